What follows belongs to an exercise in optimizing a design on an open flow for small area, a short achievable clock period and few clock cycles per item; a production flow would make more cautious choices.
Where RTL was checked, it was by simulation tests only, not by an equivalence proof against the original.
The runs stand in the order in which they began. Some may have run side by side, so a run need not build on the results above it, and the first need not be the original design.
Not every run is shown, and edits may drop behaviour that the tests do not exercise.
Function not checked in runs 1, 3 to 5 and 15: the RTL went through the layout flow alone.
In runs 13 to 26 the design's own scripts or RTL, not TritonCTS, make the clock network.
The clock port is modelled as an ideal driver, which makes a skipped or thinned clock tree look cheaper than it is; a real chip needs a root buffer or a tree.
Power is estimated from default activity; no workload was simulated.

===== flow/config.mk =====
export PLATFORM = sky130hd
export DESIGN_NAME = mproc
export DESIGN_NICKNAME = mproc
export VERILOG_FILES = /design/flow/design.v
export SDC_FILE = /design/flow/constraint.sdc
export NUM_CORES = 4
export LEC_CHECK = 0
export CAP_MARGIN = 20
export CORE_MARGIN = 2
export CORE_UTILIZATION = 40
export SLEW_MARGIN = 20

===== flow/constraint.sdc =====
create_clock -name core_clock -period 12.0 [get_ports {clk}]
set_input_delay 2.4000 -clock core_clock [delete_from_list [all_inputs] [get_ports {clk}]]
set_output_delay 2.4000 -clock core_clock [all_outputs]
set_load 0.01 [all_outputs]

===== flow/design.v =====
module invert (input wire i, output wire o);
   assign o = !i;
endmodule
module and2 (input wire i0, i1, output wire o);
  assign o = i0 & i1;
endmodule
module or2 (input wire i0, i1, output wire o);
  assign o = i0 | i1;
endmodule
module xor2 (input wire i0, i1, output wire o);
  assign o = i0 ^ i1;
endmodule
module nand2 (input wire i0, i1, output wire o);
   wire t;
   and2 and2_0 (i0, i1, t);
   invert invert_0 (t, o);
endmodule
module nor2 (input wire i0, i1, output wire o);
   wire t;
   or2 or2_0 (i0, i1, t);
   invert invert_0 (t, o);
endmodule
module xnor2 (input wire i0, i1, output wire o);
   wire t;
   xor2 xor2_0 (i0, i1, t);
   invert invert_0 (t, o);
endmodule
module and3 (input wire i0, i1, i2, output wire o);
   wire t;
   and2 and2_0 (i0, i1, t);
   and2 and2_1 (i2, t, o);
endmodule
module or3 (input wire i0, i1, i2, output wire o);
   wire t;
   or2 or2_0 (i0, i1, t);
   or2 or2_1 (i2, t, o);
endmodule
module nor3 (input wire i0, i1, i2, output wire o);
   wire t;
   or2 or2_0 (i0, i1, t);
   nor2 nor2_0 (i2, t, o);
endmodule
module nand3 (input wire i0, i1, i2, output wire o);
   wire t;
   and2 and2_0 (i0, i1, t);
   nand2 nand2_1 (i2, t, o);
endmodule
module xor3 (input wire i0, i1, i2, output wire o);
   wire t;
   xor2 xor2_0 (i0, i1, t);
   xor2 xor2_1 (i2, t, o);
endmodule
module xnor3 (input wire i0, i1, i2, output wire o);
   wire t;
   xor2 xor2_0 (i0, i1, t);
   xnor2 xnor2_0 (i2, t, o);
endmodule
module mux2 (input wire i0, i1, j, output wire o);
  assign o = (j==0)?i0:i1;
endmodule
module mux4 (input wire [0:3] i, input wire j1, j0, output wire o);
  wire  t0, t1;
  mux2 mux2_0 (i[0], i[1], j1, t0);
  mux2 mux2_1 (i[2], i[3], j1, t1);
  mux2 mux2_2 (t0, t1, j0, o);
endmodule
module mux8 (input wire [0:7] i, input wire j2, j1, j0, output wire o);
  wire  t0, t1;
  mux4 mux4_0 (i[0:3], j2, j1, t0);
  mux4 mux4_1 (i[4:7], j2, j1, t1);
  mux2 mux2_0 (t0, t1, j0, o);
endmodule
module demux2 (input wire i, j, output wire o0, o1);
  assign o0 = (j==0)?i:1'b0;
  assign o1 = (j==1)?i:1'b0;
endmodule
module demux4 (input wire i, j1, j0, output wire [0:3] o);
  wire  t0, t1;
  demux2 demux2_0 (i, j1, t0, t1);
  demux2 demux2_1 (t0, j0, o[0], o[1]);
  demux2 demux2_2 (t1, j0, o[2], o[3]);
endmodule
module demux8 (input wire i, j2, j1, j0, output wire [0:7] o);
  wire  t0, t1;
  demux2 demux2_0 (i, j2, t0, t1);
  demux4 demux4_0 (t0, j1, j0, o[0:3]);
  demux4 demux4_1 (t1, j1, j0, o[4:7]);
endmodule
module df (input wire clk, in, output wire out);
  reg df_out;
  always@(posedge clk) df_out <= in;
  assign out = df_out;
endmodule
module dfr (input wire clk, reset, in, output wire out);
  wire reset_, df_in;
  invert invert_0 (reset, reset_);
  and2 and2_0 (in, reset_, df_in);
  df df_0 (clk, df_in, out);
endmodule
module dfrl (input wire clk, reset, load, in, output wire out);
  wire _in;
  mux2 mux2_0(out, in, load, _in);
  dfr dfr_1(clk, reset, _in, out);
endmodule
module dfs (input wire clk, set, in, output wire out);
  wire dfr_in,dfr_out;
  invert invert_0(in, dfr_in);
  invert invert_1(dfr_out, out);
  dfr dfr_2(clk, set, dfr_in, dfr_out);
endmodule
module dfsl (input wire clk, set, load, in, output wire out);
  wire _in;
  mux2 mux2_0(out, in, load, _in);
  dfs dfs_1(clk, set, _in, out);
endmodule
module alu_slice (input wire [1:0] op, input wire i0, i1, cin, output wire o, cout);
   wire t_sumdiff, t_and, t_or, t_andor;
   addsub _i0 (op[0], i0, i1, cin, t_sumdiff, cout);
   and2 _i1 (i0, i1, t_and);
   or2 _i2 (i0, i1, t_or);
   mux2 _i3 (t_and, t_or, op[0], t_andor);
   mux2 _i4 (t_sumdiff, t_andor, op[1], o);
endmodule
module alu (input wire [1:0] op, input wire [15:0] i0, i1,
    output wire [15:0] o, output wire cout);
   wire	[14:0] c;
   alu_slice _i0 (op, i0[0], i1[0], op[0] , o[0], c[0]);
   alu_slice _i1 (op, i0[1], i1[1], c[0], o[1], c[1]);
   alu_slice _i2 (op, i0[2], i1[2], c[1], o[2], c[2]);
   alu_slice _i3 (op, i0[3], i1[3], c[2], o[3], c[3]);
   alu_slice _i4 (op, i0[4], i1[4], c[3], o[4], c[4]);
   alu_slice _i5 (op, i0[5], i1[5], c[4], o[5], c[5]);
   alu_slice _i6 (op, i0[6], i1[6], c[5], o[6], c[6]);
   alu_slice _i7 (op, i0[7], i1[7], c[6], o[7], c[7]);
   alu_slice _i8 (op, i0[8], i1[8], c[7], o[8], c[8]);
   alu_slice _i9 (op, i0[9], i1[9], c[8], o[9], c[9]);
   alu_slice _i10 (op, i0[10], i1[10], c[9] , o[10], c[10]);
   alu_slice _i11 (op, i0[11], i1[11], c[10], o[11], c[11]);
   alu_slice _i12 (op, i0[12], i1[12], c[11], o[12], c[12]);
   alu_slice _i13 (op, i0[13], i1[13], c[12], o[13], c[13]);
   alu_slice _i14 (op, i0[14], i1[14], c[13], o[14], c[14]);
   alu_slice _i15 (op, i0[15], i1[15], c[14], o[15], cout);
endmodule
module fa (input wire i0, i1, cin, output wire sum, cout);
   wire t0, t1, t2;
   xor3 _i0 (i0,i1,cin,sum);
   and2 _i1 (i0,i1,t0);
   and2 _i2 (i1,cin,t1);
   and2 _i3 (cin,i0,t2);
   or3 _i4 (t0,t1,t2,cout);
endmodule
module addsub(input wire addsub,i0,i1,cin, output wire sumdiff,cout);
wire t;
fa _i0 (i0,t,cin,sumdiff,cout);
xor2 _i1 (i1,addsub,t);
endmodule
module pc_slice (input wire clk, reset, cin, load, inc, sub, offset,
  output wire cout, pc);
  wire in, inc_, t;
  invert invert_0 (inc, inc_);
  and2 and2_0 (offset, inc_, t);
  addsub addsub_0 (sub, pc, t, cin, in, cout);
  dfrl dfrl_0 (clk, reset, load, in, pc);
endmodule
module pc_slice0 (input wire clk, reset, cin, load, inc, sub, offset,
  output wire cout, pc);
  wire in, t;
  or2 or2_0 (offset, inc, t);
  addsub addsub_0 (sub, pc, t, cin, in, cout);
  dfrl dfrl_0 (clk, reset, load, in, pc);
endmodule
module pc (input wire clk, reset, inc, add, sub, input wire [15:0] offset,
  output wire [15:0] pc);
  wire load; wire [15:0] c;
  or3 or3_0 (inc, add, sub, load);
  pc_slice0 pc_slice_0 (clk, reset, sub, load, inc, sub, offset[0], c[0], pc[0]);
  pc_slice pc_slice_1 (clk, reset, c[0], load, inc, sub, offset[1], c[1], pc[1]);
  pc_slice pc_slice_2 (clk, reset, c[1], load, inc, sub, offset[2], c[2], pc[2]);
  pc_slice pc_slice_3 (clk, reset, c[2], load, inc, sub, offset[3], c[3], pc[3]);
  pc_slice pc_slice_4 (clk, reset, c[3], load, inc, sub, offset[4], c[4], pc[4]);
  pc_slice pc_slice_5 (clk, reset, c[4], load, inc, sub, offset[5], c[5], pc[5]);
  pc_slice pc_slice_6 (clk, reset, c[5], load, inc, sub, offset[6], c[6], pc[6]);
  pc_slice pc_slice_7 (clk, reset, c[6], load, inc, sub, offset[7], c[7], pc[7]);
  pc_slice pc_slice_8 (clk, reset, c[7], load, inc, sub, offset[8], c[8], pc[8]);
  pc_slice pc_slice_9 (clk, reset, c[8], load, inc, sub, offset[9], c[9], pc[9]);
  pc_slice pc_slice_10 (clk, reset, c[9], load, inc, sub, offset[10], c[10], pc[10]);
  pc_slice pc_slice_11 (clk, reset, c[10], load, inc, sub, offset[11], c[11], pc[11]);
  pc_slice pc_slice_12 (clk, reset, c[11], load, inc, sub, offset[12], c[12], pc[12]);
  pc_slice pc_slice_13 (clk, reset, c[12], load, inc, sub, offset[13], c[13], pc[13]);
  pc_slice pc_slice_14 (clk, reset, c[13], load, inc, sub, offset[14], c[14], pc[14]);
  pc_slice pc_slice_15 (clk, reset, c[14], load, inc, sub, offset[15], c[15], pc[15]);
endmodule
module reg_file_2_1 (input wire clk, reset, wr, rd_addr_a, rd_addr_b, wr_addr, d_in, output wire d_out_a, d_out_b);
  wire l0, l1, o0, o1;
  dfrl dfrl_0 (clk, reset, l0, d_in, o0);
  dfrl dfrl_1 (clk, reset, l1, d_in, o1);
  mux2 mux2_a (o0, o1, rd_addr_a, d_out_a);
  mux2 mux2_b (o0, o1, rd_addr_b, d_out_b);
  demux2 demux2_0 (wr, wr_addr, l0, l1);
endmodule
module _reg_file_2_1 (input wire clk, reset, wr, rd_addr_a, rd_addr_b, wr_addr, d_in, output wire d_out_a, d_out_b);
  wire l0, l1, o0, o1;
  dfsl dfsl_0 (clk, reset, l0, d_in, o0);
  dfrl dfrl_1 (clk, reset, l1, d_in, o1);
  mux2 mux2_a (o0, o1, rd_addr_a, d_out_a);
  mux2 mux2_b (o0, o1, rd_addr_b, d_out_b);
  demux2 demux2_0 (wr, wr_addr, l0, l1);
endmodule
module _reg_file_4_1 (input wire clk, reset, wr, input wire [1:0] rd_addr_a, rd_addr_b, wr_addr, input wire d_in, output wire d_out_a, d_out_b);
  wire wr0, wr1, o0_a, o0_b, o1_a, o1_b;
  _reg_file_2_1 reg_file_2_1_0 (clk, reset, wr0, rd_addr_a[0], rd_addr_b[0], wr_addr[0],
  d_in, o0_a, o0_b);
  reg_file_2_1 reg_file_2_1_1 (clk, reset, wr1, rd_addr_a[0], rd_addr_b[0], wr_addr[0],
  d_in, o1_a, o1_b);
  mux2 mux2_a (o0_a, o1_a, rd_addr_a[1], d_out_a);
  mux2 mux2_b (o0_b, o1_b, rd_addr_b[1], d_out_b);
  demux2 demux2_0 (wr, wr_addr[1], wr0, wr1);
endmodule
module reg_file_4_1 (input wire clk, reset, wr, input wire [1:0] rd_addr_a, rd_addr_b, wr_addr, input wire d_in, output wire d_out_a, d_out_b);
  wire wr0, wr1, o0_a, o0_b, o1_a, o1_b;
  reg_file_2_1 reg_file_2_1_0 (clk, reset, wr0, rd_addr_a[0], rd_addr_b[0], wr_addr[0],
  d_in, o0_a, o0_b);
  reg_file_2_1 reg_file_2_1_1 (clk, reset, wr1, rd_addr_a[0], rd_addr_b[0], wr_addr[0],
  d_in, o1_a, o1_b);
  mux2 mux2_a (o0_a, o1_a, rd_addr_a[1], d_out_a);
  mux2 mux2_b (o0_b, o1_b, rd_addr_b[1], d_out_b);
  demux2 demux2_0 (wr, wr_addr[1], wr0, wr1);
endmodule
module reg_file_8_1 (input wire clk, reset, wr, input wire [2:0] rd_addr_a, rd_addr_b, wr_addr, input wire d_in, output wire d_out_a, d_out_b);
  wire wr0, wr1, o0_a, o0_b, o1_a, o1_b;
  _reg_file_4_1 reg_file_4_1_0 (clk, reset, wr0, rd_addr_a[1:0], rd_addr_b[1:0], wr_addr[1:0],
  d_in, o0_a, o0_b);
  reg_file_4_1 reg_file_4_1_1 (clk, reset, wr1, rd_addr_a[1:0], rd_addr_b[1:0], wr_addr[1:0],
  d_in, o1_a, o1_b);
  mux2 mux2_a (o0_a, o1_a, rd_addr_a[2], d_out_a);
  mux2 mux2_b (o0_b, o1_b, rd_addr_b[2], d_out_b);
  demux2 demux2_0 (wr, wr_addr[2], wr0, wr1);
endmodule
module reg_file_8_4 (input wire clk, reset, wr, input wire [2:0] rd_addr_a, rd_addr_b, wr_addr, input wire [3:0] d_in, output wire [3:0] d_out_a, d_out_b);
  reg_file_8_1 reg_file_8_1_0 (clk, reset, wr, rd_addr_a, rd_addr_b, wr_addr,
  d_in[0], d_out_a[0], d_out_b[0]);
  reg_file_8_1 reg_file_8_1_1 (clk, reset, wr, rd_addr_a, rd_addr_b, wr_addr,
  d_in[1], d_out_a[1], d_out_b[1]);
  reg_file_8_1 reg_file_8_1_2 (clk, reset, wr, rd_addr_a, rd_addr_b, wr_addr,
  d_in[2], d_out_a[2], d_out_b[2]);
  reg_file_8_1 reg_file_8_1_3 (clk, reset, wr, rd_addr_a, rd_addr_b, wr_addr,
  d_in[3], d_out_a[3], d_out_b[3]);
endmodule
module reg_file (input wire clk, reset, wr, input wire [2:0] rd_addr_a, rd_addr_b, wr_addr, input wire [15:0] d_in, output wire [15:0] d_out_a, d_out_b);
  reg_file_8_4 reg_file_8_4_0 (clk, reset, wr, rd_addr_a, rd_addr_b, wr_addr,
  d_in[3:0], d_out_a[3:0], d_out_b[3:0]);
  reg_file_8_4 reg_file_8_4_1 (clk, reset, wr, rd_addr_a, rd_addr_b, wr_addr,
  d_in[7:4], d_out_a[7:4], d_out_b[7:4]);
  reg_file_8_4 reg_file_8_4_2 (clk, reset, wr, rd_addr_a, rd_addr_b, wr_addr,
  d_in[11:8], d_out_a[11:8], d_out_b[11:8]);
  reg_file_8_4 reg_file_8_4_3 (clk, reset, wr, rd_addr_a, rd_addr_b, wr_addr,
  d_in[15:12], d_out_a[15:12], d_out_b[15:12]);
endmodule
module mux2_4 (input wire [3:0] i0, i1, input wire j, output wire [3:0] o);
  mux2 mux2_0 (i0[0], i1[0], j, o[0]);
  mux2 mux2_1 (i0[1], i1[1], j, o[1]);
  mux2 mux2_2 (i0[2], i1[2], j, o[2]);
  mux2 mux2_3 (i0[3], i1[3], j, o[3]);
endmodule
module mux2_16 (input wire [15:0] i0, i1, input wire j, output wire [15:0] o);
  mux2_4 mux2_4_0 (i0[3:0], i1[3:0], j, o[3:0]);
  mux2_4 mux2_4_1 (i0[7:4], i1[7:4], j, o[7:4]);
  mux2_4 mux2_4_2 (i0[11:8], i1[11:8], j, o[11:8]);
  mux2_4 mux2_4_3 (i0[15:12], i1[15:12], j, o[15:12]);
endmodule
module reg_alu (input wire clk, reset, sel, wr, input wire [1:0] op, input wire [2:0] rd_addr_a,
  rd_addr_b, wr_addr, input wire [15:0] d_in, output wire [15:0] d_out_a, d_out_b, output wire cout,
  output wire [15:0] wr_data);
  wire [15:0] d_in_alu, d_in_reg; wire cout_0;
  alu alu_0 (op, d_out_a, d_out_b, d_in_alu, cout_0);
  reg_file reg_file_0 (clk, reset, wr, rd_addr_a, rd_addr_b, wr_addr, d_in_reg, d_out_a, d_out_b);
  mux2_16 mux2_16_0 (d_in, d_in_alu, sel, d_in_reg);
  dfr dfr_0 (clk, reset, cout_0, cout);
  assign wr_data = d_in_reg;
endmodule
module ir (input wire clk, reset, load, input wire [15:0] din, output wire [15:0] dout);  
dfrl dfrl_0 (clk, reset, load, din['h0], dout['h0]);  
dfrl dfrl_1 (clk, reset, load, din['h1], dout['h1]);  
dfrl dfrl_2 (clk, reset, load, din['h2], dout['h2]);  
dfrl dfrl_3 (clk, reset, load, din['h3], dout['h3]); 
dfrl dfrl_4 (clk, reset, load, din['h4], dout['h4]);  
dfrl dfrl_5 (clk, reset, load, din['h5], dout['h5]); 
dfrl dfrl_6 (clk, reset, load, din['h6], dout['h6]);  
dfrl dfrl_7 (clk, reset, load, din['h7], dout['h7]);  
dfrl dfrl_8 (clk, reset, load, din['h8], dout['h8]);  
dfrl dfrl_9 (clk, reset, load, din['h9], dout['h9]);  
dfrl dfrl_a (clk, reset, load, din['ha], dout['ha]);  
dfrl dfrl_b (clk, reset, load, din['hb], dout['hb]); 
dfrl dfrl_c (clk, reset, load, din['hc], dout['hc]);  
dfrl dfrl_d (clk, reset, load, din['hd], dout['hd]);  
dfrl dfrl_e (clk, reset, load, din['he], dout['he]); 
dfrl dfrl_f (clk, reset, load, din['hf], dout['hf]);
endmodule
module nor5 (input wire [0:4] i, output wire o);  
wire t; 
or3 or3_0 (i[0],i[1],i[2],t); 
 nor3 nor3_0 (t,i[3],i[4],o);
endmodule
module control_logic (input wire clk, reset, input wire [15:0] cur_ins, 
output wire [2:0] rd_addr_a, rd_addr_b, wr_addr, output wire [1:0] op, output wire pc_inc, load_ir, wr_reg, halted);  
wire t, alu_ins; 
assign halted = ~(pc_inc | t);
 dfsl fetch (clk, reset, 1'b1, wr_reg, pc_inc);  
assign load_ir=pc_inc;  
dfrl dec_exec (clk, reset, 1'b1, load_ir, t); 
 nor5 nor5_0 (cur_ins[15:11], alu_ins);
 and2 and2_0 (t, alu_ins, wr_reg);  
assign rd_addr_a = cur_ins[2:0];
assign rd_addr_b = cur_ins[5:3];  
assign wr_addr = cur_ins[8:6]; 
assign op = cur_ins[10:9];
endmodule
module mproc (input wire clk, reset, input wire [15:0] ins, output wire [15:0] addr,
  output wire halted, wb_en, output wire [2:0] wb_addr, output wire [15:0] wb_data); 
 wire pc_inc, cout, load_ir, wr_reg;
 wire [2:0] rd_addr_a, rd_addr_b, wr_addr; 
wire [1:0] op; 
wire [15:0] cur_ins, d_out_a, d_out_b;  
 pc pc_0 (clk, reset, pc_inc, 1'b0, 1'b0, 16'b0, addr);
ir ir_0 (clk, reset, load_ir, ins, cur_ins);
control_logic control_logic_0 (clk, reset, cur_ins, rd_addr_a, rd_addr_b, wr_addr, op, pc_inc, load_ir, wr_reg, halted);
 reg_alu reg_alu_0 (clk, reset, 1'b1, wr_reg, op, rd_addr_a, rd_addr_b, wr_addr, 16'b0, d_out_a, d_out_b, cout, wb_data);
 assign wb_en = wr_reg;
 assign wb_addr = wr_addr;
endmodule

===== flow/run.sh =====
#!/bin/bash
# synth_recipe.tcl (not shown) runs the flow's synth.tcl, then flattens the netlist and writes it again
# the make line also repeats each setting of config.mk as NAME=value (left out here)
make -C /OpenROAD-flow-scripts/flow DESIGN_CONFIG=/design/flow/config.mk WORK_HOME=/design/flow/orfs CLKGATE_MAP_FILE= SYNTH_SCRIPT=/design/flow/synth_recipe.tcl finish

==> results_dict.tcl, run 1 <==
set metrics [dict create \
    coreArea_um2 22600 \
    syn_avg_cell_area_um2 10.2 \
    dp_slack_ns 0.443 \
    drv_cap 0 \
    grt_usage_pct 18.8 \
    worstPathMaxFanout 9 \
    num_vias 6604 \
    p_clk_share_pct 35.4 \
    wl_per_cell_um 18.6 \
    antenna_found_initial 0 \
    fin_tns_setup_ns 0 \
    drt_wl_total_mm 22.1 \
    num-nets-final 935 \
    drcViolationCount 0 \
    syn-instance-count 898 \
    die_area_um2 24100 \
    yosys.cell_count.top_type "dfxtp_1" \
    cp.arrival_ns 9.19 \
    cts_made_buffers 17 \
    grt_pass1_vias 6372 \
    swShare_pct 30.3 \
    yosys_register_bits 162 \
    gp_congestion 0.757 \
    seq_area_frac_synth_pct 35.4 \
    clock_sinks 162 \
    yosys.cell_types.count 51 \
    drive_above_1_share_pct 14.6 \
    initial_utilization_pct 40.6 \
    hold_viol_final 0 \
    grt_pass1_wl_mm 35.2 \
    outcome "finished clean" \
    cts_hold_buf 0 \
    powerDensity_nw_per_um2 152 \
    p_leak_nw 3.70 \
    drt_first_pass_iters 5 \
    io_buffers 54 \
    combinationalPowerShare_pct 28.5 \
    hold_ws_ns 0.485 \
    p_int_mw 1.09 \
    sequentialPowerShare_pct 36.1 \
    r2r_slack_ns 3.36 \
    grt_remaining_overflow 0 \
    clk_pin_slew_ns 0.06 \
    synth_top_area_cell "dfxtp_1" \
    cts_tree "yes" \
    antenna_cells 0 \
    hp-class "reg2reg" \
    ys.warnings.count 1 \
    clkLatencyLatePin_ns 0.42 \
    synthToLayoutAreaGrowth_pct 11.8 \
    tightestPinTransition_ns 1.07 \
    drtAntennaViolNets 0 \
    switchingPower_mw 0.471 \
    fin_skew_ns 0.0113 \
    drt-vias-per-instance 5.57 \
    cts_buffer_depth 2 \
    peakVddDrop_uv 94.0 \
    finalWorstSetupSlack_ns 0.406 \
    period_needed_ns 11.59 \
    die_width_um 155 \
    setup_violations 0 \
    finalMaxSlewViolations 0 \
    synth_ff_type "dfxtp_1" \
    synth_commonest_cells "dfxtp_1, nor2_1, nand3b_1" \
    root_buffer "clkbuf_16" \
    cp-start-kind "flop" \
    die_h_um 155 \
    critPathKind "reg2out" \
    fin_crit_sh_pct 96.6 \
    grt_max_degree 101 \
    worst_setup_path_end_kind "primary output" \
    async_reset_ff_share_pct 0 \
    cts_max_level 4 \
    drtIter0Drc 404 \
    syn_nets 945 \
    synthTopCellsByArea "dfxtp_1, mux4_2, mux2i_1" \
    rsz0062_at_grt "no" \
    synth_edf_count 0 \
    crit_required_ns 9.60 \
    num_io_pins 55 \
    slew_headroom_pct 28.3 \
    max_freq_mhz 86.3 \
    syn_area_um2 9160 \
    rows 55 \
    yosysTopAreaCellShare_pct 35.4 \
    hpwl_mm 14.3 \
]
## metrics by stage
stage	util, %	power, mW	cell area, um2	cells
6_report	45.4	1.56	10200	1185
5_1_grt	45.4	1.63	10200	1185
4_1_cts	45.2	1.57	10200	1181
3_5_place_dp	42.5	1.01	9590	1150
3_3_place_gp	42.5	1.02	9590	1150
2_1_floorplan	-	0.900	9160	898
## repair_timing
item,4_1_cts,5_1_grt
setup buffers,0,4
pin swaps,0,1
resized for setup,1,6
endpoints found under the setup margin,1,1
## cell usage in the layout, fill, tap and decap left out, types with 2 or more instances in the layout
| cell | n |
|---|---|
| or2_4 | 2 |
| nand2b_1 | 9 |
| mux4_2 | 53 |
| dfxtp_2 | 4 |
| or3_1 | 11 |
| o31ai_1 | 6 |
| nor3_1 | 15 |
| clkbuf_16 | 17 |
| clkinv_2 | 3 |
| o21ai_0 | 71 |
| inv_1 | 21 |
| a32o_1 | 2 |
| nor2_1 | 99 |
| fa_1 | 11 |
| fa_2 | 3 |
| mux2i_4 | 2 |
| nor3_2 | 3 |
| maj3_1 | 2 |
| nand3b_1 | 77 |
| bufinv_16 | 2 |
| a21oi_1 | 19 |
| clkdlybuf4s50_1 | 53 |
| o22ai_1 | 3 |
| dfxtp_1 | 157 |
| nand2_1 | 24 |
| a21o_1 | 14 |
| a211oi_1 | 27 |
| mux4_1 | 7 |
| xnor2_1 | 15 |
| nor4_1 | 2 |
| clkbuf_8 | 5 |
| mux2_2 | 4 |
| buf_4 | 23 |
| ha_1 | 15 |
| nor3b_1 | 14 |
| nand3_1 | 2 |
| nor2b_1 | 19 |
| clkinv_4 | 3 |
| mux2i_1 | 62 |
## critical path, stage by stage, from the launching register on
cell             delay (ns)
dfxtp_4                0.42
mux4_1                 0.55
mux2_2                 0.30
xnor2_1                0.18
fa_2                   0.24
fa_1                   0.17
inv_1                  0.06
fa_1                   0.45
fa_1                   0.46
fa_1                   0.47
fa_1                   0.49
fa_1                   0.47
fa_1                   0.46
fa_1                   0.46
fa_1                   0.46
fa_2                   0.43
fa_1                   0.46
fa_1                   0.46
fa_2                   0.43
nor2b_1                0.15
a222oi_1               0.32
buf_4                  0.18
nand3_2                0.08
inv_1                  0.08
clkdlybuf4s50_1        0.53
## final cells by class
type	instances	area, um2
clock buffer	23	498
clock inverter	8	101
fill	2138	12300
inverter	22	82.6
multi-input combinational	609	5250
sequential	162	3250
tap	285	357
timing repair buffer	76	703
## power groups by stage
stage,clock network (mW),registers (mW),logic (mW)
after CTS,0.559,0.563,0.443
after detailed placement,0,0.575,0.440
after global routing,0.582,0.564,0.489
after floorplan,0,0.567,0.333
final,0.551,0.563,0.444
after global placement,0,0.575,0.442
## final timing paths
path | startpoint | depth (start not counted) | endpoint
hold reg to reg | flop | 2 | flop
setup reg to reg | ir_0.dfrl_3.dfr_1.df_0.df_out$_DFF_P_ | 24 | flop
setup / recovery | ir_0.dfrl_3.dfr_1.df_0.df_out$_DFF_P_ | 24 | wb_data[15]
hold / removal | flop | 2 | flop
## kinds of logic (layout without fill, tap and decap cells)
| family | Yosys count | in the layout | share of synthesized area (%) |
|---|---|---|---|
| adder cells (fa/ha/maj) | 31 | 31 | 5.33 |
| AO/OA/AOI/OAI | 151 | 151 | 10.1 |
| XOR/XNOR | 16 | 16 | 1.53 |
| buffers and inverters | 127 | 129 | 7.53 |
| AND/OR/NAND/NOR | 281 | 281 | 17.0 |
| multiplexers | 130 | 130 | 23.1 |
| flip-flops | 162 | 162 | 35.4 |
## routing by layer
| layer | global-route usage, % | up-vias | share of wire [%] |
|---|---|---|---|
| li1 | - | 3198 | - |
| met1 | 25.6 | 3237 | 47 |
| met2 | 30.0 | 149 | 47 |
| met3 | 4.12 | 20 | 5.0 |
| met4 | 5.68 | 0 | 1.3 |
| met5 | 0 | - | 0 |
==> run 2, diff against run 1 <==
==> flow/design.v (replaced) <==
module mproc (input wire clk, reset, input wire [15:0] ins, output wire [15:0] addr,
  output wire halted, wb_en, output wire [2:0] wb_addr, output wire [15:0] wb_data);
  reg [15:0] pc;
  reg        ir_v;      
  reg        ir_h;      
  reg [10:0] ir;
  wire is_alu = ins[15:11] == 5'd0;
  always @(posedge clk) begin
    if (reset) begin
      pc   <= 16'd0;
      ir_v <= 1'b0;
      ir_h <= 1'b0;
    end else if (!ir_h) begin
      pc   <= pc + 16'd1;
      ir_v <= is_alu;
      ir_h <= !is_alu;
    end
    if (!ir_h) ir <= ins[10:0];
  end
  wire [1:0] op = ir[10:9];
  wire [2:0] d  = ir[8:6];
  wire [2:0] b  = ir[5:3];
  wire [2:0] a  = ir[2:0];
  reg [15:0] rf [0:7];
  wire [15:0] va = rf[a];
  wire [15:0] vb = rf[b];
  reg  [15:0] res;
  always @(*) begin
    case (op)
      2'b00: res = va + vb;
      2'b01: res = va - vb;
      2'b10: res = va & vb;
      default: res = va | vb;
    endcase
  end
  wire [15:0] wd0 = res | {16{reset}};
  wire [15:0] wdx = res & ~{16{reset}};
  integer i;
  always @(posedge clk) begin
    if (reset | (ir_v & d == 3'd0)) rf[0] <= wd0;
    for (i = 1; i < 8; i = i + 1)
      if (reset | (ir_v & d == i)) rf[i] <= wdx;
  end
  reg        wb_en_r, halted_r;
  reg [2:0]  wb_addr_r;
  reg [15:0] wb_data_r;
  always @(posedge clk) begin
    wb_en_r   <= ir_v & !reset;
    halted_r  <= ir_h & !reset;
    wb_addr_r <= d;
    wb_data_r <= res;
  end
  assign addr    = pc;
  assign halted  = halted_r;
  assign wb_en   = wb_en_r;
  assign wb_addr = wb_addr_r;
  assign wb_data = wb_data_r;
endmodule
==> run 2 against run 1 <==
Compared with the run above: still clean; clock skew is 0.0063 ns higher; sequential power up about 50%; final cell count rose by 1.6%; area after synthesis grew 2.5%; register-to-register slack gained 3.1 ns; first-iteration DRC count up 39%; worst setup slack better by 6.0 ns; critical path type is now reg2reg; critical endpoint is now rf[6][14]$_DFFE_PP_; largest power group unchanged.
==> results_dict.tcl, run 2 <==
set metrics [dict create \
    root_buffer "clkbuf_16" \
    setup_violations 0 \
    die_area_um2 24700 \
    drive_above_1_share_pct 9.49 \
    synthTopCellsByArea "edfxtp_1, dfxtp_1, mux2i_1" \
    grt_max_degree 61 \
    syn_avg_cell_area_um2 11.2 \
    cts_hold_buf 0 \
    grt_usage_pct 21.7 \
    max_freq_mhz 179 \
    drtIter0Drc 561 \
    worst_setup_path_end_kind "flop" \
    cp-startpoint "ir[2]$_DFFE_PN_" \
    synthToLayoutAreaGrowth_pct 14.3 \
    regToRegStartpoint "ir[2]$_DFFE_PN_" \
    routed-wl-met2_mm 12.1 \
    fin_skew_ns 0.0176 \
    cts_buffer_depth 2 \
    hp-class "reg2reg" \
    syn_area_um2 9390 \
    io_buffers 54 \
    num-nets-final 911 \
    hold_viol_final 0 \
    drt_wl_total_mm 25.9 \
    ys.warnings.count 2 \
    cts_max_level 4 \
    coreArea_um2 23300 \
    final_common_cell "edfxtp_1" \
    synth_edf_count 139 \
    cp.arrival_ns 5.73 \
    wl_met3_mm 1.80 \
    largest_register "rf" \
    cts-resized-gates 0 \
    initial_utilization_pct 40.4 \
    critPathKind "reg2reg" \
    outcome "finished clean" \
    crit_path_top_delay_cell "edfxtp_1" \
    largest_register_ffs 128 \
    clk_pin_slew_ns 0.07 \
    worstPathMaxFanout 16 \
    final_cell_mix "edfxtp_1, nor2_1, clkdlybuf4s50_1" \
    die_h_um 157 \
    reg.largest.list "rf x128, pc x16, wb_data_r x16" \
    drtAntennaViolNets 0 \
    rsz0062_at_grt "no" \
    clock_sinks 178 \
    syn-instance-count 838 \
    synth_top_area_cell "edfxtp_1" \
    antenna_cells 0 \
    yosys.cell_count.top_type "edfxtp_1" \
    fin_crit_sh_pct 46.5 \
    num_io_pins 55 \
    crit_buf_inv 2 \
    fin_total_pwr_mw 1.92 \
    worstHoldStart "ir[8]$_DFFE_PN_" \
    peakVddDrop_uv 79.7 \
    synth_commonest_cells "edfxtp_1, nor2_1, nand2_1" \
    antenna_found_initial 0 \
    grt_pass1_wl_mm 39.6 \
    seq_area_frac_synth_pct 52.8 \
    slew_headroom_pct 30.0 \
    gp_congestion 0.908 \
    tightestPinTransition_ns 1.05 \
    async_reset_ff_share_pct 0 \
    powerDensity_nw_per_um2 179 \
    yosys_register_bits 178 \
    cts_setup_buffers 0 \
    m1WireLength_mm 11.1 \
    finalMaxSlewViolations 0 \
    cts_tree "yes" \
    critPathTopFamily "compound AO/OA/AOI/OAI gates" \
    grt_pass1_vias 6730 \
    crit_required_ns 12.16 \
    hpwl_mm 17.5 \
    drcViolationCount 0 \
    rows 56 \
    fin_tns_setup_ns 0 \
    cp-start-kind "flop" \
    grt_remaining_overflow 0 \
    slowest_delay_ns 0.72 \
    syn_nets 877 \
    cts_made_buffers 17 \
    drt-vias-per-instance 5.70 \
    dr.max_layer_used "met4" \
    die_width_um 157 \
    num_vias 6868 \
    period_needed_ns 5.57 \
    yosys.cell_types.count 79 \
    drt_first_pass_iters 5 \
    clkLatencyLatePin_ns 0.45 \
    p_leak_nw 4.00 \
    crit_chain "buf_4 -> inv_1 -> nand2_1 -> o32ai_1 -> ha_1 -> fa_1 -> nor2b_1 -> o21ai_0 -> a21boi_1 -> o21a_1 -> o21ai_1 -> a21oi_1 -> nor3_1 -> or4_1 -> a31oi_1" \
    synth_ff_type "edfxtp_1" \
    wl_per_cell_um 21.5 \
    drv_cap 0 \
    yosysTopAreaCellShare_pct 44.5 \
]
[run 2: changes by cell type after synthesis, sizes merged, moves of 25 or more]
| cell | delta |
|---|---|
| a21oi | +28 |
| edfxtp | +139 |
| nand3b | -75 |
| nand2 | +25 |
| o21ai | -35 |
| mux4 | -52 |
| buf | -35 |
| nor2 | -26 |
| dfxtp | -123 |
[run 2: final cells by class]
class | count | area [um2]
flip-flops and latches | 178 | 4950
fillers | 2169 | 12500
well taps | 319 | 399
clock inverters | 14 | 158
repair buffers | 63 | 603
inverters | 41 | 154
multi-input cells | 571 | 4010
clock buffers | 18 | 450
[run 2: per-stage QoR]
step	util, %	hold WS, ns	instance area (um2)	instances	worst slack, ns
2_1_floorplan	-	0.434	9390	838	7.79
3_3_place_gp	43.5	0.474	10100	1172	6.69
3_5_place_dp	43.5	0.470	10100	1172	6.60
4_1_cts	46.1	0.494	10700	1204	6.58
5_1_grt	46.1	0.546	10700	1204	6.11
6_report	46.1	0.493	10700	1204	6.43
[run 2: metal layers]
layer,up-vias,global-route usage [%]
li1,3189,-
met1,3336,28.9
met2,291,34.3
met3,52,4.41
met4,0,9.57
met5,-,0
[run 2: final timing paths]
check                          to  slack, ns  depth (start not counted)
max           rf[6][14]$_DFFE_PP_       6.43                         15
min          wb_addr_r[2]$_DFF_P_       0.49                          0
max reg2reg   rf[6][14]$_DFFE_PP_       6.43                         15
min reg2reg  wb_addr_r[2]$_DFF_P_       0.49                          0
[run 2: power breakdown]
part	switching (mW)	internal, mW	total [mW]
clock	0.273	0.292	0.565
combinational	0.299	0.218	0.517
sequential	0.0503	0.793	0.843
total	0.622	1.30	1.92
[run 2: cells by family (layout without fill, tap and decap cells)]
family	count (synthesis)	after routing	synth area share, %
AOI/OAI and AO/OA	210	210	15.5
xor gates and xnor gates	34	34	3.17
adders and majority gates	29	29	3.76
buffers and inverters	89	136	4.45
DFF	178	178	52.8
muxes	60	60	7.68
and+or+nand+nor	238	238	12.7
Testbench counts for the RTL of run 2, summed over its fixed seeds: cycles 29,394, instrs 28,434.
==> run 3, diff against run 2 <==
==> flow/design.v (replaced) <==
module mproc (input wire clk, reset, input wire [15:0] ins, output wire [15:0] addr,
  output wire halted, wb_en, output wire [2:0] wb_addr, output wire [15:0] wb_data);
  reg [15:0] rf [0:7];
  reg [15:0] pc;
  reg        x_v;       
  reg        x_h;       
  reg [1:0]  x_op;
  reg [2:0]  x_d;
  reg [15:0] x_a, x_b;  
  reg        x_fa, x_fb;  
  wire       is_alu = ins[15:11] == 5'd0;
  wire [2:0] f_a = ins[2:0];
  wire [2:0] f_b = ins[5:3];
  always @(posedge clk) begin
    if (reset) begin
      pc  <= 16'd0;
      x_v <= 1'b0;
      x_h <= 1'b0;
    end else if (!x_h) begin
      pc  <= pc + 16'd1;
      x_v <= is_alu;
      x_h <= !is_alu;
    end
    x_op <= ins[10:9];
    x_d  <= ins[8:6];
    x_a  <= rf[f_a];
    x_b  <= rf[f_b];
    x_fa <= x_v & (f_a == x_d);
    x_fb <= x_v & (f_b == x_d);
  end
  reg  [15:0] wb_data_r;
  wire [15:0] va = x_fa ? wb_data_r : x_a;
  wire [15:0] vb = x_fb ? wb_data_r : x_b;
  reg  [15:0] res;
  always @(*) begin
    case (x_op)
      2'b00: res = va + vb;
      2'b01: res = va - vb;
      2'b10: res = va & vb;
      default: res = va | vb;
    endcase
  end
  wire [15:0] wd0 = res | {16{reset}};
  wire [15:0] wdx = res & ~{16{reset}};
  integer i;
  always @(posedge clk) begin
    if (reset | (x_v & x_d == 3'd0)) rf[0] <= wd0;
    for (i = 1; i < 8; i = i + 1)
      if (reset | (x_v & x_d == i)) rf[i] <= wdx;
  end
  reg        wb_en_r, halted_r;
  reg [2:0]  wb_addr_r;
  always @(posedge clk) begin
    wb_en_r   <= x_v & !reset;
    halted_r  <= x_h & !reset;
    wb_addr_r <= x_d;
    wb_data_r <= res;
  end
  assign addr    = pc;
  assign halted  = halted_r;
  assign wb_en   = wb_en_r;
  assign wb_addr = wb_addr_r;
  assign wb_data = wb_data_r;
endmodule
--- a/flow/config.mk
+++ b/flow/config.mk
@@ -6,4 +6,5 @@
 export NUM_CORES = 4
 export LEC_CHECK = 0
+export ABC_AREA = 1
 export CAP_MARGIN = 20
 export CORE_MARGIN = 2
==> run 3 against run 2 <==
Compared with the run above: combinational power increased by 9.7%; critical path depth down 11; worst setup slack gained 0.85 ns; still clean; clock skew rose by 0.0037 ns.
==> results_dict.tcl, run 3 <==
set metrics [dict create \
    outcome "finished clean" \
    clkLatencyLatePin_ns 0.52 \
    combinationalPowerShare_pct 25.9 \
    cts_made_buffers 23 \
    final_util_pct 47.5 \
    p_int_mw 1.49 \
    slew_headroom_pct 32.6 \
    fin_tns_setup_ns 0 \
    cts-resized-gates 0 \
    die_area_um2 26400 \
    hp-class "reg2reg" \
    rsz0062_at_grt "no" \
    r2r_cells 21 \
    worstPathMaxFanout 16 \
    drv_cap 0 \
    hpwl_mm 19.5 \
    p_leak_nw 4.90 \
    num-nets-final 1227 \
    drtAntennaViolNets 0 \
    fin_skew_ns 0.0212 \
    synth_ff_type "edfxtp_1" \
    yosysTopAreaCellShare_pct 38.3 \
    grt_pass1_wl_mm 41.7 \
    crit_required_ns 12.41 \
    drt-vias-per-instance 5.23 \
    largest_register "rf" \
    drcViolationCount 0 \
    num_io_pins 55 \
    syn_nets 1172 \
    antenna_found_initial 1 \
    regToRegStartpoint "x_fb$_DFF_P_" \
    coreArea_um2 24500 \
    switchingPower_mw 0.699 \
    cp.arrival_ns 5.13 \
    synth_commonest_cells "inv_1, nand2_1, edfxtp_1" \
    hold_ws_ns 0.418 \
    cp-start-kind "input pin" \
    yosys.cell_types.count 46 \
    yosys_register_bits 206 \
    drt_wl_total_mm 27.0 \
    yosys.cell_count.top_type "inv_1" \
    grt_pass1_vias 7453 \
    synth_top_area_cell "edfxtp_1" \
    synth_edf_count 128 \
    cts_buffer_depth 3 \
    final_common_cell "inv_1" \
    tightestPinTransition_ns 1.01 \
    sequentialPowerShare_pct 43.1 \
    setup_violations 0 \
    wl_per_cell_um 17.6 \
    seq_area_frac_synth_pct 53.8 \
    critPathKind "in2reg" \
    fin_crit_sh_pct 39.3 \
    rows 57 \
    synthToLayoutAreaGrowth_pct 15.7 \
    worstHoldStart "x_d[2]$_DFF_P_" \
    die_h_um 162 \
    hold_viol_final 0 \
    worst_setup_path_end_kind "flop" \
    drive_above_1_share_pct 6.14 \
    cts_tree "yes" \
    r2r_slack_ns 7.50 \
    min_to "wb_addr_r[2]$_DFF_P_" \
    synthTopCellsByArea "edfxtp_1, dfxtp_1, inv_1" \
    whs_path_depth 0 \
    gp_congestion 0.885 \
    root_buffer "clkbuf_16" \
    syn_area_um2 10000 \
    r2r-end "rf[7][13]$_DFFE_PP_" \
    num_vias 8000 \
    ys.warnings.count 2 \
    die_width_um 162 \
    drtIter0Drc 959 \
    period_needed_ns 4.72 \
    final_cell_mix "inv_1, nand2_1, edfxtp_1" \
    cts_hold_buf 0 \
    grt_usage_pct 20.4 \
    antenna_cells 0 \
    initial_utilization_pct 41.1 \
    p_clk_share_pct 31.0 \
    cp-startpoint "ins[1]" \
    cts_max_level 1 \
    cts_setup_buffers 0 \
    finalMaxSlewViolations 0 \
    syn_avg_cell_area_um2 8.86 \
    largest_register_ffs 128 \
    drt_first_pass_iters 5 \
    powerDensity_nw_per_um2 188 \
    max_freq_mhz 212 \
    io_buffers 54 \
    clock_sinks 206 \
    clk_pin_slew_ns 0.06 \
    grt_max_degree 33 \
    syn-instance-count 1134 \
    swShare_pct 31.9 \
    grt_remaining_overflow 0 \
    async_reset_ff_share_pct 0 \
    peakVddDrop_uv 96.2 \
]
==> run 3: changes by cell type in the layout (fill, tap and decap cells not counted), moves of 15 or more <==
cell,before,now
nand2_1,49,167
o22ai_1,21,97
nor2_1,72,89
o21ai_0,33,59
o211ai_1,4,38
dfxtp_1,39,78
nand2b_1,15,0
inv_1,40,227
mux2i_1,41,0
nor2b_1,27,0
nand3_1,16,36
xnor2_1,19,0
==> run 3: logic make-up (layout without fill, tap and decap cells) <==
family,Yosys count,in the layout,synth area share [%]
compound gates,285,285,17.1
xor+xnor,15,15,1.31
fa+ha+maj,20,20,2.57
buf+inv,268,340,10.6
flops,206,206,53.8
simple gates,340,340,14.6
==> run 3: power groups by stage <==
stage                     Sequential (mW)  Clock [mW]  Combinational, mW
after floorplan                     0.954           0              0.357
after global placement              0.957           0              0.553
after detailed placement            0.959           0              0.560
after CTS                           0.944       0.694              0.563
after global routing                0.955       0.720              0.637
final                               0.945       0.679              0.567
==> run 3: how the worst max path moves through the flow <==
| stage | to | slack, ns | cells past startpoint |
|---|---|---|---|
| 2_1_floorplan | rf[3][0]$_DFFE_PP_ | 8.05 | 4 |
| 3_3_place_gp | x_a[4]$_DFF_P_ | 7.03 | 4 |
| 3_5_place_dp | x_a[8]$_DFF_P_ | 6.86 | 4 |
| 4_1_cts | x_a[8]$_DFF_P_ | 7.40 | 4 |
| 5_1_grt | rf[7][13]$_DFFE_PP_ | 7.07 | 21 |
| 6_report | x_a[14]$_DFF_P_ | 7.28 | 4 |
==> run 3: cell type report <==
type / instances / area [um2]
repair buffers: 65 / 623
clock buffers: 34 / 647
fillers: 2332 / 12800
multi-input cells: 660 / 3570
inverters: 233 / 882
well taps: 324 / 405
flip-flops and latches: 206 / 5410
clock inverters: 8 / 88.8
==> run 3: through the flow <==
stage / instance area, um2 / total power, mW / setup slack, ns / cells
floorplan: 10000 / 1.31 / 8.05 / 1134
global placement: 10900 / 1.51 / 7.03 / 1488
detailed placement: 10900 / 1.52 / 6.86 / 1488
CTS: 11600 / 2.20 / 7.40 / 1530
global route: 11600 / 2.31 / 7.07 / 1530
finish: 11600 / 2.19 / 7.28 / 1530
==> run 3: metal layers <==
layer | up-vias | part of all wire (%) | track usage, %
li1 | 3968 | - | -
met1 | 3707 | 47 | 30.0
met2 | 289 | 43 | 31.0
met3 | 34 | 8.4 | 4.13
met4 | 2 | 1.8 | 4.75
met5 | - | 0.048 | 0
==> run 3: critical path, cell delays in order <==
cell and delay (ns):
clkdlybuf4s50_1 0.69, nor2_1 0.90, nand2_1 0.72, o211ai_1 0.41
==> run 4, diff against run 3 <==
==> flow/design.v (replaced) <==
module alu_add16 (input wire [15:0] a, b, input wire cin,
  output wire [15:0] sum, g, p);
  assign g = a & b;
  assign p = a ^ b;
  wire [15:0] g0 = {g[15:1], g[0] | (p[0] & cin)};
  wire [15:0] p0 = p;
  wire [15:0] g1, p1, g2, p2, g3, p3, g4, p4;
  genvar i;
  generate
    for (i = 0; i < 16; i = i + 1) begin : pre
      if (i % 2 == 1) begin
        assign g1[i] = g0[i] | (p0[i] & g0[i-1]);
        assign p1[i] = p0[i] & p0[i-1];
      end else begin
        assign g1[i] = g0[i];
        assign p1[i] = p0[i];
      end
      if (i % 4 >= 2) begin
        assign g2[i] = g1[i] | (p1[i] & g1[(i/4)*4+1]);
        assign p2[i] = p1[i] & p1[(i/4)*4+1];
      end else begin
        assign g2[i] = g1[i];
        assign p2[i] = p1[i];
      end
      if (i % 8 >= 4) begin
        assign g3[i] = g2[i] | (p2[i] & g2[(i/8)*8+3]);
        assign p3[i] = p2[i] & p2[(i/8)*8+3];
      end else begin
        assign g3[i] = g2[i];
        assign p3[i] = p2[i];
      end
      if (i % 16 >= 8) begin
        assign g4[i] = g3[i] | (p3[i] & g3[7]);
        assign p4[i] = p3[i] & p3[7];
      end else begin
        assign g4[i] = g3[i];
        assign p4[i] = p3[i];
      end
    end
  endgenerate
  assign sum = p ^ {g4[14:0], cin};
endmodule
module mproc (input wire clk, reset, input wire [15:0] ins, output wire [15:0] addr,
  output wire halted, wb_en, output wire [2:0] wb_addr, output wire [15:0] wb_data);
  reg [15:0] rf [0:7];
  reg [15:0] pc;
  reg        x_v;       
  reg        x_h;       
  reg        x_sub;     
  reg        x_log;     
  reg        x_or;      
  reg [2:0]  x_d;
  reg [15:0] x_a, x_b;  
  reg        x_fa, x_fb;  
  reg        x_ka, x_kb;  
  reg        x_ia, x_ib;  
  reg        rf_reset;    
  wire       is_alu = ins[15:11] == 5'd0;
  wire [2:0] f_a = ins[2:0];
  wire [2:0] f_b = ins[5:3];
  always @(posedge clk) begin
    if (reset) begin
      pc  <= 16'd0;
      x_v <= 1'b0;
      x_h <= 1'b0;
    end else if (!x_h) begin
      pc  <= pc + 16'd1;
      x_v <= is_alu;
      x_h <= !is_alu;
    end
    x_sub <= ins[10:9] == 2'b01;
    x_log <= ins[10];
    x_or  <= ins[9];
    x_d   <= ins[8:6];
    x_a   <= rf[f_a];
    x_b   <= rf[f_b];
    x_fa  <= x_v & (f_a == x_d);
    x_fb  <= x_v & (f_b == x_d);
    x_ka  <= !rf_reset & !(x_v & (f_a == x_d));
    x_kb  <= !rf_reset & !(x_v & (f_b == x_d));
    x_ia  <= rf_reset & (f_a == 3'd0);
    x_ib  <= rf_reset & (f_b == 3'd0);
    rf_reset <= reset;
  end
  reg  [15:0] wb_data_r;
  wire [15:0] va = ({16{x_fa}} & wb_data_r) | ({16{x_ka}} & x_a) | {16{x_ia}};
  wire [15:0] vb = (({16{x_fb}} & wb_data_r) | ({16{x_kb}} & x_b) | {16{x_ib}}) ^ {16{x_sub}};
  wire [15:0] sum, g, p;
  alu_add16 add (va, vb, x_sub, sum, g, p);
  wire [15:0] res = x_log ? (x_or ? (g | p) : g) : sum;
  wire [15:0] wd0 = res | {16{rf_reset}};
  wire [15:0] wdx = res & ~{16{rf_reset}};
  integer i;
  always @(posedge clk) begin
    if (rf_reset | (x_v & x_d == 3'd0)) rf[0] <= wd0;
    for (i = 1; i < 8; i = i + 1)
      if (rf_reset | (x_v & x_d == i)) rf[i] <= wdx;
  end
  reg        wb_en_r, halted_r;
  reg [2:0]  wb_addr_r;
  always @(posedge clk) begin
    wb_en_r   <= x_v & !reset;
    halted_r  <= x_h & !reset;
    wb_addr_r <= x_d;
    wb_data_r <= res;
  end
  assign addr    = pc;
  assign halted  = halted_r;
  assign wb_en   = wb_en_r;
  assign wb_addr = wb_addr_r;
  assign wb_data = wb_data_r;
endmodule
==> flow/flow/run.sh (new file) <==
#!/bin/bash
# The standard layout, with timing repair aiming past the design's period:
# repair_timing works until the setup slack is at least SETUP_SLACK_MARGIN.
set -euo pipefail
bash standard.sh SETUP_SLACK_MARGIN=9.0 finish > standard_flow.log 2>&1
==> flow/standard.sh (new file) <==
#!/bin/bash
# synth_recipe.tcl (not shown) runs the flow's synth.tcl, then flattens the netlist and writes it again
# the make line also repeats each setting of config.mk as NAME=value (left out here)
make -C /OpenROAD-flow-scripts/flow DESIGN_CONFIG=/design/flow/config.mk WORK_HOME=/design/flow/orfs CLKGATE_MAP_FILE= SYNTH_SCRIPT=/design/flow/synth_recipe.tcl "${@:-finish}"
removed: flow/run.sh
==> run 4 against run 3 <==
Compared with the run above: wire length up 13%; critical path depth decreased by 3; clock skew grew 0.0088 ns; critical path type is now reg2out; combinational power down 21%; first-iteration DRC count shrank 29%; final cell count increased by 3.5%; area after synthesis increased by 0.62%; die area is 0.61% higher; critical endpoint is now wb_data[15]; hold slack worse by 0.031 ns.
==> results_dict.tcl, run 4 <==
set metrics [dict create \
    clkLatencyLatePin_ns 0.53 \
    final_common_cell "inv_1" \
    clock_sinks 212 \
    crit_chain "buf_6" \
    synth_ff_type "edfxtp_1" \
    final_cell_mix "inv_1, edfxtp_1, nand2_1" \
    initial_utilization_pct 40.5 \
    yosys.cell_types.count 36 \
    drtAntennaViolNets 0 \
    path_depth 1 \
    io_buffers 54 \
    drcViolationCount 0 \
    rsz0062_at_grt "yes" \
    largest_register "rf" \
    seq_area_frac_synth_pct 54.7 \
    worst_setup_path_end_kind "primary output" \
    tightestPinTransition_ns 1.06 \
    synth_commonest_cells "inv_1, nand2_1, edfxtp_1" \
    antenna_found_initial 0 \
    slowest_delay_ns 0.36 \
    synthToLayoutAreaGrowth_pct 34.5 \
    syn-instance-count 1085 \
    crit_buf_inv 1 \
    die_area_um2 26500 \
    setup_violations 0 \
    cts_made_buffers 24 \
    crit_required_ns 9.60 \
    largest_register_ffs 128 \
    switchingPower_mw 0.601 \
    max_freq_mhz 294 \
    cp.arrival_ns 1.00 \
    rows 58 \
    wl_per_cell_um 19.3 \
    crit_path_top_delay_cell "dfxtp_4" \
    p_int_mw 1.51 \
    synth_top_area_cell "edfxtp_1" \
    async_reset_ff_share_pct 0 \
    period_needed_ns 3.40 \
    whs_path_depth 0 \
    cts_buffer_depth 3 \
    root_buffer "clkbuf_16" \
    grt_max_degree 33 \
    num_vias 8383 \
    fin_skew_ns 0.0301 \
    cts_tree "yes" \
    yosys.cell_count.top_type "inv_1" \
    gp_congestion 0.837 \
    drive_above_1_share_pct 27.8 \
    p_clk_share_pct 35.4 \
    syn_avg_cell_area_um2 9.31 \
    cts_max_level 1 \
    drtIter0Drc 683 \
    r2r_cells 17 \
    worstPathMaxFanout 2 \
    synthTopCellsByArea "edfxtp_1, dfxtp_1, inv_1" \
    synth_edf_count 128 \
    yosys_register_bits 212 \
    final_util_pct 54.4 \
    grt_pass1_vias 7991 \
    powerDensity_nw_per_um2 156 \
    clk_pin_slew_ns 0.06 \
    drt_wl_total_mm 30.5 \
    hold_viol_final 0 \
    fin_tns_setup_ns 0 \
    drt-vias-per-instance 5.29 \
    syn_area_um2 10100 \
    coreArea_um2 25000 \
    cp-start-kind "flop" \
    critPathTopFamily "flip-flops" \
    cts_hold_buf 0 \
    critPathKind "reg2out" \
    die_h_um 163 \
    hpwl_mm 17.9 \
    slew_headroom_pct 29.3 \
    outcome "finished clean" \
    hp-class "reg2reg" \
    final_cells 1584 \
    drv_cap 0 \
    yosysTopAreaCellShare_pct 38.0 \
    swShare_pct 28.4 \
    grt_pass1_wl_mm 43.9 \
    peakVddDrop_uv 99.6 \
    grt_remaining_overflow 0 \
    num-nets-final 1291 \
    dp_cells 1438 \
    fin_crit_sh_pct 28.3 \
    sequentialPowerShare_pct 43.4 \
    ys.warnings.count 2 \
    drt_first_pass_iters 5 \
    grt_usage_pct 21.6 \
    combinationalPowerShare_pct 21.3 \
    num_io_pins 55 \
    syn_nets 1140 \
    die_width_um 163 \
    finalMaxSlewViolations 0 \
    p_leak_nw 5.80 \
    antenna_cells 0 \
]
[run 4: kinds of logic (layout without fill, tap and decap cells)]
kind of cell	count (synthesis)	count (layout)	share of synthesized area, %
and+or+nand+nor	314	319	14.0
buffers and inverters	273	437	10.9
AOI/OAI and AO/OA	228	228	13.7
DFF	212	212	54.7
adders and majority gates	37	37	4.88
xor gates and xnor gates	21	21	1.82
[run 4: repair_timing]
action	4_1_cts	5_1_grt
cloned	3	2
pin swaps	15	37
resized for setup	322	88
setup buffers	60	37
setup endpoints to repair	196	169
[run 4: final timing paths]
kind	slack, ns	start	endpoint
setup / recovery	8.60	wb_data_r[15]$_DFF_P_	wb_data[15]
hold / removal	0.39	x_d[0]$_DFF_P_	wb_addr_r[0]$_DFF_P_
setup reg to reg	9.01	wb_data_r[5]$_DFF_P_	rf[0][9]$_DFFE_PP_
hold reg to reg	0.39	x_d[0]$_DFF_P_	wb_addr_r[0]$_DFF_P_
[run 4: per-layer routing]
| layer | GRT usage, % | share of wire (%) |
|---|---|---|
| met1 | 27.6 | 41 |
| met5 | 0 | 0 |
| met4 | 9.09 | 3.6 |
| met2 | 36.4 | 49 |
| met3 | 3.59 | 6.8 |
[run 4: through the flow]
stage / worst slack (ns) / total power [mW] / cell area [um2] / hold slack, ns
after detailed placement: 7.43 / 1.25 / 11000 / 0.378
after global placement: 7.44 / 1.25 / 11000 / 0.378
after global routing: 8.57 / 2.20 / 13600 / 0.415
final: 8.60 / 2.11 / 13600 / 0.388
after floorplan: 8.73 / 1.13 / 10300 / 0.364
after CTS: 8.58 / 2.06 / 12800 / 0.390
[run 4: layout make-up]
class	count	area (um2)
clock buffers	30	643
clock inverters	14	174
fillers	2178	11400
inverters	232	902
multi-input cells	605	4170
flip-flops and latches	212	5590
well taps	330	413
repair buffers	161	1700
[run 4: power groups by stage]
stage	clock, mW	sequential, mW	combinational (mW)
after floorplan	0	0.919	0.211
after global placement	0	0.929	0.318
after detailed placement	0	0.930	0.323
after CTS	0.758	0.915	0.387
after global routing	0.787	0.924	0.491
final	0.747	0.917	0.449
==> run 5, diff against run 4 <==
==> flow/flow/run.sh (replaced) <==
#!/bin/bash
# The standard layout, with timing repair aiming past the design's period:
# repair_timing works until the setup slack is at least SETUP_SLACK_MARGIN.
set -euo pipefail
bash standard.sh SETUP_SLACK_MARGIN=8.5 finish > standard_flow.log 2>&1
==> run 5 against run 4 <==
Compared with the run above: clock power is 14% lower; still clean on timing, DRC and antenna; critical endpoint is now x_b[1]$_DFF_P_; via count decreased by 7.5%; fmax fell by 2.8%; clock skew decreased by 0.011 ns; critical path depth increased by 5; synthesized cell count is the same; register-to-register slack worse by 0.31 ns; sequential power hardly changed; flip-flop and latch count did not move; worst setup slack lost 0.097 ns; power fell by 11%; first-iteration DRC count shrank 5.6%.
==> results_dict.tcl, run 5 <==
set metrics [dict create \
    final_util_pct 47.5 \
    setup_violations 0 \
    ff_latch_area_um2 5580 \
    drtIter0Drc 645 \
    fin_crit_sh_pct 29.1 \
    clkLatencyLatePin_ns 0.51 \
    die_area_um2 26500 \
    drtAntennaViolNets 0 \
    cts_made_buffers 23 \
    clk_pin_slew_ns 0.06 \
    num-nets-final 1211 \
    finalMaxSlewViolations 0 \
    coreArea_um2 25000 \
    drt_wl_total_mm 26.5 \
    num_io_pins 55 \
    rsz0062_at_grt "yes" \
    hpwl_mm 17.7 \
    root_buffer "clkbuf_16" \
    wl_met3_mm 1.82 \
    cts_hold_buf 0 \
    clock_sinks 212 \
    yosys.cell_types.count 36 \
    drt_first_pass_iters 5 \
    peakVddDrop_uv 97.1 \
    wl_per_cell_um 17.6 \
    hp-class "reg2reg" \
    multiInputGateArea_um2 3600 \
    worstPathMaxFanout 16 \
    cts_tree "yes" \
    powerDensity_nw_per_um2 159 \
    drv_cap 0 \
    async_reset_ff_share_pct 0 \
    grt_pass1_vias 7341 \
    drt-vias-per-instance 5.16 \
    initial_utilization_pct 40.5 \
    crit_required_ns 12.38 \
    synthTopCellsByArea "edfxtp_1, dfxtp_1, inv_1" \
    grt_max_degree 33 \
    final_cell_mix "inv_1, nand2_1, edfxtp_1" \
    grt_remaining_overflow 0 \
    yosysTopAreaCellShare_pct 38.0 \
    outcome "finished clean" \
    hold_viol_final 0 \
    seq_area_frac_synth_pct 54.7 \
    syn_avg_cell_area_um2 9.31 \
    ys.warnings.count 2 \
    period_needed_ns 3.50 \
    yosys.cell_count.top_type "inv_1" \
    largest_register_ffs 128 \
    num_vias 7753 \
    cts_buffer_depth 3 \
    tightestPinTransition_ns 0.791 \
    antenna_found_initial 0 \
    critPathKind "in2reg" \
    io_buffers 54 \
    largest_register "rf" \
    cp.arrival_ns 3.87 \
    cp-start-kind "input pin" \
    antenna_cells 0 \
    drcViolationCount 0 \
    yosys_register_bits 212 \
    fin_skew_ns 0.0189 \
    syn-instance-count 1085 \
    rows 58 \
    synth_ff_type "edfxtp_1" \
    slew_headroom_pct 47.2 \
    synth_edf_count 128 \
    cts_max_level 1 \
    drive_above_1_share_pct 14.3 \
    grt_pass1_wl_mm 40.9 \
    fillers 2386 \
    fin_tns_setup_ns 0 \
    synth_commonest_cells "inv_1, nand2_1, edfxtp_1" \
    gp_congestion 0.847 \
    final_common_cell "inv_1" \
    grt_usage_pct 19.9 \
    synthToLayoutAreaGrowth_pct 17.4 \
    die_width_um 163 \
    syn_area_um2 10100 \
    max_freq_mhz 286 \
    synth_top_area_cell "edfxtp_1" \
    routed-wl-met2_mm 12.7 \
    worst_setup_path_end_kind "flop" \
    m1WireLength_mm 11.3 \
    die_h_um 163 \
    p_leak_nw 5.10 \
    syn_nets 1140 \
    dr.max_layer_used "met4" \
]
## run 5: cell counts after synthesis
No cell type changed its count.
## run 5: worst max-delay path, stage by stage
cell,delay [ns]
clkdlybuf4s18_2,0.38
inv_1,0.18
nand3_4,0.25
o22ai_1,0.11
nor4_1,0.40
o21ai_0,0.15
## run 5: logic make-up after synthesis
kind of cell,count (synthesis),share of synthesized area [%]
and+or+nand+nor,314,14.0
DFF,212,54.7
AOI/OAI and AO/OA,228,13.7
xor gates and xnor gates,21,1.82
buffers and inverters,273,10.9
adders and majority gates,37,4.88
## run 5: report_power, final
| part | internal [mW] | switching [mW] | total, mW |
|---|---|---|---|
| Clock | 0.371 | 0.274 | 0.645 |
| Sequential | 0.875 | 0.0405 | 0.915 |
| Combinational | 0.115 | 0.208 | 0.323 |
| Total | 1.36 | 0.523 | 1.88 |
## run 5: worst paths after layout
check	from	endpoint	slack [ns]	cells after the start
worst max-delay path	ins[3]	x_b[1]$_DFF_P_	8.50	6
worst min-delay path	x_d[0]$_DFF_P_	wb_addr_r[0]$_DFF_P_	0.41	0
worst max register to register	wb_data_r[5]$_DFF_P_	rf[1][9]$_DFFE_PP_	8.70	17
worst min register to register	x_d[0]$_DFF_P_	wb_addr_r[0]$_DFF_P_	0.41	0
## run 5: per-stage QoR
step	power, mW	hold slack (ns)	setup slack, ns	std cells	cell area [um2]
2_1_floorplan	1.12	0.364	8.58	1085	10100
3_3_place_gp	1.24	0.397	7.38	1439	10900
3_5_place_dp	1.24	0.398	7.31	1439	10900
4_1_cts	1.89	0.406	8.43	1487	11800
5_1_grt	1.98	0.422	8.46	1503	11900
6_report	1.88	0.410	8.50	1503	11900
## run 5: final cells by class
cell class / instances / area share [%]
clock buffers: 31 / 5.36
clock inverters: 11 / 0.453
inverters: 232 / 7.39
multi-input cells: 600 / 30.3
flip-flops and latches: 212 / 47.0
well taps: 330 / 3.48
repair buffers: 87 / 5.95
## run 5: metal layers
layer	vias to the layer above	GRT usage, %
met5	-	0
met4	0	5.75
met3	63	2.60
met2	286	34.0
met1	3586	26.3
li1	3818	-
## run 5: timing repair
item,CTS,global route
endpoints found under the setup margin,92,87
gates resized for setup,177,32
setup buffers,6,16
==> run 6, diff against run 5 <==
--- a/flow/design.v
+++ b/flow/design.v
@@ -51,12 +51,8 @@
   reg        x_or;      
   reg [2:0]  x_d;
-  reg [15:0] x_a, x_b;  
-  reg        x_fa, x_fb;  
-  reg        x_ka, x_kb;  
-  reg        x_ia, x_ib;  
-  reg        rf_reset;    
+  reg [7:0]  x_sa, x_sb;  
+  reg        rf_reset;  
   wire       is_alu = ins[15:11] == 5'd0;
-  wire [2:0] f_a = ins[2:0];
-  wire [2:0] f_b = ins[5:3];
+  integer i;
   always @(posedge clk) begin
     if (reset) begin
@@ -73,17 +69,20 @@
     x_or  <= ins[9];
     x_d   <= ins[8:6];
-    x_a   <= rf[f_a];
-    x_b   <= rf[f_b];
-    x_fa  <= x_v & (f_a == x_d);
-    x_fb  <= x_v & (f_b == x_d);
-    x_ka  <= !rf_reset & !(x_v & (f_a == x_d));
-    x_kb  <= !rf_reset & !(x_v & (f_b == x_d));
-    x_ia  <= rf_reset & (f_a == 3'd0);
-    x_ib  <= rf_reset & (f_b == 3'd0);
+    for (i = 0; i < 8; i = i + 1) begin
+      x_sa[i] <= ins[2:0] == i;
+      x_sb[i] <= ins[5:3] == i;
+    end
     rf_reset <= reset;
   end
-  reg  [15:0] wb_data_r;
-  wire [15:0] va = ({16{x_fa}} & wb_data_r) | ({16{x_ka}} & x_a) | {16{x_ia}};
-  wire [15:0] vb = (({16{x_fb}} & wb_data_r) | ({16{x_kb}} & x_b) | {16{x_ib}}) ^ {16{x_sub}};
+  reg [15:0] va, vb0;
+  always @(*) begin
+    va  = 16'd0;
+    vb0 = 16'd0;
+    for (i = 0; i < 8; i = i + 1) begin
+      va  = va  | ({16{x_sa[i]}} & rf[i]);
+      vb0 = vb0 | ({16{x_sb[i]}} & rf[i]);
+    end
+  end
+  wire [15:0] vb = vb0 ^ {16{x_sub}};
   wire [15:0] sum, g, p;
   alu_add16 add (va, vb, x_sub, sum, g, p);
@@ -91,5 +90,4 @@
   wire [15:0] wd0 = res | {16{rf_reset}};
   wire [15:0] wdx = res & ~{16{rf_reset}};
-  integer i;
   always @(posedge clk) begin
     if (rf_reset | (x_v & x_d == 3'd0)) rf[0] <= wd0;
@@ -99,4 +97,5 @@
   reg        wb_en_r, halted_r;
   reg [2:0]  wb_addr_r;
+  reg [15:0] wb_data_r;
   always @(posedge clk) begin
     wb_en_r   <= x_v & !reset;
==> run 6 against run 5 <==
Compared with the run above: register-to-register slack got worse by 0.05 ns; count of clock-buffer cells in the layout fell by 9; still clean; largest power group unchanged; largest cell class unchanged; design area fell by 8.1%; critical path type is now reg2out; sequential share of layout area rose by 0.25 points; core utilization rose by 0.77 points; first-iteration DRC count rose by 12%; clock power fell by 7.1%.
==> results_dict.tcl, run 6 <==
set metrics [dict create \
    swShare_pct 30.8 \
    die_area_um2 24200 \
    seq_area_frac_synth_pct 55.4 \
    synth_commonest_cells "nand2_1, edfxtp_1, inv_1" \
    async_reset_ff_share_pct 0 \
    r2r_slack_ns 8.65 \
    drv_cap 0 \
    num_vias 7093 \
    setup_violations 0 \
    die_h_um 155 \
    cp-start-kind "flop" \
    r2r-end "rf[4][8]$_DFFE_PP_" \
    yosysTopAreaCellShare_pct 41.9 \
    p_clk_share_pct 32.6 \
    grt_pass1_vias 6706 \
    fin_skew_ns 0.0104 \
    syn-instance-count 968 \
    grt_pass1_wl_mm 38.7 \
    antenna_cells 0 \
    drcViolationCount 0 \
    crit_buf_inv 1 \
    powerDensity_nw_per_um2 169 \
    rsz0062_at_grt "yes" \
    crit_required_ns 9.60 \
    cts_max_level 4 \
    critPathTopFamily "flip-flops" \
    slew_headroom_pct 43.6 \
    synthTopCellsByArea "edfxtp_1, dfxtp_1, nand2_1" \
    sequentialPowerShare_pct 47.0 \
    peakVddDrop_uv 83.2 \
    wl_per_cell_um 19.2 \
    final_cell_mix "nand2_1, edfxtp_1, inv_1" \
    path_depth 1 \
    combinationalPowerShare_pct 20.5 \
    reg.largest.list "rf x128, pc x16, wb_data_r x16" \
    p_leak_nw 4.65 \
    synth_top_area_cell "edfxtp_1" \
    hold_viol_final 0 \
    grt_remaining_overflow 0 \
    fin_crit_sh_pct 28.9 \
    crit_chain "clkdlybuf4s15_2" \
    root_buffer "clkbuf_16" \
    drtIter0Drc 725 \
    synth.area.mux_share_pct 0 \
    clkLatencyLatePin_ns 0.44 \
    largest_register_ffs 128 \
    synth_compound_area_share_pct 10.9 \
    synthAdderAreaFrac_pct 5.37 \
    synthToLayoutAreaGrowth_pct 18.8 \
    antenna_found_initial 0 \
    syn_nets 1023 \
    io_buffers 54 \
    syn_area_um2 9180 \
    clock_sinks 190 \
    die_width_um 155 \
    synth_ff_type "edfxtp_1" \
    max_freq_mhz 288 \
    fin_tns_setup_ns 0 \
    finalWorstSetupSlack_ns 8.53 \
    switchingPower_mw 0.566 \
    top_usage_layer "met2" \
    drtAntennaViolNets 0 \
    use_met3_pct 4.35 \
    slowest_delay_ns 0.39 \
    initial_utilization_pct 40.7 \
    synth-simple-area-share_pct 19.0 \
    cts_made_buffers 17 \
    largest_register "rf" \
    gp_congestion 0.830 \
    p_int_mw 1.27 \
    rows 55 \
    drt_first_pass_iters 5 \
    use_met1_pct 28.6 \
    num-nets-final 1081 \
    r2r_cells 17 \
    hpwl_mm 16.1 \
    yosys_register_bits 190 \
    grt_usage_pct 21.5 \
    period_needed_ns 3.47 \
    syn_avg_cell_area_um2 9.48 \
    cp-startpoint "pc[0]$_SDFFE_PP0N_" \
    critical_path.endpoint "addr[0]" \
    final_common_cell "nand2_1" \
    synth_top_family_by_area "simple AND/OR/NAND/NOR gates" \
    dp_slack_ns 7.89 \
    yosys.cell_count.top_type "nand2_1" \
    coreArea_um2 22600 \
    synth-xor-area-share_pct 2.19 \
    critPathKind "reg2out" \
    tightestPinTransition_ns 0.845 \
    hp-class "reg2reg" \
    num_io_pins 55 \
    worstPathMaxFanout 4 \
    drive_above_1_share_pct 14.4 \
    ys.warnings.count 2 \
    synth_edf_count 128 \
    worst_setup_path_end_kind "primary output" \
    cts_tree "yes" \
    cts_hold_buf 0 \
    drt-vias-per-instance 5.36 \
    regToRegStartpoint "x_sa[7]$_DFF_P_" \
    yosys.cell_types.count 40 \
    drt_wl_total_mm 25.4 \
    outcome "finished clean" \
    finalMaxSlewViolations 0 \
    cts_buffer_depth 2 \
    grt_max_degree 33 \
    cp.arrival_ns 1.07 \
    grt_use_met2_pct 35.3 \
    crit_path_top_delay_cell "dfxtp_2" \
    clk_pin_slew_ns 0.08 \
]
==> run 6: final cells by class <==
| cell class | count | area, um2 |
|---|---|---|
| clock buffer | 22 | 528 |
| clock inverter | 10 | 101 |
| fill | 2083 | 11700 |
| inverter | 119 | 452 |
| multi-input combinational | 616 | 3610 |
| sequential | 190 | 5150 |
| tap | 285 | 357 |
| timing repair buffer | 82 | 701 |
==> run 6: cell families after synthesis <==
kind of cell / Yosys count
compound gates: 156
xor+xnor: 23
fa+ha+maj: 37
buf+inv: 162
flops: 190
simple gates: 400
==> run 6: power by group through the flow <==
stage / Sequential, mW / Combinational [mW] / Clock [mW]
3_3_place_gp: 0.881 / 0.353 / 0
2_1_floorplan: 0.863 / 0.230 / 0
4_1_cts: 0.866 / 0.351 / 0.607
5_1_grt: 0.871 / 0.424 / 0.633
6_report: 0.863 / 0.376 / 0.599
3_5_place_dp: 0.880 / 0.360 / 0
==> run 6: worst min path at each step <==
stage | startpoint | end | slack [ns] | cells after the start
floorplan | x_d[2]$_DFF_P_ | wb_addr_r[2]$_DFF_P_ | 0.34 | 0
global placement | x_d[2]$_DFF_P_ | wb_addr_r[2]$_DFF_P_ | 0.37 | 0
finish | x_d[2]$_DFF_P_ | wb_addr_r[2]$_DFF_P_ | 0.38 | 0
detailed placement | x_d[2]$_DFF_P_ | wb_addr_r[2]$_DFF_P_ | 0.37 | 0
CTS | x_d[2]$_DFF_P_ | wb_addr_r[2]$_DFF_P_ | 0.38 | 0
global route | x_d[2]$_DFF_P_ | wb_addr_r[2]$_DFF_P_ | 0.39 | 0
==> run 6: metrics by stage <==
stage / hold slack (ns) / power (mW) / area (um2) / utilization [%] / cells
after floorplan: 0.344 / 1.09 / 9180 / - / 968
after global placement: 0.368 / 1.23 / 9980 / 44.2 / 1275
after detailed placement: 0.370 / 1.24 / 9990 / 44.3 / 1275
after CTS: 0.381 / 1.82 / 10700 / 47.2 / 1307
after global routing: 0.394 / 1.93 / 10900 / 48.3 / 1324
final: 0.376 / 1.84 / 10900 / 48.3 / 1324
==> run 6: timing repair <==
action | 4_1_cts | 5_1_grt
setup buffers | 0 | 17
pin swaps | 0 | 5
setup endpoints to repair | 139 | 117
resized for setup | 86 | 52
endpoints found under the hold margin | 0 | 0
==> run 6: per-layer routing <==
metal	wire length [um]	vias to the layer above
met5	0	-
met4	441	0
met3	1970	39
met2	11900	314
met1	11100	3341
li1	-	3399
Testbench counts for the RTL of run 6, summed over its fixed seeds: cycles 29,394, instrs 28,434.
==> run 7, diff against run 6 <==
==> flow/flow/run.sh (replaced) <==
#!/bin/bash
# The standard layout, with timing repair aiming past the design's period:
# repair_timing works until the setup slack is at least SETUP_SLACK_MARGIN.
set -euo pipefail
bash standard.sh SETUP_SLACK_MARGIN=9.0 finish > standard_flow.log 2>&1
==> run 7 against run 6 <==
Compared with the run above: still clean; register-to-register slack better by 0.21 ns; count of clock-buffer cells in the layout down 5; non-clock buffer count up 103; clock power down 2%; first-iteration DRC count up 5.8%; flip-flop and latch count unchanged; die area unchanged; largest power group unchanged.
==> results_dict.tcl, run 7 <==
set metrics [dict create \
    num_io_pins 55 \
    largest_register_ffs 128 \
    yosys.cell_types.count 40 \
    crit_path_top_delay_cell "dfxtp_4" \
    hp-class "reg2reg" \
    clkLatencyLatePin_ns 0.44 \
    crit_chain "buf_6" \
    coreArea_um2 22600 \
    rows 55 \
    io_buffers 54 \
    finalWorstSetupSlack_ns 8.69 \
    powerDensity_nw_per_um2 161 \
    hold_viol_final 0 \
    drive_above_1_share_pct 35.6 \
    drt_first_pass_iters 8 \
    synth_top_area_cell "edfxtp_1" \
    cts_hold_buf 0 \
    critPathKind "reg2out" \
    final_common_cell "nand2_1" \
    syn-instance-count 968 \
    slowest_delay_ns 0.36 \
    rsz0062_at_grt "yes" \
    largest_register "rf" \
    setup_violations 0 \
    drtAntennaViolNets 0 \
    die_area_um2 24200 \
    antenna_cells 0 \
    tightestPinTransition_ns 1.09 \
    ys.warnings.count 2 \
    grt_use_met2_pct 35.8 \
    grt_max_degree 33 \
    top_usage_layer "met2" \
    drcViolationCount 0 \
    gp_congestion 0.819 \
    num_vias 7703 \
    fin_skew_ns 0.0114 \
    cp.arrival_ns 0.91 \
    worst_setup_path_end_kind "primary output" \
    clock_sinks 190 \
    max_freq_mhz 302 \
    p_leak_nw 5.37 \
    outcome "finished clean" \
    final_cell_mix "nand2_1, edfxtp_1, buf_4" \
    slew_headroom_pct 27.2 \
    use_met3_pct 4.29 \
    async_reset_ff_share_pct 0 \
    antenna_found_initial 0 \
    reg.largest.list "rf x128, pc x16, wb_data_r x16" \
    num-nets-final 1184 \
    cts_tree "yes" \
    cts_buffer_depth 2 \
    crit_required_ns 9.60 \
    die_width_um 155 \
    fin_area_um2 12600 \
    cts_made_buffers 17 \
    grt_usage_pct 22.0 \
    yosys.cell_count.top_type "nand2_1" \
    drtIter0Drc 767 \
    syn_area_um2 9180 \
    fin_tns_setup_ns 0 \
    drv_cap 0 \
    drt_wl_total_mm 27.6 \
    worstPathMaxFanout 4 \
    period_needed_ns 3.31 \
    cp-start-kind "flop" \
    use_met1_pct 28.9 \
    grt_pass1_wl_mm 40.1 \
    finalMaxSlewViolations 0 \
    syn_nets 1023 \
    die_h_um 155 \
    wl_per_cell_um 19.3 \
    synth_edf_count 128 \
    initial_utilization_pct 40.7 \
    fin_crit_sh_pct 27.6 \
    seq_area_frac_synth_pct 55.4 \
    yosysTopAreaCellShare_pct 41.9 \
    synthToLayoutAreaGrowth_pct 36.9 \
    peakVddDrop_uv 94.4 \
    root_buffer "clkbuf_16" \
    synthTopCellsByArea "edfxtp_1, dfxtp_1, nand2_1" \
    hpwl_mm 15.9 \
    synth_ff_type "edfxtp_1" \
    grt_remaining_overflow 0 \
    dpl_cell_area_um2 10000 \
    fillers 1891 \
    fin_total_pwr_mw 2.03 \
    synth_commonest_cells "nand2_1, edfxtp_1, inv_1" \
    hold_ws_ns 0.372 \
    crit_buf_inv 1 \
    cts_max_level 4 \
    grt_pass1_vias 7085 \
    syn_avg_cell_area_um2 9.48 \
    clk_pin_slew_ns 0.07 \
    dp_slack_ns 7.95 \
    drt-vias-per-instance 5.40 \
    yosys_register_bits 190 \
    critPathTopFamily "flip-flops" \
]
run 7: cell counts after synthesis:
No cell type changed its count.
run 7: where the power goes:
group          switching (mW)  total, mW  internal [mW]  leakage (nW)
Clock                   0.270      0.585          0.315         0.296
Combinational           0.324      0.574          0.251          3.25
Sequential             0.0599      0.869          0.809          1.83
Total                   0.653       2.03           1.37          5.37
run 7: cells by family (layout without fill, tap and decap cells):
logic type               count (synthesis)  after routing  synth area share [%]
AND/OR/NAND/NOR                        400            400                  19.0
flip-flops                             190            190                  55.4
buffers and inverters                  162            336                  7.10
AO/OA/AOI/OAI                          156            156                  10.9
adder cells (fa/ha/maj)                 37             37                  5.37
XOR/XNOR                                23             23                  2.20
run 7: final cells by class:
class                   count  area (um2)  area share [%]
inverters                 119         463            3.68
multi-input cells         616        4350            34.6
repair buffers            185        1600            12.8
clock inverters            15         175            1.39
clock buffers              17         425            3.39
well taps                 285         357            2.84
flip-flops and latches    190        5190            41.3
run 7: final timing paths:
| path | to | from | slack (ns) | cells after the start |
|---|---|---|---|---|
| max reg2reg | rf[4][8]$_DFFE_PP_ | x_sb[5]$_DFF_P_ | 8.86 | 17 |
| max | addr[10] | pc[10]$_SDFFE_PP0N_ | 8.69 | 1 |
| min reg2reg | wb_addr_r[2]$_DFF_P_ | x_d[2]$_DFF_P_ | 0.37 | 0 |
| min | wb_addr_r[2]$_DFF_P_ | x_d[2]$_DFF_P_ | 0.37 | 0 |
run 7: routing by layer:
metal	up-vias	wire length [um]
met2	374	13300
met4	0	900
li1	3607	-
met1	3653	11400
met3	69	1980
met5	-	0
run 7: repair_timing:
action / in CTS / in global routing
resized for setup: 300 / 146
setup buffers: 77 / 46
gates cloned: 0 / 0
endpoints found under the setup margin: 183 / 163
pin swaps: 30 / 60
hold endpoints to repair: 0 / 0
run 7: metrics by stage:
step | utilization (%) | std cells
detailed placement | 44.3 | 1272
finish | 55.7 | 1427
CTS | 51.3 | 1381
global route | 55.7 | 1427
global placement | 44.3 | 1272
floorplan | - | 968
==> run 8, diff against run 7 <==
==> flow/flow/run.sh (replaced) <==
#!/bin/bash
# The standard layout with three changes to how it is made:
#  - adders are left to abc (no full/half-adder cells, which are slow);
#  - ports are buffered with buf_2 rather than a delay-cell buffer;
#  - timing repair works until the setup slack is at least SETUP_SLACK_MARGIN.
# Each tool's output goes to standard_flow.log (and ORFS's own logs under orfs/logs).
set -euo pipefail
bash standard.sh ADDER_MAP_FILE= SETUP_SLACK_MARGIN=9.0 \
  'BUFFER_PORTS_ARGS=-buffer_cell sky130_fd_sc_hd__buf_2' finish > standard_flow.log 2>&1
==> run 8 against run 7 <==
Compared with the run above: core utilization is 8.5 points lower; still clean on timing, DRC and antenna; critical path depth unchanged; wire length fell by 7.0%; sequential power shrank 3.2%; critical path type unchanged; synthesized cell count increased by 17%; critical endpoint is now addr[8].
==> results_dict.tcl, run 8 <==
set metrics [dict create \
    outcome "finished clean" \
    rsz0062_at_grt "yes" \
    gp_congestion 0.841 \
    drt_first_pass_iters 6 \
    peakVddDrop_uv 98.9 \
    dp_cells 1471 \
    crit_buf_inv 1 \
    clock_sinks 190 \
    final_cells 1517 \
    num-nets-final 1209 \
    seq_area_frac_synth_pct 54.4 \
    root_buffer "clkbuf_16" \
    reg.largest.list "rf x128, pc x16, wb_data_r x16" \
    regToRegStartpoint "x_log$_DFF_P_" \
    drt-vias-per-instance 4.91 \
    crit_path_top_delay_cell "dfxtp_4" \
    yosys.cell_count.top_type "nand2_1" \
    ys.warnings.count 2 \
    final_common_cell "nand2_1" \
    largest_register_ffs 128 \
    drtAntennaViolNets 0 \
    coreArea_um2 22800 \
    yosysTopAreaCellShare_pct 41.2 \
    setup_violations 0 \
    cts_max_level 4 \
    fillers 2154 \
    slowest_delay_ns 0.35 \
    hpwl_mm 15.4 \
    clk_pin_slew_ns 0.08 \
    final_cell_mix "nand2_1, edfxtp_1, inv_1" \
    clkLatencyLatePin_ns 0.44 \
    p_leak_nw 4.95 \
    synthToLayoutAreaGrowth_pct 15.1 \
    r2r_cells 3 \
    drv_cap 0 \
    r2r_slack_ns 9.23 \
    synth_edf_count 128 \
    grt_remaining_overflow 0 \
    num_io_pins 55 \
    max_freq_mhz 302 \
    rows 55 \
    yosys.cell_types.count 44 \
    grt_pass1_vias 7099 \
    antenna_cells 0 \
    cp.arrival_ns 0.91 \
    grt_max_degree 24 \
    drive_above_1_share_pct 19.6 \
    critical_path.endpoint "addr[8]" \
    worstPathMaxFanout 2 \
    largest_register "rf" \
    hold_viol_final 0 \
    die_h_um 157 \
    initial_utilization_pct 41.0 \
    syn_area_um2 9340 \
    finalMaxSlewViolations 0 \
    fin_crit_sh_pct 27.6 \
    num_vias 7443 \
    crit_required_ns 9.60 \
    syn-instance-count 1137 \
    async_reset_ff_share_pct 0 \
    synth_ff_type "edfxtp_1" \
    synth_top_area_cell "edfxtp_1" \
    critPathTopFamily "flip-flops" \
    cp-start-kind "flop" \
    wl_per_cell_um 16.9 \
    cts_made_buffers 17 \
    cts_tree "yes" \
    r2r-end "rf[6][3]$_DFFE_PP_" \
    worst_setup_path_end_kind "primary output" \
    synth_commonest_cells "nand2_1, edfxtp_1, inv_1" \
    fin_tns_setup_ns 0 \
    grt_usage_pct 21.6 \
    syn_nets 1155 \
    io_buffers 54 \
    powerDensity_nw_per_um2 161 \
    hp-class "reg2reg" \
    fin_skew_ns 0.0147 \
    synthTopCellsByArea "edfxtp_1, nand2_1, dfxtp_1" \
    cts_hold_buf 0 \
    die_width_um 157 \
    cp-startpoint "pc[8]$_SDFFE_PP0N_" \
    crit_chain "buf_6" \
    die_area_um2 24600 \
    fin_total_pwr_mw 1.73 \
    slew_headroom_pct 40.9 \
    cts_buffer_depth 2 \
    hold_ws_ns 0.361 \
    dp_slack_ns 8.82 \
    syn_avg_cell_area_um2 8.21 \
    path_depth 1 \
    critPathKind "reg2out" \
    grt_pass1_wl_mm 39.4 \
    drcViolationCount 0 \
    period_needed_ns 3.31 \
    yosys_register_bits 190 \
    tightestPinTransition_ns 0.886 \
    finalWorstSetupSlack_ns 8.69 \
    antenna_found_initial 0 \
    drt_wl_total_mm 25.6 \
    drtIter0Drc 622 \
]
## run 8: changes by cell type in the layout (fill, tap and decap cells not counted), sizes merged, moves of 18 or more
cell    before  now
a221oi      26    1
nand3       30   64
inv        125  106
a21oi       44   19
a22o        22    4
buf        168   80
nand2      271  543
xor2        21    2
nor2        39   98
o21ai       53   22
ha          33    0
## run 8: what timing repair did
item                                    4_1_cts  5_1_grt
resized for setup                            56       34
endpoints found under the setup margin      114      121
hold endpoints to repair                      0        0
buffers inserted                             12        2
## run 8: how the worst min path moves through the flow
stage,start,to,cells after the start
finish,x_d[2]$_DFF_P_,wb_addr_r[2]$_DFF_P_,0
global route,x_d[2]$_DFF_P_,wb_addr_r[2]$_DFF_P_,0
CTS,x_d[2]$_DFF_P_,wb_addr_r[2]$_DFF_P_,0
detailed placement,x_d[2]$_DFF_P_,wb_addr_r[2]$_DFF_P_,0
global placement,x_d[2]$_DFF_P_,wb_addr_r[2]$_DFF_P_,0
floorplan,x_d[2]$_DFF_P_,wb_addr_r[2]$_DFF_P_,0
## run 8: power by group
part / switching, mW / leakage, nW / internal (mW)
Combinational: 0.201 / 2.83 / 0.107
Clock: 0.284 / 0.300 / 0.295
Sequential: 0.0508 / 1.82 / 0.791
## run 8: per-stage QoR
| stage | area [um2] | util (%) |
|---|---|---|
| after floorplan | 9350 | - |
| after global placement | 9760 | 42.9 |
| after detailed placement | 9760 | 42.9 |
| after CTS | 10600 | 46.7 |
| after global routing | 10800 | 47.2 |
| final | 10800 | 47.2 |
## run 8: final cells by class
cell class | count | area [um2] | area share, %
sequential | 190 | 5180 | 48.2
multi-input combinational | 806 | 3570 | 33.2
timing repair buffer | 80 | 641 | 5.96
clock buffer | 18 | 450 | 4.19
tap | 313 | 392 | 3.64
inverter | 96 | 363 | 3.37
clock inverter | 14 | 155 | 1.44
## run 8: cell families after synthesis
group           Yosys count  share of synthesized area (%)
xor+xnor                  3                          0.281
buf+inv                 141                           7.65
flops                   190                           54.4
compound gates           55                           3.54
simple gates            748                           34.1
## run 8: routing by layer
metal	share of wire (%)	wire length (um)	up-vias	track usage, %
met4	2.9	736	0	7.51
li1	-	-	3729	-
met3	6.0	1550	57	3.52
met1	43	11100	3390	28.0
met2	48	12200	267	36.5
met5	0	0	-	0
==> run 9, diff against run 8 <==
--- a/flow/flow/run.sh
+++ b/flow/flow/run.sh
@@ -6,4 +6,4 @@
 # Each tool's output goes to standard_flow.log (and ORFS's own logs under orfs/logs).
 set -euo pipefail
-bash standard.sh ADDER_MAP_FILE= SETUP_SLACK_MARGIN=9.0 \
+bash standard.sh ADDER_MAP_FILE= SETUP_SLACK_MARGIN=8.7 \
   'BUFFER_PORTS_ARGS=-buffer_cell sky130_fd_sc_hd__buf_2' finish > standard_flow.log 2>&1
==> run 9 against run 8 <==
Compared with the run above: still clean on timing, DRC and antenna; combinational power shrank 2%; via count rose by 1.4%; worst setup slack worse by 0.00077 ns; clock skew increased by 0.00079 ns; power down 0.62%; critical path depth unchanged; flip-flop and latch count stayed put; final cell count about the same.
==> results_dict.tcl, run 9 <==
set metrics [dict create \
    outcome "finished clean" \
    reg.largest.list "rf x128, pc x16, wb_data_r x16" \
    cp.arrival_ns 0.91 \
    grt_pass1_wl_mm 39.5 \
    slowest_delay_ns 0.36 \
    crit_chain "buf_6" \
    crit_buf_inv 1 \
    p_leak_nw 4.93 \
    die_h_um 157 \
    grt_remaining_overflow 0 \
    finalMaxSlewViolations 0 \
    seq_area_frac_synth_pct 54.4 \
    worst_setup_path_end_kind "primary output" \
    syn_nets 1155 \
    p_int_mw 1.19 \
    clk_pin_slew_ns 0.08 \
    cts_tree "yes" \
    critPathTopFamily "flip-flops" \
    die_width_um 157 \
    cp-start-kind "flop" \
    antenna_cells 0 \
    fin_tns_setup_ns 0 \
    switchingPower_mw 0.530 \
    crit_path_top_delay_cell "dfxtp_2" \
    period_needed_ns 3.31 \
    drtIter0Drc 694 \
    yosysTopAreaCellShare_pct 41.2 \
    p_clk_share_pct 33.4 \
    yosys_register_bits 190 \
    hpwl_mm 15.7 \
    drtAntennaViolNets 0 \
    drt_wl_total_mm 25.7 \
    swShare_pct 30.9 \
    powerDensity_nw_per_um2 161 \
    combinationalPowerShare_pct 17.6 \
    yosys.cell_count.top_type "nand2_1" \
    final_common_cell "nand2_1" \
    syn_area_um2 9340 \
    largest_register "rf" \
    synthToLayoutAreaGrowth_pct 14.2 \
    drt-vias-per-instance 4.98 \
    rows 55 \
    async_reset_ff_share_pct 0 \
    cts_made_buffers 17 \
    hp-class "reg2reg" \
    tightestPinTransition_ns 0.718 \
    peakVddDrop_uv 95.3 \
    antenna_found_initial 0 \
    grt_usage_pct 21.8 \
    grt_max_degree 24 \
    setup_violations 0 \
    num-nets-final 1208 \
    fin_area_um2 10700 \
    gp_congestion 0.831 \
    cts_max_level 4 \
    synthTopCellsByArea "edfxtp_1, nand2_1, dfxtp_1" \
    hold_viol_final 0 \
    fin_skew_ns 0.0155 \
    num_vias 7550 \
    drt_first_pass_iters 7 \
    largest_register_ffs 128 \
    fin_crit_sh_pct 27.6 \
    synth_edf_count 128 \
    drv_cap 0 \
    crit_required_ns 9.60 \
    synth_commonest_cells "nand2_1, edfxtp_1, inv_1" \
    final_cell_mix "nand2_1, edfxtp_1, inv_1" \
    max_freq_mhz 302 \
    critPathKind "reg2out" \
    io_buffers 54 \
    sequentialPowerShare_pct 49.0 \
    initial_utilization_pct 41.0 \
    synth_top_area_cell "edfxtp_1" \
    rsz0062_at_grt "yes" \
    die_area_um2 24600 \
    root_buffer "clkbuf_16" \
    num_io_pins 55 \
    ys.warnings.count 2 \
    grt_pass1_vias 7180 \
    clkLatencyLatePin_ns 0.44 \
    synth_ff_type "edfxtp_1" \
    worstPathMaxFanout 3 \
    drive_above_1_share_pct 19.1 \
    yosys.cell_types.count 44 \
    syn-instance-count 1137 \
    clock_sinks 190 \
    slew_headroom_pct 52.1 \
    cts_buffer_depth 2 \
    dpl_cell_area_um2 9770 \
    wl_per_cell_um 16.9 \
    coreArea_um2 22800 \
    final_util_pct 46.8 \
    drcViolationCount 0 \
    syn_avg_cell_area_um2 8.21 \
]
## run 9: cell counts after synthesis
No cell type changed its count.
## run 9: cell families after synthesis
logic type	after synthesis	share of synthesized area [%]
and+or+nand+nor	748	34.1
xor gates and xnor gates	3	0.281
buffers and inverters	141	7.65
AOI/OAI and AO/OA	55	3.54
DFF	190	54.4
## run 9: routing by layer
layer	vias up	GRT usage, %	routed length [um]
li1	3721	-	-
met5	-	0	0
met3	58	3.77	2150
met2	314	36.6	11900
met1	3457	28.1	10900
met4	0	8.48	739
## run 9: timing repair
action,in CTS,in global routing
setup buffers,11,2
pin swaps,0,0
hold buffers,0,0
gates resized for setup,40,23
endpoints found under the setup margin,23,109
## run 9: power by group through the flow
stage               registers (mW)  clock network [mW]  logic, mW
detailed placement           0.853                   0      0.296
finish                       0.841               0.573      0.302
global placement             0.853                   0      0.294
floorplan                    0.838                   0      0.217
CTS                          0.840               0.583      0.303
global route                 0.849               0.607      0.343
## run 9: final cells by class
type                       count  area, um2
clock inverter                14        163
tap                          313        392
timing repair buffer          79        596
multi-input combinational    806       3570
sequential                   190       5140
inverter                      96        360
fill                        2202      12100
clock buffer                  18        450
## run 9: path summary, 6_finish.rpt
check	startpoint	to	slack, ns	depth (start not counted)
setup reg to reg	x_sub$_DFF_P_	rf[4][8]$_DFFE_PP_	9.15	14
hold / removal	x_d[2]$_DFF_P_	wb_addr_r[2]$_DFF_P_	0.36	0
hold reg to reg	x_d[2]$_DFF_P_	wb_addr_r[2]$_DFF_P_	0.36	0
setup / recovery	pc[5]$_SDFFE_PP0N_	addr[5]	8.69	1
## run 9: metrics by stage
stage	cells	worst slack, ns	total power, mW	hold WS (ns)
finish	1516	8.69	1.72	0.358
global route	1516	8.65	1.80	0.366
CTS	1514	8.67	1.72	0.366
detailed placement	1471	8.76	1.15	0.371
global placement	1471	8.80	1.15	0.365
floorplan	1137	8.83	1.06	0.344
==> run 10, diff against run 9 <==
--- a/flow/config.mk
+++ b/flow/config.mk
@@ -9,4 +9,7 @@
 export CAP_MARGIN = 20
 export CORE_MARGIN = 2
-export CORE_UTILIZATION = 40
+export CORE_UTILIZATION = 65
+export CTS_CLUSTER_DIAMETER = 60
+export CTS_CLUSTER_SIZE = 40
+export PLACE_DENSITY = 0.75
 export SLEW_MARGIN = 20
==> run 10 against run 9 <==
Compared with the run above: critical path depth unchanged; flip-flop and latch count stayed put; worst setup slack got worse by 0.038 ns; wire length decreased by 0.22%; hold slack improved by 0.0097 ns; synthesized cell count did not move; sequential share of layout area increased by 0.92 points; non-clock buffer count decreased by 2; sequential power about the same; via count up 4.3%.
==> results_dict.tcl, run 10 <==
set metrics [dict create \
    gp_congestion 0.883 \
    wl_per_cell_um 18.6 \
    p_clk_share_pct 32.8 \
    coreArea_um2 13900 \
    dpl_cell_area_um2 9580 \
    fin_skew_ns 0.0129 \
    fillers 1002 \
    clock_sinks 190 \
    final_common_cell "nand2_1" \
    reg.largest.list "rf x128, pc x16, wb_data_r x16" \
    p_int_mw 1.20 \
    die_area_um2 15300 \
    ys.warnings.count 2 \
    fin_tns_setup_ns 0 \
    tightestPinTransition_ns 0.916 \
    syn_area_um2 9340 \
    crit_path_top_delay_cell "dfxtp_4" \
    setup_violations 0 \
    largest_register_ffs 128 \
    syn_nets 1155 \
    seq_area_frac_synth_pct 54.4 \
    yosys_register_bits 190 \
    clk_pin_slew_ns 0.07 \
    final_cell_mix "nand2_1, edfxtp_1, inv_1" \
    syn_avg_cell_area_um2 8.21 \
    yosys.cell_count.top_type "nand2_1" \
    powerDensity_nw_per_um2 162 \
    critPathKind "reg2out" \
    finalMaxSlewViolations 0 \
    fin_crit_sh_pct 27.9 \
    drt-vias-per-instance 5.70 \
    async_reset_ff_share_pct 0 \
    hp-class "reg2reg" \
    syn-instance-count 1137 \
    io_buffers 54 \
    cts_buffer_depth 2 \
    hpwl_mm 14.7 \
    synthToLayoutAreaGrowth_pct 12.1 \
    drcViolationCount 0 \
    drv_cap 0 \
    outcome "finished clean" \
    cts_tree "yes" \
    rsz0062_at_grt "yes" \
    grt_pass1_wl_mm 37.6 \
    num_vias 7874 \
    cts_max_level 4 \
    combinationalPowerShare_pct 17.8 \
    cp.arrival_ns 0.95 \
    slowest_delay_ns 0.39 \
    yosys.cell_types.count 44 \
    p_leak_nw 4.91 \
    rows 43 \
    worst_setup_path_end_kind "primary output" \
    drive_above_1_share_pct 18.9 \
    initial_utilization_pct 67.0 \
    synth_ff_type "edfxtp_1" \
    synth_edf_count 128 \
    synth_commonest_cells "nand2_1, edfxtp_1, inv_1" \
    slew_headroom_pct 38.9 \
    largest_register "rf" \
    grt_pass1_vias 7086 \
    finalWorstSetupSlack_ns 8.65 \
    cp-start-kind "flop" \
    fin_total_pwr_mw 1.70 \
    fin_area_um2 10500 \
    synthTopCellsByArea "edfxtp_1, nand2_1, dfxtp_1" \
    switchingPower_mw 0.505 \
    drtIter0Drc 908 \
    final_util_pct 75.2 \
    worstPathMaxFanout 4 \
    max_freq_mhz 299 \
    antenna_found_initial 0 \
    die_h_um 124 \
    grt_remaining_overflow 0 \
    crit_chain "buf_6" \
    sequentialPowerShare_pct 49.5 \
    hold_viol_final 0 \
    root_buffer "clkbuf_16" \
    crit_buf_inv 1 \
    clkLatencyLatePin_ns 0.43 \
    antenna_cells 0 \
    r2r_slack_ns 8.92 \
    drt_wl_total_mm 25.6 \
    die_width_um 124 \
    crit_required_ns 9.60 \
    grt_usage_pct 34.1 \
    drt_first_pass_iters 8 \
    critPathTopFamily "flip-flops" \
    peakVddDrop_uv 127 \
    synth_top_area_cell "edfxtp_1" \
    cts_made_buffers 17 \
    drtAntennaViolNets 0 \
    num-nets-final 1206 \
    yosysTopAreaCellShare_pct 41.2 \
    dp_slack_ns 8.83 \
    grt_max_degree 25 \
    num_io_pins 55 \
    swShare_pct 29.7 \
    period_needed_ns 3.35 \
]
run 10: logic make-up after synthesis:
group           Yosys count  share of synthesized area, %
simple gates            748                          34.1
flops                   190                          54.4
buf+inv                 141                          7.65
compound gates           55                          3.54
xor+xnor                  3                         0.281
run 10: timing repair:
action                                  CTS  global route
hold buffers                              0             0
buffers inserted                         10             4
endpoints found under the setup margin   16            87
cloned                                    0             0
resized for setup                        26            38
run 10: final timing paths:
kind | to | depth (start not counted) | startpoint
worst max-delay path | addr[8] | 1 | pc[8]$_SDFFE_PP0N_
worst min-delay path | wb_addr_r[2]$_DFF_P_ | 0 | x_d[2]$_DFF_P_
worst max register to register | rf[6][11]$_DFFE_PP_ | 18 | x_sa[2]$_DFF_P_
worst min register to register | wb_addr_r[2]$_DFF_P_ | 0 | x_d[2]$_DFF_P_
run 10: power groups by stage:
| stage | clock network (mW) | registers (mW) | logic [mW] |
|---|---|---|---|
| 2_1_floorplan | 0 | 0.838 | 0.217 |
| 3_3_place_gp | 0 | 0.850 | 0.284 |
| 3_5_place_dp | 0 | 0.851 | 0.290 |
| 4_1_cts | 0.558 | 0.837 | 0.293 |
| 5_1_grt | 0.584 | 0.848 | 0.341 |
| 6_report | 0.557 | 0.842 | 0.302 |
run 10: per-layer routing:
layer / share of wire, % / track usage, % / wire, um
met1: 38 / 44.5 / 9790
met2: 47 / 55.0 / 12200
met3: 9.9 / 7.05 / 2530
met4: 4.5 / 15.6 / 1150
met5: 0 / 0 / 0
run 10: layout make-up:
class / count / area, um2 / share of cell area (%)
Sequential cell: 190 / 5140 / 49.1
Multi-Input combinational cell: 806 / 3580 / 34.2
Timing Repair Buffer: 77 / 587 / 5.60
Clock buffer: 19 / 454 / 4.34
Inverter: 96 / 360 / 3.44
Tap cell: 180 / 225 / 2.15
Clock inverter: 13 / 125 / 1.19
run 10: stage by stage:
step / hold slack, ns / std cells
2_1_floorplan: 0.344 / 1137
3_3_place_gp: 0.352 / 1335
3_5_place_dp: 0.355 / 1335
4_1_cts: 0.366 / 1377
5_1_grt: 0.376 / 1381
6_report: 0.368 / 1381
==> run 11, diff against run 10 <==
==> flow/config.mk (replaced) <==
export PLATFORM = sky130hd
export DESIGN_NAME = mproc
export DESIGN_NICKNAME = mproc
export VERILOG_FILES = /design/flow/design.v
export SDC_FILE = /design/flow/constraint.sdc
export NUM_CORES = 4
export LEC_CHECK = 0
export CAP_MARGIN = 20
export CORE_MARGIN = 2
export CORE_UTILIZATION = 40
export SLEW_MARGIN = 20
==> run 11 against run 10 <==
Compared with the run above: still clean; power rose by 17%; critical path depth rose by 11; flip-flop and latch count stayed put; sequential share of layout area decreased by 2.0 points.
==> results_dict.tcl, run 11 <==
set metrics [dict create \
    outcome "finished clean" \
    worstHoldStart "x_d[2]$_DFF_P_" \
    wl_per_cell_um 22.9 \
    grt_pass1_vias 6717 \
    die_h_um 153 \
    syn_area_um2 8930 \
    whs_path_depth 0 \
    ys.warnings.count 2 \
    synth_ff_type "edfxtp_1" \
    finalMaxSlewViolations 0 \
    rsz0062_at_grt "yes" \
    grt_max_degree 40 \
    hpwl_mm 16.0 \
    yosys_register_bits 190 \
    num-nets-final 865 \
    synth_top_area_cell "edfxtp_1" \
    initial_utilization_pct 40.8 \
    die_area_um2 23500 \
    setup_violations 0 \
    syn-instance-count 766 \
    slew_headroom_pct 25.9 \
    min_to "wb_addr_r[2]$_DFF_P_" \
    io_buffers 54 \
    critPathTopFamily "simple AND/OR/NAND/NOR gates" \
    cp.arrival_ns 3.77 \
    period_needed_ns 3.57 \
    drtIter0Drc 756 \
    num_io_pins 55 \
    tightestPinTransition_ns 1.11 \
    final_cell_mix "edfxtp_1, a22oi_1, buf_4" \
    largest_register_ffs 128 \
    r2r_cells 12 \
    powerDensity_nw_per_um2 181 \
    num_vias 7078 \
    drt-vias-per-instance 6.21 \
    fin_area_um2 11000 \
    drive_above_1_share_pct 32.1 \
    antenna_found_initial 0 \
    synth_edf_count 128 \
    seq_area_frac_synth_pct 57.0 \
    r2r-end "rf[1][9]$_DFFE_PP_" \
    worstPathMaxFanout 7 \
    drtAntennaViolNets 0 \
    cts_max_level 4 \
    crit_required_ns 12.19 \
    p_leak_nw 3.97 \
    synthToLayoutAreaGrowth_pct 23.1 \
    fillers 1931 \
    fin_total_pwr_mw 1.99 \
    fin_crit_sh_pct 29.8 \
    drt_first_pass_iters 7 \
    clk_pin_slew_ns 0.07 \
    grt_remaining_overflow 0 \
    die_width_um 153 \
    largest_register "rf" \
    hp-class "reg2reg" \
    crit_chain "a22oi_2 -> nand4_2 -> mux2_4 -> maj3_2 -> maj3_2 -> buf_6 -> buf_6 -> o2111ai_4 -> nand2_2 -> o21a_1 -> or3_4 -> and2_4" \
    drcViolationCount 0 \
    hold_viol_final 0 \
    clock_sinks 190 \
    synthTopCellsByArea "edfxtp_1, dfxtp_1, a22oi_1" \
    peakVddDrop_uv 96.9 \
    max_freq_mhz 280 \
    cts_buffer_depth 2 \
    cp-start-kind "flop" \
    hold_ws_ns 0.445 \
    clkLatencyLatePin_ns 0.45 \
    cts_tree "yes" \
    yosys.cell_types.count 77 \
    coreArea_um2 21900 \
    reg.largest.list "rf x128, pc x16, wb_data_r x16" \
    grt_usage_pct 21.7 \
    synth_commonest_cells "edfxtp_1, a22oi_1, dfxtp_1" \
    rows 54 \
    dpl_cell_area_um2 9340 \
    r2r_slack_ns 8.43 \
    cts_made_buffers 17 \
    cts_hold_buf 0 \
    critPathKind "reg2reg" \
    async_reset_ff_share_pct 0 \
    worst_setup_path_end_kind "flop" \
    fin_skew_ns 0.0129 \
    slowest_delay_ns 0.49 \
    yosysTopAreaCellShare_pct 43.0 \
    drv_cap 0 \
    root_buffer "clkbuf_16" \
    gp_congestion 0.905 \
    syn_avg_cell_area_um2 11.7 \
    fin_tns_setup_ns 0 \
    regToRegStartpoint "rf[0][0]$_DFFE_PP_" \
    drt_wl_total_mm 26.1 \
    final_common_cell "edfxtp_1" \
    yosys.cell_count.top_type "edfxtp_1" \
    antenna_cells 0 \
    grt_pass1_wl_mm 38.7 \
    crit_path_top_delay_cell "edfxtp_1" \
    syn_nets 784 \
    crit_buf_inv 2 \
]
==> run 11: cell count changes after synthesis, sizes merged, moves of 19 or more <==
cell	change
xnor2	+21
a22oi	+130
inv	-84
nand4	+21
nor2	-41
nand2	-496
xor2	+19
nand3	-49
==> run 11: final cells by class <==
class	instances	area, um2	area share (%)
Sequential cell	190	5170	47.1
Multi-Input combinational cell	512	3940	35.8
Timing Repair Buffer	114	911	8.28
Clock buffer	17	425	3.87
Tap cell	280	350	3.19
Clock inverter	15	153	1.39
Inverter	12	45.0	0.410
==> run 11: cell families (layout without fill, tap and decap cells) <==
family	after synthesis	in the layout	synth area share (%)
adders and majority gates	7	7	0.813
muxes	9	9	1.11
AOI/OAI and AO/OA	227	227	19.6
and+or+nand+nor	226	226	13.6
xor gates and xnor gates	43	43	4.30
DFF	190	190	57.0
buffers and inverters	64	158	3.60
==> run 11: worst register-to-register path, stage by stage (launching register included) <==
cell	delay (ns)
edfxtp_1	0.49
a22oi_2	0.23
nand4_2	0.12
mux2_4	0.33
maj3_2	0.34
maj3_2	0.38
buf_6	0.14
buf_6	0.10
o2111ai_4	0.28
nand2_2	0.13
o21a_1	0.23
or3_4	0.36
and2_4	0.20
==> run 11: what timing repair did <==
item	4_1_cts	5_1_grt
setup buffers	25	29
gates resized for setup	104	59
pin swaps	18	34
endpoints found under the setup margin	138	145
==> run 11: worst max path at each step <==
stage,start,to,cells after the start
final,rf[0][0]$_DFFE_PP_,rf[1][9]$_DFFE_PP_,12
after global routing,rf[0][0]$_DFFE_PP_,rf[4][14]$_DFFE_PP_,11
after global placement,x_sb[0]$_DFF_P_,rf[5][12]$_DFFE_PP_,10
after detailed placement,x_sb[1]$_DFF_P_,rf[5][12]$_DFFE_PP_,10
after CTS,rf[0][0]$_DFFE_PP_,rf[2][14]$_DFFE_PP_,11
after floorplan,rf[4][0]$_DFFE_PP_,rf[1][14]$_DFFE_PP_,10
==> run 11: layer usage <==
| layer | share of wire [%] | track usage (%) |
|---|---|---|
| met5 | 0 | 0 |
| met4 | 3.1 | 8.65 |
| met3 | 8.5 | 5.39 |
| met2 | 48 | 34.6 |
| met1 | 41 | 28.4 |
==> run 11: through the flow <==
| step | utilization, % | worst slack, ns | instances |
|---|---|---|---|
| finish | 50.2 | 8.43 | 1140 |
| detailed placement | 42.7 | 7.87 | 1053 |
| floorplan | - | 8.65 | 766 |
| CTS | 47.9 | 8.47 | 1110 |
| global placement | 42.7 | 7.99 | 1053 |
| global route | 50.2 | 8.33 | 1140 |
==> run 11: power by group <==
group | total [mW] | internal [mW] | switching [mW]
logic | 0.555 | 0.243 | 0.312
clock network | 0.551 | 0.276 | 0.275
registers | 0.888 | 0.818 | 0.0701
total | 1.99 | 1.34 | 0.657
==> run 12, diff against run 11 <==
--- a/flow/flow/run.sh
+++ b/flow/flow/run.sh
@@ -6,4 +6,4 @@
 # Each tool's output goes to standard_flow.log (and ORFS's own logs under orfs/logs).
 set -euo pipefail
-bash standard.sh ADDER_MAP_FILE= SETUP_SLACK_MARGIN=8.7 \
+bash standard.sh ADDER_MAP_FILE= SETUP_SLACK_MARGIN=8.5 \
   'BUFFER_PORTS_ARGS=-buffer_cell sky130_fd_sc_hd__buf_2' finish > standard_flow.log 2>&1
--- a/flow/config.mk
+++ b/flow/config.mk
@@ -6,4 +6,5 @@
 export NUM_CORES = 4
 export LEC_CHECK = 0
+export ABC_AREA = 1
 export CAP_MARGIN = 20
 export CORE_MARGIN = 2
==> run 12 against run 11 <==
Compared with the run above: sequential share of layout area up 1.9 points; core utilization down 4.6 points; clock power up 4.2%; final cell count up 32%; register-to-register slack better by 0.30 ns; first-iteration DRC count down 5.7%; global-route usage about the same; die area up 4.5%; design area down 5.5%; area after synthesis up 4.6%; hold slack worse by 0.080 ns; largest cell class unchanged; largest power group unchanged; highest routed layer unchanged.
==> results_dict.tcl, run 12 <==
set metrics [dict create \
    critPathTopFamily "flip-flops" \
    cp-start-kind "flop" \
    drt-vias-per-instance 5.02 \
    rows 55 \
    hp-class "reg2reg" \
    ys.warnings.count 2 \
    gp_congestion 0.831 \
    synth_ff_type "edfxtp_1" \
    synth_commonest_cells "nand2_1, edfxtp_1, inv_1" \
    num_vias 7542 \
    outcome "finished clean" \
    path_depth 1 \
    die_area_um2 24600 \
    yosys.cell_count.top_type "nand2_1" \
    synthTopCellsByArea "edfxtp_1, nand2_1, dfxtp_1" \
    num_io_pins 55 \
    r2r-end "rf[1][11]$_DFFE_PP_" \
    drv_cap 0 \
    hold_ws_ns 0.365 \
    synth_compound_area_share_pct 3.54 \
    synth-simple-area-share_pct 34.1 \
    seq_area_frac_synth_pct 54.4 \
    final_cells 1503 \
    slew_headroom_pct 25.5 \
    final_common_cell "nand2_1" \
    max_freq_mhz 291 \
    antenna_cells 0 \
    grt_usage_pct 21.6 \
    crit_required_ns 9.60 \
    grt_remaining_overflow 0 \
    r2r_cells 16 \
    antenna_found_initial 0 \
    hpwl_mm 15.7 \
    clk_pin_slew_ns 0.08 \
    final_cell_mix "nand2_1, edfxtp_1, inv_1" \
    crit_chain "buf_2" \
    die_h_um 157 \
    largest_register_ffs 128 \
    grt_pass1_vias 7100 \
    syn_area_um2 9340 \
    drt_first_pass_iters 7 \
    num-nets-final 1195 \
    drcViolationCount 0 \
    clkLatencyLatePin_ns 0.45 \
    fin_crit_sh_pct 28.6 \
    cts_max_level 4 \
    initial_utilization_pct 41.0 \
    clock_sinks 190 \
    drtIter0Drc 713 \
    critPathKind "reg2out" \
    fin_tns_setup_ns 0 \
    dp_cells 1471 \
    worst_setup_path_end_kind "primary output" \
    crit_path_top_delay_cell "dfxtp_1" \
    syn_nets 1155 \
    synth_top_area_cell "edfxtp_1" \
    drive_above_1_share_pct 15.2 \
    coreArea_um2 22800 \
    setup_violations 0 \
    cp-startpoint "pc[8]$_SDFFE_PP0N_" \
    p_leak_nw 4.82 \
    syn_avg_cell_area_um2 8.21 \
    r2r_slack_ns 8.73 \
    yosys.cell_types.count 44 \
    slowest_delay_ns 0.42 \
    cts_buffer_depth 2 \
    drtAntennaViolNets 0 \
    io_buffers 54 \
    fin_total_pwr_mw 1.71 \
    yosysTopAreaCellShare_pct 41.2 \
    synth-xor-area-share_pct 0.281 \
    tightestPinTransition_ns 1.12 \
    crit_buf_inv 1 \
    syn-instance-count 1137 \
    root_buffer "clkbuf_16" \
    wl_per_cell_um 17.0 \
    reg.largest.list "rf x128, pc x16, wb_data_r x16" \
    synth.area.mux_share_pct 0 \
    cts_tree "yes" \
    peakVddDrop_uv 96.2 \
    fin_skew_ns 0.0139 \
    grt_pass1_wl_mm 39.1 \
    period_needed_ns 3.43 \
    grt_max_degree 24 \
    cp.arrival_ns 1.03 \
    largest_register "rf" \
    drt_wl_total_mm 25.6 \
    finalWorstSetupSlack_ns 8.57 \
    regToRegStartpoint "x_sub$_DFF_P_" \
    critical_path.endpoint "addr[8]" \
    cts_made_buffers 17 \
    powerDensity_nw_per_um2 165 \
    worstPathMaxFanout 4 \
    async_reset_ff_share_pct 0 \
    synth_top_family_by_area "simple AND/OR/NAND/NOR gates" \
    yosys_register_bits 190 \
    hold_viol_final 0 \
    synthAdderAreaFrac_pct 0 \
    dp_slack_ns 8.76 \
    synth_edf_count 128 \
    rsz0062_at_grt "no" \
    synthToLayoutAreaGrowth_pct 11.2 \
    die_width_um 157 \
    finalMaxSlewViolations 0 \
]
run 12: changes by cell type in the layout (fill, tap and decap cells not counted), sizes merged, moves of 15 or more:
cell   before  now
nor3        7   22
buf       114   66
nand4      31   10
nand2      47  543
xor2       21    2
nand3      15   64
a22oi     130    0
inv        18  103
nor2       57   98
xnor2      22    1
run 12: metal layers:
| metal | wire length (um) | vias to the layer above | global-route usage (%) | part of all wire (%) |
|---|---|---|---|---|
| li1 | - | 3693 | - | - |
| met1 | 10900 | 3470 | 28.0 | 43 |
| met2 | 11800 | 308 | 36.1 | 46 |
| met3 | 1960 | 71 | 3.74 | 7.6 |
| met4 | 854 | 0 | 8.48 | 3.3 |
| met5 | 0 | - | 0 | 0 |
run 12: logic make-up after synthesis:
kind of cell    after synthesis
compound gates               55
xor+xnor                      3
simple gates                748
buf+inv                     141
flops                       190
run 12: worst min path at each step:
stage                              start              endpoint  depth (start not counted)
after floorplan           x_d[2]$_DFF_P_  wb_addr_r[2]$_DFF_P_                          0
after global placement    x_d[2]$_DFF_P_  wb_addr_r[2]$_DFF_P_                          0
after detailed placement  x_d[2]$_DFF_P_  wb_addr_r[2]$_DFF_P_                          0
after CTS                 x_d[2]$_DFF_P_  wb_addr_r[2]$_DFF_P_                          0
after global routing      x_d[2]$_DFF_P_  wb_addr_r[2]$_DFF_P_                          0
final                     x_d[2]$_DFF_P_  wb_addr_r[2]$_DFF_P_                          0
run 12: stage by stage:
stage               utilization, %  cell area [um2]
floorplan                        -             9340
global placement              42.9             9760
detailed placement            42.9             9770
CTS                           45.6            10400
global route                  45.6            10400
finish                        45.6            10400
run 12: cell type report:
class                           instances  area (um2)
Clock buffer                           18         450
Clock inverter                         14         163
Fill cell                            2233       12400
Inverter                               96         360
Multi-Input combinational cell        806        3570
Sequential cell                       190        5090
Tap cell                              313         392
Timing Repair Buffer                   66         360
run 12: timing repair:
item                                   4_1_cts  5_1_grt
resized for setup                            0        3
hold buffers                                 0        0
setup endpoints to repair                    0       13
setup buffers                                0        0
endpoints found under the hold margin        0        0
run 12: where the power goes:
part           internal [mW]  switching, mW
Combinational         0.0959          0.200
Clock                  0.293          0.281
Sequential             0.790         0.0491
==> run 13, diff against run 12 <==
==> flow/flow/run.sh (replaced) <==
#!/bin/bash
# The standard layout with four changes to how it is made:
#  - synthesis is the standard flow's own script with abc mapping for area
#    (flow/mysynth.tcl, flow/abc_area.script), and adders are left to abc
#    (no full/half-adder cells, which are slow);
#  - ports are buffered with buf_2 rather than a delay-cell buffer;
#  - the clock tree is built by flow/mytree.tcl (two balanced levels of
#    clkbuf_16: 4 roots on the clock port, 12 leaves) instead of TritonCTS,
#    for a shorter clock insertion delay;
#  - timing repair works until the setup slack is at least SETUP_SLACK_MARGIN.
# Each tool's output goes to standard_flow.log (and ORFS's own logs under orfs/logs).
set -euo pipefail
bash standard.sh SYNTH_SCRIPT="$PWD/flow/mysynth.tcl" ADDER_MAP_FILE= SETUP_SLACK_MARGIN=8.8 \
  'BUFFER_PORTS_ARGS=-buffer_cell sky130_fd_sc_hd__buf_2' \
  PRE_CTS_TCL="$PWD/flow/mytree.tcl" finish > standard_flow.log 2>&1
==> flow/flow/abc_area.script (new file) <==
strash
&get -n
&st
&dch
&nf -a
&put
topo
stime -c
==> flow/flow/mysynth.tcl (new file) <==
# The standard synthesis script (synth_recipe.tcl) with one change: abc
# maps with flow/abc_area.script (area-oriented mapping) instead of ORFS's.
set mysynth_abc_script [file join [file dirname [file normalize [info script]]] abc_area.script]
proc synth {args} { yosys synth -nofsm -noshare {*}$args }
proc abc {args} {
  set i [lsearch -exact $args -script]
  if {$i >= 0} { lset args [expr {$i+1}] $::mysynth_abc_script }
  yosys abc {*}$args
}
source $::env(SCRIPTS_DIR)/synth.tcl
# left out here: clear keep_hierarchy, flatten, clean up, hide names made inside functions, write 1_2_yosys.v
==> flow/flow/mytree.tcl (new file) <==
# A shallow clock tree built by hand: the register clock pins are split into
# NLEAF clusters (k-means on their locations), each driven by one leaf
# buffer at its centre; the leaf buffers are split the same way into NROOT
# groups, each driven by one root buffer, which the clock port drives.
proc mytree_kmeans { pts k } {
  # pts: list of {x y}; returns {assign centroids}
  set n [llength $pts]
  set order [lsort -real -index 0 $pts]
  set cent {}
  for {set c 0} {$c < $k} {incr c} {
    lappend cent [lindex $order [expr {int(($c+0.5)*$n/$k)}]]
  }
  for {set iter 0} {$iter < 50} {incr iter} {
    set sum [lrepeat $k {0 0 0}]
    set assign {}
    foreach p $pts {
      lassign $p x y
      set best 0; set bd 1e30
      for {set c 0} {$c < $k} {incr c} {
        lassign [lindex $cent $c] cx cy
        set d [expr {($x-$cx)*($x-$cx)+($y-$cy)*($y-$cy)}]
        if {$d < $bd} { set bd $d; set best $c }
      }
      lappend assign $best
      lassign [lindex $sum $best] sx sy sc
      lset sum $best [list [expr {$sx+$x}] [expr {$sy+$y}] [expr {$sc+1}]]
    }
    for {set c 0} {$c < $k} {incr c} {
      lassign [lindex $sum $c] sx sy sc
      if {$sc > 0} { lset cent $c [list [expr {$sx/double($sc)}] [expr {$sy/double($sc)}]] }
    }
  }
  return [list $assign $cent]
}

proc mytree_add_buf { block master name in_net cx cy } {
  set inst [odb::dbInst_create $block $master $name]
  set net [odb::dbNet_create $block "${name}_net"]
  $net setSigType CLOCK
  [$inst findITerm A] connect $in_net
  [$inst findITerm X] connect $net
  $inst setLocation [expr {int($cx)}] [expr {int($cy)}]
  $inst setPlacementStatus PLACED
  return $net
}

proc mytree_build { nleaf nroot leafcell rootcell } {
  set block [ord::get_db_block]
  set clk_net [[[$block findBTerm clk] getNet] getName]
  set clk_net [$block findNet $clk_net]
  set iterms [$clk_net getITerms]
  set pts {}
  foreach it $iterms {
    set bb [[$it getInst] getBBox]
    lappend pts [list [expr {([$bb xMin]+[$bb xMax])/2.0}] [expr {([$bb yMin]+[$bb yMax])/2.0}]]
  }
  lassign [mytree_kmeans $pts $nleaf] la lc
  # disconnect the sinks first
  foreach it $iterms { $it disconnect }
  set rootnets {}
  if {$nroot > 0} {
    lassign [mytree_kmeans $lc $nroot] ra rc
    set rm [[ord::get_db] findMaster $rootcell]
    for {set r 0} {$r < $nroot} {incr r} {
      lassign [lindex $rc $r] cx cy
      lappend rootnets [mytree_add_buf $block $rm "mytree_root_$r" $clk_net $cx $cy]
    }
  }
  set lm [[ord::get_db] findMaster $leafcell]
  set leafnets {}
  for {set c 0} {$c < $nleaf} {incr c} {
    lassign [lindex $lc $c] cx cy
    set in $clk_net
    if {$nroot > 0} { set in [lindex $rootnets [lindex $ra $c]] }
    lappend leafnets [mytree_add_buf $block $lm "mytree_leaf_$c" $in $cx $cy]
  }
  set cnt [lrepeat $nleaf 0]
  foreach it $iterms c $la {
    $it connect [lindex $leafnets $c]
    lset cnt $c [expr {[lindex $cnt $c]+1}]
  }
  puts "mytree: [llength $iterms] sinks over $nleaf leaves ([join $cnt /]), $nroot roots"
}

# Used as ORFS's PRE_CTS_TCL hook: build the tree here, then let the CTS
# step's clock_tree_synthesis call only switch to propagated clocks; the
# rest of the step (timing repair, detailed placement) runs as usual.
mytree_build 12 4 sky130_fd_sc_hd__clkbuf_16 sky130_fd_sc_hd__clkbuf_16
rename clock_tree_synthesis mytree_unused_cts
proc clock_tree_synthesis { args } {
  puts "clock_tree_synthesis replaced by the hand-built tree (mytree.tcl)"
  set_propagated_clock [all_clocks]
}
==> run 13 against run 12 <==
Compared with the run above: clock skew rose by 0.037 ns; register-to-register slack lost 0.15 ns; critical path depth up 13; power increased by 5.7%; sequential power grew 4.9%; clock power is 26% lower; largest cell class unchanged; global-route usage up 1.6 points.
==> results_dict.tcl, run 13 <==
set metrics [dict create \
    wl_per_cell_um 23.6 \
    fin_area_um2 10100 \
    drt-vias-per-instance 6.23 \
    yosysTopAreaCellShare_pct 48.4 \
    fin_tns_setup_ns 0 \
    largest_register_ffs 128 \
    outcome "finished clean" \
    whs_path_depth 0 \
    drt_first_pass_iters 9 \
    grt_pass1_wl_mm 36.9 \
    drt_wl_total_mm 24.8 \
    cts_hold_buf 0 \
    worstPathMaxFanout 7 \
    slew_headroom_pct 21.5 \
    dpl_cell_area_um2 8580 \
    die_width_um 145 \
    gp_congestion 0.849 \
    clkLatencyLatePin_ns 0.31 \
    regToRegStartpoint "x_sb[0]$_DFF_P_" \
    crit_required_ns 12.04 \
    async_reset_ff_share_pct 0 \
    peakVddDrop_uv 75.3 \
    drtIter0Drc 960 \
    die_area_um2 21000 \
    initial_utilization_pct 40.8 \
    grt_pass1_vias 6531 \
    grt_remaining_overflow 0 \
    fillers 1633 \
    largest_register "rf" \
    io_buffers 54 \
    antenna_cells 0 \
    num-nets-final 806 \
    synthToLayoutAreaGrowth_pct 27.8 \
    drcViolationCount 0 \
    synth_top_area_cell "edfxtp_1" \
    drtAntennaViolNets 0 \
    setup_violations 0 \
    yosys_register_bits 190 \
    drive_above_1_share_pct 32.8 \
    syn_area_um2 7940 \
    critical_path.endpoint "rf[4][15]$_DFFE_PP_" \
    seq_area_frac_synth_pct 64.1 \
    syn_nets 654 \
    ys.warnings.count 2 \
    synth_commonest_cells "edfxtp_1, dfxtp_1, nor2_1" \
    coreArea_um2 19500 \
    drv_cap 0 \
    synthTopCellsByArea "edfxtp_1, dfxtp_1, a222oi_1" \
    reg.largest.list "rf x128, pc x16, wb_data_r x16" \
    num_vias 6547 \
    syn_avg_cell_area_um2 12.5 \
    synth_edf_count 128 \
    clk_pin_slew_ns 0.09 \
    hold_viol_final 0 \
    yosys.cell_count.top_type "edfxtp_1" \
    r2r_cells 14 \
    grt_max_degree 28 \
    fin_crit_sh_pct 28.5 \
    syn-instance-count 636 \
    rows 51 \
    max_freq_mhz 292 \
    r2r_slack_ns 8.58 \
    dp_slack_ns 7.92 \
    synth_ff_type "edfxtp_1" \
    fin_skew_ns 0.0507 \
    yosys.cell_types.count 44 \
    r2r-end "rf[4][15]$_DFFE_PP_" \
    worst_setup_path_end_kind "flop" \
    critPathKind "reg2reg" \
    num_io_pins 55 \
    period_needed_ns 3.42 \
    die_h_um 145 \
    tightestPinTransition_ns 1.18 \
    finalWorstSetupSlack_ns 8.58 \
    cp-start-kind "flop" \
    hp-class "reg2reg" \
    final_cell_mix "edfxtp_1, buf_4, nand2_1" \
    cp.arrival_ns 3.46 \
    final_common_cell "edfxtp_1" \
    grt_usage_pct 23.2 \
    finalMaxSlewViolations 0 \
    rsz0062_at_grt "yes" \
    cp-startpoint "x_sb[0]$_DFF_P_" \
    powerDensity_nw_per_um2 178 \
    final_util_pct 52.1 \
    hpwl_mm 13.5 \
    antenna_found_initial 0 \
    p_leak_nw 3.79 \
]
-- run 13: changes by cell type after synthesis, sizes merged, moves of 15 or more --
| cell | delta |
|---|---|
| inv | -95 |
| nand2 | -490 |
| nor2 | -42 |
| xnor2 | +27 |
| a222oi | +50 |
| buf | -36 |
| clkinv | +15 |
| a22oi | +23 |
| nand3 | -41 |
-- run 13: critical path: stages (launching register included) --
cell and delay [ns]:
dfxtp_4 0.40, buf_12 0.14, buf_6 0.11, buf_6 0.11, a222oi_1 0.35, nand3_1 0.20
xnor2_2 0.29, xnor2_2 0.19, nand2_2 0.10, or3_4 0.40, nor4_4 0.27, a221oi_2 0.11
xnor2_1 0.25, a211oi_2 0.10, buf_4 0.18
-- run 13: logic make-up (layout without fill, tap and decap cells) --
| kind of cell | after synthesis | count (layout) | share of synthesized area, % |
|---|---|---|---|
| buf+inv | 16 | 166 | 0.757 |
| xor+xnor | 38 | 38 | 4.19 |
| flops | 190 | 190 | 64.1 |
| compound gates | 179 | 179 | 17.8 |
| simple gates | 208 | 208 | 12.6 |
| mux | 1 | 1 | 0.126 |
| fa+ha+maj | 4 | 4 | 0.505 |
-- run 13: per-stage QoR --
stage          power (mW)  instances  hold slack (ns)
2_1_floorplan        1.10        636            0.388
3_3_place_gp         1.20        957            0.406
3_5_place_dp         1.21        957            0.415
4_1_cts              1.74       1034            0.430
5_1_grt              1.89       1051            0.438
6_report             1.81       1051            0.431
-- run 13: worst min path at each step --
stage,from,slack [ns],end
after floorplan,x_d[2]$_DFF_P_,0.39,wb_addr_r[2]$_DFF_P_
after global placement,x_d[2]$_DFF_P_,0.41,wb_addr_r[2]$_DFF_P_
after detailed placement,x_d[2]$_DFF_P_,0.41,wb_addr_r[2]$_DFF_P_
after CTS,x_d[2]$_DFF_P_,0.43,wb_addr_r[2]$_DFF_P_
after global routing,x_d[2]$_DFF_P_,0.44,wb_addr_r[2]$_DFF_P_
final,x_d[2]$_DFF_P_,0.43,wb_addr_r[2]$_DFF_P_
-- run 13: routing by layer --
layer	share of wire [%]	wire, um	vias to the layer above	global-route usage [%]
li1	-	-	2855	-
met1	38	9460	3130	30.3
met2	46	11500	454	38.3
met3	11	2680	108	4.28
met4	4.6	1150	0	9.35
met5	0	0	-	0
-- run 13: power by group --
group | switching (mW) | internal [mW]
clock network | 0.191 | 0.236
registers | 0.0649 | 0.815
logic | 0.269 | 0.231
total | 0.525 | 1.28
-- run 13: timing repair --
action / in CTS / in global routing
setup endpoints to repair: 115 / 122
buffers inserted: 61 / 17
resized for setup: 108 / 40
pin swaps: 53 / 27
-- run 13: cell type report --
type | instances | area [um2] | area share, %
Sequential cell | 190 | 5160 | 50.9
Multi-Input combinational cell | 430 | 3230 | 31.8
Timing Repair Buffer | 134 | 950 | 9.37
Buffer | 16 | 400 | 3.95
Tap cell | 265 | 332 | 3.27
Inverter | 16 | 65.1 | 0.642
==> run 14, diff against run 13 <==
==> flow/flow/run.sh (replaced) <==
#!/bin/bash
# The standard layout with four changes to how it is made:
#  - adders are left to abc (no full/half-adder cells, which are slow);
#  - ports are buffered with buf_2 rather than a delay-cell buffer;
#  - the clock tree is built by flow/mytree.tcl (two balanced levels of
#    clkbuf_16: 4 roots on the clock port, 12 leaves) instead of TritonCTS,
#    for a shorter clock insertion delay;
#  - timing repair works until the setup slack is at least SETUP_SLACK_MARGIN.
# Each tool's output goes to standard_flow.log (and ORFS's own logs under orfs/logs).
set -euo pipefail
bash standard.sh ADDER_MAP_FILE= SETUP_SLACK_MARGIN=8.8 \
  'BUFFER_PORTS_ARGS=-buffer_cell sky130_fd_sc_hd__buf_2' \
  PRE_CTS_TCL="$PWD/flow/mytree.tcl" finish > standard_flow.log 2>&1
removed: flow/flow/abc_area.script
removed: flow/flow/mysynth.tcl
==> run 14 against run 13 <==
Compared with the run above: still clean; combinational power decreased by 41%; sequential power fell by 4.5%; area after synthesis up 18%.
==> results_dict.tcl, run 14 <==
set metrics [dict create \
    outcome "finished clean" \
    r2r_slack_ns 9.15 \
    fin_skew_ns 0.0412 \
    final_common_cell "nand2_1" \
    synth_commonest_cells "nand2_1, edfxtp_1, inv_1" \
    die_width_um 157 \
    synth_edf_count 128 \
    grt_max_degree 27 \
    final_util_pct 45.1 \
    die_area_um2 24600 \
    p_clk_share_pct 27.5 \
    io_buffers 54 \
    rsz0062_at_grt "no" \
    synthToLayoutAreaGrowth_pct 9.94 \
    async_reset_ff_share_pct 0 \
    synth_ff_type "edfxtp_1" \
    drtAntennaViolNets 0 \
    synth_top_area_cell "edfxtp_1" \
    cp.arrival_ns 0.76 \
    antenna_cells 0 \
    path_depth 1 \
    num_vias 7508 \
    drive_above_1_share_pct 16.6 \
    num-nets-final 1199 \
    sequentialPowerShare_pct 53.6 \
    crit_buf_inv 1 \
    syn_area_um2 9340 \
    worstPathMaxFanout 2 \
    cp-startpoint "pc[11]$_SDFFE_PP0N_" \
    crit_path_top_delay_cell "dfxtp_4" \
    p_int_mw 1.12 \
    hp-class "reg2reg" \
    combinationalPowerShare_pct 18.8 \
    fin_tns_setup_ns 0 \
    drt-vias-per-instance 5.03 \
    antenna_found_initial 0 \
    regToRegStartpoint "x_sb[1]$_DFF_P_" \
    yosys_register_bits 190 \
    period_needed_ns 3.16 \
    r2r_cells 18 \
    yosysTopAreaCellShare_pct 41.2 \
    critPathKind "reg2out" \
    drcViolationCount 0 \
    slowest_delay_ns 0.34 \
    worst_setup_path_end_kind "primary output" \
    syn_avg_cell_area_um2 8.21 \
    gp_congestion 0.831 \
    seq_area_frac_synth_pct 54.4 \
    critPathTopFamily "flip-flops" \
    hold_viol_final 0 \
    initial_utilization_pct 41.0 \
    syn_nets 1155 \
    cts_hold_buf 0 \
    final_cell_mix "nand2_1, edfxtp_1, inv_1" \
    dp_slack_ns 8.76 \
    syn-instance-count 1137 \
    finalWorstSetupSlack_ns 8.84 \
    synthTopCellsByArea "edfxtp_1, nand2_1, dfxtp_1" \
    wl_per_cell_um 17.0 \
    grt_remaining_overflow 0 \
    max_freq_mhz 316 \
    die_h_um 157 \
    setup_violations 0 \
    crit_chain "buf_4" \
    reg.largest.list "rf x128, pc x16, wb_data_r x16" \
    drtIter0Drc 639 \
    ys.warnings.count 2 \
    fillers 2247 \
    peakVddDrop_uv 88.4 \
    grt_pass1_vias 7078 \
    hpwl_mm 15.7 \
    yosys.cell_types.count 44 \
    slew_headroom_pct 53.4 \
    critical_path.endpoint "addr[11]" \
    powerDensity_nw_per_um2 152 \
    grt_usage_pct 20.7 \
    crit_required_ns 9.60 \
    largest_register "rf" \
    fin_crit_sh_pct 26.4 \
    cp-start-kind "flop" \
    drt_wl_total_mm 25.3 \
    p_leak_nw 4.76 \
    tightestPinTransition_ns 0.700 \
    largest_register_ffs 128 \
    grt_pass1_wl_mm 38.8 \
    yosys.cell_count.top_type "nand2_1" \
    switchingPower_mw 0.443 \
    drt_first_pass_iters 7 \
    r2r-end "rf[6][8]$_DFFE_PP_" \
    finalMaxSlewViolations 0 \
    num_io_pins 55 \
    drv_cap 0 \
    clkLatencyLatePin_ns 0.30 \
    rows 55 \
    coreArea_um2 22800 \
    clk_pin_slew_ns 0.07 \
    swShare_pct 28.3 \
]
run 14: cell families (layout without fill, tap and decap cells):
family                 count (synthesis)  in the layout  share of synthesized area [%]
AND/OR/NAND/NOR                      748            748                           34.1
buffers and inverters                141            183                           7.65
AO/OA/AOI/OAI                         55             55                           3.54
XOR/XNOR                               3              3                          0.281
flip-flops                           190            190                           54.4
run 14: timing repair:
action | CTS | global route
setup endpoints to repair | 9 | 94
buffers inserted | 2 | 3
gates resized for setup | 9 | 26
run 14: cell type report:
type	instances	area, um2	area share [%]
plain buffers	16	400	3.90
inverters	96	360	3.51
multi-input cells	806	3570	34.8
flip-flops and latches	190	5130	49.9
well taps	313	392	3.81
repair buffers	71	419	4.08
run 14: worst register-to-register path, stage by stage, from the launching register on:
cell	delay, ns
dfxtp_2	0.72
nand2_1	0.11
nand2_1	0.09
nor2_1	0.05
nand2_1	0.10
clkinv_1	0.09
nor2_1	0.14
nor2_1	0.08
nand3_2	0.08
nand2_1	0.07
nand2_1	0.07
nand2_2	0.09
nand2_2	0.14
nand2_4	0.10
nand2_2	0.09
nand3_1	0.07
nand2_1	0.13
inv_1	0.07
nor2_1	0.33
run 14: routing by layer:
layer | up-vias | part of all wire (%) | global-route usage (%) | wire length (um)
li1 | 3684 | - | - | -
met1 | 3472 | 43 | 27.6 | 10900
met2 | 297 | 47 | 36.0 | 11900
met3 | 55 | 7.6 | 2.08 | 1930
met4 | 0 | 2.6 | 5.37 | 646
met5 | - | 0 | 0 | 0
run 14: power by group through the flow:
stage               logic [mW]  clock network, mW  registers (mW)
floorplan                0.217                  0           0.838
global placement         0.294                  0           0.853
detailed placement       0.296                  0           0.853
CTS                      0.298              0.438           0.839
global route             0.337              0.464           0.847
finish                   0.295              0.431           0.840
run 14: worst min path at each step:
stage                               from                   end  slack [ns]  cells past startpoint
final                     x_d[2]$_DFF_P_  wb_addr_r[2]$_DFF_P_        0.38                      0
after global routing      x_d[2]$_DFF_P_  wb_addr_r[2]$_DFF_P_        0.39                      0
after CTS                 x_d[2]$_DFF_P_  wb_addr_r[2]$_DFF_P_        0.38                      0
after detailed placement  x_d[2]$_DFF_P_  wb_addr_r[2]$_DFF_P_        0.37                      0
after global placement    x_d[2]$_DFF_P_  wb_addr_r[2]$_DFF_P_        0.36                      0
after floorplan           x_d[2]$_DFF_P_  wb_addr_r[2]$_DFF_P_        0.34                      0
run 14: per-stage QoR:
stage | std cells | instance area [um2] | hold WS, ns | power, mW
floorplan | 1137 | 9340 | 0.344 | 1.06
global placement | 1471 | 9760 | 0.365 | 1.15
detailed placement | 1471 | 9770 | 0.371 | 1.15
CTS | 1489 | 10200 | 0.381 | 1.57
global route | 1492 | 10300 | 0.392 | 1.65
finish | 1492 | 10300 | 0.377 | 1.57
==> run 15, diff against run 14 <==
--- a/flow/design.v
+++ b/flow/design.v
@@ -51,5 +51,5 @@
   reg        x_or;      
   reg [2:0]  x_d;
-  reg [7:0]  x_sa, x_sb;  
+  reg [2:0]  x_a, x_b;
   reg        rf_reset;  
   wire       is_alu = ins[15:11] == 5'd0;
@@ -69,19 +69,10 @@
     x_or  <= ins[9];
     x_d   <= ins[8:6];
-    for (i = 0; i < 8; i = i + 1) begin
-      x_sa[i] <= ins[2:0] == i;
-      x_sb[i] <= ins[5:3] == i;
-    end
+    x_a   <= ins[2:0];
+    x_b   <= ins[5:3];
     rf_reset <= reset;
   end
-  reg [15:0] va, vb0;
-  always @(*) begin
-    va  = 16'd0;
-    vb0 = 16'd0;
-    for (i = 0; i < 8; i = i + 1) begin
-      va  = va  | ({16{x_sa[i]}} & rf[i]);
-      vb0 = vb0 | ({16{x_sb[i]}} & rf[i]);
-    end
-  end
+  wire [15:0] va  = rf[x_a];
+  wire [15:0] vb0 = rf[x_b];
   wire [15:0] vb = vb0 ^ {16{x_sub}};
   wire [15:0] sum, g, p;
==> flow/flow/run.sh (replaced) <==
#!/bin/bash
# The standard layout with four changes to how it is made:
#  - synthesis is the standard flow's own script with abc mapping for area
#    (flow/mysynth.tcl, flow/abc_area.script), and adders are left to abc
#    (no full/half-adder cells, which are slow);
#  - ports are buffered with buf_2 rather than a delay-cell buffer;
#  - the clock tree is built by flow/mytree.tcl (two balanced levels of
#    clkbuf_16: 4 roots on the clock port, 12 leaves) instead of TritonCTS,
#    for a shorter clock insertion delay;
#  - timing repair works until the setup slack is at least SETUP_SLACK_MARGIN.
# Each tool's output goes to standard_flow.log (and ORFS's own logs under orfs/logs).
set -euo pipefail
bash standard.sh SYNTH_SCRIPT="$PWD/flow/mysynth.tcl" ADDER_MAP_FILE= SETUP_SLACK_MARGIN=8.8 \
  'BUFFER_PORTS_ARGS=-buffer_cell sky130_fd_sc_hd__buf_2' \
  PRE_CTS_TCL="$PWD/flow/mytree.tcl" finish > standard_flow.log 2>&1
==> flow/flow/abc_area.script (new file) <==
strash
dch
map -a
topo
stime -c
buffer -c
upsize -c
dnsize -c
==> flow/flow/mysynth.tcl (new file) <==
# The standard synthesis script (synth_recipe.tcl) with one change: abc
# maps with flow/abc_area.script (area-oriented mapping) instead of ORFS's.
set mysynth_abc_script [file join [file dirname [file normalize [info script]]] abc_area.script]
proc synth {args} { yosys synth -nofsm -noshare {*}$args }
proc abc {args} {
  set i [lsearch -exact $args -script]
  if {$i >= 0} { lset args [expr {$i+1}] $::mysynth_abc_script }
  yosys abc {*}$args
}
source $::env(SCRIPTS_DIR)/synth.tcl
# left out here: clear keep_hierarchy, flatten, clean up, hide names made inside functions, write 1_2_yosys.v
==> run 15 against run 14 <==
Compared with the run above: still clean; fmax shrank 9.8%; design area shrank 2.3%; synthesized cell count shrank 34%; worst setup slack lost 0.34 ns; clock power shrank 2%; sequential share of layout area shrank 0.87 points; power grew 5.4%; critical path depth grew 16; hold slack lost 0.013 ns; die area shrank 14%; flip-flop and latch count shrank 10.
==> results_dict.tcl, run 15 <==
set metrics [dict create \
    die_width_um 146 \
    peakVddDrop_uv 80.6 \
    antenna_found_initial 0 \
    final_util_pct 51.2 \
    grt_remaining_overflow 0 \
    fin_area_um2 10000 \
    yosysTopAreaCellShare_pct 47.8 \
    yosys.cell_count.top_type "edfxtp_1" \
    synthTopCellsByArea "edfxtp_1, dfxtp_1, a22oi_1" \
    drt-vias-per-instance 5.74 \
    wl_per_cell_um 21.0 \
    final_cell_mix "edfxtp_1, a22oi_1, nand2_1" \
    seq_area_frac_synth_pct 60.8 \
    critPathKind "reg2reg" \
    io_buffers 54 \
    critical_path.endpoint "rf[0][15]$_DFFE_PP_" \
    num_io_pins 55 \
    dpl_cell_area_um2 8690 \
    syn_area_um2 8040 \
    coreArea_um2 19600 \
    drcViolationCount 0 \
    drtAntennaViolNets 0 \
    fin_total_pwr_mw 1.65 \
    finalMaxSlewViolations 0 \
    syn-instance-count 749 \
    rows 51 \
    fin_crit_sh_pct 29.2 \
    grt_max_degree 25 \
    yosys_register_bits 180 \
    path_depth 17 \
    crit_required_ns 12.05 \
    drv_cap 0 \
    hp-class "reg2reg" \
    antenna_cells 0 \
    num-nets-final 882 \
    grt_pass1_wl_mm 34.9 \
    critPathTopFamily "simple AND/OR/NAND/NOR gates" \
    drive_above_1_share_pct 34.7 \
    r2r_slack_ns 8.49 \
    final_common_cell "edfxtp_1" \
    outcome "finished clean" \
    hpwl_mm 14.3 \
    synth_ff_type "edfxtp_1" \
    synth_commonest_cells "edfxtp_1, a22oi_1, nand2_1" \
    largest_register_ffs 128 \
    slowest_delay_ns 0.41 \
    grt_pass1_vias 6172 \
    die_h_um 146 \
    largest_register "rf" \
    syn_nets 767 \
    reg.largest.list "rf x128, pc x16, wb_data_r x16" \
    crit_path_top_delay_cell "dfxtp_4" \
    worstPathMaxFanout 6 \
    crit_buf_inv 5 \
    crit_chain "inv_8 -> nor3_4 -> clkbuf_16 -> buf_4 -> a221oi_2 -> nand4_1 -> xor2_2 -> nand2_1 -> inv_1 -> nor2_4 -> nand2_1 -> nor2_2 -> inv_1 -> o41ai_4 -> xor2_1 -> o21ai_2 -> or2_1" \
    cp.arrival_ns 3.56 \
    max_freq_mhz 285 \
    clkLatencyLatePin_ns 0.30 \
    period_needed_ns 3.51 \
    synth_top_area_cell "edfxtp_1" \
    initial_utilization_pct 41.0 \
    worst_setup_path_end_kind "flop" \
    powerDensity_nw_per_um2 165 \
    drt_first_pass_iters 8 \
    setup_violations 0 \
    slew_headroom_pct 28.9 \
    synth_edf_count 128 \
    drt_wl_total_mm 23.7 \
    grt_usage_pct 21.0 \
    syn_avg_cell_area_um2 10.7 \
    cp-start-kind "flop" \
    fin_tns_setup_ns 0 \
    cp-startpoint "x_b[0]$_DFF_P_" \
    p_leak_nw 3.92 \
    r2r-end "rf[0][15]$_DFFE_PP_" \
    regToRegStartpoint "x_b[0]$_DFF_P_" \
    ys.warnings.count 2 \
    rsz0062_at_grt "yes" \
    yosys.cell_types.count 39 \
    r2r_cells 17 \
    drtIter0Drc 702 \
    die_area_um2 21200 \
    tightestPinTransition_ns 1.06 \
    clk_pin_slew_ns 0.07 \
    fin_skew_ns 0.0469 \
    synthToLayoutAreaGrowth_pct 24.8 \
    num_vias 6473 \
    hold_viol_final 0 \
    async_reset_ff_share_pct 0 \
    gp_congestion 0.862 \
    hold_ws_ns 0.364 \
]
-- run 15: cell types whose count changed in the layout (fill, tap and decap cells not counted), moves of 10 or more --
cell / before / now
inv_1: 86 / 45
xor2_1: 2 / 18
nand2_1: 517 / 80
or2_2: 3 / 14
nand2_2: 24 / 7
a22oi_1: 0 / 88
nor2_1: 77 / 38
o21ai_0: 12 / 22
nand3_1: 53 / 4
buf_4: 18 / 61
a21oi_1: 18 / 38
nand4_1: 10 / 27
-- run 15: power breakdown --
part / internal (mW) / switching, mW / total, mW
Combinational: 0.157 / 0.249 / 0.407
Sequential: 0.774 / 0.0490 / 0.823
Clock: 0.236 / 0.184 / 0.421
Total: 1.17 / 0.483 / 1.65
-- run 15: layer usage --
metal | up-vias | wire [um] | GRT usage (%)
met5 | - | 0 | 0
met4 | 0 | 1200 | 8.63
met3 | 89 | 1750 | 2.60
met2 | 325 | 11100 | 34.3
met1 | 3079 | 9630 | 28.4
li1 | 2980 | - | -
-- run 15: layout make-up --
| class | count | area, um2 |
|---|---|---|
| inverters | 61 | 272 |
| well taps | 265 | 332 |
| repair buffers | 126 | 872 |
| flip-flops and latches | 180 | 4920 |
| fillers | 1765 | 9560 |
| plain buffers | 16 | 400 |
| multi-input cells | 479 | 3230 |
-- run 15: per-stage QoR --
stage / setup slack [ns] / cells
floorplan: 8.78 / 749
global placement: 7.92 / 1057
detailed placement: 7.88 / 1057
CTS: 8.61 / 1108
global route: 8.32 / 1127
finish: 8.49 / 1127
-- run 15: worst min-delay path by stage --
| stage | slack, ns | depth (start not counted) | start | endpoint |
|---|---|---|---|---|
| 3_5_place_dp | 0.36 | 0 | x_d[2]$_DFF_P_ | wb_addr_r[2]$_DFF_P_ |
| 3_3_place_gp | 0.35 | 0 | x_d[2]$_DFF_P_ | wb_addr_r[2]$_DFF_P_ |
| 2_1_floorplan | 0.34 | 0 | x_d[2]$_DFF_P_ | wb_addr_r[2]$_DFF_P_ |
| 6_report | 0.36 | 0 | x_d[2]$_DFF_P_ | wb_addr_r[2]$_DFF_P_ |
| 4_1_cts | 0.37 | 0 | x_d[2]$_DFF_P_ | wb_addr_r[2]$_DFF_P_ |
| 5_1_grt | 0.38 | 0 | x_d[2]$_DFF_P_ | wb_addr_r[2]$_DFF_P_ |
-- run 15: logic make-up (layout without fill, tap and decap cells) --
kind of cell	count (synthesis)	count (layout)	share of synthesized area (%)
AO/OA/AOI/OAI	216	216	17.7
XOR/XNOR	22	22	2.40
buffers and inverters	90	203	4.41
flip-flops	180	180	60.8
AND/OR/NAND/NOR	241	241	14.7
-- run 15: repair_timing --
action                     4_1_cts  5_1_grt
gates resized for setup        117       43
hold buffers                     0        0
pin swaps                       26       18
setup buffers                   34       17
gates cloned                     1        2
setup endpoints to repair      125      132
==> run 16, diff against run 15 <==
--- a/flow/design.v
+++ b/flow/design.v
@@ -51,5 +51,5 @@
   reg        x_or;      
   reg [2:0]  x_d;
-  reg [2:0]  x_a, x_b;
+  reg [7:0]  x_sa, x_sb;  
   reg        rf_reset;  
   wire       is_alu = ins[15:11] == 5'd0;
@@ -69,10 +69,19 @@
     x_or  <= ins[9];
     x_d   <= ins[8:6];
-    x_a   <= ins[2:0];
-    x_b   <= ins[5:3];
+    for (i = 0; i < 8; i = i + 1) begin
+      x_sa[i] <= ins[2:0] == i;
+      x_sb[i] <= ins[5:3] == i;
+    end
     rf_reset <= reset;
   end
-  wire [15:0] va  = rf[x_a];
-  wire [15:0] vb0 = rf[x_b];
+  reg [15:0] va, vb0;
+  always @(*) begin
+    va  = 16'd0;
+    vb0 = 16'd0;
+    for (i = 0; i < 8; i = i + 1) begin
+      va  = va  | ({16{x_sa[i]}} & rf[i]);
+      vb0 = vb0 | ({16{x_sb[i]}} & rf[i]);
+    end
+  end
   wire [15:0] vb = vb0 ^ {16{x_sub}};
   wire [15:0] sum, g, p;
==> flow/flow/abc_area.script (replaced) <==
strash
dch
map -B 0.9
topo
stime -c
==> run 16 against run 15 <==
Compared with the run above: core utilization down 5.1 points; wire length grew 4.9%; clock skew up 0.0011 ns; die area increased by 8.9%; final cell count is 29% higher; register-to-register slack better by 0.63 ns; hold slack improved by 0.012 ns; global-route usage is essentially flat; via count grew 13%; clock power up 1%; sequential power up 2%; largest power group unchanged.
==> results_dict.tcl, run 16 <==
set metrics [dict create \
    outcome "finished clean" \
    ys.warnings.count 2 \
    antenna_cells 0 \
    rsz0062_at_grt "no" \
    drt_first_pass_iters 8 \
    die_width_um 152 \
    hp-class "reg2reg" \
    io_buffers 54 \
    r2r_slack_ns 9.12 \
    die_area_um2 23100 \
    fin_tns_setup_ns 0 \
    syn_avg_cell_area_um2 8.03 \
    multiInputGateArea_um2 3370 \
    async_reset_ff_share_pct 0 \
    synthToLayoutAreaGrowth_pct 14.1 \
    seq_area_frac_synth_pct 58.0 \
    crit_buf_inv 1 \
    slew_headroom_pct 23.3 \
    yosys.cell_count.top_type "nand2_1" \
    syn-instance-count 1092 \
    powerDensity_nw_per_um2 154 \
    die_h_um 152 \
    worst_setup_path_end_kind "primary output" \
    cp-start-kind "flop" \
    grt_usage_pct 21.0 \
    fillers 2099 \
    yosys_register_bits 190 \
    period_needed_ns 3.17 \
    drt-vias-per-instance 5.04 \
    syn_nets 1110 \
    grt_pass1_vias 6778 \
    num-nets-final 1194 \
    grt_remaining_overflow 0 \
    synth_top_area_cell "edfxtp_1" \
    clk_pin_slew_ns 0.08 \
    rows 54 \
    antenna_found_initial 0 \
    worstPathMaxFanout 1 \
    drtIter0Drc 649 \
    peakVddDrop_uv 72.8 \
    hpwl_mm 15.1 \
    tightestPinTransition_ns 1.15 \
    crit_path_top_delay_cell "dfxtp_1" \
    drt_wl_total_mm 24.8 \
    num_vias 7333 \
    fin_crit_sh_pct 26.4 \
    fin_skew_ns 0.0480 \
    critPathTopFamily "flip-flops" \
    synth_ff_type "edfxtp_1" \
    cts_hold_buf 0 \
    finalMaxSlewViolations 0 \
    synth_commonest_cells "nand2_1, edfxtp_1, nor2_1" \
    wl_per_cell_um 17.1 \
    gp_congestion 0.838 \
    yosys.cell_types.count 25 \
    final_util_pct 46.1 \
    max_freq_mhz 316 \
    p_leak_nw 4.42 \
    slowest_delay_ns 0.33 \
    synth_edf_count 128 \
    largest_register_ffs 128 \
    drv_cap 0 \
    crit_chain "buf_2" \
    largest_register "rf" \
    critPathKind "reg2out" \
    num_io_pins 55 \
    synthTopCellsByArea "edfxtp_1, nand2_1, dfxtp_1" \
    drcViolationCount 0 \
    drtAntennaViolNets 0 \
    yosysTopAreaCellShare_pct 43.8 \
    coreArea_um2 21700 \
    clkLatencyLatePin_ns 0.30 \
    final_common_cell "nand2_1" \
    final_cell_mix "nand2_1, edfxtp_1, clkinv_1" \
    hold_viol_final 0 \
    ff_latch_area_um2 5150 \
    grt_pass1_wl_mm 38.1 \
    cp.arrival_ns 0.77 \
    syn_area_um2 8770 \
    drive_above_1_share_pct 11.7 \
    initial_utilization_pct 40.4 \
    setup_violations 0 \
    reg.largest.list "rf x128, pc x16, wb_data_r x16" \
    crit_required_ns 9.60 \
    grt_max_degree 25 \
]
run 16: changes by cell type in the layout (fill, tap and decap cells not counted), sizes merged, moves of 56 or more:
cell	before	now
buf	125	66
nand3	5	64
inv	57	1
clkinv	2	95
nand2	90	543
a22oi	92	0
run 16: stage by stage:
step	hold WS [ns]	power, mW	cells	cell area, um2	setup WS (ns)
after floorplan	0.344	1.03	1092	8770	9.05
after global placement	0.355	1.12	1437	9500	8.38
after detailed placement	0.374	1.13	1437	9500	8.25
after CTS	0.380	1.55	1453	9930	8.80
after global routing	0.387	1.62	1454	10000	8.80
final	0.375	1.54	1454	10000	8.83
run 16: final timing paths:
path	start	cells past startpoint	to
setup / recovery	wb_data_r[6]$_DFF_P_	1	wb_data[6]
hold / removal	x_d[2]$_DFF_P_	0	wb_addr_r[2]$_DFF_P_
setup reg to reg	x_log$_DFF_P_	3	rf[2][3]$_DFFE_PP_
hold reg to reg	x_d[2]$_DFF_P_	0	wb_addr_r[2]$_DFF_P_
run 16: per-layer routing:
| metal | routed length [um] | share of wire [%] | global-route usage (%) | up-vias |
|---|---|---|---|---|
| met4 | 895 | 3.6 | 5.87 | 0 |
| met2 | 11000 | 44 | 34.6 | 296 |
| met3 | 2090 | 8.4 | 1.85 | 68 |
| li1 | - | - | - | 3677 |
| met5 | 0 | 0 | 0 | - |
| met1 | 10800 | 44 | 29.8 | 3292 |
run 16: cells by family (layout without fill, tap and decap cells):
kind of cell	Yosys count	count (layout)	synth area share, %
buf+inv	96	178	4.11
flops	190	190	58.0
simple gates	748	748	33.9
xor+xnor	3	3	0.300
compound gates	55	55	3.67
run 16: cell type report:
class	instances	area share (%)
Tap cell	280	3.50
Timing Repair Buffer	66	3.66
Sequential cell	190	51.5
Buffer	16	4.00
Multi-Input combinational cell	806	33.7
Inverter	96	3.63
run 16: power by group:
part	total, mW	switching [mW]	internal, mW
sequential	0.839	0.0499	0.789
clock	0.427	0.190	0.237
combinational	0.279	0.189	0.0895
run 16: timing repair:
item	4_1_cts	5_1_grt
buffers inserted	0	1
resized for setup	20	30
endpoints found under the setup margin	123	88
Testbench counts for the RTL of run 16, summed over its fixed seeds: cycles 29,394, instrs 28,434.
==> run 17, diff against run 16 <==
--- a/flow/config.mk
+++ b/flow/config.mk
@@ -9,4 +9,5 @@
 export CAP_MARGIN = 20
 export CORE_MARGIN = 2
-export CORE_UTILIZATION = 40
+export CORE_UTILIZATION = 60
+export PLACE_DENSITY = 0.7
 export SLEW_MARGIN = 20
==> run 17 against run 16 <==
Compared with the run above: register-to-register slack barely moved; still clean; final cell count fell by 6.8%; critical path depth did not move; worst setup slack improved by 0.0018 ns; clock skew fell by 0.015 ns; sequential power barely moved.
==> results_dict.tcl, run 17 <==
set metrics [dict create \
    fin_tns_setup_ns 0 \
    die_h_um 125 \
    worstHoldStart "x_d[2]$_DFF_P_" \
    async_reset_ff_share_pct 0 \
    r2r-end "rf[5][13]$_DFFE_PP_" \
    gp_congestion 0.883 \
    critPathTopFamily "flip-flops" \
    multiInputGateArea_um2 3370 \
    setup_violations 0 \
    crit_path_top_delay_cell "dfxtp_2" \
    yosys.cell_types.count 25 \
    clkLatencyLatePin_ns 0.30 \
    worst_setup_path_end_kind "primary output" \
    num-nets-final 1191 \
    coreArea_um2 14400 \
    seq_area_frac_synth_pct 58.0 \
    drtIter0Drc 758 \
    drive_above_1_share_pct 11.5 \
    reg.largest.list "rf x128, pc x16, wb_data_r x16" \
    synth_ff_type "edfxtp_1" \
    drv_cap 0 \
    ys.warnings.count 2 \
    hp-class "reg2reg" \
    regToRegStartpoint "x_sa[3]$_DFF_P_" \
    syn-instance-count 1092 \
    powerDensity_nw_per_um2 156 \
    drt_first_pass_iters 6 \
    outcome "finished clean" \
    rsz0062_at_grt "no" \
    num_io_pins 55 \
    syn_avg_cell_area_um2 8.03 \
    grt_pass1_vias 7018 \
    wl_per_cell_um 17.6 \
    synth_commonest_cells "nand2_1, edfxtp_1, nor2_1" \
    syn_nets 1110 \
    drcViolationCount 0 \
    p_leak_nw 4.40 \
    final_cell_mix "nand2_1, edfxtp_1, clkinv_1" \
    synth_edf_count 128 \
    slew_headroom_pct 26.0 \
    whs_path_depth 0 \
    worstPathMaxFanout 4 \
    fillers 1234 \
    grt_max_degree 25 \
    die_width_um 125 \
    fin_crit_sh_pct 26.4 \
    slowest_delay_ns 0.35 \
    use_met1_pct 40.3 \
    max_freq_mhz 316 \
    final_common_cell "nand2_1" \
    fin_total_pwr_mw 1.54 \
    largest_register_ffs 128 \
    initial_utilization_pct 60.8 \
    finalMaxSlewViolations 0 \
    syn_area_um2 8770 \
    antenna_cells 0 \
    fin_skew_ns 0.0333 \
    num_vias 7413 \
    critPathKind "reg2out" \
    drt_wl_total_mm 23.9 \
    synth_top_area_cell "edfxtp_1" \
    period_needed_ns 3.17 \
    yosysTopAreaCellShare_pct 43.8 \
    hold_viol_final 0 \
    cts_setup_buffers 0 \
    largest_register "rf" \
    cts_hold_buf 0 \
    peakVddDrop_uv 123 \
    use_met3_pct 3.99 \
    crit_buf_inv 1 \
    io_buffers 54 \
    ff_latch_area_um2 5160 \
    r2r_cells 18 \
    crit_chain "buf_2" \
    clk_pin_slew_ns 0.07 \
    dpl_cell_area_um2 9370 \
    grt_usage_pct 30.6 \
    yosys.cell_count.top_type "nand2_1" \
    grt_remaining_overflow 0 \
    path_depth 1 \
    grt_use_met2_pct 53.4 \
    die_area_um2 15600 \
    hpwl_mm 14.3 \
    synthTopCellsByArea "edfxtp_1, nand2_1, dfxtp_1" \
    tightestPinTransition_ns 1.10 \
    top_usage_layer "met2" \
    grt_pass1_wl_mm 37.0 \
    antenna_found_initial 0 \
    drt-vias-per-instance 5.47 \
    cp-start-kind "flop" \
    fin_area_um2 9860 \
    drtAntennaViolNets 0 \
    hold_ws_ns 0.366 \
    min_to "wb_addr_r[2]$_DFF_P_" \
    cp.arrival_ns 0.77 \
    yosys_register_bits 190 \
    crit_required_ns 9.60 \
    rows 44 \
    synthToLayoutAreaGrowth_pct 12.4 \
    r2r_slack_ns 9.13 \
]
-- run 17: cell types whose count changed in the layout (fill, tap and decap cells not counted), moves of 2 or more --
| cell | delta |
|---|---|
| buf_4 | -3 |
| dfxtp_1 | -3 |
| dfxtp_4 | +2 |
| nor2_1 | +2 |
| nor2_2 | -2 |
-- run 17: cells by family after synthesis --
group	after synthesis	share of synthesized area (%)
XOR/XNOR	3	0.300
buffers and inverters	96	4.11
AND/OR/NAND/NOR	748	33.9
flip-flops	190	58.0
AO/OA/AOI/OAI	55	3.67
-- run 17: worst register-to-register path: stages, from the launching register on --
cell	delay (ns)
dfxtp_4	0.55
nand2_1	0.09
nand2_1	0.08
nor2_1	0.06
nand2_1	0.11
nor2_1	0.07
nor2_1	0.20
nand3_1	0.16
nand2_1	0.11
nand2_1	0.05
nand2_1	0.13
nand2_1	0.10
nand2_2	0.18
nand2_1	0.10
nand2_1	0.07
nand2_1	0.05
nand3_1	0.07
nand2_1	0.13
nor2_1	0.33
-- run 17: stage by stage --
| stage | utilization, % | setup slack [ns] | std cells |
|---|---|---|---|
| after detailed placement | 64.9 | 8.25 | 1339 |
| after CTS | 67.9 | 8.82 | 1355 |
| final | 68.4 | 8.83 | 1355 |
| after global placement | 64.9 | 8.36 | 1339 |
| after floorplan | - | 9.05 | 1092 |
| after global routing | 68.4 | 8.81 | 1355 |
-- run 17: worst max-delay path by stage --
stage                     endpoint  slack [ns]                start
2_1_floorplan       x_h$_SDFF_PP0_        9.05              ins[11]
3_3_place_gp    rf[3][9]$_DFFE_PP_        8.36        x_sub$_DFF_P_
3_5_place_dp   rf[5][11]$_DFFE_PP_        8.25        x_sub$_DFF_P_
4_1_cts                   addr[11]        8.82  pc[11]$_SDFFE_PP0N_
5_1_grt                   addr[15]        8.81  pc[15]$_SDFFE_PP0N_
6_report                  addr[13]        8.83  pc[13]$_SDFFE_PP0N_
-- run 17: layout make-up --
| type | instances | share of cell area (%) |
|---|---|---|
| plain buffers | 16 | 4.06 |
| inverters | 96 | 3.68 |
| multi-input cells | 806 | 34.2 |
| flip-flops and latches | 190 | 52.3 |
| well taps | 184 | 2.34 |
| repair buffers | 63 | 3.43 |
-- run 17: metal layers --
layer  vias up  routed length, um
met2       332              11700
met4         0                693
met5         -                  0
li1       3675                  -
met1      3346               9420
met3        60               2140
-- run 17: timing repair --
item / 4_1_cts / 5_1_grt
resized for setup: 20 / 32
endpoints found under the hold margin: 0 / 0
cloned: 0 / 0
setup endpoints to repair: 115 / 81
-- run 17: power by group --
group          switching [mW]  internal (mW)  total (mW)
sequential             0.0503          0.789       0.839
combinational           0.187         0.0890       0.276
clock                   0.189          0.237       0.426
==> run 18, diff against run 17 <==
==> flow/flow/abc_area.script (replaced) <==
strash
dch
map -D 2200
topo
stime -c
--- a/flow/config.mk
+++ b/flow/config.mk
@@ -9,5 +9,4 @@
 export CAP_MARGIN = 20
 export CORE_MARGIN = 2
-export CORE_UTILIZATION = 60
-export PLACE_DENSITY = 0.7
+export CORE_UTILIZATION = 40
 export SLEW_MARGIN = 20
==> run 18 against run 17 <==
Compared with the run above: still clean on timing, DRC and antenna; first-iteration DRC count fell by 30%; design area rose by 0.70%; global-route usage fell by 9.6 points; fmax fell by 3.2%; die area rose by 37%; core utilization fell by 19 points; combinational power rose by 42%; critical endpoint is now rf[0][14]$_DFFE_PP_; largest cell class unchanged; largest power group unchanged; highest routed layer unchanged.
==> results_dict.tcl, run 18 <==
set metrics [dict create \
    r2r_slack_ns 8.73 \
    largest_register_ffs 128 \
    p_int_mw 1.21 \
    fin_tns_setup_ns 0 \
    drcViolationCount 0 \
    max_freq_mhz 306 \
    regToRegStartpoint "x_sb[0]$_DFF_P_" \
    outcome "finished clean" \
    fillers 1801 \
    synth_commonest_cells "edfxtp_1, nand2_1, nor2_1" \
    hpwl_mm 13.3 \
    yosys_register_bits 190 \
    rsz0062_at_grt "yes" \
    cp-start-kind "flop" \
    dp_slack_ns 8.12 \
    synthToLayoutAreaGrowth_pct 22.7 \
    r2r_cells 15 \
    grt_usage_pct 21.0 \
    seq_area_frac_synth_pct 62.9 \
    fin_area_um2 9930 \
    hp-class "reg2reg" \
    io_buffers 54 \
    synth_top_area_cell "edfxtp_1" \
    r2r-end "rf[0][14]$_DFFE_PP_" \
    syn-instance-count 744 \
    sequentialPowerShare_pct 51.5 \
    rows 52 \
    drt_wl_total_mm 23.5 \
    ys.warnings.count 2 \
    clkLatencyLatePin_ns 0.31 \
    yosys.cell_types.count 27 \
    initial_utilization_pct 40.4 \
    antenna_cells 0 \
    cp.arrival_ns 3.31 \
    synth_edf_count 128 \
    die_area_um2 21400 \
    drtAntennaViolNets 0 \
    coreArea_um2 20000 \
    clk_pin_slew_ns 0.08 \
    final_cells 1123 \
    reg.largest.list "rf x128, pc x16, wb_data_r x16" \
    antenna_found_initial 0 \
    syn_area_um2 8090 \
    peakVddDrop_uv 92.3 \
    worst_setup_path_end_kind "flop" \
    drv_cap 0 \
    worstPathMaxFanout 6 \
    swShare_pct 28.5 \
    synthTopCellsByArea "edfxtp_1, dfxtp_1, nand2_1" \
    fin_skew_ns 0.0534 \
    setup_violations 0 \
    drive_above_1_share_pct 32.5 \
    async_reset_ff_share_pct 0 \
    crit_required_ns 12.04 \
    num-nets-final 873 \
    fin_total_pwr_mw 1.69 \
    final_common_cell "edfxtp_1" \
    slew_headroom_pct 29.9 \
    critPathKind "reg2reg" \
    syn_nets 762 \
    die_width_um 146 \
    cp-startpoint "x_sb[0]$_DFF_P_" \
    synth_ff_type "edfxtp_1" \
    switchingPower_mw 0.482 \
    final_cell_mix "edfxtp_1, nand2_1, nor2_1" \
    gp_congestion 0.846 \
    p_clk_share_pct 25.5 \
    finalWorstSetupSlack_ns 8.73 \
    num_vias 6359 \
    largest_register "rf" \
    die_h_um 146 \
    yosys.cell_count.top_type "edfxtp_1" \
    dpl_cell_area_um2 8820 \
    p_leak_nw 3.66 \
    num_io_pins 55 \
    drtIter0Drc 533 \
    tightestPinTransition_ns 1.05 \
    grt_pass1_vias 6152 \
    dp_cells 1079 \
    hold_viol_final 0 \
    wl_per_cell_um 20.9 \
    yosysTopAreaCellShare_pct 47.5 \
    powerDensity_nw_per_um2 171 \
    critical_path.endpoint "rf[0][14]$_DFFE_PP_" \
    grt_max_degree 25 \
    grt_remaining_overflow 0 \
    fin_crit_sh_pct 27.3 \
    drt-vias-per-instance 5.66 \
    combinationalPowerShare_pct 23.1 \
    finalMaxSlewViolations 0 \
    syn_avg_cell_area_um2 10.9 \
    period_needed_ns 3.27 \
    grt_pass1_wl_mm 34.8 \
    drt_first_pass_iters 6 \
]
-- run 18: changes by cell type in the layout (fill, tap and decap cells not counted), moves of 14 or more --
| cell | before | now |
|---|---|---|
| and2_2 | 1 | 17 |
| buf_4 | 9 | 35 |
| nor2_1 | 93 | 60 |
| a221oi_2 | 0 | 14 |
| clkinv_1 | 95 | 57 |
| xor2_1 | 2 | 20 |
| nand2_1 | 542 | 113 |
| nand3_1 | 64 | 17 |
| a22oi_1 | 0 | 55 |
-- run 18: worst min-delay path by stage --
stage | start | end | slack (ns) | cells after the start
global route | x_d[1]$_DFF_P_ | wb_addr_r[1]$_DFF_P_ | 0.39 | 0
global placement | x_d[2]$_DFF_P_ | wb_addr_r[2]$_DFF_P_ | 0.36 | 0
floorplan | x_d[2]$_DFF_P_ | wb_addr_r[2]$_DFF_P_ | 0.34 | 0
detailed placement | x_d[2]$_DFF_P_ | wb_addr_r[2]$_DFF_P_ | 0.36 | 0
finish | x_d[2]$_DFF_P_ | wb_addr_r[2]$_DFF_P_ | 0.37 | 0
CTS | x_d[2]$_DFF_P_ | wb_addr_r[2]$_DFF_P_ | 0.38 | 0
-- run 18: stage by stage --
| step | util [%] | hold WS (ns) |
|---|---|---|
| 5_1_grt | 49.5 | 0.391 |
| 4_1_cts | 47.8 | 0.376 |
| 2_1_floorplan | - | 0.344 |
| 3_3_place_gp | 44.0 | 0.363 |
| 6_report | 49.5 | 0.373 |
| 3_5_place_dp | 44.0 | 0.364 |
-- run 18: worst max-delay path, cell delays in order, from the launching register on --
cell and delay [ns]:
dfxtp_4 0.42, a22oi_1 0.19, nand3_1 0.10, a221o_2 0.32, a221oi_2 0.19, xor2_1 0.18, or2_2 0.14, nand2_1 0.07
nor2_1 0.20, nand2_2 0.13, nor2_4 0.15, nand2_1 0.13, o21ai_2 0.19, xor2_1 0.20, o21ai_1 0.12, or2_2 0.29
-- run 18: final cells by class --
class                      instances  area (um2)  share of cell area [%]
timing repair buffer              93         613                    6.18
sequential                       190        5140                    51.8
multi-input combinational        488        3180                    32.0
tap                              270         338                    3.40
inverter                          66         255                    2.57
buffer                            16         400                    4.03
-- run 18: repair_timing --
item	CTS	global route
endpoints found under the setup margin	125	120
resized for setup	86	70
hold buffers	0	0
pin swaps	19	14
buffers inserted	17	11
-- run 18: power groups by stage --
stage                     Sequential [mW]  Clock, mW  Combinational [mW]
after floorplan                     0.872          0               0.189
after global placement              0.881          0               0.284
after detailed placement            0.881          0               0.289
after CTS                           0.869      0.439               0.334
after global routing                0.879      0.461               0.428
final                               0.871      0.431               0.391
-- run 18: logic make-up after synthesis --
group           count (synthesis)  synth area share (%)
compound gates                168                  14.9
xor+xnor                       24                  2.60
buf+inv                        66                  3.06
flops                         190                  62.9
simple gates                  296                  16.6
-- run 18: metal layers --
| layer | track usage [%] | routed length, um | share of wire [%] |
|---|---|---|---|
| met1 | 27.7 | 9280 | 40 |
| met2 | 35.3 | 11000 | 47 |
| met3 | 2.69 | 2120 | 9.0 |
| met4 | 8.20 | 1110 | 4.7 |
| met5 | 0 | 0 | 0 |
==> run 19, diff against run 18 <==
==> flow/flow/abc_area.script (replaced) <==
strash
dch
map -D 1800
topo
stime -c
==> run 19 against run 18 <==
Compared with the run above: critical path type is now reg2out; fmax grew 3.4%; core utilization shrank 2.0 points; critical endpoint is now addr[6]; wire length shrank 5.6%; clock skew shrank 0.022 ns; highest routed layer unchanged.
==> results_dict.tcl, run 19 <==
set metrics [dict create \
    outcome "finished clean" \
    drive_above_1_share_pct 21.9 \
    fin_total_pwr_mw 1.60 \
    synth_commonest_cells "nand2_1, edfxtp_1, a22oi_1" \
    crit_required_ns 9.60 \
    drtAntennaViolNets 0 \
    fin_crit_sh_pct 26.4 \
    period_needed_ns 3.16 \
    yosys.cell_count.top_type "nand2_1" \
    largest_register_ffs 128 \
    async_reset_ff_share_pct 0 \
    drv_cap 0 \
    path_depth 1 \
    hpwl_mm 14.2 \
    grt_pass1_vias 6070 \
    hold_ws_ns 0.365 \
    peakVddDrop_uv 95.6 \
    critPathKind "reg2out" \
    powerDensity_nw_per_um2 167 \
    io_buffers 54 \
    syn_nets 797 \
    die_area_um2 21600 \
    grt_usage_pct 20.1 \
    synth_edf_count 128 \
    regToRegStartpoint "x_sa[2]$_DFF_P_" \
    clkLatencyLatePin_ns 0.30 \
    reg.largest.list "rf x128, pc x16, wb_data_r x16" \
    slew_headroom_pct 31.7 \
    crit_buf_inv 1 \
    whs_path_depth 0 \
    max_freq_mhz 316 \
    syn_avg_cell_area_um2 10.5 \
    worstPathMaxFanout 3 \
    worst_setup_path_end_kind "primary output" \
    r2r_slack_ns 8.98 \
    hp-class "reg2reg" \
    wl_per_cell_um 19.5 \
    cp.arrival_ns 0.76 \
    final_cell_mix "nand2_1, edfxtp_1, a22oi_1" \
    seq_area_frac_synth_pct 62.2 \
    tightestPinTransition_ns 1.02 \
    crit_path_top_delay_cell "dfxtp_1" \
    slowest_delay_ns 0.37 \
    antenna_cells 0 \
    p_leak_nw 3.57 \
    yosys.cell_types.count 30 \
    gp_congestion 0.901 \
    grt_max_degree 24 \
    largest_register "rf" \
    dpl_cell_area_um2 8890 \
    final_common_cell "nand2_1" \
    worstHoldStart "x_d[2]$_DFF_P_" \
    ys.warnings.count 2 \
    min_to "wb_addr_r[2]$_DFF_P_" \
    finalMaxSlewViolations 0 \
    critPathTopFamily "flip-flops" \
    synth_top_area_cell "edfxtp_1" \
    setup_violations 0 \
    drtIter0Drc 614 \
    r2r-end "rf[2][13]$_DFFE_PP_" \
    clk_pin_slew_ns 0.07 \
    crit_chain "buf_6" \
    initial_utilization_pct 40.5 \
    drcViolationCount 0 \
    fin_skew_ns 0.0315 \
    die_width_um 147 \
    rows 52 \
    synth_ff_type "edfxtp_1" \
    synthToLayoutAreaGrowth_pct 17.4 \
    drt_wl_total_mm 22.2 \
    hold_viol_final 0 \
    cts_hold_buf 0 \
    fin_area_um2 9600 \
    fillers 1878 \
    num_io_pins 55 \
    antenna_found_initial 0 \
    drt-vias-per-instance 5.61 \
    cp-start-kind "flop" \
    r2r_cells 12 \
    die_h_um 147 \
    num_vias 6381 \
    syn_area_um2 8170 \
    yosysTopAreaCellShare_pct 47.0 \
    fin_tns_setup_ns 0 \
    coreArea_um2 20200 \
    rsz0062_at_grt "yes" \
    grt_pass1_wl_mm 34.1 \
    grt_remaining_overflow 0 \
    synthTopCellsByArea "edfxtp_1, dfxtp_1, a22oi_1" \
    syn-instance-count 779 \
    drt_first_pass_iters 5 \
    final_util_pct 47.6 \
    yosys_register_bits 190 \
    num-nets-final 887 \
]
## run 19: metrics by stage
step / worst slack, ns / cells
final: 8.84 / 1137
after global placement: 8.08 / 1112
after global routing: 8.70 / 1137
after CTS: 8.78 / 1129
after floorplan: 8.73 / 779
after detailed placement: 7.96 / 1112
## run 19: where the power goes
group / leakage (nW) / internal (mW) / total (mW) / switching [mW]
Clock: 0.197 / 0.237 / 0.432 / 0.195
Sequential: 1.82 / 0.803 / 0.861 / 0.0571
Combinational: 1.55 / 0.108 / 0.306 / 0.198
Total: 3.57 / 1.15 / 1.60 / 0.450
## run 19: layout make-up
cell class	count	area (um2)	share of cell area [%]
plain buffers	16	400	4.17
inverters	71	272	2.83
multi-input cells	518	3030	31.5
flip-flops and latches	190	5150	53.7
well taps	270	338	3.52
repair buffers	72	412	4.29
## run 19: logic make-up (layout without fill, tap and decap cells)
logic type	count (synthesis)	count (layout)	share of synthesized area, %
simple gates	312	312	16.9
flops	190	190	62.2
compound gates	186	186	15.5
buf+inv	71	159	3.26
xor+xnor	20	20	2.14
## run 19: per-layer routing
| layer | global-route usage (%) | up-vias | wire length (um) |
|---|---|---|---|
| met4 | 5.77 | 0 | 695 |
| met1 | 28.1 | 3010 | 9470 |
| met5 | 0 | - | 0 |
| met3 | 2.95 | 47 | 1850 |
| li1 | - | 3024 | - |
| met2 | 33.0 | 300 | 10200 |
## run 19: worst max path at each step
stage	slack, ns	from	end
after floorplan	8.73	ins[11]	x_v$_SDFFE_PP0N_
after global placement	8.08	x_sub$_DFF_P_	rf[1][15]$_DFFE_PP_
after detailed placement	7.96	x_sub$_DFF_P_	rf[1][15]$_DFFE_PP_
after CTS	8.78	rf[0][11]$_DFFE_PP_	rf[1][15]$_DFFE_PP_
after global routing	8.70	x_sa[1]$_DFF_P_	rf[2][13]$_DFFE_PP_
final	8.84	pc[6]$_SDFFE_PP0N_	addr[6]
## run 19: timing repair
| action | in CTS | in global routing |
|---|---|---|
| endpoints found under the setup margin | 97 | 96 |
| setup buffers | 1 | 8 |
| resized for setup | 41 | 38 |
| pin swaps | 1 | 6 |
| cloned | 0 | 0 |
| hold endpoints to repair | 0 | 0 |
==> run 20, diff against run 19 <==
==> flow/flow/abc_area.script (replaced) <==
strash
dch
map -D 1700
topo
stime -c
==> run 20 against run 19 <==
Compared with the run above: register-to-register slack lost 0.02 ns; power shrank 0.15%; first-iteration DRC count shrank 3.1%; critical path type unchanged; area after synthesis fell by 0.12%; global-route usage is 0.65 points higher; critical path depth unchanged; synthesized cell count shrank 0.51%; largest power group unchanged; core utilization grew 0.15 points; still clean on timing, DRC and antenna.
==> results_dict.tcl, run 20 <==
set metrics [dict create \
    initial_utilization_pct 40.6 \
    async_reset_ff_share_pct 0 \
    drcViolationCount 0 \
    finalMaxSlewViolations 0 \
    num_io_pins 55 \
    critPathKind "reg2out" \
    hold_viol_final 0 \
    final_util_pct 47.7 \
    period_needed_ns 3.18 \
    num-nets-final 883 \
    ff_latch_area_um2 5150 \
    reg.largest.list "rf x128, pc x16, wb_data_r x16" \
    critPathTopFamily "flip-flops" \
    grt_pass1_wl_mm 35.0 \
    finalWorstSetupSlack_ns 8.82 \
    yosys.cell_types.count 33 \
    drtIter0Drc 595 \
    antenna_cells 0 \
    crit_path_top_delay_cell "dfxtp_2" \
    gp_congestion 0.854 \
    syn-instance-count 775 \
    clk_pin_slew_ns 0.09 \
    crit_buf_inv 1 \
    crit_chain "buf_6" \
    grt_remaining_overflow 0 \
    ys.warnings.count 2 \
    syn_area_um2 8160 \
    drive_above_1_share_pct 21.8 \
    drv_cap 0 \
    multiInputGateArea_um2 3030 \
    clkLatencyLatePin_ns 0.30 \
    fin_skew_ns 0.0344 \
    cts_hold_buf 0 \
    grt_max_degree 25 \
    synth_commonest_cells "nand2_1, edfxtp_1, a22oi_1" \
    worstPathMaxFanout 4 \
    yosys.cell_count.top_type "nand2_1" \
    yosys_register_bits 190 \
    slew_headroom_pct 48.1 \
    cp.arrival_ns 0.78 \
    grt_pass1_vias 6210 \
    rows 52 \
    die_h_um 147 \
    outcome "finished clean" \
    cp-start-kind "flop" \
    fillers 1832 \
    drt_wl_total_mm 23.0 \
    p_leak_nw 3.54 \
    worst_setup_path_end_kind "primary output" \
    coreArea_um2 20100 \
    drtAntennaViolNets 0 \
    r2r_slack_ns 8.96 \
    antenna_found_initial 0 \
    hp-class "reg2reg" \
    drt-vias-per-instance 5.69 \
    slowest_delay_ns 0.37 \
    crit_required_ns 9.60 \
    final_cell_mix "nand2_1, edfxtp_1, a22oi_1" \
    synth_ff_type "edfxtp_1" \
    synth_top_area_cell "edfxtp_1" \
    num_vias 6448 \
    setup_violations 0 \
    synthToLayoutAreaGrowth_pct 17.6 \
    dp_cells 1113 \
    seq_area_frac_synth_pct 62.3 \
    fin_crit_sh_pct 26.5 \
    largest_register "rf" \
    max_freq_mhz 315 \
    yosysTopAreaCellShare_pct 47.1 \
    powerDensity_nw_per_um2 166 \
    hold_ws_ns 0.368 \
    syn_nets 793 \
    io_buffers 54 \
    fin_area_um2 9600 \
    tightestPinTransition_ns 0.776 \
    dp_slack_ns 7.83 \
    fin_total_pwr_mw 1.60 \
    syn_avg_cell_area_um2 10.5 \
    grt_usage_pct 20.8 \
    die_area_um2 21600 \
    rsz0062_at_grt "yes" \
    final_cells 1133 \
    synth_edf_count 128 \
    peakVddDrop_uv 71.9 \
    die_width_um 147 \
    drt_first_pass_iters 5 \
    dpl_cell_area_um2 8920 \
    wl_per_cell_um 20.3 \
    hpwl_mm 14.4 \
    synthTopCellsByArea "edfxtp_1, dfxtp_1, a22oi_1" \
    fin_tns_setup_ns 0 \
    largest_register_ffs 128 \
]
==> run 20: layout make-up <==
cell class                 instances  share of cell area [%]
buffer                            16                    4.17
inverter                          70                    2.76
multi-input combinational        515                    31.6
sequential                       190                    53.6
tap                              270                    3.52
timing repair buffer              72                    4.35
==> run 20: worst paths after layout <==
path                      start              endpoint  depth (start not counted)
max reg2reg     x_sb[0]$_DFF_P_   rf[2][13]$_DFFE_PP_                         12
max          pc[0]$_SDFFE_PP0N_               addr[0]                          1
min reg2reg      x_d[2]$_DFF_P_  wb_addr_r[2]$_DFF_P_                          0
min              x_d[2]$_DFF_P_  wb_addr_r[2]$_DFF_P_                          0
==> run 20: layer usage <==
layer | part of all wire (%) | up-vias | global-route usage (%)
met5 | 0 | - | 0
met4 | 3.5 | 0 | 6.02
met3 | 8.2 | 64 | 3.14
met2 | 47 | 342 | 35.3
met1 | 42 | 3022 | 27.8
li1 | - | 3020 | -
==> run 20: logic make-up (layout without fill, tap and decap cells) <==
group / count (synthesis) / after routing / synth area share (%)
DFF: 190 / 190 / 62.3
buffers and inverters: 70 / 158 / 3.22
and+or+nand+nor: 302 / 302 / 16.3
AOI/OAI and AO/OA: 195 / 195 / 16.3
xor gates and xnor gates: 18 / 18 / 1.93
==> run 20: where the power goes <==
group	leakage [nW]	internal, mW	switching (mW)
Clock	0.197	0.237	0.194
Combinational	1.52	0.111	0.201
Sequential	1.82	0.800	0.0527
==> run 20: what timing repair did <==
action	CTS	global route
buffers inserted	0	4
pin swaps	1	5
resized for setup	36	48
setup endpoints to repair	122	105
gates cloned	0	0
==> run 21, diff against run 20 <==
--- a/flow/flow/run.sh
+++ b/flow/flow/run.sh
@@ -6,5 +6,6 @@
 #  - ports are buffered with buf_2 rather than a delay-cell buffer;
 #  - the clock tree is built by flow/mytree.tcl (two balanced levels of
-#    clkbuf_16: 4 roots on the clock port, 12 leaves) instead of TritonCTS,
+#    buffers: 4 clkbuf_16 roots on the clock port, 16 clkbuf_8 leaves)
+#    instead of TritonCTS,
 #    for a shorter clock insertion delay;
 #  - timing repair works until the setup slack is at least SETUP_SLACK_MARGIN.
==> flow/flow/abc_area.script (replaced) <==
strash
dch
map -D 1800
topo
stime -c
--- a/flow/flow/mysynth.tcl
+++ b/flow/flow/mysynth.tcl
@@ -1,4 +1,5 @@
 # The standard synthesis script (synth_recipe.tcl) with one change: abc
-# maps with flow/abc_area.script (area-oriented mapping) instead of ORFS's.
+# maps with flow/abc_area.script instead of ORFS's: a delay-targeted map
+# (map -D, in ps) that recovers area on every path faster than the target.
 set mysynth_abc_script [file join [file dirname [file normalize [info script]]] abc_area.script]
 proc synth {args} { yosys synth -nofsm -noshare {*}$args }
--- a/flow/flow/mytree.tcl
+++ b/flow/flow/mytree.tcl
@@ -86,5 +86,5 @@
 # step's clock_tree_synthesis call only switch to propagated clocks; the
 # rest of the step (timing repair, detailed placement) runs as usual.
-mytree_build 12 4 sky130_fd_sc_hd__clkbuf_16 sky130_fd_sc_hd__clkbuf_16
+mytree_build 16 4 sky130_fd_sc_hd__clkbuf_8 sky130_fd_sc_hd__clkbuf_16
 rename clock_tree_synthesis mytree_unused_cts
 proc clock_tree_synthesis { args } {
==> run 21 against run 20 <==
Compared with the run above: flip-flop and latch count is the same; synthesized cell count grew 0.52%; wire length shrank 2.9%; first-iteration DRC count grew 7.9%; hold slack is essentially flat; area after synthesis grew 0.12%; die area grew 0.12%; via count shrank 0.39%.
==> results_dict.tcl, run 21 <==
set metrics [dict create \
    antenna_found_initial 0 \
    synth_commonest_cells "nand2_1, edfxtp_1, a22oi_1" \
    finalMaxSlewViolations 0 \
    hpwl_mm 14.2 \
    drtIter0Drc 642 \
    die_h_um 147 \
    antenna_cells 0 \
    clk_pin_slew_ns 0.10 \
    num_io_pins 55 \
    critPathKind "reg2out" \
    grt_remaining_overflow 0 \
    drtAntennaViolNets 0 \
    syn_avg_cell_area_um2 10.5 \
    max_freq_mhz 316 \
    drive_above_1_share_pct 23.3 \
    gp_congestion 0.901 \
    m1WireLength_mm 9.62 \
    fin_skew_ns 0.0432 \
    slowest_delay_ns 0.34 \
    yosys.cell_count.top_type "nand2_1" \
    crit_required_ns 9.60 \
    dpl_cell_area_um2 8890 \
    hp-class "reg2reg" \
    ys.warnings.count 2 \
    grt_usage_pct 20.2 \
    io_buffers 54 \
    rsz0062_at_grt "yes" \
    final_common_cell "nand2_1" \
    crit_buf_inv 1 \
    worst_setup_path_end_kind "primary output" \
    wl_met3_mm 1.81 \
    syn_area_um2 8170 \
    setup_violations 0 \
    num-nets-final 897 \
    worstPathMaxFanout 1 \
    seq_area_frac_synth_pct 62.2 \
    num_vias 6423 \
    hold_viol_final 0 \
    drt-vias-per-instance 5.60 \
    cts_hold_buf 0 \
    tightestPinTransition_ns 0.752 \
    drv_cap 0 \
    synth_edf_count 128 \
    peakVddDrop_uv 72.5 \
    rows 52 \
    drt_first_pass_iters 5 \
    powerDensity_nw_per_um2 161 \
    period_needed_ns 3.17 \
    synth_top_area_cell "edfxtp_1" \
    final_cell_mix "nand2_1, edfxtp_1, a22oi_1" \
    synth_ff_type "edfxtp_1" \
    outcome "finished clean" \
    fillers 1889 \
    die_area_um2 21600 \
    cp.arrival_ns 0.77 \
    reg.largest.list "rf x128, pc x16, wb_data_r x16" \
    initial_utilization_pct 40.5 \
    fin_crit_sh_pct 26.4 \
    async_reset_ff_share_pct 0 \
    p_leak_nw 3.57 \
    yosys.cell_types.count 30 \
    slew_headroom_pct 49.7 \
    yosysTopAreaCellShare_pct 47.0 \
    largest_register_ffs 128 \
    synthToLayoutAreaGrowth_pct 17.4 \
    cp-start-kind "flop" \
    syn_nets 797 \
    routed-wl-met2_mm 10.3 \
    grt_pass1_vias 6121 \
    clkLatencyLatePin_ns 0.31 \
    crit_chain "buf_2" \
    dr.max_layer_used "met4" \
    grt_pass1_wl_mm 34.3 \
    drt_wl_total_mm 22.4 \
    fin_area_um2 9600 \
    yosys_register_bits 190 \
    die_width_um 147 \
    wl_per_cell_um 19.5 \
    synthTopCellsByArea "edfxtp_1, dfxtp_1, a22oi_1" \
    largest_register "rf" \
    grt_max_degree 19 \
    crit_path_top_delay_cell "dfxtp_1" \
    final_util_pct 47.6 \
    coreArea_um2 20200 \
    fin_tns_setup_ns 0 \
    critPathTopFamily "flip-flops" \
    drcViolationCount 0 \
    syn-instance-count 779 \
]
==> run 21: cell count changes after synthesis, moves of 3 or more <==
cell / change
nand3_1: +10
a22oi_1: -4
nor2_1: -4
a21oi_1: -3
a221oi_1: +3
and3_2: +3
o211ai_1: +3
xor2_1: +3
==> run 21: metrics by stage <==
| stage | hold WS, ns | cells | setup slack, ns | power, mW |
|---|---|---|---|---|
| final | 0.368 | 1147 | 8.83 | 1.55 |
| after global routing | 0.377 | 1147 | 8.75 | 1.63 |
| after CTS | 0.370 | 1133 | 8.74 | 1.53 |
| after detailed placement | 0.355 | 1112 | 7.96 | 1.16 |
| after global placement | 0.353 | 1112 | 8.08 | 1.16 |
| after floorplan | 0.344 | 779 | 8.73 | 1.05 |
==> run 21: final cells by class <==
type | count | area [um2] | area share, %
plain buffers | 20 | 320 | 3.34
multi-input cells | 518 | 3060 | 31.9
flip-flops and latches | 190 | 5150 | 53.7
inverters | 71 | 272 | 2.83
well taps | 270 | 338 | 3.52
repair buffers | 78 | 450 | 4.69
==> run 21: repair_timing <==
item                       4_1_cts  5_1_grt
setup endpoints to repair       97      105
setup buffers                    1       14
pin swaps                        1        5
gates resized for setup         39       48
==> run 21: cell families after synthesis <==
logic type / Yosys count / synth area share [%]
simple gates: 312 / 16.9
flops: 190 / 62.2
compound gates: 186 / 15.5
buf+inv: 71 / 3.26
xor+xnor: 20 / 2.14
==> run 21: power breakdown <==
group / internal [mW] / switching, mW
Sequential: 0.803 / 0.0567
Clock: 0.180 / 0.192
Combinational: 0.112 / 0.202
==> run 21: per-layer routing <==
layer	global-route usage [%]	vias up
met4	5.72	0
met3	2.98	55
li1	-	3037
met1	28.3	3027
met5	0	-
met2	33.1	304
==> run 21: path summary, 6_finish.rpt <==
path,startpoint,end,slack (ns),cells past startpoint
worst max register to register,x_sa[2]$_DFF_P_,rf[1][12]$_DFFE_PP_,8.96,11
worst min-delay path,x_d[2]$_DFF_P_,wb_addr_r[2]$_DFF_P_,0.37,0
worst max-delay path,wb_data_r[6]$_DFF_P_,wb_data[6],8.83,1
worst min register to register,x_d[2]$_DFF_P_,wb_addr_r[2]$_DFF_P_,0.37,0
==> run 22, diff against run 21 <==
==> flow/flow/run.sh (replaced) <==
#!/bin/bash
# The standard layout with four changes to how it is made:
#  - synthesis is the standard flow's own script with abc mapping for area
#    (flow/mysynth.tcl, flow/abc_area.script), and adders are left to abc
#    (no full/half-adder cells, which are slow);
#  - ports are buffered with buf_2 rather than a delay-cell buffer;
#  - the clock tree is built by flow/mytree.tcl (two balanced levels of
#    clkbuf_16: 4 roots on the clock port, 12 leaves) instead of TritonCTS,
#    for a shorter clock insertion delay;
#  - timing repair works until the setup slack is at least SETUP_SLACK_MARGIN.
# Each tool's output goes to standard_flow.log (and ORFS's own logs under orfs/logs).
set -euo pipefail
bash standard.sh SYNTH_SCRIPT="$PWD/flow/mysynth.tcl" ADDER_MAP_FILE= SETUP_SLACK_MARGIN=8.75 \
  'BUFFER_PORTS_ARGS=-buffer_cell sky130_fd_sc_hd__buf_2' \
  PRE_CTS_TCL="$PWD/flow/mytree.tcl" finish > standard_flow.log 2>&1
--- a/flow/flow/mytree.tcl
+++ b/flow/flow/mytree.tcl
@@ -86,5 +86,5 @@
 # step's clock_tree_synthesis call only switch to propagated clocks; the
 # rest of the step (timing repair, detailed placement) runs as usual.
-mytree_build 16 4 sky130_fd_sc_hd__clkbuf_8 sky130_fd_sc_hd__clkbuf_16
+mytree_build 12 4 sky130_fd_sc_hd__clkbuf_16 sky130_fd_sc_hd__clkbuf_16
 rename clock_tree_synthesis mytree_unused_cts
 proc clock_tree_synthesis { args } {
==> run 22 against run 21 <==
Compared with the run above: global-route usage fell by 0.24 points; register-to-register slack barely moved; flip-flop and latch count did not move; final cell count fell by 0.87%; highest routed layer unchanged; first-iteration DRC count fell by 7.6%; sequential share of layout area fell by 0.14 points; power rose by 3.6%; hold slack barely moved; sequential power barely moved; critical path depth did not move.
==> results_dict.tcl, run 22 <==
set metrics [dict create \
    hpwl_mm 14.0 \
    wl_per_cell_um 19.7 \
    sequentialPowerShare_pct 53.7 \
    fin_crit_sh_pct 26.8 \
    grt_max_degree 22 \
    num-nets-final 887 \
    synth_commonest_cells "nand2_1, edfxtp_1, a22oi_1" \
    antenna_found_initial 0 \
    tightestPinTransition_ns 1.04 \
    drt-vias-per-instance 5.64 \
    whs_path_depth 0 \
    dpl_cell_area_um2 8890 \
    grt_pass1_wl_mm 33.9 \
    largest_register "rf" \
    worst_setup_path_end_kind "primary output" \
    max_freq_mhz 311 \
    clkLatencyLatePin_ns 0.32 \
    rsz0062_at_grt "no" \
    setup_violations 0 \
    num_vias 6412 \
    p_leak_nw 3.56 \
    seq_area_frac_synth_pct 62.2 \
    outcome "finished clean" \
    regToRegStartpoint "x_sa[0]$_DFF_P_" \
    synthTopCellsByArea "edfxtp_1, dfxtp_1, a22oi_1" \
    gp_congestion 0.901 \
    drt_first_pass_iters 6 \
    initial_utilization_pct 40.5 \
    io_buffers 54 \
    multiInputGateArea_um2 3030 \
    worstPathMaxFanout 4 \
    min_to "wb_addr_r[2]$_DFF_P_" \
    hp-class "reg2reg" \
    rows 52 \
    syn_nets 797 \
    r2r_cells 14 \
    critPathKind "reg2out" \
    crit_required_ns 9.60 \
    async_reset_ff_share_pct 0 \
    synth_top_area_cell "edfxtp_1" \
    drtAntennaViolNets 0 \
    yosys_register_bits 190 \
    drt_wl_total_mm 22.4 \
    fin_total_pwr_mw 1.60 \
    drcViolationCount 0 \
    num_io_pins 55 \
    yosys.cell_types.count 30 \
    largest_register_ffs 128 \
    final_common_cell "nand2_1" \
    swShare_pct 28.1 \
    fillers 1894 \
    synth_edf_count 128 \
    syn_area_um2 8170 \
    p_int_mw 1.15 \
    yosys.cell_count.top_type "nand2_1" \
    powerDensity_nw_per_um2 167 \
    ys.warnings.count 2 \
    switchingPower_mw 0.450 \
    cp-start-kind "flop" \
    syn_avg_cell_area_um2 10.5 \
    r2r_slack_ns 8.96 \
    grt_pass1_vias 6012 \
    slew_headroom_pct 30.3 \
    drive_above_1_share_pct 21.2 \
    slowest_delay_ns 0.36 \
    hold_viol_final 0 \
    r2r-end "rf[1][15]$_DFFE_PP_" \
    combinationalPowerShare_pct 19.4 \
    ff_latch_area_um2 5140 \
    drv_cap 0 \
    die_h_um 147 \
    clk_pin_slew_ns 0.07 \
    synthToLayoutAreaGrowth_pct 17.3 \
    drtIter0Drc 593 \
    period_needed_ns 3.21 \
    fin_area_um2 9590 \
    finalMaxSlewViolations 0 \
    crit_chain "buf_2" \
    die_width_um 147 \
    peakVddDrop_uv 70.5 \
    cp.arrival_ns 0.81 \
    synth_ff_type "edfxtp_1" \
    crit_buf_inv 1 \
    crit_path_top_delay_cell "dfxtp_1" \
    critPathTopFamily "flip-flops" \
    die_area_um2 21600 \
    yosysTopAreaCellShare_pct 47.0 \
    coreArea_um2 20200 \
    grt_remaining_overflow 0 \
    worstHoldStart "x_d[2]$_DFF_P_" \
    p_clk_share_pct 26.9 \
    reg.largest.list "rf x128, pc x16, wb_data_r x16" \
    syn-instance-count 779 \
    antenna_cells 0 \
    fin_skew_ns 0.0607 \
    cts_hold_buf 0 \
    final_cell_mix "nand2_1, edfxtp_1, a22oi_1" \
    fin_tns_setup_ns 0 \
    grt_usage_pct 20.0 \
]
==> run 22: power groups by stage <==
stage | clock, mW | sequential, mW | combinational (mW)
after floorplan | 0 | 0.863 | 0.187
after global placement | 0 | 0.871 | 0.284
after detailed placement | 0 | 0.871 | 0.286
after CTS | 0.441 | 0.858 | 0.292
after global routing | 0.464 | 0.868 | 0.347
final | 0.430 | 0.860 | 0.311
==> run 22: per-layer routing <==
metal	global-route usage (%)	routed length, um	vias up
met5	0	0	-
met4	6.11	903	0
met3	1.77	1500	62
met2	32.5	10000	289
met1	28.8	9950	3033
li1	-	-	3028
==> run 22: per-stage QoR <==
| step | util, % | hold slack, ns | cells | setup slack, ns |
|---|---|---|---|---|
| finish | 47.5 | 0.368 | 1137 | 8.79 |
| global route | 47.5 | 0.375 | 1137 | 8.72 |
| CTS | 46.5 | 0.371 | 1129 | 8.75 |
| detailed placement | 44.1 | 0.359 | 1112 | 8.02 |
| global placement | 44.1 | 0.353 | 1112 | 8.06 |
| floorplan | - | 0.344 | 779 | 8.73 |
==> run 22: logic make-up after synthesis <==
group,share of synthesized area [%]
AOI/OAI and AO/OA,15.5
DFF,62.2
buffers and inverters,3.26
xor gates and xnor gates,2.14
and+or+nand+nor,16.9
==> run 22: final cells by class <==
type	instances	area share (%)
flip-flops and latches	190	53.6
multi-input cells	518	31.6
repair buffers	72	4.27
plain buffers	16	4.18
well taps	270	3.52
inverters	71	2.81
==> run 22: repair_timing <==
action,4_1_cts,5_1_grt
buffers inserted,1,7
pin swaps,1,5
gates resized for setup,33,38
hold endpoints to repair,0,0
setup endpoints to repair,95,87
==> run 22: worst max-delay path by stage <==
stage / startpoint / endpoint / cells after the start
CTS: pc[2]$_SDFFE_PP0N_ / addr[2] / 1
global placement: x_sub$_DFF_P_ / rf[1][15]$_DFFE_PP_ / 12
detailed placement: x_sa[2]$_DFF_P_ / rf[1][15]$_DFFE_PP_ / 12
floorplan: ins[11] / x_v$_SDFFE_PP0N_ / 4
global route: x_sb[0]$_DFF_P_ / rf[4][14]$_DFFE_PP_ / 18
finish: pc[10]$_SDFFE_PP0N_ / addr[10] / 1
==> run 23, diff against run 22 <==
--- a/flow/flow/run.sh
+++ b/flow/flow/run.sh
@@ -11,5 +11,5 @@
 # Each tool's output goes to standard_flow.log (and ORFS's own logs under orfs/logs).
 set -euo pipefail
-bash standard.sh SYNTH_SCRIPT="$PWD/flow/mysynth.tcl" ADDER_MAP_FILE= SETUP_SLACK_MARGIN=8.75 \
+bash standard.sh SYNTH_SCRIPT="$PWD/flow/mysynth.tcl" ADDER_MAP_FILE= SETUP_SLACK_MARGIN=8.8 \
   'BUFFER_PORTS_ARGS=-buffer_cell sky130_fd_sc_hd__buf_2' \
   PRE_CTS_TCL="$PWD/flow/mytree.tcl" finish > standard_flow.log 2>&1
--- a/flow/config.mk
+++ b/flow/config.mk
@@ -11,2 +11,3 @@
 export CORE_UTILIZATION = 40
 export SLEW_MARGIN = 20
+export TNS_END_PERCENT = 10
==> run 23 against run 22 <==
Compared with the run above: sequential power barely moved; area after synthesis did not move; clock power barely moved; still clean on timing, DRC and antenna; hold slack barely moved; first-iteration DRC count fell by 4.9%.
==> results_dict.tcl, run 23 <==
set metrics [dict create \
    antenna_found_initial 0 \
    outcome "finished clean" \
    yosys.cell_count.top_type "nand2_1" \
    synth_edf_count 128 \
    yosys.cell_types.count 30 \
    wl_per_cell_um 19.7 \
    syn_nets 797 \
    drt_first_pass_iters 5 \
    clk_pin_slew_ns 0.07 \
    rsz0062_at_grt "yes" \
    yosys_register_bits 190 \
    syn-instance-count 779 \
    final_cells 1137 \
    powerDensity_nw_per_um2 167 \
    slew_headroom_pct 30.3 \
    gp_congestion 0.901 \
    fin_tns_setup_ns 0 \
    yosysTopAreaCellShare_pct 47.0 \
    initial_utilization_pct 40.5 \
    die_width_um 147 \
    die_h_um 147 \
    slowest_delay_ns 0.37 \
    die_area_um2 21600 \
    synth_top_area_cell "edfxtp_1" \
    tightestPinTransition_ns 1.04 \
    hold_viol_final 0 \
    fin_area_um2 9590 \
    drt_wl_total_mm 22.4 \
    fin_skew_ns 0.0614 \
    hpwl_mm 14.0 \
    dp_cells 1112 \
    critPathTopFamily "flip-flops" \
    period_needed_ns 3.23 \
    num-nets-final 887 \
    reg.largest.list "rf x128, pc x16, wb_data_r x16" \
    cp-start-kind "flop" \
    io_buffers 54 \
    largest_register_ffs 128 \
    grt_pass1_vias 6015 \
    drive_above_1_share_pct 21.2 \
    fin_crit_sh_pct 26.9 \
    crit_chain "buf_2" \
    ys.warnings.count 2 \
    drtAntennaViolNets 0 \
    worstPathMaxFanout 4 \
    num_vias 6432 \
    synthTopCellsByArea "edfxtp_1, dfxtp_1, a22oi_1" \
    grt_remaining_overflow 0 \
    drv_cap 0 \
    num_io_pins 55 \
    final_cell_mix "nand2_1, edfxtp_1, a22oi_1" \
    critPathKind "reg2out" \
    clkLatencyLatePin_ns 0.32 \
    rows 52 \
    dp_slack_ns 8.02 \
    final_common_cell "nand2_1" \
    p_leak_nw 3.56 \
    antenna_cells 0 \
    setup_violations 0 \
    coreArea_um2 20200 \
    cp.arrival_ns 0.83 \
    drcViolationCount 0 \
    grt_max_degree 22 \
    syn_avg_cell_area_um2 10.5 \
    crit_required_ns 9.60 \
    crit_path_top_delay_cell "dfxtp_1" \
    worst_setup_path_end_kind "primary output" \
    async_reset_ff_share_pct 0 \
    synth_commonest_cells "nand2_1, edfxtp_1, a22oi_1" \
    hp-class "reg2reg" \
    syn_area_um2 8170 \
    seq_area_frac_synth_pct 62.2 \
    finalWorstSetupSlack_ns 8.77 \
    peakVddDrop_uv 70.4 \
    cts_hold_buf 0 \
    grt_usage_pct 20.0 \
    grt_pass1_wl_mm 33.9 \
    synthToLayoutAreaGrowth_pct 17.3 \
    largest_register "rf" \
    max_freq_mhz 310 \
    drtIter0Drc 564 \
    dpl_cell_area_um2 8890 \
    drt-vias-per-instance 5.66 \
    finalMaxSlewViolations 0 \
    synth_ff_type "edfxtp_1" \
    crit_buf_inv 1 \
]
## run 23: cell counts after synthesis
No cell type changed its count.
## run 23: worst paths after layout
path	startpoint	to	slack (ns)	cells past startpoint
min	x_d[2]$_DFF_P_	wb_addr_r[2]$_DFF_P_	0.37	0
max	pc[7]$_SDFFE_PP0N_	addr[7]	8.77	1
min reg2reg	x_d[2]$_DFF_P_	wb_addr_r[2]$_DFF_P_	0.37	0
max reg2reg	x_sa[0]$_DFF_P_	rf[1][15]$_DFFE_PP_	8.95	14
## run 23: where the power goes
part | total (mW) | leakage, nW | switching, mW | internal, mW
registers | 0.860 | 1.82 | 0.0562 | 0.804
clock network | 0.428 | 0.197 | 0.192 | 0.237
logic | 0.311 | 1.55 | 0.201 | 0.110
total | 1.60 | 3.56 | 0.449 | 1.15
## run 23: stage by stage
stage | power, mW | util [%] | hold WS (ns)
2_1_floorplan | 1.05 | - | 0.344
3_3_place_gp | 1.16 | 44.1 | 0.353
3_5_place_dp | 1.16 | 44.1 | 0.359
4_1_cts | 1.59 | 46.5 | 0.371
5_1_grt | 1.68 | 47.5 | 0.375
6_report | 1.60 | 47.5 | 0.368
## run 23: per-layer routing
metal / routed length, um / track usage [%] / part of all wire, %
met1: 9680 / 28.8 / 43
met5: 0 / 0 / 0
met4: 871 / 6.11 / 3.9
met3: 1790 / 1.77 / 8.0
met2: 10000 / 32.5 / 45
## run 23: kinds of logic (layout without fill, tap and decap cells)
family / count (synthesis) / after routing / share of synthesized area [%]
simple gates: 312 / 312 / 16.9
flops: 190 / 190 / 62.2
compound gates: 186 / 186 / 15.5
buf+inv: 71 / 159 / 3.26
xor+xnor: 20 / 20 / 2.14
## run 23: layout make-up
cell class                      count  area (um2)
Tap cell                          270         338
Fill cell                        1895       10600
Inverter                           71         269
Buffer                             16         400
Timing Repair Buffer               72         409
Multi-Input combinational cell    518        3040
Sequential cell                   190        5130
## run 23: repair_timing
item | 4_1_cts | 5_1_grt
endpoints found under the hold margin | 0 | 0
pin swaps | 1 | 5
setup buffers | 1 | 7
gates resized for setup | 33 | 38
endpoints found under the setup margin | 114 | 99
==> run 24, diff against run 23 <==
--- a/flow/config.mk
+++ b/flow/config.mk
@@ -11,3 +11,3 @@
 export CORE_UTILIZATION = 40
 export SLEW_MARGIN = 20
-export TNS_END_PERCENT = 10
+export TNS_END_PERCENT = 40
==> run 24 against run 23 <==
Compared with the run above: still clean on timing, DRC and antenna; synthesized cell count is the same; core utilization barely moved; flip-flop and latch count unchanged; worst setup slack is essentially flat; final cell count is the same; first-iteration DRC count decreased by 0.53%; critical path type unchanged; critical endpoint unchanged.
==> results_dict.tcl, run 24 <==
set metrics [dict create \
    outcome "finished clean" \
    grt_pass1_wl_mm 33.9 \
    die_width_um 147 \
    final_common_cell "nand2_1" \
    period_needed_ns 3.23 \
    powerDensity_nw_per_um2 167 \
    fin_skew_ns 0.0607 \
    synth_commonest_cells "nand2_1, edfxtp_1, a22oi_1" \
    slew_headroom_pct 29.6 \
    die_h_um 147 \
    cp.arrival_ns 0.83 \
    drtAntennaViolNets 0 \
    largest_register_ffs 128 \
    drt_wl_total_mm 22.3 \
    finalMaxSlewViolations 0 \
    fin_crit_sh_pct 26.9 \
    yosysTopAreaCellShare_pct 47.0 \
    fin_area_um2 9590 \
    synth_top_family_by_area "simple AND/OR/NAND/NOR gates" \
    rsz0062_at_grt "yes" \
    antenna_found_initial 0 \
    grt_pass1_vias 6015 \
    synthAdderAreaFrac_pct 0 \
    crit_path_top_delay_cell "dfxtp_1" \
    hp-class "reg2reg" \
    drcViolationCount 0 \
    drv_cap 0 \
    synth_top_area_cell "edfxtp_1" \
    crit_buf_inv 1 \
    syn-instance-count 779 \
    initial_utilization_pct 40.5 \
    synth.area.mux_share_pct 0 \
    drtIter0Drc 561 \
    fin_total_pwr_mw 1.60 \
    hpwl_mm 14.0 \
    num_io_pins 55 \
    slowest_delay_ns 0.37 \
    critPathKind "reg2out" \
    p_leak_nw 3.57 \
    worstPathMaxFanout 4 \
    grt_usage_pct 20.0 \
    drt-vias-per-instance 5.61 \
    synth-xor-area-share_pct 2.14 \
    synth_compound_area_share_pct 15.5 \
    num_vias 6376 \
    clk_pin_slew_ns 0.07 \
    final_cells 1137 \
    cts_hold_buf 0 \
    cp-start-kind "flop" \
    syn_nets 797 \
    async_reset_ff_share_pct 0 \
    dp_cells 1112 \
    yosys.cell_count.top_type "nand2_1" \
    peakVddDrop_uv 70.5 \
    crit_chain "buf_2" \
    crit_required_ns 9.60 \
    yosys_register_bits 190 \
    rows 52 \
    die_area_um2 21600 \
    syn_area_um2 8170 \
    synth_edf_count 128 \
    synth-simple-area-share_pct 16.9 \
    ys.warnings.count 2 \
    coreArea_um2 20200 \
    syn_avg_cell_area_um2 10.5 \
    synth_ff_type "edfxtp_1" \
    grt_remaining_overflow 0 \
    max_freq_mhz 310 \
    largest_register "rf" \
    yosys.cell_types.count 30 \
    synthToLayoutAreaGrowth_pct 17.4 \
    drt_first_pass_iters 7 \
    final_cell_mix "nand2_1, edfxtp_1, a22oi_1" \
    clkLatencyLatePin_ns 0.32 \
    tightestPinTransition_ns 1.05 \
    seq_area_frac_synth_pct 62.2 \
    num-nets-final 887 \
    hold_viol_final 0 \
    antenna_cells 0 \
    worst_setup_path_end_kind "primary output" \
    drive_above_1_share_pct 21.6 \
    gp_congestion 0.901 \
    wl_per_cell_um 19.6 \
    reg.largest.list "rf x128, pc x16, wb_data_r x16" \
    fin_tns_setup_ns 0 \
    grt_max_degree 22 \
    setup_violations 0 \
    dpl_cell_area_um2 8890 \
    synthTopCellsByArea "edfxtp_1, dfxtp_1, a22oi_1" \
    io_buffers 54 \
    critPathTopFamily "flip-flops" \
]
-- run 24: cell type report --
cell class                 instances  area [um2]
multi-input combinational        518        3040
inverter                          71         269
buffer                            16         400
tap                              270         338
timing repair buffer              72         409
fill                            1894       10600
sequential                       190        5130
-- run 24: cell families (layout without fill, tap and decap cells) --
| kind of cell | after synthesis | after routing |
|---|---|---|
| flip-flops | 190 | 190 |
| AND/OR/NAND/NOR | 312 | 312 |
| buffers and inverters | 71 | 159 |
| XOR/XNOR | 20 | 20 |
| AO/OA/AOI/OAI | 186 | 186 |
-- run 24: final timing paths --
kind | endpoint | start | cells past startpoint | slack [ns]
worst max-delay path | addr[7] | pc[7]$_SDFFE_PP0N_ | 1 | 8.77
worst min-delay path | wb_addr_r[2]$_DFF_P_ | x_d[2]$_DFF_P_ | 0 | 0.37
worst max register to register | rf[6][12]$_DFFE_PP_ | x_sb[7]$_DFF_P_ | 13 | 8.98
worst min register to register | wb_addr_r[2]$_DFF_P_ | x_d[2]$_DFF_P_ | 0 | 0.37
-- run 24: repair_timing --
item                       CTS  global route
buffers inserted             1             7
pin swaps                    1             6
setup endpoints to repair  114            99
resized for setup           34            40
-- run 24: layer usage --
layer,GRT usage [%],vias up,wire [um]
li1,-,3028,-
met1,28.8,3002,9860
met2,32.5,284,9950
met3,1.77,62,1580
met4,6.11,0,914
met5,0,-,0
-- run 24: report_power, final --
| part | internal [mW] | total [mW] | switching, mW | leakage, nW |
|---|---|---|---|---|
| Combinational | 0.111 | 0.313 | 0.201 | 1.55 |
| Sequential | 0.804 | 0.860 | 0.0559 | 1.82 |
| Clock | 0.237 | 0.430 | 0.193 | 0.197 |
| Total | 1.15 | 1.60 | 0.451 | 3.57 |
-- run 24: per-stage QoR --
stage	util (%)	worst slack [ns]	hold WS, ns
final	47.6	8.77	0.368
after global routing	47.6	8.75	0.375
after CTS	46.5	8.72	0.371
after detailed placement	44.1	8.02	0.359
after global placement	44.1	8.06	0.353
after floorplan	-	8.73	0.344
==> run 25, diff against run 24 <==
==> flow/flow/abc_area.script (replaced) <==
strash
dch
map -D 1800 -F 3
topo
stime -c
--- a/flow/config.mk
+++ b/flow/config.mk
@@ -11,3 +11,2 @@
 export CORE_UTILIZATION = 40
 export SLEW_MARGIN = 20
-export TNS_END_PERCENT = 40
==> run 25 against run 24 <==
Compared with the run above: critical path type unchanged; largest cell class unchanged; clock skew shrank 0.026 ns; die area decreased by 1.0%; hold slack worse by 0.0053 ns; fmax rose by 1.7%; wire length rose by 0.54%; register-to-register slack lost 0.07 ns; sequential power decreased by 1%; flip-flop and latch count is the same.
==> results_dict.tcl, run 25 <==
set metrics [dict create \
    outcome "finished clean" \
    antenna_found_initial 0 \
    grt_pass1_wl_mm 33.7 \
    hpwl_mm 13.4 \
    drcViolationCount 0 \
    drive_above_1_share_pct 23.4 \
    fin_skew_ns 0.0346 \
    fillers 1848 \
    yosysTopAreaCellShare_pct 47.5 \
    setup_violations 0 \
    drt-vias-per-instance 5.68 \
    p_int_mw 1.15 \
    tightestPinTransition_ns 1.19 \
    worst_setup_path_end_kind "primary output" \
    r2r_cells 14 \
    finalMaxSlewViolations 0 \
    ys.warnings.count 2 \
    dp_slack_ns 8.09 \
    synth_commonest_cells "edfxtp_1, nand2_1, a22oi_1" \
    die_width_um 146 \
    coreArea_um2 20000 \
    whs_path_depth 0 \
    yosys.cell_count.top_type "edfxtp_1" \
    p_leak_nw 3.49 \
    fin_crit_sh_pct 26.4 \
    crit_path_top_delay_cell "dfxtp_1" \
    final_cells 1107 \
    num_vias 6286 \
    yosys.cell_types.count 29 \
    antenna_cells 0 \
    critPathTopFamily "flip-flops" \
    die_h_um 146 \
    wl_per_cell_um 20.3 \
    slowest_delay_ns 0.34 \
    cts_hold_buf 0 \
    swShare_pct 28.0 \
    switchingPower_mw 0.445 \
    crit_chain "buf_2" \
    grt_remaining_overflow 0 \
    largest_register "rf" \
    grt_pass1_vias 6055 \
    drt_first_pass_iters 5 \
    die_area_um2 21400 \
    syn_area_um2 8090 \
    r2r-end "rf[2][15]$_DFFE_PP_" \
    critPathKind "reg2out" \
    grt_max_degree 25 \
    rows 52 \
    final_cell_mix "edfxtp_1, nand2_1, a22oi_1" \
    clkLatencyLatePin_ns 0.30 \
    combinationalPowerShare_pct 19.8 \
    hp-class "reg2reg" \
    reg.largest.list "rf x128, pc x16, wb_data_r x16" \
    crit_required_ns 9.60 \
    fin_tns_setup_ns 0 \
    ff_latch_area_um2 5120 \
    max_freq_mhz 315 \
    dp_cells 1088 \
    regToRegStartpoint "x_sb[0]$_DFF_P_" \
    grt_usage_pct 20.1 \
    num_io_pins 55 \
    syn-instance-count 748 \
    p_clk_share_pct 26.9 \
    io_buffers 54 \
    powerDensity_nw_per_um2 167 \
    cp.arrival_ns 0.77 \
    seq_area_frac_synth_pct 62.9 \
    drt_wl_total_mm 22.4 \
    drtAntennaViolNets 0 \
    syn_nets 766 \
    num-nets-final 857 \
    yosys_register_bits 190 \
    worstPathMaxFanout 3 \
    synthTopCellsByArea "edfxtp_1, dfxtp_1, a22oi_1" \
    sequentialPowerShare_pct 53.3 \
    final_common_cell "edfxtp_1" \
    synth_edf_count 128 \
    syn_avg_cell_area_um2 10.8 \
    hold_viol_final 0 \
    peakVddDrop_uv 81.4 \
    worstHoldStart "x_d[2]$_DFF_P_" \
    finalWorstSetupSlack_ns 8.83 \
    cp-start-kind "flop" \
    r2r_slack_ns 8.91 \
    min_to "wb_addr_r[2]$_DFF_P_" \
    gp_congestion 0.885 \
    multiInputGateArea_um2 3010 \
    drtIter0Drc 604 \
    slew_headroom_pct 20.4 \
    crit_buf_inv 1 \
    initial_utilization_pct 40.4 \
    async_reset_ff_share_pct 0 \
    period_needed_ns 3.17 \
    largest_register_ffs 128 \
    synth_top_area_cell "edfxtp_1" \
    synthToLayoutAreaGrowth_pct 18.2 \
    rsz0062_at_grt "yes" \
    synth_ff_type "edfxtp_1" \
    clk_pin_slew_ns 0.06 \
    drv_cap 0 \
]
run 25: changes by cell type after synthesis, sizes merged, moves of 3 or more:
cell     change
nand2       -15
a22oi       +12
clkinv      -10
nand4        +9
nand3        -8
nor2         -8
and2         +4
a2111oi      -3
a211oi       -3
xor2         -3
run 25: area by class of cell:
type,count,area share (%)
buffer,16,4.19
inverter,61,2.49
multi-input combinational,497,31.5
sequential,190,53.6
tap,270,3.53
timing repair buffer,73,4.69
run 25: logic make-up (layout without fill, tap and decap cells):
kind of cell    after synthesis  in the layout  synth area share (%)
compound gates              192            192                  16.3
simple gates                288            288                  16.1
buf+inv                      61            150                  2.83
flops                       190            190                  62.9
xor+xnor                     17             17                  1.84
run 25: power groups by stage:
stage | Combinational, mW | Clock (mW) | Sequential [mW]
floorplan | 0.181 | 0 | 0.859
global placement | 0.282 | 0 | 0.861
detailed placement | 0.284 | 0 | 0.860
CTS | 0.290 | 0.438 | 0.846
global route | 0.353 | 0.462 | 0.857
finish | 0.315 | 0.429 | 0.849
run 25: worst max-delay path by stage:
stage                       startpoint                  end  slack, ns  cells past startpoint
floorplan                      ins[11]     x_v$_SDFFE_PP0N_       8.73                      4
global placement         x_sub$_DFF_P_  rf[3][15]$_DFFE_PP_       8.19                     14
detailed placement       x_sub$_DFF_P_  rf[2][15]$_DFFE_PP_       8.09                     14
CTS                    x_sa[0]$_DFF_P_  rf[2][15]$_DFFE_PP_       8.79                     15
global route           x_sb[0]$_DFF_P_  rf[0][15]$_DFFE_PP_       8.73                     17
finish              pc[3]$_SDFFE_PP0N_              addr[3]       8.83                      1
run 25: repair_timing:
item	CTS	global route
endpoints found under the setup margin	111	217
pin swaps	0	12
gates resized for setup	28	59
setup buffers	0	3
run 25: metal layers:
layer | wire (um) | part of all wire [%] | GRT usage, % | vias up
met5 | 0 | 0 | 0 | -
met4 | 752 | 3.4 | 6.21 | 0
met3 | 1770 | 7.9 | 1.84 | 56
met2 | 10300 | 46 | 32.6 | 298
met1 | 9640 | 43 | 28.9 | 2974
li1 | - | - | - | 2958
run 25: per-stage QoR:
step                      instance area, um2  hold WS [ns]  util (%)  total power [mW]
after floorplan                         8090         0.344         -              1.04
after global placement                  8850         0.354      44.2              1.14
after detailed placement                8870         0.357      44.2              1.14
after CTS                               9330         0.368      46.6              1.57
after global routing                    9560         0.381      47.7              1.67
final                                   9560         0.363      47.7              1.59
==> run 26, diff against run 25 <==
==> flow/flow/abc_area.script (replaced) <==
strash
dch
map -D 1800
topo
stime -c
upsize -c -D 1800
dnsize -c -D 1800
==> run 26 against run 25 <==
Compared with the run above: area after synthesis is 1.9% higher; critical path depth is the same; flip-flop and latch count is the same; power up 1.4%; hold slack better by 0.0027 ns; global-route usage increased by 0.29 points; wire length is 2.8% higher; worst setup slack improved by 0.0038 ns; fmax increased by 0.12%; clock skew grew 0.029 ns; critical path type unchanged.
==> results_dict.tcl, run 26 <==
set metrics [dict create \
    final_cells 1138 \
    grt_pass1_wl_mm 34.7 \
    die_width_um 148 \
    synth_edf_count 128 \
    slew_headroom_pct 43.6 \
    syn_area_um2 8240 \
    fin_crit_sh_pct 26.4 \
    dpl_cell_area_um2 8960 \
    critical_path.endpoint "addr[4]" \
    io_buffers 54 \
    regToRegStartpoint "x_sb[7]$_DFF_P_" \
    peakVddDrop_uv 88.6 \
    synthTopCellsByArea "edfxtp_1, dfxtp_1, a22oi_1" \
    r2r_slack_ns 8.98 \
    final_cell_mix "edfxtp_1, nand2_1, a22oi_1" \
    path_depth 1 \
    initial_utilization_pct 40.7 \
    async_reset_ff_share_pct 0 \
    grt_remaining_overflow 0 \
    hold_viol_final 0 \
    p_leak_nw 3.58 \
    synth_commonest_cells "edfxtp_1, nand2_1, a22oi_1" \
    synth_ff_type "edfxtp_1" \
    cp.arrival_ns 0.77 \
    final_common_cell "edfxtp_1" \
    synthToLayoutAreaGrowth_pct 16.7 \
    gp_congestion 0.823 \
    hp-class "reg2reg" \
    grt_max_degree 27 \
    yosys.cell_count.top_type "edfxtp_1" \
    worstPathMaxFanout 3 \
    setup_violations 0 \
    dp_cells 1113 \
    drv_cap 0 \
    grt_usage_pct 20.4 \
    drcViolationCount 0 \
    die_h_um 148 \
    synth_top_area_cell "edfxtp_1" \
    powerDensity_nw_per_um2 168 \
    cp-start-kind "flop" \
    r2r_cells 15 \
    outcome "finished clean" \
    worst_setup_path_end_kind "primary output" \
    crit_chain "buf_2" \
    finalMaxSlewViolations 0 \
    finalWorstSetupSlack_ns 8.83 \
    clkLatencyLatePin_ns 0.32 \
    fillers 1848 \
    hpwl_mm 14.1 \
    crit_buf_inv 1 \
    fin_skew_ns 0.0632 \
    die_area_um2 21800 \
    num_vias 6468 \
    rows 52 \
    r2r-end "rf[4][13]$_DFFE_PP_" \
    max_freq_mhz 316 \
    coreArea_um2 20200 \
    grt_pass1_vias 6042 \
    period_needed_ns 3.17 \
    antenna_found_initial 0 \
    drtIter0Drc 688 \
    drt_wl_total_mm 23.0 \
    largest_register "rf" \
    drt_first_pass_iters 6 \
    syn-instance-count 779 \
    fin_tns_setup_ns 0 \
    num_io_pins 55 \
    dp_slack_ns 8.48 \
    syn_avg_cell_area_um2 10.6 \
    critPathKind "reg2out" \
    ys.warnings.count 2 \
    yosys.cell_types.count 46 \
    drt-vias-per-instance 5.68 \
    yosysTopAreaCellShare_pct 46.6 \
    slowest_delay_ns 0.35 \
    wl_per_cell_um 20.3 \
    seq_area_frac_synth_pct 61.7 \
    cp-startpoint "pc[4]$_SDFFE_PP0N_" \
    clk_pin_slew_ns 0.07 \
    largest_register_ffs 128 \
    crit_path_top_delay_cell "dfxtp_2" \
    critPathTopFamily "flip-flops" \
    syn_nets 797 \
    num-nets-final 888 \
    drtAntennaViolNets 0 \
    yosys_register_bits 190 \
    antenna_cells 0 \
    fin_area_um2 9620 \
    drive_above_1_share_pct 21.8 \
    reg.largest.list "rf x128, pc x16, wb_data_r x16" \
    crit_required_ns 9.60 \
    rsz0062_at_grt "yes" \
    cts_hold_buf 0 \
    tightestPinTransition_ns 0.845 \
]
-- run 26: cell families after synthesis --
| kind of cell | share of synthesized area, % |
|---|---|
| xor+xnor | 2.13 |
| compound gates | 16.0 |
| buf+inv | 3.26 |
| simple gates | 16.9 |
| flops | 61.7 |
-- run 26: report_power, final --
group          internal, mW  total, mW  switching (mW)
registers             0.804      0.860          0.0560
clock network         0.237      0.433           0.196
logic                 0.112      0.323           0.210
total                  1.15       1.62           0.463
-- run 26: repair_timing --
action                     CTS  global route
hold endpoints to repair     0             0
pin swaps                    0             6
setup buffers                1             7
gates resized for setup     35            28
setup endpoints to repair   88            74
-- run 26: worst min path at each step --
stage / startpoint / to / slack [ns] / depth (start not counted)
3_5_place_dp: x_d[2]$_DFF_P_ / wb_addr_r[2]$_DFF_P_ / 0.36 / 0
4_1_cts: x_d[2]$_DFF_P_ / wb_addr_r[2]$_DFF_P_ / 0.37 / 0
6_report: x_d[2]$_DFF_P_ / wb_addr_r[2]$_DFF_P_ / 0.37 / 0
3_3_place_gp: x_d[2]$_DFF_P_ / wb_addr_r[2]$_DFF_P_ / 0.35 / 0
2_1_floorplan: x_d[2]$_DFF_P_ / wb_addr_r[2]$_DFF_P_ / 0.34 / 0
5_1_grt: x_d[2]$_DFF_P_ / wb_addr_r[2]$_DFF_P_ / 0.38 / 0
-- run 26: final cells by class --
cell class	instances	area, um2	share of cell area, %
Multi-Input combinational cell	518	3040	31.6
Inverter	71	273	2.84
Buffer	16	400	4.16
Sequential cell	190	5150	53.5
Timing Repair Buffer	73	417	4.33
Tap cell	270	338	3.51
-- run 26: per-stage QoR --
step / util [%] / hold slack [ns] / power (mW)
detailed placement: 44.3 / 0.356 / 1.17
floorplan: - / 0.344 / 1.07
CTS: 46.6 / 0.367 / 1.61
global placement: 44.3 / 0.354 / 1.17
finish: 47.5 / 0.366 / 1.62
global route: 47.5 / 0.377 / 1.69
-- run 26: per-layer routing --
metal | global-route usage, % | part of all wire (%)
met1 | 28.7 | 43
met2 | 34.5 | 47
met3 | 2.04 | 7.8
met4 | 4.42 | 2.4
met5 | 0 | 0

-- static timing again, ports no longer ideal --
The results above use ideal ports. As a check the final layouts listed here were re-extracted and re-timed, cells and wires unchanged. Step 1, drivers: a clkbuf_16 drives clk and a buf_2 each remaining input, both assumed. Step 2 times the ports against the registers' clock, not the clock port: input delays grow and output delays shrink by t, the midpoint of the rising clock arrivals with the driver on. Slacks: ideal ports / drivers / drivers and shift; pairs: ideal ports / drivers.
run	t, ns	setup WS [ns]	hold WS [ns]	pins driven straight from the clock port
run 1	0.467	0.406 / 0.357 / 0.824	0.485 / 0.485 / 0.485	1
run 2	0.491	6.425 / 6.425 / 6.425	0.493 / 0.493 / 0.493	1
run 3	0.557	7.280 / 7.302 / 6.745	0.418 / 0.418 / 0.418	1
run 4	0.565	8.600 / 8.554 / 8.379	0.388 / 0.388 / 0.388	1
run 5	0.546	8.503 / 8.492 / 7.973	0.410 / 0.410 / 0.410	1
run 6	0.481	8.527 / 8.483 / 8.245	0.376 / 0.376 / 0.376	1
run 7	0.481	8.693 / 8.645 / 8.589	0.372 / 0.372 / 0.372	1
run 8	0.477	8.690 / 8.646 / 8.830	0.361 / 0.361 / 0.361	1
run 9	0.481	8.690 / 8.644 / 8.781	0.358 / 0.358 / 0.358	1
run 10	0.472	8.652 / 8.607 / 8.600	0.368 / 0.368 / 0.368	1
run 11	0.488	8.425 / 8.425 / 8.425	0.445 / 0.445 / 0.445	1
run 12	0.483	8.566 / 8.521 / 8.726	0.365 / 0.365 / 0.365	1
run 13	0.388	8.578 / 8.578 / 8.578	0.431 / 0.431 / 0.431	4
run 14	0.373	8.837 / 8.742 / 8.765	0.377 / 0.377 / 0.377	4
run 15	0.378	8.494 / 8.494 / 8.494	0.364 / 0.364 / 0.364	4
run 16	0.372	8.832 / 8.739 / 8.753	0.375 / 0.375 / 0.375	4
run 17	0.389	8.833 / 8.725 / 8.731	0.366 / 0.366 / 0.366	4
run 18	0.381	8.728 / 8.728 / 8.571	0.373 / 0.373 / 0.373	4
run 19	0.393	8.836 / 8.725 / 8.589	0.365 / 0.365 / 0.365	4
run 20	0.378	8.825 / 8.728 / 8.596	0.368 / 0.368 / 0.368	4
run 21	0.385	8.831 / 8.732 / 8.593	0.368 / 0.368 / 0.368	4
run 22	0.391	8.789 / 8.686 / 8.622	0.368 / 0.368 / 0.368	4
run 23	0.390	8.775 / 8.672 / 8.623	0.368 / 0.368 / 0.368	4
run 24	0.391	8.774 / 8.671 / 8.623	0.368 / 0.368 / 0.368	4
run 25	0.378	8.827 / 8.730 / 8.593	0.363 / 0.363 / 0.363	4
run 26	0.389	8.831 / 8.733 / 8.618	0.366 / 0.366 / 0.366	4
After both steps every run listed still meets setup and hold. The setup slack of run 3, which loses most, moves by +0.022 ns with the drivers and by -0.535 ns with both steps.
